Context: an optimization exercise on an open-source flow, tuned for small area. The choices shown serve that exercise and are no tape-out recipe. Only simulation tests tie the RTL to the original design; equivalence was not proved. Runs are listed by start time; runs that overlapped did not see each other's results, and the first one shown may already differ from the original design. Not every run is shown, and edits may drop behaviour that the tests do not exercise. Power figures rest on the tool's default switching activity, not on a simulated workload.

### flow/design.v
module b58_cliky
	(
		CLOCK_50,						 
    KEY,
    SW,
    HEX0, HEX1, HEX2, HEX3, HEX4, HEX5, HEX6, HEX7,
		PLOT_X,
		PLOT_Y,
		PLOT_COLOUR,
		PLOT_EN
	);
	input			CLOCK_50;				 
	input   [9:0]   SW;
	input   [3:0]   KEY;
    output 	[6:0]   HEX0, HEX1, HEX2, HEX3, HEX4, HEX5, HEX6, HEX7;
	output	[7:0]	PLOT_X;
	output	[7:0]	PLOT_Y;
	output	[2:0]	PLOT_COLOUR;
	output			PLOT_EN;
   wire resetn;
   assign resetn = SW[0];
	wire [2:0] colour;
	wire [7:0] x;
        wire [7:0] y;
	wire writeEn;
	assign PLOT_X = x;
	assign PLOT_Y = y;
	assign PLOT_COLOUR = colour;
	assign PLOT_EN = writeEn;
   wire [2:0] next_square, curr_square;
   wire [6:0] next_colour;
   wire [2:0] curr_colour;
   wire [3:0] next_mode, curr_mode;
   wire [15:0] score, high_score;
   wire [3:0] lives;
   wire times_up, have_pressed, correct_answer;
   wire [9:0] squares_drawn;
   wire [19:0] current_state, next_state;
   wire [4:0] pressed_key;
   top_clicky top(
   		.clk(CLOCK_50),
   		.resetn(resetn),
   		.restart(SW[9]),
   		.key1(~KEY[3]), .key2(~KEY[2]), .key3(~KEY[1]), .key4(~KEY[0]),
   		.next_square(next_square), 
		.curr_square(curr_square),
   		.next_colour(next_colour), 
   		.curr_colour(curr_colour),
   		.next_mode(next_mode), 
   		.curr_mode(curr_mode),
   		.score(score),
  		.high_score(high_score),
  		.lives(lives),
  		.x(x), 
  		.y(y),  
  		.colour(colour),  
  		.times_up(times_up), 
  		.have_pressed(have_pressed), 
  		.correct_answer(correct_answer),
  		.squares_drawn(squares_drawn),
   		.current_state(current_state), 
   		.next_state(next_state),
   		.pressed_key(pressed_key),
   		.plot(writeEn)  
   		);
      hex_display score_1(
        .IN(score[3:0]),
        .OUT(HEX0)
      );
      hex_display score_2(
        .IN(score[7:4]),
        .OUT(HEX1)
      );
	hex_display high_score_1(
        .IN(high_score[3:0]),
        .OUT(HEX6)
      );
	hex_display high_score_2(
        .IN(high_score[7:4]),
        .OUT(HEX7)
      );
      hex_display lives_count(
        .IN(lives),
        .OUT(HEX4)
      );
	assign HEX5 = 7'b1000111;
	assign HEX3 = 7'b0010010;
	assign HEX2 = 7'b1000110;
endmodule
module hex_display(IN, OUT);
   input [3:0] IN;
	 output reg [6:0] OUT;
	 always @(*)
	 begin
		case(IN[3:0])
			4'b0000: OUT = 7'b1000000;
			4'b0001: OUT = 7'b1111001;
			4'b0010: OUT = 7'b0100100;
			4'b0011: OUT = 7'b0110000;
			4'b0100: OUT = 7'b0011001;
			4'b0101: OUT = 7'b0010010;
			4'b0110: OUT = 7'b0000010;
			4'b0111: OUT = 7'b1111000;
			4'b1000: OUT = 7'b0000000;
			4'b1001: OUT = 7'b0011000;
			4'b1010: OUT = 7'b0001000;
			4'b1011: OUT = 7'b0000011;
			4'b1100: OUT = 7'b1000110;
			4'b1101: OUT = 7'b0100001;
			4'b1110: OUT = 7'b0000110;
			4'b1111: OUT = 7'b0001110;
			default: OUT = 7'b0111111;
		endcase
	end
endmodule
 module top_clicky(
   input clk, resetn, restart,
   input key1, key2, key3, key4,
   output wire [2:0] next_square, curr_square,
   output wire [6:0] next_colour, 
   output wire [2:0] curr_colour,
   output wire [3:0] next_mode,
   output wire [3:0] curr_mode,
   output wire [15:0] score,
   output wire [15:0] high_score,
   output wire [3:0] lives,
   output wire [7:0] x, y,
   output wire [2:0] colour,
   output wire times_up, have_pressed, correct_answer,
   output wire [9:0] squares_drawn,
   output wire [19:0] current_state, next_state,
   output wire [4:0] pressed_key,
   output wire plot
   );
    wire [4:0] ld_w_square;
    wire ld_next_square;
    wire update;
    wire reset, set_answer, drawing_bar;
    clicky_datapath d0(
      .clk(clk),
      .resetn(resetn),
      .start(1'd1),
      .reset(reset),
      .ld_w_square(ld_w_square),
      .ld_next_square(ld_next_square),
      .plot(plot),
      .pressed_key(pressed_key),
      .update(update),
      .set_answer(set_answer),
      .drawing_bar(drawing_bar),
      .times_up(times_up),
      .have_pressed(have_pressed), 
      .correct_answer(correct_answer),
      .squares_drawn(squares_drawn),
      .out_x(x),
      .out_y(y),
      .colour(colour),
      .score(score),
      .high_score(high_score),
      .lives(lives),
      .next_square(next_square),
      .next_colour(next_colour),
      .curr_colour(curr_colour),
      .curr_square(curr_square),
      .next_mode(next_mode),
      .curr_mode(curr_mode)
    );
    clicky_control c0(
      .resetn(resetn),
      .start(1'd1),
      .restart(restart),
      .times_up(times_up),
      .clk(clk),
      .key1(key1), 
      .key2(key2), 
      .key3(key3), 
      .key4(key4),
      .have_pressed(have_pressed), 
      .correct_answer(correct_answer),
      .squares_drawn(squares_drawn),
      .lives(lives), 
      .score(score),
      .ld_w_square(ld_w_square),
      .ld_next_square(ld_next_square),
      .plot(plot),
      .pressed_key(pressed_key),
      .update(update),
      .current_state(current_state), 
      .next_state(next_state),
      .reset(reset),
      .set_answer(set_answer),
      .drawing_bar(drawing_bar)
    );
endmodule
module clicky_control(
    input resetn,
    input start, 
    input restart,
    input times_up,
    input clk,
    input key1, key2, key3, key4,
    input have_pressed, correct_answer,
    input [9:0] squares_drawn,
    input [3:0] lives, 
    input [15:0] score,
    output reg [4:0] ld_w_square,
    output reg ld_next_square,
    output reg plot,
    output reg [4:0] pressed_key,
    output reg update,
    output reg [19:0] current_state, next_state,
    output reg reset,
    output reg set_answer,
    output reg drawing_bar
    );
    localparam
    START		           = 20'd1,
    LOAD_W_SQUARE_1		    =	20'd2,
    DRAW_W_SQUARE_1		    =	20'd3,
    DRAW_W_SQUARE_1_WAIT	    =	20'd4,
    LOAD_W_SQUARE_2		    =	20'd5,
    DRAW_W_SQUARE_2		    =	20'd6,
    DRAW_W_SQUARE_2_WAIT	    =	20'd7,
    LOAD_W_SQUARE_3		    =	20'd8,
    DRAW_W_SQUARE_3		    =	20'd9,
    DRAW_W_SQUARE_3_WAIT	    =	20'd10,
    LOAD_W_SQUARE_4		    =  20'd11,
    DRAW_W_SQUARE_4		    =  20'd12,
    DRAW_W_SQUARE_4_WAIT	    =	20'd13,
    LOAD_NEXT_SQUARE		    =  20'd14,
    DRAW_NEXT_SQUARE		    =	20'd15,
    DRAW_NEXT_SQUARE_WAIT	    =	20'd16,
    LOAD_LEFT_BAR           =    20'd30,
    DRAW_LEFT_BAR           =    20'd31,
    DRAW_LEFT_BAR_WAIT      =    20'd32,
    LOAD_RIGHT_BAR          =    20'd33,
    DRAW_RIGHT_BAR          =    20'd34,
    DRAW_RIGHT_BAR_WAIT     =    20'd35,
    WAIT_ANSWER		    =	20'd17,
    PRESSED_KEY_1_WAIT	    =	20'd19,
    PRESSED_KEY_2_WAIT	    =	20'd21,
    PRESSED_KEY_3_WAIT	    =	20'd23,
    PRESSED_KEY_4_WAIT	    =	20'd25,
    TIMES_UP			    =	20'd26,
    UPDATE_SCORE		    =	20'd27,
    RESTART			   	    =	20'd28,
    RESTART_WAIT	        =   20'd29,
	UPDATE_SCORE_WAIT		=   20'd36;
    always@(*)
    begin: state_table 
            case (current_state)
              START: next_state = start ? LOAD_W_SQUARE_1 : START;
              LOAD_W_SQUARE_1: next_state = DRAW_W_SQUARE_1;
              DRAW_W_SQUARE_1: next_state = (squares_drawn < 10'd256) ? DRAW_W_SQUARE_1 : DRAW_W_SQUARE_1_WAIT;
              DRAW_W_SQUARE_1_WAIT: next_state = LOAD_W_SQUARE_2;
              LOAD_W_SQUARE_2: next_state = DRAW_W_SQUARE_2;
              DRAW_W_SQUARE_2: next_state = (squares_drawn < 10'd256) ? DRAW_W_SQUARE_2 : DRAW_W_SQUARE_2_WAIT;
              DRAW_W_SQUARE_2_WAIT: next_state = LOAD_W_SQUARE_3;
              LOAD_W_SQUARE_3: next_state = DRAW_W_SQUARE_3;
              DRAW_W_SQUARE_3: next_state = (squares_drawn < 10'd256) ? DRAW_W_SQUARE_3 : DRAW_W_SQUARE_3_WAIT;
              DRAW_W_SQUARE_3_WAIT: next_state = LOAD_W_SQUARE_4;
              LOAD_W_SQUARE_4: next_state = DRAW_W_SQUARE_4;
              DRAW_W_SQUARE_4: next_state = (squares_drawn < 10'd256) ? DRAW_W_SQUARE_4 : DRAW_W_SQUARE_4_WAIT;
              DRAW_W_SQUARE_4_WAIT: next_state = LOAD_NEXT_SQUARE;
              LOAD_NEXT_SQUARE: next_state = DRAW_NEXT_SQUARE;
              DRAW_NEXT_SQUARE: next_state = (squares_drawn < 10'd256) ? DRAW_NEXT_SQUARE : DRAW_NEXT_SQUARE_WAIT;
              DRAW_NEXT_SQUARE_WAIT: next_state = LOAD_LEFT_BAR;
              LOAD_LEFT_BAR: next_state = DRAW_LEFT_BAR;
              DRAW_LEFT_BAR: next_state = (squares_drawn < 10'd480) ? DRAW_LEFT_BAR : DRAW_LEFT_BAR_WAIT;
              DRAW_LEFT_BAR_WAIT: next_state = LOAD_RIGHT_BAR;
              LOAD_RIGHT_BAR: next_state = DRAW_RIGHT_BAR;
              DRAW_RIGHT_BAR: next_state = (squares_drawn < 10'd480) ? DRAW_RIGHT_BAR : DRAW_RIGHT_BAR_WAIT;
              DRAW_RIGHT_BAR_WAIT: next_state = WAIT_ANSWER;
              WAIT_ANSWER:
                    begin
		              if (times_up == 1'b1)
                            next_state = TIMES_UP;
                      else if ((key1 == 1'b1) && (have_pressed == 1'b0))
                        	next_state = PRESSED_KEY_1_WAIT;
                      else if ((key2 == 1'b1) && (have_pressed == 1'b0))
                        	next_state = PRESSED_KEY_2_WAIT;
                      else if ((key3 == 1'b1) && (have_pressed == 1'b0))
                        	next_state = PRESSED_KEY_3_WAIT;
                      else if ((key4 == 1'b1) && (have_pressed == 1'b0))
                        	next_state = PRESSED_KEY_4_WAIT;
                      else
                        	next_state = WAIT_ANSWER;	
                    end
		    PRESSED_KEY_1_WAIT:
			begin
				if ((times_up == 1'b0) && (key1 == 1'b0))
					next_state = WAIT_ANSWER;
				else if (times_up == 1'b1)
					next_state = TIMES_UP;
				else
					next_state = PRESSED_KEY_1_WAIT;
			end
            PRESSED_KEY_2_WAIT:
			begin
				if ((times_up == 1'b0) && (key2 == 1'b0))
					next_state = WAIT_ANSWER;
				else if (times_up == 1'b1)
					next_state = TIMES_UP;
				else
					next_state = PRESSED_KEY_2_WAIT;
			end
            PRESSED_KEY_3_WAIT:
			begin
				if ((times_up == 1'b0) && (key3 == 1'b0))
					next_state = WAIT_ANSWER;
				else if (times_up == 1'b1)
					next_state = TIMES_UP;
				else
					next_state = PRESSED_KEY_3_WAIT;
			end
            PRESSED_KEY_4_WAIT:
			begin
				if ((times_up == 1'b0) && (key4 == 1'b0))
					next_state = WAIT_ANSWER;
				else if (times_up == 1'b1)
					next_state = TIMES_UP;
				else
					next_state = PRESSED_KEY_4_WAIT;
			end
                TIMES_UP: next_state = UPDATE_SCORE;
                UPDATE_SCORE: next_state = UPDATE_SCORE_WAIT;
					 UPDATE_SCORE_WAIT: next_state = (lives != 4'd0) ? LOAD_W_SQUARE_1 : RESTART;
                RESTART: next_state = restart ? RESTART_WAIT : RESTART;
                RESTART_WAIT: next_state = restart ? RESTART_WAIT : START;
            default:     next_state = START;
        endcase
    end
    always @(*)
    begin: enable_signals
	    set_answer = 1'b0;
      	reset = 1'b0;
      	ld_w_square = 5'd0;
		ld_next_square = 1'b0;
      	plot = 1'b0;
		pressed_key = 5'd0;
		update = 1'b0;
		drawing_bar = 1'b0;
        case (current_state)
           START:
             	begin
                reset = 1'b1;
                end
           LOAD_W_SQUARE_1: 
                begin
                set_answer = 1'b1;
                ld_w_square = 5'd1;
                end
           LOAD_W_SQUARE_2: 
                begin
                ld_w_square = 5'd2;
                end
           LOAD_W_SQUARE_3: 
                begin
                ld_w_square = 5'd3;
                end
           LOAD_W_SQUARE_4: 
                begin
                ld_w_square = 5'd4;
                end
           LOAD_NEXT_SQUARE: 
                begin
                ld_next_square = 1'b1;
                end
           LOAD_LEFT_BAR:
                begin
                ld_w_square = 5'd5;
                end
           LOAD_RIGHT_BAR:
                begin
                ld_w_square = 5'd6;
                end
           DRAW_W_SQUARE_1:
             	begin
                plot = 1'b1;
                end
           DRAW_W_SQUARE_2:
             	begin
                plot = 1'b1;
                end
           DRAW_W_SQUARE_3:
             	begin
                plot = 1'b1;
                end
           DRAW_W_SQUARE_4:
             	begin
                plot = 1'b1;
                end
           DRAW_NEXT_SQUARE:
             	begin
                plot = 1'b1;
                end
           DRAW_LEFT_BAR:
             	begin
                plot = 1'b1;
                drawing_bar = 1'b1;
                end
           DRAW_RIGHT_BAR:
             	begin
                plot = 1'b1;
                drawing_bar = 1'b1;
                end
           PRESSED_KEY_1_WAIT:
                begin
                pressed_key = 5'd1;
                end
           PRESSED_KEY_2_WAIT:
                begin
                pressed_key = 5'd2;
                end
           PRESSED_KEY_3_WAIT:
                begin
                pressed_key = 5'd3;
                end
           PRESSED_KEY_4_WAIT:
           	    begin
                pressed_key = 5'd4;
                end
           UPDATE_SCORE:
             	begin
                update = 1'b1;
                end
        endcase
    end 
    always@(posedge clk)
    begin: state_FFs
      if(!resetn || !start)
            current_state <= START;
        else
            current_state <= next_state;
    end 
endmodule
module clicky_datapath(
   input clk,
   input resetn,
   input start,
   input reset,
   input [4:0] ld_w_square,
   input ld_next_square,
   input plot,
   input [4:0] pressed_key,
   input update,
   input set_answer,
   input drawing_bar,
   output times_up,
   output reg have_pressed, correct_answer,
   output reg [9:0] squares_drawn,  
   output reg [7:0] out_x, out_y,
   output reg [2:0] colour, 
   output reg [15:0] score,
   output reg [15:0] high_score,
   output reg [3:0] lives,  
   output reg [2:0] next_square,
   output reg [6:0] next_colour,
   output reg [2:0] curr_colour,
   output reg [2:0] curr_square,
   output reg [3:0] next_mode,
   output reg [3:0] curr_mode
    );
    localparam
    w_square_1_x		=	8'd30,
    w_square_1_y		=	8'd52,
    w_square_2_x		=	8'd60,
    w_square_2_y		=	8'd52,
    w_square_3_x		=	8'd90,
    w_square_3_y		=	8'd52,
    w_square_4_x		=	8'd120,
    w_square_4_y		=	8'd52,
    left_bar_x          =   8'd0,
    right_bar_x         =   8'd156,
    bar_y               =   8'd0,
    black			=      3'b000,
    blue			=      3'b001,
    green			=      3'b010,
    cyan			=      3'b011,
    red			    =	   3'b100,
    pink			=      3'b101,
    yellow			=	   3'b110,
    white		    =	   3'b111;
    reg [17:0] max_count;
    reg inc_life, dec_life, inc_speed, dec_speed, inc_score, dec_score;
   rate_divider rate_div(
   			.clk(clk), 
   			.resetn(resetn),
   			.reset(reset), 
   			.max_count(max_count),
   		    .enable(times_up)
   		    );
   reg [7:0] x,y;
   reg [2:0] c;  
   reg [9:0] ct;
   wire [3:0] x_add = ct[3:0];
   wire [3:0] y_add = ct[7:4];
   wire [1:0] x_add_bar = ct[1:0];
   wire [7:0] y_add_bar = ct[9:2];
   always @(posedge clk)
   begin
		if (next_square >= 3'd4)
		    next_square <= 3'd0;
		else
		    next_square <= next_square + 3'd1;
		if (next_colour >= 7'd100)
		    next_colour <= 7'd0;
		else
		    next_colour <= next_colour + 7'd1;
		if (next_mode >= 4'd10)
		    next_mode <= 4'd0;
		else
		    next_mode <= next_mode + 7'd1;
       if (set_answer == 1'b1)
           correct_answer <= 1'b0;
        if (reset == 1'b1)
        begin
        x <= 8'd0;
        y <= 8'd0;
        c <= 3'd0;
        inc_speed <= 0;
        dec_speed <= 0;
        inc_life <= 0;
		  dec_life <= 0;
		  inc_score <= 0;
		  dec_score <= 0;
        have_pressed <= 1'd0;
        lives <= 4'd3;
        score <= 16'd0;
		  max_count <= 18'd18_000;
		  curr_mode <= 0;
        end
        if (update == 1'b1)
        begin
					 if (inc_speed)
    	            max_count <= max_count - (18'd1_000);
                if (dec_speed)
                    max_count <= max_count + (18'd1_000);
                if (inc_score)
					     begin
                    score <= score + 1;
						  if (high_score <= score+1)
								high_score <= score +1;
						  end
                if (dec_score)
                    score <= score - 1;
                if (inc_life)
                    lives <= lives + 1;
                if ((dec_life) & (lives != 0)) 
                    lives <= lives - 1;
					 if ((have_pressed == 1'b0) && ((curr_colour == 3'd0) || (curr_colour == 3'd1)) && (lives != 3'd0))
					     lives <= lives -1;
		    if (curr_mode == 4'd0)      
		    begin
		        if (next_mode == 4'd1)   
		            curr_mode <= 4'd1;
		    end
		    else if (curr_mode == 4'd3)  
		        curr_mode <= 4'd0;
		    else                         
		        curr_mode <= curr_mode + 4'd1;
        end
        if (pressed_key == 5'd1)
            begin
            inc_speed <= 0;
            dec_speed <= 0;
            inc_life <= 0;
            dec_life <= 0;
            inc_score <= 0;
            dec_score <= 0;
            if (curr_mode == 4'd0)
            begin
                if (curr_colour == 3'd4 && curr_square == 3'd1)
                begin
                	inc_speed <= 1'b1;
                end
                else if (curr_colour == 3'd3 && curr_square == 3'd1)
                begin
                        dec_speed <= 1'b1;
                end
                else if (curr_colour == 3'd2 && curr_square == 3'd1)
                begin
                        inc_life <= 1'b1;
                end
                else if (curr_colour == 3'd1)
                begin
                    if (curr_square == 3'd1)
                        inc_score <= 1'b1;
                    else
                        dec_life <= 1'b1;
                end
                else if (curr_colour == 3'd0)
                begin
                    if (curr_square != 3'd1)
                        inc_score <= 1'b1;
                    else
                        dec_life <= 1'b1;
                end
            end
         	else
         	begin
                if (curr_colour == 3'd4 && curr_square == 3'd1)
                begin
                    dec_speed <= 1'b1;
                end
                else if (curr_colour == 3'd3 && curr_square == 3'd1)
                begin
                    inc_speed <= 1'b1;
                end
                else if (curr_colour == 3'd2 && curr_square == 3'd1)
                begin
                     dec_life <= 1'b1;
                end
                else if (curr_colour == 3'd0)
                begin
                    if (curr_square == 3'd1)
                        inc_score <= 1'b1;
                    else
                        dec_life <= 1'b1;
                end
                else if (curr_colour == 3'd1)
                begin
                    if (curr_square != 3'd1)
                        inc_score <= 1'b1;
                    else
                        dec_life <= 1'b1;
                end
         	end    
            have_pressed <= 1'b1;
            end
        if (pressed_key == 5'd2)
            begin
            inc_speed <= 0;
            dec_speed <= 0;
            inc_life <= 0;
            dec_life <= 0;
            inc_score <= 0;
            dec_score <= 0;
            if (curr_mode == 4'd0)
            begin
                if (curr_colour == 3'd4 && curr_square == 3'd2)
                begin
                	inc_speed <= 1'b1;
                end
                else if (curr_colour == 3'd3 && curr_square == 3'd2)
                begin
                        dec_speed <= 1'b1;
                end
                else if (curr_colour == 3'd2 && curr_square == 3'd2)
                begin
                        inc_life <= 1'b1;
                end
                else if (curr_colour == 3'd1)
                begin
                    if (curr_square == 3'd2)
                        inc_score <= 1'b1;
                    else
                        dec_life <= 1'b1;
                end
                else if (curr_colour == 3'd0)
                begin
                    if (curr_square != 3'd2)
                        inc_score <= 1'b1;
                    else
                        dec_life <= 1'b1;
                end
            end
         	else
         	begin
                if (curr_colour == 3'd4 && curr_square == 3'd2)
                begin
                    dec_speed <= 1'b1;
                end
                else if (curr_colour == 3'd3 && curr_square == 3'd2)
                begin
                    inc_speed <= 1'b1;
                end
                else if (curr_colour == 3'd2 && curr_square == 3'd2)
                begin
                     dec_life <= 1'b1;
                end
                else if (curr_colour == 3'd0)
                begin
                    if (curr_square == 3'd2)
                        inc_score <= 1'b1;
                    else
                        dec_life <= 1'b1;
                end
                else if (curr_colour == 3'd1)
                begin
                    if (curr_square != 3'd2)
                        inc_score <= 1'b1;
                    else
                        dec_life <= 1'b1;
                end
         	end    
            have_pressed <= 1'b1;
            end
        if (pressed_key == 5'd3)
            begin
            inc_speed <= 0;
            dec_speed <= 0;
            inc_life <= 0;
            dec_life <= 0;
            inc_score <= 0;
            dec_score <= 0;
            if (curr_mode == 4'd0)
            begin
                if (curr_colour == 3'd4 && curr_square == 3'd3)
                begin
                	inc_speed <= 1'b1;
                end
                else if (curr_colour == 3'd3 && curr_square == 3'd3)
                begin
                        dec_speed <= 1'b1;
                end
                else if (curr_colour == 3'd2 && curr_square == 3'd3)
                begin
                        inc_life <= 1'b1;
                end
                else if (curr_colour == 3'd1)
                begin
                    if (curr_square == 3'd3)
                        inc_score <= 1'b1;
                    else
                        dec_life <= 1'b1;
                end
                else if (curr_colour == 3'd0)
                begin
                    if (curr_square != 3'd3)
                        inc_score <= 1'b1;
                    else
                        dec_life <= 1'b1;
                end
            end
         	else
         	begin
                if (curr_colour == 3'd4 && curr_square == 3'd3)
                begin
                    dec_speed <= 1'b1;
                end
                else if (curr_colour == 3'd3 && curr_square == 3'd3)
                begin
                    inc_speed <= 1'b1;
                end
                else if (curr_colour == 3'd2 && curr_square == 3'd3)
                begin
                     dec_life <= 1'b1;
                end
                else if (curr_colour == 3'd0)
                begin
                    if (curr_square == 3'd3)
                        inc_score <= 1'b1;
                    else
                        dec_life <= 1'b1;
                end
                else if (curr_colour == 3'd1)
                begin
                    if (curr_square != 3'd3)
                        inc_score <= 1'b1;
                    else
                        dec_life <= 1'b1;
                end
         	end    
            have_pressed <= 1'b1;
            end
        if (pressed_key == 5'd4)
            begin
            inc_speed <= 0;
            dec_speed <= 0;
            inc_life <= 0;
            dec_life <= 0;
            inc_score <= 0;
            dec_score <= 0;
            if (curr_mode == 4'd0)
            begin
                if (curr_colour == 3'd4 && curr_square == 3'd4)
                begin
                	inc_speed <= 1'b1;
                end
                else if (curr_colour == 3'd3 && curr_square == 3'd4)
                begin
                        dec_speed <= 1'b1;
                end
                else if (curr_colour == 3'd2 && curr_square == 3'd4)
                begin
                        inc_life <= 1'b1;
                end
                else if (curr_colour == 3'd1)
                begin
                    if (curr_square == 3'd4)
                        inc_score <= 1'b1;
                    else
                        dec_life <= 1'b1;
                end
                else if (curr_colour == 3'd0)
                begin
                    if (curr_square != 3'd4)
                        inc_score <= 1'b1;
                    else
                        dec_life <= 1'b1;
                end
            end
         	else
         	begin
                if (curr_colour == 3'd4 && curr_square == 3'd4)
                begin
                    dec_speed <= 1'b1;
                end
                else if (curr_colour == 3'd3 && curr_square == 3'd4)
                begin
                    inc_speed <= 1'b1;
                end
                else if (curr_colour == 3'd2 && curr_square == 3'd4)
                begin
                     dec_life <= 1'b1;
                end
                else if (curr_colour == 3'd0)
                begin
                    if (curr_square == 3'd4)
                        inc_score <= 1'b1;
                    else
                        dec_life <= 1'b1;
                end
                else if (curr_colour == 3'd1)
                begin
                    if (curr_square != 3'd4)
                        inc_score <= 1'b1;
                    else
                        dec_life <= 1'b1;
                end
         	end    
            have_pressed <= 1'b1;
            end
        if (ld_w_square == 5'd1)
        begin
		      have_pressed <= 1'd0;
            x <= w_square_1_x;
            y <= w_square_1_y;
            c <= white;
				inc_speed <= 0;
            dec_speed <= 0;
            inc_life <= 0;
            dec_life <= 0;
            inc_score <= 0;
            dec_score <= 0;
        end
        else if (ld_w_square == 5'd2)
        begin
            x <= w_square_2_x;
            y <= w_square_2_y;
            c <= white;
        end
        else if (ld_w_square == 5'd3)
        begin
            x <= w_square_3_x;
            y <= w_square_3_y;
            c <= white;
        end
        else if (ld_w_square == 5'd4)
        begin
            x <= w_square_4_x;
            y <= w_square_4_y;
            c <= white;
        end
        else if (ld_w_square == 5'd5)
        begin
            x <= left_bar_x;
            y <= bar_y;
            if (curr_mode == 4'd0)
                c <= black;
            else
                c <= red;
        end
        else if (ld_w_square == 5'd6)
        begin
            x <= right_bar_x;
            y <= bar_y;
            if (curr_mode == 4'd0)
                c <= black;
            else
                c <= red;
        end
       if (ld_next_square == 1'b1)
       begin
	    if (score%5 == 4)
	    begin
	        max_count <= max_count - (18'd1_000);
	    end
	    if (next_colour >= 7'd0 && next_colour <= 7'd44)
	    begin
	            c <= red;
                curr_colour <= 3'd1;
        end
	    else if (next_colour >= 7'd45 && next_colour <= 7'd89)
	    begin
	            c <= yellow;
                curr_colour <= 3'd0;
        end
	    else if (next_colour >= 7'd90 && next_colour <= 7'd94)
	    begin
	            c <= green;
                curr_colour <= 3'd2;
        end
	    else if (next_colour >= 7'd95 && next_colour <= 7'd97)
	    begin
                c <= pink;
                curr_colour <= 3'd4;
        end
	    else if (next_colour >= 7'd98 && next_colour <= 7'd100)
	    begin
		        c <= cyan;
                curr_colour <= 3'd3;
        end
            if (next_square == 3'd1)
            begin
            	x <= w_square_1_x;
            	y <= w_square_1_y;
              	curr_square <= 3'd1;
            end
            else if (next_square == 3'd2)
            begin
            	x <= w_square_2_x;
            	y <= w_square_2_y;
                curr_square <= 3'd2;
            end
            else if (next_square == 3'd3)
            begin
            	x <= w_square_3_x;
            	y <= w_square_3_y;
                curr_square <= 3'd3;
            end
            else if (next_square == 3'd4)
            begin
            	x <= w_square_4_x;
            	y <= w_square_4_y;
                curr_square <= 3'd4;
            end
        end
        if (plot == 1'b0)
            ct <= 0;
        else if (ct == 10'd1023)
            begin
            ct <= 0;
            end
        else if (plot == 1'b1)
            ct <= ct + 1'b1;
        else
            ct <= ct;
        if (plot == 1'b0) 
        begin
            out_x <= 8'b0000_0000;
            out_y <= 8'b0000_0000;
            colour <= 3'b000;
            squares_drawn <= 10'd0;
        end
        else
        begin
            if (drawing_bar == 1'b1)
            begin
                out_x <= x + x_add_bar;
                out_y <= y + y_add_bar;
                colour <= c;
            end
            else
            begin
                out_x <= x + x_add;
                out_y <= y + y_add;
                colour <= c;
            end
            squares_drawn <= squares_drawn + 10'd1;
        end
        if (!resetn)
        begin
            lives <= 4'd3;
            score <= 16'd0;
            have_pressed <= 1'b0;
            correct_answer <= 1'b0;
            next_square <= 3'd1;
            next_colour <= 7'd0;
            squares_drawn <= 10'd0;
            max_count <= 18'd18_000;
            high_score <= 16'd0;
            inc_life <= 0;
            dec_life <= 0;
            inc_speed <= 0;
            dec_speed <= 0;
            inc_score <= 0;
            dec_score <= 0;
            curr_mode <= 0;
            next_mode <= 0;
            curr_colour <= 3'd0;
            curr_square <= 3'd0;
            x <= 8'd0;
            y <= 8'd0;
            c <= 3'd0;
            ct <= 10'd0;
            out_x <= 8'd0;
            out_y <= 8'd0;
            colour <= 3'd0;
        end
    end
endmodule
module rate_divider(
  	input clk,
  	input resetn,
	input reset,
  	input [17:0] max_count, 
  	output reg enable
    );
  	reg [17:0] ct;
    always @(posedge clk)
    begin
		  if (!resetn)
		  begin
		      ct <= 18'd0;
				enable <= 1'b0;
		  end
		  else if (reset)
		  begin
		      ct <= max_count - 1;
				enable <= 1'b0;
		  end
        else if (ct > 0)
        begin
            ct <= ct - 18'd1;
      		enable <= 1'b0;
        end
        else
        begin
            ct <= max_count;
          	enable <= 1'b1;
        end
    end
endmodule
### flow/config.mk
export PLATFORM = sky130hd
export DESIGN_NAME = b58_cliky
export DESIGN_NICKNAME = b58_cliky
export VERILOG_FILES = /design/flow/design.v
export SDC_FILE = /design/flow/constraint.sdc
export NUM_CORES = 4
export LEC_CHECK = 0
export CAP_MARGIN = 20
export CORE_MARGIN = 2
export CORE_UTILIZATION = 40
export PLACE_DENSITY = 0.6
export SLEW_MARGIN = 20
### flow/run.sh
#!/bin/bash
# synth_recipe.tcl (not shown) runs the flow's synth.tcl, then flattens the netlist and writes it again
# the make line also repeats each setting of config.mk as NAME=value (left out here)
make -C /OpenROAD-flow-scripts/flow DESIGN_CONFIG=/design/flow/config.mk WORK_HOME=/design/flow/orfs CLKGATE_MAP_FILE= SYNTH_SCRIPT=/design/flow/synth_recipe.tcl finish
### flow/constraint.sdc
create_clock -name core_clock -period 16.0 [get_ports {CLOCK_50}]
set_input_delay 3.2000 -clock core_clock [delete_from_list [all_inputs] [get_ports {CLOCK_50}]]
set_output_delay 3.2000 -clock core_clock [all_outputs]
set_load 0.01 [all_outputs]
==> results.yml, run 1 <==
yosys:
  area_share_of_the_largest_cell_type_after_synthesis: 0.231
  ffs_latches_synth: 213
  synth_compound_gate_area_share: 0.259
  synth_enable_flop_cells: 0
  synthSimpleGateAreaFrac: 0.285
  synth_sequential_area_ratio: 0.231
  synth.cell_area_sq_mm: 0.0184
  syn-instance-count: 2546
  dominant_synthesized_flop_cell: "sky130_fd_sc_hd__dfxtp_1"
  yosys.area_share.adder: 0.0616
  async_flop_share: 0
  synth_top_family_by_area: "simple AND/OR/NAND/NOR gates"
  yosysMostFrequentCell: "sky130_fd_sc_hd__nor2_1"
  ys_types: 126
  synth_common_cells: "sky130_fd_sc_hd__nor2_1 (315), sky130_fd_sc_hd__nand2_1 (271), sky130_fd_sc_hd__dfxtp_1 (213), sky130_fd_sc_hd__a21oi_1 (160), sky130_fd_sc_hd__o21ai_0 (151)"
  yosys.area_share.xor_xnor: 0.0603
  syn-mean-instance-area_sq_um: 7.24
  yosysWarningCount: 4
  synthTopCellsByArea: "sky130_fd_sc_hd__dfxtp_1 (23%), sky130_fd_sc_hd__nor2_1 (6.4%), sky130_fd_sc_hd__ha_1 (5.8%)"
  synth_largest_area_cell: "sky130_fd_sc_hd__dfxtp_1"
  yosys-mux-area-fraction: 0.0348
timing:
  finalClockSkew_ps: 9.63
  setup_viol: 0
  fin_worst_hold_slack_ps: 435
  final-max-slew-violation-count: 0
  max_freq_ghz: 0.0673
  worst-slew-pin-transition_ps: 1180
  layout_worst_path_cycle_share: 0.929
  report.final.hold_viol_count: 0
  rsz_0062_raised_after_global_routing: "false"
  layout_min_cycle_time_ps: 14860
  setup_tns_ps: 0
  max-slew-margin-rel: 0.212
worst_hold_path:
  hold-path-cell-count: 2
  min_path_type: "reg2reg"
  worst_hold_startpoint: "top.d0.x[0]$_SDFF_PN0_"
  worst_hold_path.endpoint: "top.d0.x[0]$_SDFF_PN0_"
global_routing:
  globalRouteTotalUtil: 0.214
  grt_first_pass_wirelength_um: 86000
  globalRoute.totalOverflow: 0
  grt_antenna_before_repair: 0
  grt_start_max_net_pins: 55
  via_count_of_the_first_global_routing_pass: 17260
critical_path:
  max_stage_delay_ps: 760
  regToRegStartpoint: "top.d0.score[13]$_SDFF_PN0_"
  cp-end-kind: "flop"
  crit_path_start_kind: "flop"
  regToRegEndpoint: "top.d0.max_count[11]$_SDFF_PN0_"
  r2r.worst_path.cells: 46
  crit_required_ps: 16510
  crit_slowest_cell: "sky130_fd_sc_hd__dfxtp_1"
  worst-setup-path-type: "reg2reg"
  rrSetupSlack_ps: 1140
  worstPathMaxFanout: 18
  crit_arrival_ps: 15370
detailed_routing:
  drt_wl_total_um: 52300
  detail_route.drc_violations: 0
  met2_wirelength_um: 24900
  antenna_violating_nets_post_route: 0
  wirelength_met1_um: 23200
  met3WireLength_um: 3070
  wl_per_cell_um: 16.7
  drt_iter0_drc: 1549
  drt_first_pass_iters: 5
  detailroute.via_count: 18406
  route.detailed.vias_per_inst: 5.89
  top_sig_layer: "met4"
cts:
  clk_pin_slew_ps: 60
  cts_setup_buffers: 0
  cts_max_path_buffers: 3
  numClockSinks: 213
  cts_inserted_buffers: 27
  htree_levels: 1
  clock_tree_from_tritoncts: "yes"
  cts_root_buf: "sky130_fd_sc_hd__clkbuf_16"
  clkLatencyLatePin_ps: 580
pwr:
  switching_power_uw: 481
  ir_drop_v: 0.000104
  p_seq_frac: 0.387
  leakage_nw: 7.86
  share_clk_of_total_power: 0.438
  combinationalPowerShare: 0.175
  swShare: 0.307
  p_per_area_mw_per_mm2: 77.5
  internal-power_mw: 1.08
layout:
  post_route_cells_drive_above_1_share: 0.0665
  fin_nets: 2607
  n_antenna_cell: 0
  postLayoutCellArea_sq_mm: 0.0202
  areaGrowthSynthToFinish_pct: 9.59
floorplan:
  floorplan.die.height_um: 219
  design.core.area_sq_mm: 0.0454
  die_width_um: 219
  start_util: 0.406
  num_rows: 78
  floorplan.die_area_sq_mm: 0.0478
  ioPinCount: 91
flow_run:
  maxCapViolations: 0
placed_design:
  post_dp_cell_area_sq_mm: 0.0192
  place.detailed.hpwl_um: 38200
  gpl.final_weighted_congestion: 0.911
  port-buffer-count: 61
status:
  outcome: "no timing/DRC/antenna violations"
-- worst max-delay path by stage --
stage | from | endpoint | slack, ps
2_1_floorplan | top.d0.score[13]$_SDFF_PN0_ | top.d0.max_count[11]$_SDFF_PN0_ | 3950
3_5_place_dp | top.d0.score[15]$_SDFF_PN0_ | top.d0.max_count[11]$_SDFF_PN0_ | 1300
4_1_cts | top.d0.score[13]$_SDFF_PN0_ | top.d0.max_count[11]$_SDFF_PN0_ | 1220
6_report | top.d0.score[13]$_SDFF_PN0_ | top.d0.max_count[11]$_SDFF_PN0_ | 1140
5_1_grt | top.d0.score[13]$_SDFF_PN0_ | top.d0.max_count[11]$_SDFF_PN0_ | 60
3_3_place_gp | top.d0.score[13]$_SDFF_PN0_ | top.d0.max_count[11]$_SDFF_PN0_ | 1500
-- placed cells by master, fill, tap and decap left out, types with 29 or more instances in the layout --
| master | instances |
|---|---|
| sky130_fd_sc_hd__a21oi_1 | 160 |
| sky130_fd_sc_hd__a31oi_1 | 46 |
| sky130_fd_sc_hd__and2_1 | 38 |
| sky130_fd_sc_hd__and3_1 | 34 |
| sky130_fd_sc_hd__clkdlybuf4s50_1 | 60 |
| sky130_fd_sc_hd__dfxtp_1 | 213 |
| sky130_fd_sc_hd__ha_1 | 86 |
| sky130_fd_sc_hd__inv_1 | 111 |
| sky130_fd_sc_hd__mux2i_1 | 40 |
| sky130_fd_sc_hd__nand2_1 | 271 |
| sky130_fd_sc_hd__nand2b_1 | 31 |
| sky130_fd_sc_hd__nand3_1 | 101 |
| sky130_fd_sc_hd__nand4_1 | 29 |
| sky130_fd_sc_hd__nor2_1 | 314 |
| sky130_fd_sc_hd__nor3_1 | 60 |
| sky130_fd_sc_hd__nor4_1 | 29 |
| sky130_fd_sc_hd__o21ai_0 | 151 |
| sky130_fd_sc_hd__xnor2_1 | 84 |
| sky130_fd_sc_hd__xor2_1 | 41 |
-- worst max-delay path, delay by kind of cell (launching register included) --
| kind | cells | cell delay, ps |
|---|---|---|
| fa+ha+maj | 3 | 890 |
| simple gates | 15 | 5130 |
| xor+xnor | 3 | 980 |
| mux | 4 | 1390 |
| flops | 1 | 760 |
| buf+inv | 3 | 530 |
| compound gates | 18 | 5110 |
-- per-layer routing --
layer / up-vias / track usage
li1: 9076 / -
met1: 8712 / 0.280
met2: 533 / 0.368
met3: 85 / 0.0234
met4: 0 / 0.0612
met5: - / 0
-- power by group through the flow --
stage / sequential [mW] / combinational, mW / clock [mW]
after global placement: 0.615 / 0.271 / 0
after global routing: 0.611 / 0.311 / 0.724
after detailed placement: 0.616 / 0.274 / 0
final: 0.606 / 0.274 / 0.685
after CTS: 0.605 / 0.275 / 0.705
after floorplan: 0.592 / 0.224 / 0
-- kinds of logic after synthesis --
kind of cell | Yosys count
and+or+nand+nor | 1068
AOI/OAI and AO/OA | 703
buffers and inverters | 284
DFF | 213
xor gates and xnor gates | 126
adders and majority gates | 90
muxes | 60
other | 2
-- area by class of cell --
class                   count  area (sq um)
fillers                  4555         25200
multi-input cells        2068         13000
flip-flops and latches    213          4260
well taps                 600           751
clock buffers              33           738
repair buffers             76           718
inverters                 118           443
clock inverters            17           263
-- through the flow --
step / setup slack [ps] / instances / power, mW / util
after floorplan: 3950 / 2565 / 0.816 / -
after global placement: 1500 / 3075 / 0.886 / 0.423
after detailed placement: 1300 / 3075 / 0.890 / 0.423
after CTS: 1220 / 3125 / 1.59 / 0.445
after global routing: 62.6 / 3125 / 1.65 / 0.445
final: 1140 / 3125 / 1.57 / 0.445
-- registers in the layout, indices dropped and copies added, names as in the netlist, 8 cells and up --
signal	count
top.d0.max_count	18
top.d0.rate_div.ct	18
top.d0.high_score	16
top.d0.score	16
top.d0.ct	10
top.d0.squares_drawn	10
top.d0.out_x	8
top.d0.out_y	8
top.d0.x	8
top.d0.y	8
-- what timing repair did --
action | 4_1_cts | 5_1_grt
hold buffers | 0 | 0
resized for setup | 0 | 1
setup endpoints to repair | 0 | 15
==> run 2, diff against run 1 <==
==> flow/design.v (replaced) <==
module b58_cliky
	(
		CLOCK_50,
		KEY,
		SW,
		HEX0, HEX1, HEX2, HEX3, HEX4, HEX5, HEX6, HEX7,
		PLOT_X,
		PLOT_Y,
		PLOT_COLOUR,
		PLOT_EN
	);
	input			CLOCK_50;
	input   [9:0]   SW;
	input   [3:0]   KEY;
	output 	[6:0]   HEX0, HEX1, HEX2, HEX3, HEX4, HEX5, HEX6, HEX7;
	output	[7:0]	PLOT_X;
	output	[7:0]	PLOT_Y;
	output	[2:0]	PLOT_COLOUR;
	output			PLOT_EN;
	wire clk     = CLOCK_50;
	wire resetn  = SW[0];
	wire restart = SW[9];
	wire key1 = ~KEY[3], key2 = ~KEY[2], key3 = ~KEY[1], key4 = ~KEY[0];
	localparam [1:0] PH_MISC = 2'b00, PH_LOAD = 2'b01, PH_DRAW = 2'b11, PH_WAIT = 2'b10;
	localparam [2:0] M_START = 3'd0, M_ANSWER = 3'd1, M_PRESSED = 3'd2, M_TIMESUP = 3'd3,
	                 M_UPDATE = 3'd4, M_UPWAIT = 3'd5, M_RESTART = 3'd6, M_RSWAIT = 3'd7;
	reg [1:0] ph;
	reg [2:0] id;
	reg [8:0]  q;           
	reg        pv;          
	reg [2:0]  c5;          
	reg [6:0]  ncol;        
	reg [3:0]  nmode;       
	reg [2:0]  cc;          
	reg        sqv;         
	reg [1:0]  sqi;         
	reg        p0;          
	reg [1:0]  mode;        
	reg        hp;          
	reg [1:0]  kreg;        
	reg [3:0]  lives;
	reg [15:0] score;
	reg [2:0]  r5;          
	reg [15:0] high_score;
	reg [14:0] m;           
	reg [17:0] tct;         
	reg        skip;
	reg        times_up;
	wire misc = (ph == PH_MISC);
	wire st_start   = misc & (id == M_START);
	wire st_answer  = misc & (id == M_ANSWER);
	wire st_pressed = misc & (id == M_PRESSED);
	wire st_update  = misc & (id == M_UPDATE);
	wire plot       = (ph == PH_DRAW);
	wire ld_next    = (ph == PH_LOAD) & (id == 3'd4);
	wire is_bar  = id[2] & (id[1] | id[0]);
	wire draw_done = q[7] & q[6] & (&q[4:0]) & (is_bar ? q[8] : q[5]);
	wire anykey = key1 | key2 | key3 | key4;
	wire [1:0] kprio = key1 ? 2'd0 : key2 ? 2'd1 : key3 ? 2'd2 : 2'd3;
	reg  ksel;
	always @(*)
		case (kreg)
			2'd0: ksel = key1;
			2'd1: ksel = key2;
			2'd2: ksel = key3;
			default: ksel = key4;
		endcase
	reg [1:0] nph;
	reg [2:0] nid;
	always @(*) begin
		nph = ph;
		nid = id;
		case (ph)
			PH_LOAD: nph = PH_DRAW;
			PH_DRAW: if (draw_done) nph = PH_WAIT;
			PH_WAIT: begin
				if (id == 3'd6) begin
					nph = PH_MISC;
					nid = M_ANSWER;
				end else begin
					nph = PH_LOAD;
					nid = id + 3'd1;
				end
			end
			default: begin
				case (id)
					M_START: begin nph = PH_LOAD; nid = 3'd0; end
					M_ANSWER: begin
						if (times_up) nid = M_TIMESUP;
						else if (anykey & ~hp) nid = M_PRESSED;
					end
					M_PRESSED: begin
						if (times_up) nid = M_TIMESUP;
						else if (~ksel) nid = M_ANSWER;
					end
					M_TIMESUP: nid = M_UPDATE;
					M_UPDATE:  nid = M_UPWAIT;
					M_UPWAIT: begin
						if (lives != 4'd0) begin nph = PH_LOAD; nid = 3'd0; end
						else nid = M_RESTART;
					end
					M_RESTART: if (restart) nid = M_RSWAIT;
					default:   if (~restart) nid = M_START;
				endcase
			end
		endcase
	end
	always @(posedge clk) begin
		if (!resetn) begin
			ph <= PH_MISC;
			id <= M_START;
		end else begin
			ph <= nph;
			id <= nid;
		end
	end
	wire red    = (cc == 3'b100);
	wire yellow = (cc == 3'b110);
	wire green  = (cc == 3'b010);
	wire pink   = (cc == 3'b101);
	wire cyan   = (cc == 3'b011);
	wire ry     = red | yellow;
	wire mode_on = (mode != 2'd0);
	wire match  = sqv & (sqi == kreg);
	wire inc_score = hp & ry & (match ^ yellow ^ mode_on);
	wire dec_life  = (~hp & ry) | (hp & ry & ~(match ^ yellow ^ mode_on)) | (hp & match & green & mode_on);
	wire inc_life  = hp & match & green & ~mode_on;
	wire inc_speed = hp & match & (mode_on ? cyan : pink);
	wire dec_speed = hp & match & (mode_on ? pink : cyan);
	wire [15:0] score_inc = score + 16'd1;
	wire hs_eq = (high_score == score);
	wire dec_speed_sel = st_update & dec_speed;
	wire [14:0] m_step = m + (dec_speed_sel ? 15'd125 : 15'h7F83);
	wire m_upd = (st_update & (inc_speed | dec_speed)) | (ld_next & (r5 == 3'd4));
	wire rst_any = ~resetn | st_start;
	always @(posedge clk) begin
		c5    <= (!resetn || c5 == 3'd4) ? 3'd0 : c5 + 3'd1;
		ncol  <= (!resetn || ncol == 7'd100) ? 7'd0 : ncol + 7'd1;
		nmode <= (!resetn || nmode == 4'd10) ? 4'd0 : nmode + 4'd1;
		if (st_start) begin
			tct <= {m, 3'b000};
			skip <= 1'b1;
			times_up <= 1'b0;
		end else if (tct == {17'd0, skip}) begin
			tct <= {m, 3'b000};
			skip <= 1'b0;
			times_up <= 1'b1;
		end else begin
			tct <= tct - 18'd1;
			times_up <= 1'b0;
		end
		if (rst_any)
			m <= 15'd2250;
		else if (m_upd)
			m <= m_step;
		if (st_answer & ~hp)
			kreg <= kprio;
		if (st_start | (ph == PH_LOAD && id == 3'd0))
			hp <= 1'b0;
		else if (st_pressed)
			hp <= 1'b1;
		if (!resetn)
			sqv <= 1'b0;
		else if (ld_next && !c5[2])
			sqv <= 1'b1;
		if (ld_next) begin
			if (!c5[2])
				sqi <= c5[1:0];
			p0 <= c5[2];
			if (ncol <= 7'd44)      cc <= 3'b100;
			else if (ncol <= 7'd89) cc <= 3'b110;
			else if (ncol <= 7'd94) cc <= 3'b010;
			else if (ncol <= 7'd97) cc <= 3'b101;
			else                    cc <= 3'b011;
		end
		if (rst_any) begin
			score <= 16'd0;
			r5 <= 3'd0;
			lives <= 4'd3;
		end else if (st_update) begin
			if (inc_score) begin
				score <= score_inc;
				r5 <= (r5 == 3'd4) ? 3'd0 : r5 + 3'd1;
			end
			if (inc_life)
				lives <= lives + 4'd1;
			else if (dec_life && lives != 4'd0)
				lives <= lives - 4'd1;
		end
		if (!resetn)
			high_score <= 16'd0;
		else if (st_update && inc_score && hs_eq)
			high_score <= score_inc;
		if (st_start)
			mode <= 2'd0;
		else if (st_update) begin
			if (mode == 2'd0) begin
				if (nmode == 4'd1)
					mode <= 2'd1;
			end else
				mode <= mode + 2'd1;
		end
		pv <= plot & resetn;
		q  <= pv ? q + 9'd1 : 9'd0;
	end
	wire [1:0] pos = id[2] ? (p0 ? 2'd3 : sqi) : id[1:0];
	reg  [7:0] sq_x;
	always @(*)
		case (pos)
			2'd0: sq_x = 8'd30;
			2'd1: sq_x = 8'd60;
			2'd2: sq_x = 8'd90;
			default: sq_x = 8'd120;
		endcase
	wire [7:0] px = is_bar ? (id[1] ? {6'b100111, q[1:0]} : {6'b000000, q[1:0]})
	                       : sq_x + {4'd0, q[3:0]};
	wire [7:0] py = is_bar ? {1'b0, q[8:2]} : 8'd52 + {4'd0, q[7:4]};
	wire [2:0] pc = ~id[2] ? 3'b111 : (~is_bar ? cc : (mode_on ? 3'b100 : 3'b000));
	assign PLOT_EN     = plot;
	assign PLOT_X      = pv ? px : 8'd0;
	assign PLOT_Y      = pv ? py : 8'd0;
	assign PLOT_COLOUR = pv ? pc : 3'd0;
	hex_display score_1(.IN(score[3:0]), .OUT(HEX0));
	hex_display score_2(.IN(score[7:4]), .OUT(HEX1));
	hex_display high_score_1(.IN(high_score[3:0]), .OUT(HEX6));
	hex_display high_score_2(.IN(high_score[7:4]), .OUT(HEX7));
	hex_display lives_count(.IN(lives), .OUT(HEX4));
	assign HEX5 = 7'b1000111;
	assign HEX3 = 7'b0010010;
	assign HEX2 = 7'b1000110;
endmodule
module hex_display(IN, OUT);
	input [3:0] IN;
	output reg [6:0] OUT;
	always @(*)
		case (IN)
			4'h0: OUT = 7'b1000000;
			4'h1: OUT = 7'b1111001;
			4'h2: OUT = 7'b0100100;
			4'h3: OUT = 7'b0110000;
			4'h4: OUT = 7'b0011001;
			4'h5: OUT = 7'b0010010;
			4'h6: OUT = 7'b0000010;
			4'h7: OUT = 7'b1111000;
			4'h8: OUT = 7'b0000000;
			4'h9: OUT = 7'b0011000;
			4'hA: OUT = 7'b0001000;
			4'hB: OUT = 7'b0000011;
			4'hC: OUT = 7'b1000110;
			4'hD: OUT = 7'b0100001;
			4'hE: OUT = 7'b0000110;
			default: OUT = 7'b0001110;
		endcase
endmodule
==> run 2 against run 1 <==
Compared with the run above: still clean; largest power group unchanged; register-to-register slack improved by 10000 ps; count of clock-buffer cells in the layout fell by 14; non-clock buffer count fell by 11; clock skew rose by 0.81 ps; largest cell class unchanged; critical path depth fell by 37; sequential power fell by 33%; utilization rose by 2.2 points.
==> results.yml, run 2 <==
timing:
  finalClockSkew_ps: 10.4
  report.final.hold_viol_count: 0
  final-max-slew-violation-count: 0
  setup_slack_ps: 9420
  max-slew-margin-rel: 0.310
  max_freq_ghz: 0.152
  setup_viol: 0
  setup_tns_ps: 0
  worst-slew-pin-transition_ps: 1030
  rsz_0062_raised_after_global_routing: "false"
  layout_worst_path_cycle_share: 0.411
  layout_min_cycle_time_ps: 6580
cts:
  clock_tree_from_tritoncts: "yes"
  cts_setup_buffers: 0
  cts_max_path_buffers: 2
  clk_pin_slew_ps: 60
  clkLatencyLatePin_ps: 430
  cts_hold_buffers: 0
  cts_inserted_buffers: 17
  numClockSinks: 150
  cts_root_buf: "sky130_fd_sc_hd__clkbuf_16"
  htree_levels: 4
  cts_resized: 0
pwr:
  ir_drop_v: 0.0000706
  internal-power_uw: 665
  combinationalPowerShare: 0.062
  p_seq_frac: 0.459
  share_clk_of_total_power: 0.478
  leakage_nw: 4.11
  switching_power_uw: 213
  swShare: 0.243
  p_per_area_mw_per_mm2: 86.0
yosys:
  synth_sequential_area_ratio: 0.347
  dominant_synthesized_flop_cell: "sky130_fd_sc_hd__dfxtp_1"
  ys_types: 77
  async_flop_share: 0
  synth_common_cells: "sky130_fd_sc_hd__dfxtp_1 (142), sky130_fd_sc_hd__nor2_1 (140), sky130_fd_sc_hd__nand2_1 (88), sky130_fd_sc_hd__a21oi_1 (74)"
  synthTopCellsByArea: "sky130_fd_sc_hd__dfxtp_1 (32%), sky130_fd_sc_hd__ha_1 (8.3%), sky130_fd_sc_hd__nor2_1 (5.9%)"
  yosysWarningCount: 2
  synth_compound_gate_area_share: 0.154
  area_share_of_the_largest_cell_type_after_synthesis: 0.320
  syn-mean-instance-area_sq_um: 8.41
  synthSimpleGateAreaFrac: 0.203
  synth.cell_area_sq_mm: 0.00888
  syn-instance-count: 1056
  ffs_latches_synth: 150
  synth_enable_flop_cells: 8
  yosys-mux-area-fraction: 0.0475
  synth_largest_area_cell: "sky130_fd_sc_hd__dfxtp_1"
  yosys.area_share.adder: 0.0898
  yosys.area_share.xor_xnor: 0.0918
  synth_top_family_by_area: "simple AND/OR/NAND/NOR gates"
  yosysMostFrequentCell: "sky130_fd_sc_hd__dfxtp_1"
critical_path:
  worstPathMaxFanout: 20
  crit_path_start_kind: "flop"
  crit_slowest_cell: "sky130_fd_sc_hd__dfxtp_1"
  crit_arrival_ps: 3380
  worst-setup-path-type: "reg2out"
  timing.critical_path.cells: "nand2b_1, o22ai_1, ha_1, inv_1, fa_1, ha_1, xnor2_1, nor2_1, clkdlybuf4s50_1"
  critical_path_buf_inv_count: 2
  cp-end-kind: "output pin"
  cp_most_frequent_cell: "sky130_fd_sc_hd__ha_1"
  max_stage_delay_ps: 760
  critPathTopFamily: "adder cells"
  crit_required_ps: 12800
layout:
  fin_nets: 1171
  registers.top_by_ff_count: "tct"
  areaGrowthSynthToFinish_pct: 14.8
  post_route_cells_drive_above_1_share: 0.0596
  finalCoreUtilization: 0.467
  layout_commonest_cell: "sky130_fd_sc_hd__dfxtp_1"
  postLayoutCellArea_sq_mm: 0.0102
  largest_register_ffs: 18
  final_cell_mix: "sky130_fd_sc_hd__dfxtp_1 (142), sky130_fd_sc_hd__nor2_1 (140), sky130_fd_sc_hd__nand2_1 (88)"
  n_antenna_cell: 0
  fill_cells: 2135
  instances_no_fill: 1387
  largest_registers: "tct: 18 flops, high_score: 16 flops, score: 16 flops"
detailed_routing:
  route.detailed.vias_per_inst: 5.15
  drt_wl_total_um: 18500
  drt_first_pass_iters: 4
  detail_route.drc_violations: 0
  detailroute.via_count: 7138
  drt_iter0_drc: 411
  wl_per_cell_um: 13.3
  antenna_violating_nets_post_route: 0
placed_design:
  gpl.final_weighted_congestion: 0.833
  port-buffer-count: 60
  dp_slack_ps: 9250
  placed_cells: 1355
  post_dp_cell_area_sq_mm: 0.00958
  place.detailed.hpwl_um: 13100
floorplan:
  start_util: 0.407
  ioPinCount: 91
  design.core.area_sq_mm: 0.0218
  floorplan.die_area_sq_mm: 0.0234
  num_rows: 54
  die_width_um: 153
  floorplan.die.height_um: 153
flow_run:
  maxCapViolations: 0
global_routing:
  globalRoute.totalOverflow: 0
  via_count_of_the_first_global_routing_pass: 6836
  globalRouteTotalUtil: 0.162
  grt_start_max_net_pins: 32
  grt_first_pass_wirelength_um: 32100
  grt_antenna_before_repair: 0
worst_hold_path:
  min_path_type: "reg2reg"
status:
  outcome: "no timing/DRC/antenna violations"
-- run 2: cell count changes in the layout (fill, tap and decap cells not counted), moves of 52 or more --
cell,before,now
sky130_fd_sc_hd__nand2_1,271,88
sky130_fd_sc_hd__o21ai_0,151,30
sky130_fd_sc_hd__nor2_1,314,140
sky130_fd_sc_hd__a21oi_1,160,74
sky130_fd_sc_hd__dfxtp_1,213,142
sky130_fd_sc_hd__nand3_1,101,20
sky130_fd_sc_hd__inv_1,111,59
-- run 2: cell families after synthesis --
logic type	Yosys count
mux	39
other cells	2
buf+inv	127
compound gates	209
fa+ha+maj	62
xor+xnor	90
simple gates	377
flops	150
-- run 2: layer usage --
layer,vias to the layer above,GRT usage,part of all wire
li1,3665,-,-
met1,3339,0.210,0.48
met2,111,0.270,0.47
met3,23,0.0369,0.037
met4,0,0.0476,0.013
met5,-,0,0
-- run 2: layout make-up --
| cell class | instances | area [sq um] | area share |
|---|---|---|---|
| Clock inverter | 13 | 171 | 0.0168 |
| Inverter | 61 | 229 | 0.0224 |
| Sequential cell | 150 | 3080 | 0.302 |
| Tap cell | 280 | 350 | 0.0343 |
| Clock buffer | 19 | 443 | 0.0434 |
| Multi-Input combinational cell | 799 | 5290 | 0.518 |
| Timing Repair Buffer | 65 | 638 | 0.0625 |
-- run 2: final timing paths --
path | endpoint | cells past startpoint | slack [ps] | start
setup / recovery | PLOT_X[5] | 9 | 9420 | id[2]$_SDFFE_PN0P_
hold / removal | skip$_SDFFE_PP1P_ | 2 | 460 | skip$_SDFFE_PP1P_
setup reg to reg | m[13]$_SDFFE_PP0P_ | 15 | 11530 | sqi[1]$_DFFE_PP_
hold reg to reg | skip$_SDFFE_PP1P_ | 2 | 460 | skip$_SDFFE_PP1P_
-- run 2: per-stage QoR --
stage,hold WS (ps),total power [mW]
after floorplan,431,0.455
after detailed placement,453,0.466
after global routing,498,0.911
after CTS,463,0.886
after global placement,443,0.465
final,464,0.878
-- run 2: worst register-to-register path: cells and delay by family, from the launching register on --
kind | cells | cell delay (ps)
and+or+nand+nor | 5 | 1340
AOI/OAI and AO/OA | 5 | 1220
xor gates and xnor gates | 2 | 470
DFF | 1 | 410
adders and majority gates | 1 | 390
buffers and inverters | 1 | 380
muxes | 1 | 140
-- run 2: power by group through the flow --
stage | sequential (mW) | combinational, mW | clock (mW)
2_1_floorplan | 0.407 | 0.0482 | 0
3_3_place_gp | 0.411 | 0.0543 | 0
3_5_place_dp | 0.411 | 0.0545 | 0
4_1_cts | 0.403 | 0.0553 | 0.428
5_1_grt | 0.405 | 0.0626 | 0.443
6_report | 0.403 | 0.0547 | 0.420
==> run 3, diff against run 2 <==
--- a/flow/design.v
+++ b/flow/design.v
@@ -231,24 +231,10 @@
 endmodule
 module hex_display(IN, OUT);
 	input [3:0] IN;
-	output reg [6:0] OUT;
-	always @(*)
-		case (IN)
-			4'h0: OUT = 7'b1000000;
-			4'h1: OUT = 7'b1111001;
-			4'h2: OUT = 7'b0100100;
-			4'h3: OUT = 7'b0110000;
-			4'h4: OUT = 7'b0011001;
-			4'h5: OUT = 7'b0010010;
-			4'h6: OUT = 7'b0000010;
-			4'h7: OUT = 7'b1111000;
-			4'h8: OUT = 7'b0000000;
-			4'h9: OUT = 7'b0011000;
-			4'hA: OUT = 7'b0001000;
-			4'hB: OUT = 7'b0000011;
-			4'hC: OUT = 7'b1000110;
-			4'hD: OUT = 7'b0100001;
-			4'hE: OUT = 7'b0000110;
-			default: OUT = 7'b0001110;
-		endcase
+	output [6:0] OUT;
+	wire [111:0] tbl = {7'b0001110, 7'b0000110, 7'b0100001, 7'b1000110,
+	                    7'b0000011, 7'b0001000, 7'b0011000, 7'b0000000,
+	                    7'b1111000, 7'b0000010, 7'b0010010, 7'b0011001,
+	                    7'b0110000, 7'b0100100, 7'b1111001, 7'b1000000};
+	assign OUT = tbl[IN * 7 +: 7];
 endmodule
==> run 3 against run 2 <==
Compared with the run above: synthesized cell count fell by 6.0%; setup slack worse by 40 ps; global-route usage grew 0.10 points; critical endpoint unchanged; largest cell class unchanged; critical path type unchanged; area after synthesis down 11%; via count shrank 8.6%; sequential cell count fell by 35.
==> results.yml, run 3 <==
detailed_routing:
  detail_route.drc_violations: 0
  route.detailed.vias_per_inst: 5.04
  antenna_violating_nets_post_route: 0
  detailroute.via_count: 6526
  drt_wl_total_um: 16900
  drt_first_pass_iters: 5
  drt_iter0_drc: 330
  wl_per_cell_um: 13.0
global_routing:
  grt_start_max_net_pins: 34
  globalRouteTotalUtil: 0.163
  grt_first_pass_wirelength_um: 28800
  grt_antenna_before_repair: 0
  via_count_of_the_first_global_routing_pass: 6011
  globalRoute.totalOverflow: 0
timing:
  max_freq_ghz: 0.151
  finalClockSkew_ps: 9.44
  layout_worst_path_cycle_share: 0.414
  setup_tns_ps: 0
  final-max-slew-violation-count: 0
  max-slew-margin-rel: 0.367
  setup_viol: 0
  setup_slack_ps: 9380
  worst-slew-pin-transition_ps: 950
  layout_min_cycle_time_ps: 6620
  rsz_0062_raised_after_global_routing: "false"
  report.final.hold_viol_count: 0
yosys:
  ys_types: 66
  yosysWarningCount: 1
  synth_enable_flop_cells: 8
  syn-instance-count: 993
  synthTopCellsByArea: "sky130_fd_sc_hd__dfxtp_1 (27%), sky130_fd_sc_hd__ha_1 (9.1%), sky130_fd_sc_hd__xnor2_1 (7.2%)"
  area_share_of_the_largest_cell_type_after_synthesis: 0.270
  syn-mean-instance-area_sq_um: 8.00
  async_flop_share: 0
  yosysMostFrequentCell: "sky130_fd_sc_hd__nor2_1"
  synth_largest_area_cell: "sky130_fd_sc_hd__dfxtp_1"
  ffs_latches_synth: 115
  dominant_synthesized_flop_cell: "sky130_fd_sc_hd__dfxtp_1"
  synth_sequential_area_ratio: 0.300
  synth_common_cells: "sky130_fd_sc_hd__nor2_1 (116), sky130_fd_sc_hd__dfxtp_1 (107), sky130_fd_sc_hd__nand2_1 (100), sky130_fd_sc_hd__xnor2_1 (65), sky130_fd_sc_hd__ha_1 (58)"
  synth.cell_area_sq_mm: 0.00795
cts:
  numClockSinks: 115
  cts_setup_buffers: 0
  cts_max_path_buffers: 2
  clk_pin_slew_ps: 50
  cts_hold_buffers: 0
  clock_tree_from_tritoncts: "yes"
  cts_resized: 0
  htree_levels: 4
  cts_inserted_buffers: 17
  cts_root_buf: "sky130_fd_sc_hd__clkbuf_16"
  clkLatencyLatePin_ps: 420
pwr:
  share_clk_of_total_power: 0.508
  p_per_area_mw_per_mm2: 84.3
  swShare: 0.233
  combinationalPowerShare: 0.081
  leakage_nw: 3.47
  p_seq_frac: 0.411
  internal-power_uw: 593
  switching_power_uw: 180
  ir_drop_v: 0.0000778
floorplan:
  die_width_um: 145
  floorplan.die.height_um: 145
  design.core.area_sq_mm: 0.0195
  floorplan.die_area_sq_mm: 0.0210
  ioPinCount: 91
  num_rows: 51
  start_util: 0.408
layout:
  n_antenna_cell: 0
  registers.top_by_ff_count: "tct"
  post_route_cells_drive_above_1_share: 0.0543
  sequential_cell_area_sq_mm: 0.00238
  postLayoutCellArea_sq_mm: 0.00916
  areaGrowthSynthToFinish_pct: 15.3
  final_cell_mix: "sky130_fd_sc_hd__nor2_1 (116), sky130_fd_sc_hd__dfxtp_1 (107), sky130_fd_sc_hd__nand2_1 (100)"
  fill_cells: 1921
  layout_commonest_cell: "sky130_fd_sc_hd__nor2_1"
  multi_input_comb_area_sq_mm: 0.00503
  instances_no_fill: 1296
  largest_registers: "tct: 18 flops, high_score: 16 flops, score: 16 flops"
  largest_register_ffs: 18
  fin_nets: 1095
critical_path:
  cp-end-kind: "output pin"
  timing.critical_path.cells: "nand2b_1, o21ai_0, ha_1, inv_1, fa_1, ha_1, xnor2_1, nor2_1, clkdlybuf4s50_1"
  crit_arrival_ps: 3420
  max_stage_delay_ps: 680
  worst-setup-path-type: "reg2out"
  cp_most_frequent_cell: "sky130_fd_sc_hd__ha_1"
  worstPathMaxFanout: 18
  crit_slowest_cell: "sky130_fd_sc_hd__dfxtp_1"
  crit_required_ps: 12800
  crit_path_start_kind: "flop"
worst_hold_path:
  min_path_type: "reg2reg"
placed_design:
  place.detailed.hpwl_um: 11800
  dp_slack_ps: 9780
  post_dp_cell_area_sq_mm: 0.00855
  gpl.final_weighted_congestion: 0.798
  port-buffer-count: 60
  placed_cells: 1265
flow_run:
  maxCapViolations: 0
status:
  outcome: "no timing/DRC/antenna violations"
run 3: final cells by class:
class	instances	area share
repair buffers	65	0.0697
well taps	265	0.0362
inverters	46	0.0188
clock buffers	21	0.0492
clock inverters	10	0.0173
multi-input cells	774	0.549
flip-flops and latches	115	0.260
run 3: per-layer routing:
layer,wire length (um),up-vias,GRT usage
met5,0,-,0
met4,227,0,0.0525
met3,632,17,0.0327
met2,7810,121,0.271
met1,8210,2968,0.212
li1,-,3420,-
run 3: final timing paths:
kind,startpoint,end,slack [ps],depth (start not counted)
hold reg to reg,skip$_SDFFE_PP1P_,skip$_SDFFE_PP1P_,460,2
setup / recovery,id[2]$_SDFFE_PN0P_,PLOT_X[5],9380,9
hold / removal,skip$_SDFFE_PP1P_,skip$_SDFFE_PP1P_,460,2
setup reg to reg,id[2]$_SDFFE_PN0P_,m[14]$_SDFFE_PP0P_,12020,13
run 3: stage by stage:
step	hold WS [ps]	utilization	total power, mW
floorplan	424	-	0.374
global placement	448	0.439	0.385
detailed placement	456	0.439	0.386
CTS	463	0.471	0.782
global route	477	0.471	0.805
finish	455	0.471	0.773
run 3: kinds of logic after synthesis:
logic type,after synthesis,synth area share
AOI/OAI and AO/OA,201,0.165
xor gates and xnor gates,92,0.103
adders and majority gates,61,0.0989
buffers and inverters,124,0.0768
DFF,115,0.300
muxes,21,0.0283
other,2,0.000945
and+or+nand+nor,377,0.227
run 3: power by group through the flow:
stage               Combinational, mW  Sequential, mW  Clock, mW
finish                         0.0623           0.318      0.393
global route                   0.0713           0.320      0.414
CTS                            0.0630           0.318      0.402
detailed placement             0.0623           0.323          0
global placement               0.0618           0.323          0
floorplan                      0.0558           0.318          0
run 3: worst max-delay path, delay by kind of cell (launching register included):
kind / cells / cell delay [ps]
compound gates: 1 / 470
xor+xnor: 1 / 120
fa+ha+maj: 3 / 900
buf+inv: 2 / 610
flops: 1 / 680
simple gates: 2 / 230
==> run 4, diff against run 3 <==
--- a/flow/config.mk
+++ b/flow/config.mk
@@ -8,5 +8,6 @@
 export CAP_MARGIN = 20
 export CORE_MARGIN = 2
 export CORE_UTILIZATION = 40
+export CTS_BUF_LIST = sky130_fd_sc_hd__clkbuf_4
 export PLACE_DENSITY = 0.6
 export SLEW_MARGIN = 20
==> run 4 against run 3 <==
Compared with the run above: still clean on timing, DRC and antenna; hold slack better by 7.3 ps; area after synthesis did not move; critical path depth unchanged; register-to-register slack got worse by 30 ps; sequential share of layout area rose by 0.86 points; first-iteration DRC count is 3.9% lower; routed wire length fell by 0.69%; sequential power about the same; die area did not move; critical path type unchanged; highest routed layer unchanged.
==> results.yml, run 4 <==
status:
  outcome: "no timing/DRC/antenna violations"
placed_design:
  placed_cells: 1265
  post_dp_cell_area_sq_mm: 0.00855
  dp_slack_ps: 9780
  port-buffer-count: 60
  place.detailed.hpwl_um: 11800
  gpl.final_weighted_congestion: 0.798
detailed_routing:
  drt_first_pass_iters: 5
  drt_iter0_drc: 317
  route.detailed.vias_per_inst: 5.03
  drt_wl_total_um: 16800
  detailroute.via_count: 6520
  antenna_violating_nets_post_route: 0
  wl_per_cell_um: 12.9
  detail_route.drc_violations: 0
cts:
  htree_levels: 4
  cts_hold_buffers: 0
  numClockSinks: 115
  clock_tree_from_tritoncts: "yes"
  cts_resized: 0
  cts_max_path_buffers: 2
  cts_root_buf: "sky130_fd_sc_hd__clkbuf_4"
  clk_pin_slew_ps: 110
  cts_inserted_buffers: 17
  cts_setup_buffers: 0
  clkLatencyLatePin_ps: 530
yosys:
  yosysWarningCount: 1
  synth_common_cells: "sky130_fd_sc_hd__nor2_1 (116), sky130_fd_sc_hd__dfxtp_1 (107), sky130_fd_sc_hd__nand2_1 (100), sky130_fd_sc_hd__xnor2_1 (65), sky130_fd_sc_hd__ha_1 (58)"
  synthTopCellsByArea: "sky130_fd_sc_hd__dfxtp_1 (27%), sky130_fd_sc_hd__ha_1 (9.1%), sky130_fd_sc_hd__xnor2_1 (7.2%)"
  synth_sequential_area_ratio: 0.300
  area_share_of_the_largest_cell_type_after_synthesis: 0.270
  async_flop_share: 0
  synth_enable_flop_cells: 8
  ffs_latches_synth: 115
  syn-mean-instance-area_sq_um: 8.00
  ys_types: 66
  syn-instance-count: 993
  dominant_synthesized_flop_cell: "sky130_fd_sc_hd__dfxtp_1"
  synth.cell_area_sq_mm: 0.00795
  synth_largest_area_cell: "sky130_fd_sc_hd__dfxtp_1"
  yosysMostFrequentCell: "sky130_fd_sc_hd__nor2_1"
floorplan:
  die_width_um: 145
  num_rows: 51
  start_util: 0.408
  floorplan.die.height_um: 145
  floorplan.die_area_sq_mm: 0.0210
  ioPinCount: 91
  design.core.area_sq_mm: 0.0195
pwr:
  ir_drop_v: 0.0000394
  total_power_uw: 616
  leakage_nw: 3.34
  p_per_area_mw_per_mm2: 69.5
critical_path:
  crit_required_ps: 12800
  crit_path_start_kind: "flop"
  crit_arrival_ps: 3550
  worst-setup-path-type: "reg2out"
  worstPathMaxFanout: 18
  cp-end-kind: "output pin"
layout:
  largest_register_ffs: 18
  largest_registers: "tct: 18 flops, high_score: 16 flops, score: 16 flops"
  final_cell_mix: "sky130_fd_sc_hd__nor2_1 (116), sky130_fd_sc_hd__dfxtp_1 (107), sky130_fd_sc_hd__nand2_1 (100)"
  post_route_cells_drive_above_1_share: 0.0563
  instances_no_fill: 1297
  areaGrowthSynthToFinish_pct: 11.6
  finalCoreUtilization: 0.456
  registers.top_by_ff_count: "tct"
  layout_commonest_cell: "sky130_fd_sc_hd__nor2_1"
  postLayoutCellArea_sq_mm: 0.00887
  fin_nets: 1095
global_routing:
  grt_first_pass_wirelength_um: 28500
  grt_start_max_net_pins: 34
  globalRouteTotalUtil: 0.162
  via_count_of_the_first_global_routing_pass: 5975
  globalRoute.totalOverflow: 0
  grt_antenna_before_repair: 1
worst_hold_path:
  min_path_type: "reg2reg"
timing:
  layout_worst_path_cycle_share: 0.422
  fin_worst_hold_slack_ps: 462
  rsz_0062_raised_after_global_routing: "false"
  setup_slack_ps: 9250
  layout_min_cycle_time_ps: 6750
  setup_tns_ps: 0
  setup_viol: 0
  report.final.hold_viol_count: 0
  max-slew-margin-rel: 0.373
  max_freq_ghz: 0.148
  worst-slew-pin-transition_ps: 941
  final-max-slew-violation-count: 0
  finalClockSkew_ps: 19.2
flow_run:
  maxCapViolations: 0
-- run 4: cell count changes in the layout (fill, tap and decap cells not counted) --
cell                        delta
sky130_fd_sc_hd__clkbuf_4     +20
sky130_fd_sc_hd__clkbuf_16    -17
sky130_fd_sc_hd__clkbuf_1      -3
sky130_fd_sc_hd__clkbuf_8      -1
sky130_fd_sc_hd__clkinv_1      +1
sky130_fd_sc_hd__diode_2       +1
-- run 4: critical path, cell delays in order (launching register included) --
cell,delay (ps)
sky130_fd_sc_hd__dfxtp_1,690
sky130_fd_sc_hd__nand2b_1,130
sky130_fd_sc_hd__o21ai_0,470
sky130_fd_sc_hd__ha_1,290
sky130_fd_sc_hd__inv_1,70
sky130_fd_sc_hd__fa_1,400
sky130_fd_sc_hd__ha_1,210
sky130_fd_sc_hd__xnor2_1,120
sky130_fd_sc_hd__nor2_1,100
sky130_fd_sc_hd__clkdlybuf4s50_1,540
-- run 4: kinds of logic after synthesis --
family,count (synthesis),share of synthesized area
mux,21,0.0283
buf+inv,124,0.0768
other cells,2,0.000945
xor+xnor,92,0.103
flops,115,0.300
compound gates,201,0.165
simple gates,377,0.227
fa+ha+maj,61,0.0989
-- run 4: cell type report --
type | instances | area (sq um)
timing repair buffer | 65 | 638
antenna | 1 | 2.50
clock buffer | 20 | 150
inverter | 46 | 173
fill | 1970 | 10600
sequential | 115 | 2380
multi-input combinational | 774 | 5030
clock inverter | 11 | 163
tap | 265 | 332
-- run 4: report_power, final --
| group | internal (mW) | switching [mW] |
|---|---|---|
| Sequential | 0.302 | 0.0145 |
| Combinational | 0.0270 | 0.0352 |
| Clock | 0.127 | 0.110 |
| Total | 0.456 | 0.160 |
-- run 4: final timing paths --
| kind | startpoint | end | slack (ps) | cells past startpoint |
|---|---|---|---|---|
| worst min register to register | skip$_SDFFE_PP1P_ | skip$_SDFFE_PP1P_ | 460 | 2 |
| worst min-delay path | skip$_SDFFE_PP1P_ | skip$_SDFFE_PP1P_ | 460 | 2 |
| worst max register to register | id[2]$_SDFFE_PN0P_ | m[14]$_SDFFE_PP0P_ | 11990 | 13 |
| worst max-delay path | id[2]$_SDFFE_PN0P_ | PLOT_X[5] | 9250 | 9 |
-- run 4: metal layers --
layer  global-route usage  vias to the layer above  part of all wire  wire (um)
met5                    0                        -                 0          0
li1                     -                     3422                 -          -
met2                0.268                      108              0.46       7720
met1                0.210                     2981              0.49       8290
met4               0.0406                        0            0.0064        108
met3               0.0421                        9             0.038        638
==> run 5, diff against run 4 <==
--- a/flow/design.v
+++ b/flow/design.v
@@ -46,6 +46,45 @@
 	reg [17:0] tct;         
 	reg        skip;
 	reg        times_up;
+	function [17:0] inc18;
+		input [17:0] x;
+		integer i;
+		reg c;
+		begin
+			c = 1'b1;
+			for (i = 0; i < 18; i = i + 1) begin
+				inc18[i] = x[i] ^ c;
+				c = c & x[i];
+			end
+		end
+	endfunction
+	function [17:0] dec18;
+		input [17:0] x;
+		integer i;
+		reg b;
+		begin
+			b = 1'b1;
+			for (i = 0; i < 18; i = i + 1) begin
+				dec18[i] = x[i] ^ b;
+				b = b & ~x[i];
+			end
+		end
+	endfunction
+	function [14:0] step125;
+		input [14:0] x;
+		input up;
+		integer i;
+		reg [14:0] a;
+		reg c;
+		begin
+			a = up ? 15'd125 : 15'h7F83;
+			c = 1'b0;
+			for (i = 0; i < 15; i = i + 1) begin
+				step125[i] = x[i] ^ a[i] ^ c;
+				c = (x[i] & a[i]) | (x[i] & c) | (a[i] & c);
+			end
+		end
+	endfunction
 	wire misc = (ph == PH_MISC);
 	wire st_start   = misc & (id == M_START);
 	wire st_answer  = misc & (id == M_ANSWER);
@@ -127,16 +166,24 @@
 	wire inc_life  = hp & match & green & ~mode_on;
 	wire inc_speed = hp & match & (mode_on ? cyan : pink);
 	wire dec_speed = hp & match & (mode_on ? pink : cyan);
-	wire [15:0] score_inc = score + 16'd1;
+	wire [17:0] score_inc18 = inc18({2'b00, score});
+	wire [15:0] score_inc = score_inc18[15:0];
 	wire hs_eq = (high_score == score);
 	wire dec_speed_sel = st_update & dec_speed;
-	wire [14:0] m_step = m + (dec_speed_sel ? 15'd125 : 15'h7F83);
+	wire [14:0] m_step = step125(m, dec_speed_sel);
 	wire m_upd = (st_update & (inc_speed | dec_speed)) | (ld_next & (r5 == 3'd4));
 	wire rst_any = ~resetn | st_start;
+	wire [17:0] c5_inc    = inc18({15'd0, c5});
+	wire [17:0] ncol_inc  = inc18({11'd0, ncol});
+	wire [17:0] nmode_inc = inc18({14'd0, nmode});
+	wire [17:0] r5_inc    = inc18({15'd0, r5});
+	wire [17:0] lives_inc = inc18({14'd0, lives});
+	wire [17:0] lives_dec = dec18({14'd0, lives});
+	wire [17:0] q_inc     = inc18({9'd0, q});
 	always @(posedge clk) begin
-		c5    <= (!resetn || c5 == 3'd4) ? 3'd0 : c5 + 3'd1;
-		ncol  <= (!resetn || ncol == 7'd100) ? 7'd0 : ncol + 7'd1;
-		nmode <= (!resetn || nmode == 4'd10) ? 4'd0 : nmode + 4'd1;
+		c5    <= (!resetn || c5 == 3'd4) ? 3'd0 : c5_inc[2:0];
+		ncol  <= (!resetn || ncol == 7'd100) ? 7'd0 : ncol_inc[6:0];
+		nmode <= (!resetn || nmode == 4'd10) ? 4'd0 : nmode_inc[3:0];
 		if (st_start) begin
 			tct <= {m, 3'b000};
 			skip <= 1'b1;
@@ -146,7 +193,7 @@
 			skip <= 1'b0;
 			times_up <= 1'b1;
 		end else begin
-			tct <= tct - 18'd1;
+			tct <= dec18(tct);
 			times_up <= 1'b0;
 		end
 		if (rst_any)
@@ -180,12 +227,12 @@
 		end else if (st_update) begin
 			if (inc_score) begin
 				score <= score_inc;
-				r5 <= (r5 == 3'd4) ? 3'd0 : r5 + 3'd1;
+				r5 <= (r5 == 3'd4) ? 3'd0 : r5_inc[2:0];
 			end
 			if (inc_life)
-				lives <= lives + 4'd1;
+				lives <= lives_inc[3:0];
 			else if (dec_life && lives != 4'd0)
-				lives <= lives - 4'd1;
+				lives <= lives_dec[3:0];
 		end
 		if (!resetn)
 			high_score <= 16'd0;
@@ -201,7 +248,7 @@
 				mode <= mode + 2'd1;
 		end
 		pv <= plot & resetn;
-		q  <= pv ? q + 9'd1 : 9'd0;
+		q  <= pv ? q_inc[8:0] : 9'd0;
 	end
 	wire [1:0] pos = id[2] ? (p0 ? 2'd3 : sqi) : id[1:0];
 	reg  [7:0] sq_x;
==> flow/flow/run.sh (new file) <==
#!/bin/bash
# Own layout flow: the standard ORFS flow (standard.sh) with
#  - synthesis through flow/my_synth.tcl: the standard synthesis script with
#    an area-oriented ABC mapping (flow/abc_small.script) and no full/half
#    adder extraction; registers are inferred and mapped as in the standard
#    synthesis;
#  - port buffers of the smallest buffer cell (buf_1) instead of the default;
#  - clock tree of clkbuf_4 cells, without dummy loads.
# Each tool's output goes to the ORFS logs under orfs/logs; make's own output
# goes to flow_make.log in this folder.
set -euo pipefail
W=$PWD
bash standard.sh \
  SYNTH_SCRIPT=$W/flow/my_synth.tcl \
  "BUFFER_PORTS_ARGS=-buffer_cell sky130_fd_sc_hd__buf_1" \
  "CTS_ARGS=-sink_clustering_enable -repair_clock_nets -buf_list sky130_fd_sc_hd__clkbuf_4 -dont_use_dummy_load" \
  finish > flow_make.log 2>&1
==> flow/flow/abc_small.script (new file) <==
strash
&get -n
&deepsyn -T 60
&put
dch -f
amap
topo
==> flow/flow/my_synth.tcl (new file) <==
# The standard synthesis (synth_recipe.tcl) with two changes to the
# combinational mapping only: no full/half-adder extraction, and an
# area-oriented ABC script. Registers are inferred and mapped exactly as in
# the standard synthesis.
proc synth {args} { yosys synth -nofsm -noshare {*}$args }
proc extract_fa {args} { }
set ::my_abc_script [file join [file dirname [file normalize [info script]]] abc_small.script]
proc abc {args} {
  set out {}
  set skip 0
  foreach a $args {
    if {$skip} { lappend out $::my_abc_script; set skip 0; continue }
    if {$a eq "-script"} { set skip 1 }
    lappend out $a
  }
  yosys abc {*}$out
}
source $::env(SCRIPTS_DIR)/synth.tcl
# left out here: clear keep_hierarchy, flatten, clean up, hide names made inside functions, write 1_2_yosys.v
==> flow/standard.sh (new file) <==
#!/bin/bash
# synth_recipe.tcl (not shown) runs the flow's synth.tcl, then flattens the netlist and writes it again
# the make line also repeats each setting of config.mk as NAME=value (left out here)
make -C /OpenROAD-flow-scripts/flow DESIGN_CONFIG=/design/flow/config.mk WORK_HOME=/design/flow/orfs CLKGATE_MAP_FILE= SYNTH_SCRIPT=/design/flow/synth_recipe.tcl "${@:-finish}"
--- a/flow/config.mk
+++ b/flow/config.mk
@@ -8,6 +8,5 @@
 export CAP_MARGIN = 20
 export CORE_MARGIN = 2
 export CORE_UTILIZATION = 40
-export CTS_BUF_LIST = sky130_fd_sc_hd__clkbuf_4
 export PLACE_DENSITY = 0.6
 export SLEW_MARGIN = 20
removed: flow/run.sh
==> run 5 against run 4 <==
Compared with the run above: clock power down 42%; power down 7.4%; first-iteration DRC count up 0.32%; utilization down 1.6 points; setup slack better by 250 ps; area after synthesis down 27%; critical path type unchanged; largest power group unchanged.
==> results.yml, run 5 <==
status:
  outcome: "no timing/DRC/antenna violations"
critical_path:
  critical_path_buf_inv_count: 3
  worstPathMaxFanout: 10
  cp-end-kind: "output pin"
  crit_arrival_ps: 3300
  max_stage_delay_ps: 690
  rrSetupSlack_ps: 11220
  crit_slowest_cell: "sky130_fd_sc_hd__o32ai_1"
  regToRegStartpoint: "kreg[1]$_SDFFCE_PN0P_"
  crit_path_start_kind: "flop"
  timing.critical_path.cells: "clkinv_1, o32ai_1, clkinv_1, o22ai_1, o22ai_1, a21oi_1, nor2_1, nor3_1, buf_1"
  crit_required_ps: 12800
  r2r.worst_path.cells: 24
  regToRegEndpoint: "high_score[15]$_SDFFE_PN0P_"
  critPathTopFamily: "compound AO/OA/AOI/OAI gates"
  worst-setup-path-type: "reg2out"
yosys:
  synth_enable_flop_cells: 8
  yosysMostFrequentCell: "sky130_fd_sc_hd__nor2_1"
  ffs_latches_synth: 115
  area_share_of_the_largest_cell_type_after_synthesis: 0.368
  synth_sequential_area_ratio: 0.410
  yosysWarningCount: 1
  synth.cell_area_sq_mm: 0.00581
  async_flop_share: 0
  synth_largest_area_cell: "sky130_fd_sc_hd__dfxtp_1"
  syn-instance-count: 813
  dominant_synthesized_flop_cell: "sky130_fd_sc_hd__dfxtp_1"
  synth_common_cells: "sky130_fd_sc_hd__nor2_1 (201), sky130_fd_sc_hd__clkinv_1 (116), sky130_fd_sc_hd__dfxtp_1 (107), sky130_fd_sc_hd__a21oi_1 (55)"
  ys_types: 43
  syn-mean-instance-area_sq_um: 7.15
  synthTopCellsByArea: "sky130_fd_sc_hd__dfxtp_1 (37%), sky130_fd_sc_hd__nor2_1 (13%), sky130_fd_sc_hd__clkinv_1 (7.5%)"
cts:
  cts_resized: 0
  cts_inserted_buffers: 17
  cts_setup_buffers: 0
  cts_root_buf: "sky130_fd_sc_hd__clkbuf_4"
  numClockSinks: 115
  clk_pin_slew_ps: 90
  clock_tree_from_tritoncts: "yes"
  clkLatencyLatePin_ps: 510
  htree_levels: 4
  cts_max_path_buffers: 2
  cts_hold_buffers: 0
layout:
  fill_cells: 1515
  fin_nets: 907
  postLayoutCellArea_sq_mm: 0.00632
  layout_commonest_cell: "sky130_fd_sc_hd__nor2_1"
  largest_register_ffs: 18
  registers.top_by_ff_count: "tct"
  largest_registers: "tct: 18 flops, high_score: 16 flops, score: 16 flops"
  post_route_cells_drive_above_1_share: 0.0213
  areaGrowthSynthToFinish_pct: 8.78
  final_cell_mix: "sky130_fd_sc_hd__nor2_1 (201), sky130_fd_sc_hd__clkinv_1 (116), sky130_fd_sc_hd__dfxtp_1 (107)"
floorplan:
  ioPinCount: 91
  die_width_um: 125
  floorplan.die.height_um: 125
  num_rows: 44
  floorplan.die_area_sq_mm: 0.0155
  design.core.area_sq_mm: 0.0144
  start_util: 0.405
detailed_routing:
  detailroute.via_count: 5547
  wl_per_cell_um: 12.1
  antenna_violating_nets_post_route: 0
  route.detailed.vias_per_inst: 5.16
  drt_wl_total_um: 13000
  detail_route.drc_violations: 0
  drt_first_pass_iters: 4
  drt_iter0_drc: 318
timing:
  setup_slack_ps: 9500
  max_freq_ghz: 0.154
  max-slew-margin-rel: 0.335
  layout_min_cycle_time_ps: 6500
  setup_viol: 0
  worst-slew-pin-transition_ps: 985
  report.final.hold_viol_count: 0
  setup_tns_ps: 0
  layout_worst_path_cycle_share: 0.406
  final-max-slew-violation-count: 0
  finalClockSkew_ps: 19.3
  rsz_0062_raised_after_global_routing: "false"
flow_run:
  maxCapViolations: 0
placed_design:
  dp_slack_ps: 10110
  place.detailed.hpwl_um: 9710
  port-buffer-count: 60
  gpl.final_weighted_congestion: 0.811
  post_dp_cell_area_sq_mm: 0.00619
global_routing:
  via_count_of_the_first_global_routing_pass: 4983
  grt_first_pass_wirelength_um: 22300
  globalRoute.totalOverflow: 0
  grt_start_max_net_pins: 30
  globalRouteTotalUtil: 0.172
  grt_antenna_before_repair: 1
worst_hold_path:
  worst_hold_startpoint: "q[0]$_SDFF_PN0_"
  hold-path-cell-count: 1
  worst_hold_path.endpoint: "q[0]$_SDFF_PN0_"
  min_path_type: "reg2reg"
pwr:
  p_per_area_mw_per_mm2: 90.2
  leakage_nw: 2.11
  ir_drop_v: 0.0000401
  total_power_uw: 571
run 5: cell types whose count changed in the layout (fill, tap and decap cells not counted), moves of 30 or more:
| cell | previous run | this run |
|---|---|---|
| sky130_fd_sc_hd__clkdlybuf4s50_1 | 60 | 0 |
| sky130_fd_sc_hd__xnor2_1 | 65 | 0 |
| sky130_fd_sc_hd__nor2_1 | 116 | 201 |
| sky130_fd_sc_hd__nand3_1 | 37 | 7 |
| sky130_fd_sc_hd__inv_1 | 45 | 0 |
| sky130_fd_sc_hd__clkinv_1 | 1 | 116 |
| sky130_fd_sc_hd__ha_1 | 58 | 0 |
| sky130_fd_sc_hd__nand2_1 | 100 | 53 |
| sky130_fd_sc_hd__buf_1 | 0 | 60 |
run 5: worst max path at each step:
stage / startpoint / endpoint / depth (start not counted)
2_1_floorplan: id[2]$_SDFFE_PN0P_ / PLOT_X[6] / 8
3_3_place_gp: id[2]$_SDFFE_PN0P_ / PLOT_X[6] / 9
3_5_place_dp: id[2]$_SDFFE_PN0P_ / PLOT_X[6] / 9
4_1_cts: id[2]$_SDFFE_PN0P_ / PLOT_X[6] / 9
5_1_grt: id[2]$_SDFFE_PN0P_ / PLOT_X[6] / 9
6_report: id[2]$_SDFFE_PN0P_ / PLOT_X[6] / 9
run 5: final cells by class:
cell class              instances  area (sq um)  share of cell area
diodes                          1          2.50            0.000396
multi-input cells             580          2910               0.459
inverters                     116           435              0.0689
well taps                     184           230              0.0364
clock buffers                  17           128              0.0202
repair buffers                 62           240              0.0380
flip-flops and latches        115          2380               0.377
run 5: cells by family (layout without fill, tap and decap cells):
| kind of cell | count (synthesis) | after routing | synth area share |
|---|---|---|---|
| AO/OA/AOI/OAI | 223 | 223 | 0.244 |
| AND/OR/NAND/NOR | 335 | 335 | 0.242 |
| buffers and inverters | 138 | 195 | 0.103 |
| flip-flops | 115 | 115 | 0.410 |
| other | 2 | 23 | 0.00129 |
run 5: metrics by stage:
stage	hold slack, ps	util	instances
4_1_cts	416	0.440	1074
5_1_grt	465	0.440	1075
3_5_place_dp	404	0.431	1057
2_1_floorplan	389	-	833
6_report	415	0.440	1075
3_3_place_gp	399	0.431	1057
run 5: metal layers:
layer  vias up  track usage  share of wire
met5         -            0              0
met4         0       0.0701          0.020
met3        24       0.0399          0.038
met2       102        0.272           0.44
met1      2448        0.227           0.50
li1       2973            -              -
run 5: power by group:
part / total [mW] / internal [mW] / switching [mW]
logic: 0.0963 / 0.0332 / 0.0631
clock network: 0.137 / 0.0484 / 0.0889
registers: 0.337 / 0.317 / 0.0203
==> run 6, diff against run 5 <==
--- a/flow/flow/run.sh
+++ b/flow/flow/run.sh
@@ -13,5 +13,5 @@
 bash standard.sh \
   SYNTH_SCRIPT=$W/flow/my_synth.tcl \
   "BUFFER_PORTS_ARGS=-buffer_cell sky130_fd_sc_hd__buf_1" \
-  "CTS_ARGS=-sink_clustering_enable -repair_clock_nets -buf_list sky130_fd_sc_hd__clkbuf_4 -dont_use_dummy_load" \
+  "CTS_ARGS=-sink_clustering_enable -repair_clock_nets -buf_list sky130_fd_sc_hd__clkbuf_8 -dont_use_dummy_load" \
   finish > flow_make.log 2>&1
==> run 6 against run 5 <==
Compared with the run above: non-clock buffer count stayed put; first-iteration DRC count is 21% higher; count of clock-buffer cells in the layout stayed put; maximum frequency is 1.1% higher; via count is 0.22% lower; sequential share of layout area is 0.61 points lower; critical endpoint unchanged.
==> results.yml, run 6 <==
cts:
  cts_inserted_buffers: 17
  cts_hold_buffers: 0
  clk_pin_slew_ps: 60
  htree_levels: 4
  cts_setup_buffers: 0
  cts_max_path_buffers: 2
  cts_root_buf: "sky130_fd_sc_hd__clkbuf_8"
  clock_tree_from_tritoncts: "yes"
  clkLatencyLatePin_ps: 430
  numClockSinks: 115
  cts_resized: 0
pwr:
  share_clk_of_total_power: 0.303
  p_per_area_mw_per_mm2: 96.8
  combinationalPowerShare: 0.154
  ir_drop_v: 0.0000443
  internal-power_uw: 444
  p_seq_frac: 0.542
  switching_power_uw: 179
  leakage_nw: 2.16
  swShare: 0.287
placed_design:
  port-buffer-count: 60
  placed_cells: 1057
  post_dp_cell_area_sq_mm: 0.00619
  place.detailed.hpwl_um: 9710
  gpl.final_weighted_congestion: 0.811
yosys:
  yosysMostFrequentCell: "sky130_fd_sc_hd__nor2_1"
  yosysWarningCount: 1
  synth_common_cells: "sky130_fd_sc_hd__nor2_1 (201), sky130_fd_sc_hd__clkinv_1 (116), sky130_fd_sc_hd__dfxtp_1 (107), sky130_fd_sc_hd__a21oi_1 (55)"
  area_share_of_the_largest_cell_type_after_synthesis: 0.368
  synth.cell_area_sq_mm: 0.00581
  ys_types: 43
  synth_largest_area_cell: "sky130_fd_sc_hd__dfxtp_1"
  ffs_latches_synth: 115
  dominant_synthesized_flop_cell: "sky130_fd_sc_hd__dfxtp_1"
  async_flop_share: 0
  syn-instance-count: 813
  synthTopCellsByArea: "sky130_fd_sc_hd__dfxtp_1 (37%), sky130_fd_sc_hd__nor2_1 (13%), sky130_fd_sc_hd__clkinv_1 (7.5%)"
  synth_enable_flop_cells: 8
  synth_sequential_area_ratio: 0.410
  syn-mean-instance-area_sq_um: 7.15
timing:
  report.final.hold_viol_count: 0
  final-max-slew-violation-count: 0
  worst-slew-pin-transition_ps: 984
  layout_worst_path_cycle_share: 0.402
  setup_viol: 0
  max_freq_ghz: 0.156
  finalClockSkew_ps: 12.9
  layout_min_cycle_time_ps: 6420
  setup_tns_ps: 0
  rsz_0062_raised_after_global_routing: "false"
  max-slew-margin-rel: 0.335
detailed_routing:
  drt_iter0_drc: 384
  antenna_violating_nets_post_route: 0
  drt_wl_total_um: 13000
  detail_route.drc_violations: 0
  drt_first_pass_iters: 4
  route.detailed.vias_per_inst: 5.15
  detailroute.via_count: 5535
  wl_per_cell_um: 12.1
critical_path:
  crit_path_start_kind: "flop"
  crit_required_ps: 12800
  regToRegStartpoint: "kreg[1]$_SDFFCE_PN0P_"
  crit_arrival_ps: 3220
  cp-end-kind: "output pin"
  worst-setup-path-type: "reg2out"
  worstPathMaxFanout: 10
  timing.critical_path.from: "id[2]$_SDFFE_PN0P_"
global_routing:
  grt_first_pass_wirelength_um: 22300
  globalRoute.totalOverflow: 0
  globalRouteTotalUtil: 0.172
  grt_start_max_net_pins: 30
  grt_antenna_before_repair: 0
  via_count_of_the_first_global_routing_pass: 4981
layout:
  layout_commonest_cell: "sky130_fd_sc_hd__nor2_1"
  postLayoutCellArea_sq_mm: 0.00643
  registers.top_by_ff_count: "tct"
  post_route_cells_drive_above_1_share: 0.0213
  instances_no_fill: 1074
  largest_register_ffs: 18
  areaGrowthSynthToFinish_pct: 10.6
  largest_registers: "tct: 18 flops, high_score: 16 flops, score: 16 flops"
  final_cell_mix: "sky130_fd_sc_hd__nor2_1 (201), sky130_fd_sc_hd__clkinv_1 (116), sky130_fd_sc_hd__dfxtp_1 (107)"
  n_antenna_cell: 0
  fin_nets: 907
flow_run:
  maxCapViolations: 0
floorplan:
  num_rows: 44
  floorplan.die_area_sq_mm: 0.0155
  start_util: 0.405
  ioPinCount: 91
  design.core.area_sq_mm: 0.0144
  floorplan.die.height_um: 125
  die_width_um: 125
worst_hold_path:
  min_path_type: "reg2reg"
  worst_hold_startpoint: "q[0]$_SDFF_PN0_"
status:
  outcome: "no timing/DRC/antenna violations"
## run 6: cell counts after synthesis
No cell type changed its count.
## run 6: routing by layer
metal / track usage / part of all wire
met1: 0.227 / 0.50
met2: 0.273 / 0.44
met3: 0.0451 / 0.040
met4: 0.0621 / 0.020
met5: 0 / 0
## run 6: power by group through the flow
stage                     Combinational (mW)  Sequential (mW)  Clock [mW]
after floorplan                       0.0796            0.338           0
after global placement                0.0963            0.343           0
after detailed placement              0.0966            0.343           0
after CTS                             0.0970            0.337       0.195
after global routing                   0.112            0.341       0.208
final                                 0.0961            0.338       0.189
## run 6: cell type report
| type | count | area, sq um |
|---|---|---|
| inverters | 116 | 435 |
| fillers | 1511 | 7940 |
| well taps | 184 | 230 |
| multi-input cells | 580 | 2910 |
| repair buffers | 62 | 240 |
| clock buffers | 17 | 234 |
| flip-flops and latches | 115 | 2380 |
## run 6: final timing paths
| check | to | slack (ps) | cells after the start |
|---|---|---|---|
| worst max-delay path | PLOT_X[6] | 9580 | 9 |
| worst min-delay path | q[0]$_SDFF_PN0_ | 410 | 1 |
| worst max register to register | high_score[15]$_SDFFE_PN0P_ | 11230 | 24 |
| worst min register to register | q[0]$_SDFF_PN0_ | 410 | 1 |
## run 6: worst max-delay path, stage by stage, from the launching register on
cell	delay [ps]
sky130_fd_sc_hd__dfxtp_1	570
sky130_fd_sc_hd__clkinv_1	290
sky130_fd_sc_hd__o32ai_1	690
sky130_fd_sc_hd__clkinv_1	190
sky130_fd_sc_hd__o22ai_1	240
sky130_fd_sc_hd__o22ai_1	160
sky130_fd_sc_hd__a21oi_1	220
sky130_fd_sc_hd__nor2_1	60
sky130_fd_sc_hd__nor3_1	210
sky130_fd_sc_hd__buf_1	180
## run 6: stage by stage
| step | hold slack, ps | util | worst slack (ps) | power (mW) |
|---|---|---|---|---|
| floorplan | 389 | - | 10680 | 0.418 |
| global placement | 399 | 0.431 | 10060 | 0.439 |
| detailed placement | 404 | 0.431 | 10110 | 0.440 |
| CTS | 412 | 0.447 | 9610 | 0.629 |
| global route | 460 | 0.447 | 9250 | 0.661 |
| finish | 411 | 0.447 | 9580 | 0.622 |
## run 6: kinds of logic (layout without fill, tap and decap cells)
group / after synthesis / count (layout) / share of synthesized area
other: 2 / 22 / 0.00129
and+or+nand+nor: 335 / 335 / 0.242
AOI/OAI and AO/OA: 223 / 223 / 0.244
DFF: 115 / 115 / 0.410
buffers and inverters: 138 / 195 / 0.103
==> run 7, diff against run 6 <==
--- a/flow/flow/run.sh
+++ b/flow/flow/run.sh
@@ -13,5 +13,5 @@
 bash standard.sh \
   SYNTH_SCRIPT=$W/flow/my_synth.tcl \
   "BUFFER_PORTS_ARGS=-buffer_cell sky130_fd_sc_hd__buf_1" \
-  "CTS_ARGS=-sink_clustering_enable -repair_clock_nets -buf_list sky130_fd_sc_hd__clkbuf_8 -dont_use_dummy_load" \
+  "CTS_ARGS=-sink_clustering_enable -repair_clock_nets -buf_list sky130_fd_sc_hd__clkbuf_4 -sink_clustering_size 30 -sink_clustering_max_diameter 100 -dont_use_dummy_load" \
   finish > flow_make.log 2>&1
==> run 7 against run 6 <==
Compared with the run above: cell area down 1.6%; first-iteration DRC count decreased by 17%; via count grew 0.22%; die area unchanged; register-to-register slack about the same; non-clock buffer count did not move; critical path type unchanged; clock power fell by 28%; count of clock-buffer cells in the layout unchanged.
==> results.yml, run 7 <==
yosys:
  yosysWarningCount: 1
  area_share_of_the_largest_cell_type_after_synthesis: 0.368
  async_flop_share: 0
  yosysMostFrequentCell: "sky130_fd_sc_hd__nor2_1"
  synth_sequential_area_ratio: 0.410
  synth_enable_flop_cells: 8
  dominant_synthesized_flop_cell: "sky130_fd_sc_hd__dfxtp_1"
  ys_types: 43
  syn-instance-count: 813
  synth_common_cells: "sky130_fd_sc_hd__nor2_1 (201), sky130_fd_sc_hd__clkinv_1 (116), sky130_fd_sc_hd__dfxtp_1 (107), sky130_fd_sc_hd__a21oi_1 (55)"
  synth_largest_area_cell: "sky130_fd_sc_hd__dfxtp_1"
  synth.cell_area_sq_mm: 0.00581
  syn-mean-instance-area_sq_um: 7.15
  ffs_latches_synth: 115
  synthTopCellsByArea: "sky130_fd_sc_hd__dfxtp_1 (37%), sky130_fd_sc_hd__nor2_1 (13%), sky130_fd_sc_hd__clkinv_1 (7.5%)"
cts:
  cts_max_path_buffers: 2
  cts_resized: 0
  cts_inserted_buffers: 17
  cts_setup_buffers: 0
  numClockSinks: 115
  cts_hold_buffers: 0
  clkLatencyLatePin_ps: 510
  clock_tree_from_tritoncts: "yes"
  htree_levels: 4
  cts_root_buf: "sky130_fd_sc_hd__clkbuf_4"
  clk_pin_slew_ps: 90
detailed_routing:
  wl_per_cell_um: 12.1
  drt_iter0_drc: 318
  antenna_violating_nets_post_route: 0
  route.detailed.vias_per_inst: 5.16
  detail_route.drc_violations: 0
  detailroute.via_count: 5547
  drt_first_pass_iters: 4
  drt_wl_total_um: 13000
layout:
  areaGrowthSynthToFinish_pct: 8.78
  sequential_cell_area_sq_mm: 0.00238
  layout_commonest_cell: "sky130_fd_sc_hd__nor2_1"
  fin_nets: 907
  final_cell_mix: "sky130_fd_sc_hd__nor2_1 (201), sky130_fd_sc_hd__clkinv_1 (116), sky130_fd_sc_hd__dfxtp_1 (107)"
  multi_input_comb_area_sq_mm: 0.00291
  largest_registers: "tct: 18 flops, high_score: 16 flops, score: 16 flops"
  largest_register_ffs: 18
  post_route_cells_drive_above_1_share: 0.0213
  fill_cells: 1515
  registers.top_by_ff_count: "tct"
global_routing:
  globalRouteTotalUtil: 0.172
  grt_start_max_net_pins: 30
  via_count_of_the_first_global_routing_pass: 4983
  groute.layer.met3.usage: 0.0399
  use_met1: 0.227
  grt_most_used_layer: "met2"
  globalRoute.totalOverflow: 0
  grt_antenna_before_repair: 1
  grt_first_pass_wirelength_um: 22300
  grt_use_met2: 0.272
critical_path:
  r2r.worst_path.cells: 24
  worstPathMaxFanout: 10
  regToRegEndpoint: "high_score[15]$_SDFFE_PN0P_"
  crit_path_start_kind: "flop"
  regToRegStartpoint: "kreg[1]$_SDFFCE_PN0P_"
  worst-setup-path-type: "reg2out"
  rrSetupSlack_ps: 11220
  crit_arrival_ps: 3300
  crit_required_ps: 12800
  cp-end-kind: "output pin"
placed_design:
  place.detailed.hpwl_um: 9710
  port-buffer-count: 60
  gpl.final_weighted_congestion: 0.811
  dp_slack_ps: 10110
timing:
  worst-slew-pin-transition_ps: 985
  setup_slack_ps: 9500
  final-max-slew-violation-count: 0
  max-slew-margin-rel: 0.335
  max_freq_ghz: 0.154
  setup_tns_ps: 0
  layout_min_cycle_time_ps: 6500
  report.final.hold_viol_count: 0
  layout_worst_path_cycle_share: 0.406
  rsz_0062_raised_after_global_routing: "false"
  setup_viol: 0
  finalClockSkew_ps: 19.3
floorplan:
  ioPinCount: 91
  design.core.area_sq_mm: 0.0144
  num_rows: 44
  die_width_um: 125
  floorplan.die_area_sq_mm: 0.0155
  floorplan.die.height_um: 125
  start_util: 0.405
flow_run:
  maxCapViolations: 0
pwr:
  leakage_nw: 2.11
  ir_drop_v: 0.0000401
  p_per_area_mw_per_mm2: 90.2
status:
  outcome: "no timing/DRC/antenna violations"
worst_hold_path:
  hold-path-cell-count: 1
  min_path_type: "reg2reg"
  worst_hold_startpoint: "q[0]$_SDFF_PN0_"
  worst_hold_path.endpoint: "q[0]$_SDFF_PN0_"
-- run 7: changes by cell type in the layout (fill, tap and decap cells not counted), sizes merged --
| cell | change |
|---|---|
| diode | +1 |
-- run 7: layout make-up --
class | count | area share
inverters | 116 | 0.0689
diodes | 1 | 0.000396
well taps | 184 | 0.0364
repair buffers | 62 | 0.0380
clock buffers | 17 | 0.0202
multi-input cells | 580 | 0.459
flip-flops and latches | 115 | 0.377
-- run 7: cell families (layout without fill, tap and decap cells) --
logic type | after synthesis | count (layout) | share of synthesized area
simple gates | 335 | 335 | 0.242
compound gates | 223 | 223 | 0.244
flops | 115 | 115 | 0.410
other cells | 2 | 23 | 0.00129
buf+inv | 138 | 195 | 0.103
-- run 7: worst max-delay path, cell delays in order, from the launching register on --
cell and delay [ps]:
sky130_fd_sc_hd__dfxtp_1 570, sky130_fd_sc_hd__clkinv_1 280, sky130_fd_sc_hd__o32ai_1 690, sky130_fd_sc_hd__clkinv_1 190
sky130_fd_sc_hd__o22ai_1 240, sky130_fd_sc_hd__o22ai_1 150, sky130_fd_sc_hd__a21oi_1 220, sky130_fd_sc_hd__nor2_1 60
sky130_fd_sc_hd__nor3_1 210, sky130_fd_sc_hd__buf_1 180
-- run 7: report_power, final --
part	total (mW)	leakage, nW	switching [mW]	internal (mW)
clock	0.137	0.0782	0.0889	0.0484
combinational	0.0963	1.09	0.0631	0.0332
sequential	0.337	0.942	0.0203	0.317
-- run 7: worst max-delay path by stage --
stage	to	startpoint	depth (start not counted)
after floorplan	PLOT_X[6]	id[2]$_SDFFE_PN0P_	8
after global placement	PLOT_X[6]	id[2]$_SDFFE_PN0P_	9
after detailed placement	PLOT_X[6]	id[2]$_SDFFE_PN0P_	9
after CTS	PLOT_X[6]	id[2]$_SDFFE_PN0P_	9
after global routing	PLOT_X[6]	id[2]$_SDFFE_PN0P_	9
final	PLOT_X[6]	id[2]$_SDFFE_PN0P_	9
-- run 7: stage by stage --
stage,std cells,util,hold WS (ps),total power [mW],area (sq um)
6_report,1075,0.440,415,0.571,6320
5_1_grt,1075,0.440,465,0.608,6320
4_1_cts,1074,0.440,416,0.577,6320
3_5_place_dp,1057,0.431,404,0.440,6190
3_3_place_gp,1057,0.431,399,0.439,6190
2_1_floorplan,833,-,389,0.418,5890
-- run 7: metal layers --
metal	routed length, um	vias up
met5	0	-
met4	263	0
met3	489	24
met2	5790	102
met1	6500	2448
li1	-	2973
==> run 8, diff against run 7 <==
--- a/flow/design.v
+++ b/flow/design.v
@@ -70,17 +70,28 @@
 			end
 		end
 	endfunction
-	function [14:0] step125;
+	function [17:0] incc18;
+		input [17:0] x;
+		input cin;
+		integer i;
+		reg c;
+		begin
+			c = cin;
+			for (i = 0; i < 18; i = i + 1) begin
+				incc18[i] = x[i] ^ c;
+				c = c & x[i];
+			end
+		end
+	endfunction
+	function [14:0] add15;
 		input [14:0] x;
-		input up;
-		integer i;
-		reg [14:0] a;
+		input [14:0] a;
+		integer i;
 		reg c;
 		begin
-			a = up ? 15'd125 : 15'h7F83;
 			c = 1'b0;
 			for (i = 0; i < 15; i = i + 1) begin
-				step125[i] = x[i] ^ a[i] ^ c;
+				add15[i] = x[i] ^ a[i] ^ c;
 				c = (x[i] & a[i]) | (x[i] & c) | (a[i] & c);
 			end
 		end
@@ -166,19 +177,22 @@
 	wire inc_life  = hp & match & green & ~mode_on;
 	wire inc_speed = hp & match & (mode_on ? cyan : pink);
 	wire dec_speed = hp & match & (mode_on ? pink : cyan);
-	wire [17:0] score_inc18 = inc18({2'b00, score});
-	wire [15:0] score_inc = score_inc18[15:0];
 	wire hs_eq = (high_score == score);
-	wire dec_speed_sel = st_update & dec_speed;
-	wire [14:0] m_step = step125(m, dec_speed_sel);
-	wire m_upd = (st_update & (inc_speed | dec_speed)) | (ld_next & (r5 == 3'd4));
+	wire m_up = st_update & dec_speed;
+	wire m_dn = (st_update & inc_speed) | (ld_next & (r5 == 3'd4));
+	wire [14:0] m_add = {{8{m_dn}}, {5{m_up}}, m_dn, m_up | m_dn};
+	wire [14:0] m_next = add15(m, m_add);
 	wire rst_any = ~resetn | st_start;
 	wire [17:0] c5_inc    = inc18({15'd0, c5});
 	wire [17:0] ncol_inc  = inc18({11'd0, ncol});
 	wire [17:0] nmode_inc = inc18({14'd0, nmode});
 	wire [17:0] r5_inc    = inc18({15'd0, r5});
-	wire [17:0] lives_inc = inc18({14'd0, lives});
-	wire [17:0] lives_dec = dec18({14'd0, lives});
+	wire score_en = st_update & inc_score;
+	wire [17:0] score_nx  = incc18({2'b00, score}, score_en);
+	wire [15:0] score_d   = rst_any ? 16'd0 : score_nx[15:0];
+	wire life_dn = st_update & dec_life & ~inc_life & (lives != 4'd0);
+	wire life_up = st_update & inc_life;
+	wire [14:0] lives_nx  = add15({11'd0, lives}, {11'd0, life_dn, life_dn, life_dn, life_dn | life_up});
 	wire [17:0] q_inc     = inc18({9'd0, q});
 	always @(posedge clk) begin
 		c5    <= (!resetn || c5 == 3'd4) ? 3'd0 : c5_inc[2:0];
@@ -196,10 +210,7 @@
 			tct <= dec18(tct);
 			times_up <= 1'b0;
 		end
-		if (rst_any)
-			m <= 15'd2250;
-		else if (m_upd)
-			m <= m_step;
+		m <= rst_any ? 15'd2250 : m_next;
 		if (st_answer & ~hp)
 			kreg <= kprio;
 		if (st_start | (ph == PH_LOAD && id == 3'd0))
@@ -220,24 +231,14 @@
 			else if (ncol <= 7'd97) cc <= 3'b101;
 			else                    cc <= 3'b011;
 		end
-		if (rst_any) begin
-			score <= 16'd0;
+		score <= score_d;
+		lives <= rst_any ? 4'd3 : lives_nx[3:0];
+		if (rst_any)
 			r5 <= 3'd0;
-			lives <= 4'd3;
-		end else if (st_update) begin
-			if (inc_score) begin
-				score <= score_inc;
-				r5 <= (r5 == 3'd4) ? 3'd0 : r5_inc[2:0];
-			end
-			if (inc_life)
-				lives <= lives_inc[3:0];
-			else if (dec_life && lives != 4'd0)
-				lives <= lives_dec[3:0];
-		end
-		if (!resetn)
-			high_score <= 16'd0;
-		else if (st_update && inc_score && hs_eq)
-			high_score <= score_inc;
+		else if (score_en)
+			r5 <= (r5 == 3'd4) ? 3'd0 : r5_inc[2:0];
+		if (!resetn || (score_en && hs_eq))
+			high_score <= score_d;
 		if (st_start)
 			mode <= 2'd0;
 		else if (st_update) begin
--- a/flow/flow/run.sh
+++ b/flow/flow/run.sh
@@ -13,5 +13,5 @@
 bash standard.sh \
   SYNTH_SCRIPT=$W/flow/my_synth.tcl \
   "BUFFER_PORTS_ARGS=-buffer_cell sky130_fd_sc_hd__buf_1" \
-  "CTS_ARGS=-sink_clustering_enable -repair_clock_nets -buf_list sky130_fd_sc_hd__clkbuf_4 -sink_clustering_size 30 -sink_clustering_max_diameter 100 -dont_use_dummy_load" \
+  "CTS_ARGS=-sink_clustering_enable -repair_clock_nets -buf_list sky130_fd_sc_hd__clkbuf_4 -dont_use_dummy_load" \
   finish > flow_make.log 2>&1
==> flow/flow/abc_small.script (replaced) <==
strash
&get -n
&deepsyn -T 120
&put
dch -f
amap
topo
==> run 8 against run 7 <==
Compared with the run above: largest cell class unchanged; power increased by 21%; combinational power rose by 98%; global-route usage is 0.090 points higher; critical endpoint unchanged.
==> results.yml, run 8 <==
layout:
  final_cell_mix: "sky130_fd_sc_hd__nor2_1 (156), sky130_fd_sc_hd__clkinv_1 (112), sky130_fd_sc_hd__dfxtp_1 (91)"
  fin_nets: 861
  largest_register_ffs: 18
  layout_commonest_cell: "sky130_fd_sc_hd__nor2_1"
  finalCoreUtilization: 0.450
  instances_no_fill: 1024
  largest_registers: "tct: 18 flops, high_score: 16 flops, score: 16 flops"
  post_route_cells_drive_above_1_share: 0.0249
  registers.top_by_ff_count: "tct"
  areaGrowthSynthToFinish_pct: 8.96
  postLayoutCellArea_sq_mm: 0.00630
  n_antenna_cell: 0
yosys:
  syn-instance-count: 766
  yosys-mux-area-fraction: 0
  synth_top_family_by_area: "compound AO/OA/AOI/OAI gates"
  dominant_synthesized_flop_cell: "sky130_fd_sc_hd__dfxtp_1"
  synthTopCellsByArea: "sky130_fd_sc_hd__dfxtp_1 (32%), sky130_fd_sc_hd__edfxtp_1 (12%), sky130_fd_sc_hd__nor2_1 (10%)"
  syn-mean-instance-area_sq_um: 7.55
  yosys.area_share.adder: 0
  synth.cell_area_sq_mm: 0.00578
  yosysMostFrequentCell: "sky130_fd_sc_hd__nor2_1"
  async_flop_share: 0
  synth_compound_gate_area_share: 0.258
  synth_common_cells: "sky130_fd_sc_hd__nor2_1 (156), sky130_fd_sc_hd__clkinv_1 (112), sky130_fd_sc_hd__dfxtp_1 (91), sky130_fd_sc_hd__a21oi_1 (67), sky130_fd_sc_hd__nand2_1 (64)"
  ffs_latches_synth: 115
  yosys.area_share.xor_xnor: 0.00151
  area_share_of_the_largest_cell_type_after_synthesis: 0.315
  yosysWarningCount: 1
  ys_types: 43
  synth_enable_flop_cells: 24
  synth_sequential_area_ratio: 0.440
  synthSimpleGateAreaFrac: 0.199
  synth_largest_area_cell: "sky130_fd_sc_hd__dfxtp_1"
status:
  outcome: "no timing/DRC/antenna violations"
pwr:
  total_power_uw: 688
  ir_drop_v: 0.0000567
  leakage_nw: 2.08
  p_per_area_mw_per_mm2: 109
critical_path:
  cp-end-kind: "output pin"
  crit_path_start_kind: "flop"
  crit_slowest_cell: "sky130_fd_sc_hd__dfxtp_1"
  rrSetupSlack_ps: 11100
  critPathTopFamily: "compound AO/OA/AOI/OAI gates"
  worstPathMaxFanout: 11
  crit_arrival_ps: 2940
  timing.critical_path.cells: "nor2_1, a21oi_1, clkinv_1, o22ai_1, o22ai_1, nand2_1, nand2_1, a221oi_1, buf_1"
  max_stage_delay_ps: 570
  crit_required_ps: 12800
  critical_path_buf_inv_count: 2
  worst-setup-path-type: "reg2out"
timing:
  layout_min_cycle_time_ps: 6140
  max_freq_ghz: 0.163
  layout_worst_path_cycle_share: 0.384
  worst-slew-pin-transition_ps: 816
  finalClockSkew_ps: 24.7
  max-slew-margin-rel: 0.450
  final-max-slew-violation-count: 0
  setup_tns_ps: 0
  report.final.hold_viol_count: 0
  setup_viol: 0
  rsz_0062_raised_after_global_routing: "false"
floorplan:
  die_width_um: 124
  ioPinCount: 91
  start_util: 0.413
  num_rows: 43
  floorplan.die.height_um: 124
  design.core.area_sq_mm: 0.0140
  floorplan.die_area_sq_mm: 0.0154
placed_design:
  gpl.final_weighted_congestion: 0.917
  placed_cells: 1007
  place.detailed.hpwl_um: 9900
  port-buffer-count: 60
  post_dp_cell_area_sq_mm: 0.00617
cts:
  numClockSinks: 115
  cts_resized: 0
  cts_setup_buffers: 0
  clk_pin_slew_ps: 90
  clkLatencyLatePin_ps: 530
  clock_tree_from_tritoncts: "yes"
  htree_levels: 4
  cts_inserted_buffers: 17
  cts_max_path_buffers: 2
  cts_hold_buffers: 0
  cts_root_buf: "sky130_fd_sc_hd__clkbuf_4"
detailed_routing:
  detail_route.drc_violations: 0
  drt_iter0_drc: 211
  drt_first_pass_iters: 5
  antenna_violating_nets_post_route: 0
  route.detailed.vias_per_inst: 5.39
  detailroute.via_count: 5518
  drt_wl_total_um: 13100
  wl_per_cell_um: 12.8
global_routing:
  globalRouteTotalUtil: 0.173
  grt_first_pass_wirelength_um: 22400
  grt_start_max_net_pins: 25
  via_count_of_the_first_global_routing_pass: 5003
  globalRoute.totalOverflow: 0
  grt_antenna_before_repair: 0
flow_run:
  maxCapViolations: 0
worst_hold_path:
  min_path_type: "reg2reg"
-- run 8: cell count changes after synthesis, moves of 4 or more --
cell | before | now
sky130_fd_sc_hd__or2_0 | 5 | 1
sky130_fd_sc_hd__dfxtp_1 | 107 | 91
sky130_fd_sc_hd__nand2_1 | 53 | 64
sky130_fd_sc_hd__a211oi_1 | 31 | 24
sky130_fd_sc_hd__o21a_1 | 2 | 8
sky130_fd_sc_hd__clkinv_1 | 116 | 112
sky130_fd_sc_hd__a221oi_1 | 17 | 13
sky130_fd_sc_hd__a22oi_1 | 4 | 11
sky130_fd_sc_hd__a21oi_1 | 55 | 67
sky130_fd_sc_hd__nor3_1 | 45 | 22
sky130_fd_sc_hd__edfxtp_1 | 8 | 24
sky130_fd_sc_hd__o211ai_1 | 5 | 1
sky130_fd_sc_hd__nor2_1 | 201 | 156
sky130_fd_sc_hd__o21ai_0 | 53 | 59
-- run 8: kinds of logic (layout without fill, tap and decap cells) --
| family | count (synthesis) | after routing |
|---|---|---|
| compound gates | 238 | 238 |
| xor+xnor | 1 | 1 |
| buf+inv | 134 | 192 |
| flops | 115 | 115 |
| other cells | 2 | 22 |
| simple gates | 276 | 276 |
-- run 8: per-layer routing --
metal  track usage  share of wire
met1         0.217           0.46
met2         0.281           0.46
met3        0.0452          0.058
met4        0.0773          0.024
met5             0              0
-- run 8: path summary, 6_finish.rpt --
path                        startpoint                  endpoint  cells after the start
setup / recovery    id[2]$_SDFFE_PN0P_                 PLOT_X[6]                      9
hold / removal         q[0]$_SDFF_PN0_           q[0]$_SDFF_PN0_                      1
setup reg to reg  mode[1]$_SDFFE_PP0P_  high_score[15]$_DFFE_PP_                     26
hold reg to reg        q[0]$_SDFF_PN0_           q[0]$_SDFF_PN0_                      1
-- run 8: layout make-up --
type / count / area, sq um
tap: 180 / 225
inverter: 112 / 420
sequential: 115 / 2540
timing repair buffer: 63 / 248
clock buffer: 17 / 128
multi-input combinational: 537 / 2740
fill: 1407 / 7690
-- run 8: stage by stage --
step | setup WS [ps] | hold slack (ps)
floorplan | 10920 | 389
global placement | 10440 | 401
detailed placement | 10440 | 409
CTS | 9860 | 423
global route | 9560 | 452
finish | 9860 | 424
-- run 8: where the power goes --
part	internal, mW	switching, mW
registers	0.330	0.0324
clock network	0.0483	0.0874
logic	0.0623	0.128
-- run 8: worst register-to-register path: stages (launching register included) --
cell                       delay, ps
sky130_fd_sc_hd__dfxtp_1         330
sky130_fd_sc_hd__nor2_1          310
sky130_fd_sc_hd__clkinv_1        190
sky130_fd_sc_hd__o22ai_1         270
sky130_fd_sc_hd__clkinv_1        150
sky130_fd_sc_hd__a21oi_1         150
sky130_fd_sc_hd__o22ai_1         110
sky130_fd_sc_hd__nor4_1          190
sky130_fd_sc_hd__buf_4           190
sky130_fd_sc_hd__clkinv_1         70
sky130_fd_sc_hd__nor2_1          190
sky130_fd_sc_hd__nand2_1         100
sky130_fd_sc_hd__nor2_1          210
sky130_fd_sc_hd__nand2_1         140
sky130_fd_sc_hd__nor2_1          220
sky130_fd_sc_hd__nand2_1         110
sky130_fd_sc_hd__nor2_1          220
sky130_fd_sc_hd__nand2_1         110
sky130_fd_sc_hd__nor2_1          210
sky130_fd_sc_hd__nand2_1         110
sky130_fd_sc_hd__nor2_1          220
sky130_fd_sc_hd__nand2_1         110
sky130_fd_sc_hd__nor2_1          220
sky130_fd_sc_hd__nand2_1         110
sky130_fd_sc_hd__nor2_1          170
sky130_fd_sc_hd__nor2_1           60
sky130_fd_sc_hd__a211oi_1        250
==> run 9, diff against run 8 <==
--- a/flow/flow/run.sh
+++ b/flow/flow/run.sh
@@ -14,4 +14,5 @@
   SYNTH_SCRIPT=$W/flow/my_synth.tcl \
   "BUFFER_PORTS_ARGS=-buffer_cell sky130_fd_sc_hd__buf_1" \
   "CTS_ARGS=-sink_clustering_enable -repair_clock_nets -buf_list sky130_fd_sc_hd__clkbuf_4 -dont_use_dummy_load" \
+  SKIP_REPAIR_TIE_FANOUT=1 \
   finish > flow_make.log 2>&1
==> run 9 against run 8 <==
Compared with the run above: sequential power hardly changed; largest cell class unchanged; die area unchanged; power grew 0.24%; critical endpoint unchanged.
==> results.yml, run 9 <==
status:
  outcome: "no timing/DRC/antenna violations"
layout:
  layout_commonest_cell: "sky130_fd_sc_hd__nor2_1"
  areaGrowthSynthToFinish_pct: 7.66
  sequential_cell_area_sq_mm: 0.00254
  final_cell_mix: "sky130_fd_sc_hd__nor2_1 (156), sky130_fd_sc_hd__clkinv_1 (112), sky130_fd_sc_hd__dfxtp_1 (91)"
  n_antenna_cell: 0
  registers.top_by_ff_count: "tct"
  finalCoreUtilization: 0.445
  post_route_cells_drive_above_1_share: 0.0255
  multi_input_comb_area_sq_mm: 0.00266
  fill_cells: 1441
  largest_registers: "tct: 18 flops, high_score: 16 flops, score: 16 flops"
  largest_register_ffs: 18
  fin_nets: 841
detailed_routing:
  detailroute.via_count: 5438
  detail_route.drc_violations: 0
  antenna_violating_nets_post_route: 0
  wl_per_cell_um: 13.1
  drt_wl_total_um: 13200
  drt_first_pass_iters: 5
  drt_iter0_drc: 245
  route.detailed.vias_per_inst: 5.42
floorplan:
  floorplan.die.height_um: 124
  ioPinCount: 91
  floorplan.die_area_sq_mm: 0.0154
  design.core.area_sq_mm: 0.0140
  num_rows: 43
  die_width_um: 124
  start_util: 0.413
yosys:
  synth_enable_flop_cells: 24
  synth.cell_area_sq_mm: 0.00578
  dominant_synthesized_flop_cell: "sky130_fd_sc_hd__dfxtp_1"
  ffs_latches_synth: 115
  yosysWarningCount: 1
  synth_largest_area_cell: "sky130_fd_sc_hd__dfxtp_1"
  synthTopCellsByArea: "sky130_fd_sc_hd__dfxtp_1 (32%), sky130_fd_sc_hd__edfxtp_1 (12%), sky130_fd_sc_hd__nor2_1 (10%)"
  yosysMostFrequentCell: "sky130_fd_sc_hd__nor2_1"
  area_share_of_the_largest_cell_type_after_synthesis: 0.315
  ys_types: 43
  syn-instance-count: 766
  synth_common_cells: "sky130_fd_sc_hd__nor2_1 (156), sky130_fd_sc_hd__clkinv_1 (112), sky130_fd_sc_hd__dfxtp_1 (91), sky130_fd_sc_hd__a21oi_1 (67), sky130_fd_sc_hd__nand2_1 (64)"
  syn-mean-instance-area_sq_um: 7.55
  async_flop_share: 0
  synth_sequential_area_ratio: 0.440
global_routing:
  via_count_of_the_first_global_routing_pass: 4974
  globalRouteTotalUtil: 0.173
  grt_start_max_net_pins: 25
  grt_first_pass_wirelength_um: 22300
  grt_antenna_before_repair: 0
  globalRoute.totalOverflow: 0
cts:
  cts_hold_buffers: 0
  cts_root_buf: "sky130_fd_sc_hd__clkbuf_4"
  cts_setup_buffers: 0
  cts_resized: 0
  numClockSinks: 115
  clock_tree_from_tritoncts: "yes"
  clk_pin_slew_ps: 90
  cts_inserted_buffers: 17
  clkLatencyLatePin_ps: 510
  htree_levels: 4
  cts_max_path_buffers: 2
timing:
  finalClockSkew_ps: 45.6
  rsz_0062_raised_after_global_routing: "false"
  fin_worst_hold_slack_ps: 425
  report.final.hold_viol_count: 0
  max-slew-margin-rel: 0.440
  setup_slack_ps: 9910
  layout_min_cycle_time_ps: 6090
  max_freq_ghz: 0.164
  setup_viol: 0
  setup_tns_ps: 0
  final-max-slew-violation-count: 0
  worst-slew-pin-transition_ps: 831
  layout_worst_path_cycle_share: 0.381
placed_design:
  dp_slack_ps: 10400
  gpl.final_weighted_congestion: 0.878
  place.detailed.hpwl_um: 9880
  port-buffer-count: 60
critical_path:
  r2r.worst_path.cells: 26
  cp-end-kind: "output pin"
  worst-setup-path-type: "reg2out"
  crit_path_start_kind: "flop"
  regToRegEndpoint: "high_score[15]$_DFFE_PP_"
  worstPathMaxFanout: 11
  crit_arrival_ps: 2890
  crit_required_ps: 12800
  regToRegStartpoint: "mode[0]$_SDFFE_PP0P_"
  rrSetupSlack_ps: 11250
pwr:
  p_seq_frac: 0.525
  swShare: 0.362
  p_per_area_mw_per_mm2: 111
  internal-power_uw: 440
  combinationalPowerShare: 0.276
  share_clk_of_total_power: 0.200
  ir_drop_v: 0.0000514
  leakage_nw: 2.02
  total_power_uw: 690
  switching_power_uw: 250
worst_hold_path:
  worst_hold_path.endpoint: "q[0]$_SDFF_PN0_"
  worst_hold_startpoint: "q[0]$_SDFF_PN0_"
  hold-path-cell-count: 1
  min_path_type: "reg2reg"
flow_run:
  maxCapViolations: 0
run 9: cell counts after synthesis:
Identical to the previous run, type by type.
run 9: layer usage:
metal,GRT usage,wire length [um],vias up
met5,0,0,-
met4,0.0628,193,0
met3,0.0478,646,15
met2,0.283,6110,143
met1,0.218,6250,2476
li1,-,-,2804
run 9: worst max-delay path: stages, from the launching register on:
cell and delay, ps:
sky130_fd_sc_hd__dfxtp_1 570, sky130_fd_sc_hd__nor2_1 140, sky130_fd_sc_hd__a21oi_1 390, sky130_fd_sc_hd__clkinv_1 200, sky130_fd_sc_hd__o22ai_1 270, sky130_fd_sc_hd__o22ai_1 140, sky130_fd_sc_hd__nand2_1 130, sky130_fd_sc_hd__nand2_1 80
sky130_fd_sc_hd__a221oi_1 310, sky130_fd_sc_hd__buf_1 180
run 9: cells by family after synthesis:
kind of cell | share of synthesized area
simple gates | 0.199
compound gates | 0.258
buf+inv | 0.101
flops | 0.440
other cells | 0.00130
xor+xnor | 0.00152
run 9: layout make-up:
cell class                 count  area share
tap                          180      0.0362
timing repair buffer          63      0.0398
clock buffer                  17      0.0205
multi-input combinational    517       0.428
sequential                   115       0.408
inverter                     112      0.0675
run 9: per-stage QoR:
step / cell area, sq um / instances
after CTS: 6220 / 1004
after global routing: 6220 / 1004
after detailed placement: 6100 / 987
after floorplan: 5780 / 766
final: 6220 / 1004
after global placement: 6100 / 987
run 9: how the worst max path moves through the flow:
stage / start / to / slack [ps]
after floorplan: id[2]$_SDFFE_PN0P_ / PLOT_X[6] / 10920
after global placement: SW[0] / high_score[14]$_DFFE_PP_ / 10450
after CTS: id[2]$_SDFFE_PN0P_ / PLOT_X[6] / 9940
after global routing: id[2]$_SDFFE_PN0P_ / PLOT_X[6] / 9580
after detailed placement: SW[0] / high_score[4]$_DFFE_PP_ / 10400
final: id[2]$_SDFFE_PN0P_ / PLOT_X[6] / 9910
run 9: power groups by stage:
stage	Sequential [mW]	Combinational, mW	Clock [mW]
4_1_cts	0.361	0.190	0.145
2_1_floorplan	0.359	0.148	0
6_report	0.362	0.190	0.138
3_5_place_dp	0.368	0.189	0
5_1_grt	0.367	0.219	0.155
3_3_place_gp	0.367	0.183	0
==> run 10, diff against run 9 <==
--- a/flow/design.v
+++ b/flow/design.v
@@ -27,7 +27,6 @@
 	reg [1:0] ph;
 	reg [2:0] id;
 	reg [8:0]  q;           
-	reg        pv;          
 	reg [2:0]  c5;          
 	reg [6:0]  ncol;        
 	reg [3:0]  nmode;       
@@ -104,7 +103,8 @@
 	wire plot       = (ph == PH_DRAW);
 	wire ld_next    = (ph == PH_LOAD) & (id == 3'd4);
 	wire is_bar  = id[2] & (id[1] | id[0]);
-	wire draw_done = q[7] & q[6] & (&q[4:0]) & (is_bar ? q[8] : q[5]);
+	wire draw_done = q[7] & q[6] & (&q[4:0]) & (is_bar ? (q[8] & ~q[5]) : (q[5] & ~q[8]));
+	wire pv = ~&q;         
 	wire anykey = key1 | key2 | key3 | key4;
 	wire [1:0] kprio = key1 ? 2'd0 : key2 ? 2'd1 : key3 ? 2'd2 : 2'd3;
 	reg  ksel;
@@ -248,8 +248,7 @@
 			end else
 				mode <= mode + 2'd1;
 		end
-		pv <= plot & resetn;
-		q  <= pv ? q_inc[8:0] : 9'd0;
+		q  <= (plot & resetn) ? q_inc[8:0] : 9'h1FF;
 	end
 	wire [1:0] pos = id[2] ? (p0 ? 2'd3 : sqi) : id[1:0];
 	reg  [7:0] sq_x;
==> run 10 against run 9 <==
Compared with the run above: cell area is 0.32% higher; critical path depth is 4 higher; clock power hardly changed; combinational power fell by 44%; critical path type unchanged; register-to-register slack about the same; still clean on timing, DRC and antenna; clock skew shrank 15 ps; maximum frequency down 6.1%.
==> results.yml, run 10 <==
global_routing:
  grt_first_pass_wirelength_um: 21500
  via_count_of_the_first_global_routing_pass: 4670
  grt_start_max_net_pins: 31
  grt_antenna_before_repair: 0
  globalRouteTotalUtil: 0.168
  globalRoute.totalOverflow: 0
timing:
  finalClockSkew_ps: 31.0
  max-slew-margin-rel: 0.372
  max_freq_ghz: 0.154
  setup_tns_ps: 0
  setup_slack_ps: 9510
  layout_min_cycle_time_ps: 6490
  final-max-slew-violation-count: 0
  worst-slew-pin-transition_ps: 936
  fin_worst_hold_slack_ps: 405
  report.final.hold_viol_count: 0
  setup_viol: 0
  rsz_0062_raised_after_global_routing: "false"
  layout_worst_path_cycle_share: 0.406
cts:
  cts_inserted_buffers: 17
  cts_resized: 0
  clkLatencyLatePin_ps: 520
  clock_tree_from_tritoncts: "yes"
  clk_pin_slew_ps: 80
  cts_root_buf: "sky130_fd_sc_hd__clkbuf_4"
  htree_levels: 4
  cts_max_path_buffers: 2
  cts_hold_buffers: 0
  numClockSinks: 114
  cts_setup_buffers: 0
floorplan:
  num_rows: 44
  die_width_um: 124
  start_util: 0.404
  design.core.area_sq_mm: 0.0144
  ioPinCount: 91
  floorplan.die.height_um: 124
  floorplan.die_area_sq_mm: 0.0155
layout:
  largest_registers: "tct: 18 flops, high_score: 16 flops, score: 16 flops"
  final_cell_mix: "sky130_fd_sc_hd__nor2_1 (191), sky130_fd_sc_hd__clkinv_1 (114), sky130_fd_sc_hd__dfxtp_1 (90)"
  layout_commonest_cell: "sky130_fd_sc_hd__nor2_1"
  areaGrowthSynthToFinish_pct: 7.54
  largest_register_ffs: 18
  post_route_cells_drive_above_1_share: 0.0237
  postLayoutCellArea_sq_mm: 0.00624
  fin_nets: 860
  n_antenna_cell: 0
  registers.top_by_ff_count: "tct"
critical_path:
  crit_arrival_ps: 3290
  crit_path_start_kind: "flop"
  worst-setup-path-type: "reg2out"
  crit_required_ps: 12800
  worstPathMaxFanout: 12
  cp-end-kind: "output pin"
placed_design:
  dp_slack_ps: 9420
  place.detailed.hpwl_um: 9610
  port-buffer-count: 60
  gpl.final_weighted_congestion: 0.839
  post_dp_cell_area_sq_mm: 0.00612
yosys:
  synth.cell_area_sq_mm: 0.00581
  yosysWarningCount: 1
  synth_common_cells: "sky130_fd_sc_hd__nor2_1 (191), sky130_fd_sc_hd__clkinv_1 (114), sky130_fd_sc_hd__dfxtp_1 (90), sky130_fd_sc_hd__nand2_1 (55), sky130_fd_sc_hd__o21ai_0 (55)"
  syn-mean-instance-area_sq_um: 7.39
  yosysMostFrequentCell: "sky130_fd_sc_hd__nor2_1"
  area_share_of_the_largest_cell_type_after_synthesis: 0.310
  ffs_latches_synth: 114
  dominant_synthesized_flop_cell: "sky130_fd_sc_hd__dfxtp_1"
  synthTopCellsByArea: "sky130_fd_sc_hd__dfxtp_1 (31%), sky130_fd_sc_hd__edfxtp_1 (12%), sky130_fd_sc_hd__nor2_1 (12%)"
  synth_sequential_area_ratio: 0.434
  synth_largest_area_cell: "sky130_fd_sc_hd__dfxtp_1"
  syn-instance-count: 786
  async_flop_share: 0
  ys_types: 38
  synth_enable_flop_cells: 24
detailed_routing:
  drt_iter0_drc: 283
  drt_first_pass_iters: 5
  antenna_violating_nets_post_route: 0
  wl_per_cell_um: 12.6
  detail_route.drc_violations: 0
  drt_wl_total_um: 12900
  route.detailed.vias_per_inst: 5.17
  detailroute.via_count: 5312
flow_run:
  maxCapViolations: 0
pwr:
  leakage_nw: 2.09
  total_power_uw: 577
  ir_drop_v: 0.0000620
  p_per_area_mw_per_mm2: 92.4
status:
  outcome: "no timing/DRC/antenna violations"
worst_hold_path:
  min_path_type: "reg2reg"
==> run 10: changes by cell type after synthesis, sizes merged, moves of 3 or more <==
cell / change
nor2: +35
a21oi: -16
nor3: +13
nand2: -9
a221oi: -7
a22oi: -6
and3: +4
o21ai: -4
a21boi: +3
nor4: +3
o22a: +3
o22ai: +3
==> run 10: critical path, stage by stage, from the launching register on <==
cell and delay, ps:
sky130_fd_sc_hd__dfxtp_1 450, sky130_fd_sc_hd__clkinv_1 350, sky130_fd_sc_hd__o31ai_1 650, sky130_fd_sc_hd__nor2_1 80
sky130_fd_sc_hd__a21oi_1 180, sky130_fd_sc_hd__nand2_1 90, sky130_fd_sc_hd__o21ai_0 160, sky130_fd_sc_hd__nand2_1 160
sky130_fd_sc_hd__o21a_1 130, sky130_fd_sc_hd__nor2_1 80, sky130_fd_sc_hd__nor2_1 40, sky130_fd_sc_hd__nor2_1 130
sky130_fd_sc_hd__o21a_1 140, sky130_fd_sc_hd__buf_1 140
==> run 10: power breakdown <==
part	switching (mW)	internal [mW]
clock network	0.0882	0.0484
registers	0.0183	0.316
logic	0.0705	0.0355
total	0.177	0.400
==> run 10: worst paths after layout <==
path,startpoint,endpoint,slack (ps),cells after the start
setup / recovery,id[2]$_SDFFE_PN0P_,PLOT_X[4],9510,13
setup reg to reg,id[0]$_SDFFE_PN0P_,high_score[15]$_DFFE_PP_,11260,15
hold / removal,q[0]$_SDFF_PN1_,q[0]$_SDFF_PN1_,400,1
hold reg to reg,q[0]$_SDFF_PN1_,q[0]$_SDFF_PN1_,400,1
==> run 10: per-stage QoR <==
stage / util / std cells
after floorplan: - / 786
after global placement: 0.426 / 1010
after detailed placement: 0.426 / 1010
after CTS: 0.435 / 1027
after global routing: 0.435 / 1027
final: 0.435 / 1027
==> run 10: final cells by class <==
cell class	instances	area [sq um]
Fill cell	1498	8120
Multi-Input combinational cell	536	2700
Sequential cell	114	2520
Inverter	114	428
Timing Repair Buffer	62	240
Tap cell	184	230
Clock buffer	17	128
==> run 10: metal layers <==
layer	GRT usage	share of wire	wire (um)
met2	0.256	0.43	5580
met3	0.0412	0.037	474
met4	0.0601	0.015	192
met5	0	0	0
met1	0.231	0.52	6680
==> run 10: logic make-up (layout without fill, tap and decap cells) <==
kind of cell	count (synthesis)	after routing	share of synthesized area
flops	114	114	0.434
other cells	2	2	0.00129
simple gates	318	318	0.229
buf+inv	136	193	0.102
compound gates	216	216	0.233
==> run 11, diff against run 10 <==
--- a/flow/flow/run.sh
+++ b/flow/flow/run.sh
@@ -13,6 +13,6 @@
 bash standard.sh \
   SYNTH_SCRIPT=$W/flow/my_synth.tcl \
   "BUFFER_PORTS_ARGS=-buffer_cell sky130_fd_sc_hd__buf_1" \
-  "CTS_ARGS=-sink_clustering_enable -repair_clock_nets -buf_list sky130_fd_sc_hd__clkbuf_4 -dont_use_dummy_load" \
+  "CTS_ARGS=-sink_clustering_enable -repair_clock_nets -buf_list sky130_fd_sc_hd__clkbuf_16 -dont_use_dummy_load" \
   SKIP_REPAIR_TIE_FANOUT=1 \
   finish > flow_make.log 2>&1
==> flow/flow/abc_small.script (replaced) <==
strash
dch -f
amap
topo
==> run 11 against run 10 <==
Compared with the run above: first-iteration DRC count is 4.6% lower; count of clock-buffer cells in the layout unchanged; synthesized cell count grew 4.3%; sequential share of layout area is 3.7 points lower; combinational power fell by 13%; cell area rose by 10%; clock skew shrank 15 ps; largest cell class unchanged.
==> results.yml, run 11 <==
global_routing:
  via_count_of_the_first_global_routing_pass: 5200
  globalRouteTotalUtil: 0.178
  globalRoute.totalOverflow: 0
  grt_antenna_before_repair: 0
  grt_first_pass_wirelength_um: 23900
  grt_start_max_net_pins: 25
worst_hold_path:
  hold-path-cell-count: 1
  worst_hold_startpoint: "q[0]$_SDFF_PN1_"
  worst_hold_path.endpoint: "q[0]$_SDFF_PN1_"
  min_path_type: "reg2reg"
yosys:
  synth.cell_area_sq_mm: 0.00608
  yosysWarningCount: 1
  async_flop_share: 0
  area_share_of_the_largest_cell_type_after_synthesis: 0.296
  synth_largest_area_cell: "sky130_fd_sc_hd__dfxtp_1"
  synthTopCellsByArea: "sky130_fd_sc_hd__dfxtp_1 (30%), sky130_fd_sc_hd__edfxtp_1 (12%), sky130_fd_sc_hd__nor2_1 (11%)"
  dominant_synthesized_flop_cell: "sky130_fd_sc_hd__dfxtp_1"
  synth_common_cells: "sky130_fd_sc_hd__nor2_1 (183), sky130_fd_sc_hd__clkinv_1 (105), sky130_fd_sc_hd__dfxtp_1 (90), sky130_fd_sc_hd__nand2_1 (72), sky130_fd_sc_hd__a21oi_1 (62)"
  synth_sequential_area_ratio: 0.415
  ffs_latches_synth: 114
  synth_enable_flop_cells: 24
  syn-instance-count: 820
  ys_types: 44
  yosysMostFrequentCell: "sky130_fd_sc_hd__nor2_1"
  syn-mean-instance-area_sq_um: 7.42
timing:
  fin_worst_hold_slack_ps: 423
  layout_min_cycle_time_ps: 6390
  setup_viol: 0
  report.final.hold_viol_count: 0
  finalClockSkew_ps: 16.2
  max-slew-margin-rel: 0.442
  setup_slack_ps: 9610
  setup_tns_ps: 0
  layout_worst_path_cycle_share: 0.400
  max_freq_ghz: 0.156
  final-max-slew-violation-count: 0
  rsz_0062_raised_after_global_routing: "false"
  worst-slew-pin-transition_ps: 828
critical_path:
  timing.critical_path.cells: "clkinv_1, nor2_1, clkinv_1, nor2_1, nor2_1, clkinv_1, a21oi_1, a31o_1, buf_1"
  crit_arrival_ps: 3190
  worst-setup-path-type: "reg2out"
  crit_path_start_kind: "flop"
  crit_slowest_cell: "sky130_fd_sc_hd__nor2_1"
  cp-end-kind: "output pin"
  regToRegStartpoint: "id[1]$_SDFFE_PN0P_"
  rrSetupSlack_ps: 10510
  regToRegEndpoint: "m[14]$_SDFF_PN0_"
  crit_required_ps: 12800
  critical_path_buf_inv_count: 4
  critPathTopFamily: "simple AND/OR/NAND/NOR gates"
  worstPathMaxFanout: 12
  max_stage_delay_ps: 670
  r2r.worst_path.cells: 32
layout:
  fill_cells: 1528
  multi_input_comb_area_sq_mm: 0.00302
  areaGrowthSynthToFinish_pct: 13.1
  n_antenna_cell: 0
  fin_nets: 900
  largest_register_ffs: 18
  finalCoreUtilization: 0.458
  final_cell_mix: "sky130_fd_sc_hd__nor2_1 (183), sky130_fd_sc_hd__clkinv_1 (105), sky130_fd_sc_hd__dfxtp_1 (90)"
  registers.top_by_ff_count: "tct"
  largest_registers: "tct: 18 flops, high_score: 16 flops, score: 16 flops"
  sequential_cell_area_sq_mm: 0.00252
  layout_commonest_cell: "sky130_fd_sc_hd__nor2_1"
  post_route_cells_drive_above_1_share: 0.0306
cts:
  cts_max_path_buffers: 2
  cts_setup_buffers: 0
  cts_resized: 0
  numClockSinks: 114
  cts_root_buf: "sky130_fd_sc_hd__clkbuf_16"
  cts_inserted_buffers: 17
  clk_pin_slew_ps: 50
  clock_tree_from_tritoncts: "yes"
  htree_levels: 4
  clkLatencyLatePin_ps: 410
  cts_hold_buffers: 0
placed_design:
  gpl.final_weighted_congestion: 0.874
  dp_slack_ps: 10080
  port-buffer-count: 60
  place.detailed.hpwl_um: 10300
detailed_routing:
  drt_wl_total_um: 13900
  detail_route.drc_violations: 0
  antenna_violating_nets_post_route: 0
  route.detailed.vias_per_inst: 5.38
  wl_per_cell_um: 13.0
  detailroute.via_count: 5761
  drt_first_pass_iters: 5
  drt_iter0_drc: 270
floorplan:
  ioPinCount: 91
  die_width_um: 127
  design.core.area_sq_mm: 0.0150
  floorplan.die.height_um: 127
  floorplan.die_area_sq_mm: 0.0162
  start_util: 0.405
  num_rows: 45
pwr:
  ir_drop_v: 0.0000621
  total_power_uw: 714
  leakage_nw: 2.32
  p_per_area_mw_per_mm2: 104
status:
  outcome: "no timing/DRC/antenna violations"
flow_run:
  maxCapViolations: 0
run 11: cell types whose count changed after synthesis, moves of 7 or more:
cell                       before  now
sky130_fd_sc_hd__a21oi_1       51   62
sky130_fd_sc_hd__a32oi_1        2   11
sky130_fd_sc_hd__clkinv_1     114  105
sky130_fd_sc_hd__nand2_1       55   72
sky130_fd_sc_hd__nor2_1       191  183
sky130_fd_sc_hd__nor3_1        35   23
sky130_fd_sc_hd__nor4_1         8   15
sky130_fd_sc_hd__o32ai_1        1   14
sky130_fd_sc_hd__or2_0          3   13
run 11: metal layers:
| metal | part of all wire | GRT usage |
|---|---|---|
| met1 | 0.50 | 0.240 |
| met2 | 0.45 | 0.285 |
| met3 | 0.040 | 0.0431 |
| met4 | 0.012 | 0.0478 |
| met5 | 0 | 0 |
run 11: final cells by class:
cell class | count | area share
clock buffer | 17 | 0.0619
inverter | 105 | 0.0573
multi-input combinational | 579 | 0.438
sequential | 114 | 0.367
tap | 188 | 0.0342
timing repair buffer | 68 | 0.0415
run 11: power breakdown:
| group | total [mW] | leakage (nW) | internal [mW] | switching, mW |
|---|---|---|---|---|
| clock network | 0.291 | 0.209 | 0.182 | 0.109 |
| logic | 0.0924 | 1.13 | 0.0317 | 0.0607 |
| registers | 0.331 | 0.972 | 0.315 | 0.0159 |
run 11: stage by stage:
| stage | std cells | cell area (sq um) |
|---|---|---|
| after global placement | 1054 | 6440 |
| final | 1071 | 6880 |
| after CTS | 1071 | 6870 |
| after floorplan | 820 | 6080 |
| after global routing | 1071 | 6880 |
| after detailed placement | 1054 | 6440 |
run 11: worst max-delay path by stage:
stage / start / endpoint / slack, ps / cells past startpoint
detailed placement: id[2]$_SDFFE_PN0P_ / PLOT_X[3] / 10080 / 9
CTS: id[2]$_SDFFE_PN0P_ / PLOT_X[3] / 9630 / 9
finish: id[2]$_SDFFE_PN0P_ / PLOT_X[3] / 9610 / 9
global placement: id[2]$_SDFFE_PN0P_ / PLOT_X[3] / 10050 / 9
global route: id[2]$_SDFFE_PN0P_ / PLOT_X[3] / 9330 / 9
floorplan: q[1]$_SDFF_PN1_ / PLOT_X[3] / 10320 / 11
run 11: logic make-up after synthesis:
logic type	synth area share
and+or+nand+nor	0.234
AOI/OAI and AO/OA	0.257
buffers and inverters	0.0920
DFF	0.415
xor gates and xnor gates	0.00144
other	0.00123
==> run 12, diff against run 11 <==
--- a/flow/flow/run.sh
+++ b/flow/flow/run.sh
@@ -13,6 +13,6 @@
 bash standard.sh \
   SYNTH_SCRIPT=$W/flow/my_synth.tcl \
   "BUFFER_PORTS_ARGS=-buffer_cell sky130_fd_sc_hd__buf_1" \
-  "CTS_ARGS=-sink_clustering_enable -repair_clock_nets -buf_list sky130_fd_sc_hd__clkbuf_16 -dont_use_dummy_load" \
+  "CTS_ARGS=-sink_clustering_enable -repair_clock_nets -buf_list sky130_fd_sc_hd__clkbuf_4 -sink_clustering_levels 1 -dont_use_dummy_load" \
   SKIP_REPAIR_TIE_FANOUT=1 \
   finish > flow_make.log 2>&1
==> run 12 against run 11 <==
Compared with the run above: still clean; first-iteration DRC count is 1.9% lower; routed wire length is 0.60% lower; cell area is 4.3% lower; sequential share of layout area is 1.6 points higher; utilization is 2.0 points lower; maximum frequency is 1.5% lower; hold slack better by 8.9 ps; combinational power hardly changed; via count is 0.42% lower; critical endpoint unchanged; clock power is 52% lower; sequential cell count stayed put; non-clock buffer count stayed put.
==> results.yml, run 12 <==
status:
  outcome: "no timing/DRC/antenna violations"
critical_path:
  crit_arrival_ps: 3290
  crit_path_start_kind: "flop"
  regToRegEndpoint: "m[14]$_SDFF_PN0_"
  worstPathMaxFanout: 12
  crit_required_ps: 12800
  worst-setup-path-type: "reg2out"
  regToRegStartpoint: "id[1]$_SDFFE_PN0P_"
  cp-end-kind: "output pin"
  r2r.worst_path.cells: 32
  rrSetupSlack_ps: 10490
timing:
  final-max-slew-violation-count: 0
  worst-slew-pin-transition_ps: 826
  finalClockSkew_ps: 37.4
  layout_worst_path_cycle_share: 0.406
  layout_min_cycle_time_ps: 6490
  report.final.hold_viol_count: 0
  fin_worst_hold_slack_ps: 432
  setup_tns_ps: 0
  rsz_0062_raised_after_global_routing: "false"
  max-slew-margin-rel: 0.443
  max_freq_ghz: 0.154
  setup_viol: 0
cts:
  cts_root_buf: "sky130_fd_sc_hd__clkbuf_4"
  numClockSinks: 114
  cts_setup_buffers: 0
  htree_levels: 4
  cts_hold_buffers: 0
  cts_resized: 0
  cts_inserted_buffers: 17
  clk_pin_slew_ps: 80
  clkLatencyLatePin_ps: 530
  cts_max_path_buffers: 2
  clock_tree_from_tritoncts: "yes"
layout:
  instances_no_fill: 1072
  largest_register_ffs: 18
  layout_commonest_cell: "sky130_fd_sc_hd__nor2_1"
  areaGrowthSynthToFinish_pct: 8.23
  fin_nets: 900
  postLayoutCellArea_sq_mm: 0.00658
  final_cell_mix: "sky130_fd_sc_hd__nor2_1 (183), sky130_fd_sc_hd__clkinv_1 (105), sky130_fd_sc_hd__dfxtp_1 (90)"
  registers.top_by_ff_count: "tct"
  fill_cells: 1566
  largest_registers: "tct: 18 flops, high_score: 16 flops, score: 16 flops"
  post_route_cells_drive_above_1_share: 0.0306
yosys:
  area_share_of_the_largest_cell_type_after_synthesis: 0.296
  synth_common_cells: "sky130_fd_sc_hd__nor2_1 (183), sky130_fd_sc_hd__clkinv_1 (105), sky130_fd_sc_hd__dfxtp_1 (90), sky130_fd_sc_hd__nand2_1 (72), sky130_fd_sc_hd__a21oi_1 (62)"
  ffs_latches_synth: 114
  yosysWarningCount: 1
  synthTopCellsByArea: "sky130_fd_sc_hd__dfxtp_1 (30%), sky130_fd_sc_hd__edfxtp_1 (12%), sky130_fd_sc_hd__nor2_1 (11%)"
  dominant_synthesized_flop_cell: "sky130_fd_sc_hd__dfxtp_1"
  async_flop_share: 0
  syn-mean-instance-area_sq_um: 7.42
  synth_enable_flop_cells: 24
  yosysMostFrequentCell: "sky130_fd_sc_hd__nor2_1"
  synth.cell_area_sq_mm: 0.00608
  syn-instance-count: 820
  synth_sequential_area_ratio: 0.415
  ys_types: 44
  synth_largest_area_cell: "sky130_fd_sc_hd__dfxtp_1"
worst_hold_path:
  hold-path-cell-count: 1
  worst_hold_startpoint: "q[0]$_SDFF_PN1_"
  min_path_type: "reg2reg"
  worst_hold_path.endpoint: "q[0]$_SDFF_PN1_"
pwr:
  total_power_uw: 560
  leakage_nw: 2.19
  p_per_area_mw_per_mm2: 85.1
  ir_drop_v: 0.0000408
detailed_routing:
  wirelength_met1_um: 6850
  antenna_violating_nets_post_route: 0
  route.detailed.vias_per_inst: 5.35
  detail_route.drc_violations: 0
  top_sig_layer: "met4"
  met2_wirelength_um: 6230
  detailroute.via_count: 5737
  wl_per_cell_um: 12.9
  drt_first_pass_iters: 4
  met3WireLength_um: 502
  drt_wl_total_um: 13800
  drt_iter0_drc: 265
floorplan:
  start_util: 0.405
  ioPinCount: 91
  design.core.area_sq_mm: 0.0150
  die_width_um: 127
  num_rows: 45
  floorplan.die_area_sq_mm: 0.0162
  floorplan.die.height_um: 127
global_routing:
  via_count_of_the_first_global_routing_pass: 5173
  globalRoute.totalOverflow: 0
  globalRouteTotalUtil: 0.178
  grt_start_max_net_pins: 25
  grt_first_pass_wirelength_um: 23800
  grt_antenna_before_repair: 1
placed_design:
  place.detailed.hpwl_um: 10300
  placed_cells: 1054
  gpl.final_weighted_congestion: 0.874
  post_dp_cell_area_sq_mm: 0.00644
  port-buffer-count: 60
flow_run:
  maxCapViolations: 0
[run 12: worst max path at each step]
| stage | from | to | slack, ps | cells after the start |
|---|---|---|---|---|
| after floorplan | q[1]$_SDFF_PN1_ | PLOT_X[3] | 10320 | 11 |
| after global placement | id[2]$_SDFFE_PN0P_ | PLOT_X[3] | 10050 | 9 |
| after detailed placement | id[2]$_SDFFE_PN0P_ | PLOT_X[3] | 10080 | 9 |
| after CTS | id[2]$_SDFFE_PN0P_ | PLOT_X[3] | 9500 | 9 |
| after global routing | id[2]$_SDFFE_PN0P_ | PLOT_X[3] | 9180 | 9 |
| final | id[2]$_SDFFE_PN0P_ | PLOT_X[3] | 9510 | 9 |
[run 12: worst max-delay path: stages (launching register included)]
cell and delay (ps):
sky130_fd_sc_hd__dfxtp_1 580, sky130_fd_sc_hd__clkinv_1 230, sky130_fd_sc_hd__nor2_1 660, sky130_fd_sc_hd__clkinv_1 550, sky130_fd_sc_hd__nor2_1 250, sky130_fd_sc_hd__nor2_1 90, sky130_fd_sc_hd__clkinv_1 70, sky130_fd_sc_hd__a21oi_1 50
sky130_fd_sc_hd__a31o_1 190, sky130_fd_sc_hd__buf_1 120
[run 12: cells by family (layout without fill, tap and decap cells)]
logic type	Yosys count	count (layout)	synth area share
buf+inv	127	190	0.0920
xor+xnor	1	1	0.00144
compound gates	241	241	0.257
simple gates	335	335	0.234
other cells	2	3	0.00123
flops	114	114	0.415
[run 12: cell type report]
class / count / area, sq um / area share
Sequential cell: 114 / 2520 / 0.383
Multi-Input combinational cell: 579 / 3020 / 0.458
Clock buffer: 17 / 128 / 0.0194
Antenna cell: 1 / 2.50 / 0.000380
Timing Repair Buffer: 68 / 285 / 0.0433
Inverter: 105 / 394 / 0.0599
Tap cell: 188 / 235 / 0.0357
[run 12: layer usage]
metal / vias up / track usage
met1: 2557 / 0.240
met2: 105 / 0.284
met3: 20 / 0.0318
met5: - / 0
met4: 0 / 0.0672
li1: 3055 / -
[run 12: through the flow]
| step | setup WS [ps] | utilization |
|---|---|---|
| 2_1_floorplan | 10320 | - |
| 6_report | 9510 | 0.438 |
| 3_5_place_dp | 10080 | 0.429 |
| 5_1_grt | 9180 | 0.438 |
| 3_3_place_gp | 10050 | 0.429 |
| 4_1_cts | 9500 | 0.437 |
[run 12: power by group]
group          switching [mW]  total [mW]  internal (mW)
clock                  0.0902       0.139         0.0484
combinational          0.0605      0.0923         0.0317
sequential             0.0160       0.329          0.313
total                   0.167       0.560          0.393
==> run 13, diff against run 12 <==
--- a/flow/design.v
+++ b/flow/design.v
@@ -233,7 +233,7 @@
 		end
 		score <= score_d;
 		lives <= rst_any ? 4'd3 : lives_nx[3:0];
-		if (rst_any)
+		if (rst_any || score_nx[16])
 			r5 <= 3'd0;
 		else if (score_en)
 			r5 <= (r5 == 3'd4) ? 3'd0 : r5_inc[2:0];
==> flow/flow/run.sh (replaced) <==
#!/bin/bash
# Own layout flow: the standard ORFS flow (standard.sh) with
#  - synthesis through flow/my_synth.tcl: the standard synthesis script with
#    an area-oriented ABC mapping (flow/abc_small.script) and no full/half
#    adder extraction; registers are inferred and mapped as in the standard
#    synthesis;
#  - port buffers of the smallest buffer cell (buf_1) instead of the default;
#  - clock tree of clkbuf_4 cells, without dummy loads;
#  - constant outputs driven by one shared tie cell per value instead of
#    one tie cell per output (SKIP_REPAIR_TIE_FANOUT).
# Each tool's output goes to the ORFS logs under orfs/logs; make's own output
# goes to flow_make.log in this folder.
set -euo pipefail
W=$PWD
bash standard.sh \
  SYNTH_SCRIPT=$W/flow/my_synth.tcl \
  "BUFFER_PORTS_ARGS=-buffer_cell sky130_fd_sc_hd__buf_1" \
  "CTS_ARGS=-sink_clustering_enable -repair_clock_nets -buf_list sky130_fd_sc_hd__clkbuf_4 -dont_use_dummy_load" \
  SKIP_REPAIR_TIE_FANOUT=1 \
  finish > flow_make.log 2>&1
==> flow/flow/abc_small.script (replaced) <==
strash
&get -n
&deepsyn -T 120
&put
dch -f
amap
topo
==> run 13 against run 12 <==
Compared with the run above: still clean on timing, DRC and antenna; highest routed layer unchanged; clock power barely moved; cell area fell by 6.1%; register-to-register slack improved by 1200 ps; non-clock buffer count fell by 6; combinational power rose by 43%; largest cell class unchanged; maximum frequency rose by 6.7%; utilization rose by 0.55 points; first-iteration DRC count rose by 7.9%; area after synthesis fell by 5.7%; sequential cell count did not move.
==> results.yml, run 13 <==
status:
  outcome: "no timing/DRC/antenna violations"
critical_path:
  cp-end-kind: "output pin"
  worst-setup-path-type: "reg2out"
  crit_arrival_ps: 2880
  rrSetupSlack_ps: 11720
  regToRegEndpoint: "high_score[14]$_DFFE_PP_"
  timing.critical_path.from: "q[1]$_SDFF_PN1_"
  r2r.worst_path.cells: 17
  crit_required_ps: 12800
  crit_path_start_kind: "flop"
  worstPathMaxFanout: 9
  regToRegStartpoint: "sqi[1]$_DFFE_PP_"
yosys:
  yosysMostFrequentCell: "sky130_fd_sc_hd__nor2_1"
  yosysWarningCount: 1
  syn-instance-count: 762
  synthSimpleGateAreaFrac: 0.220
  ys_types: 45
  synth_compound_gate_area_share: 0.241
  synth_sequential_area_ratio: 0.440
  async_flop_share: 0
  synth_top_family_by_area: "compound AO/OA/AOI/OAI gates"
  yosys.area_share.xor_xnor: 0
  yosys.area_share.adder: 0
  synthTopCellsByArea: "sky130_fd_sc_hd__dfxtp_1 (31%), sky130_fd_sc_hd__edfxtp_1 (13%), sky130_fd_sc_hd__nor2_1 (11%)"
  yosys-mux-area-fraction: 0
  syn-mean-instance-area_sq_um: 7.53
  synth_enable_flop_cells: 24
  dominant_synthesized_flop_cell: "sky130_fd_sc_hd__dfxtp_1"
  ffs_latches_synth: 114
  synth_common_cells: "sky130_fd_sc_hd__nor2_1 (168), sky130_fd_sc_hd__clkinv_1 (107), sky130_fd_sc_hd__dfxtp_1 (90), sky130_fd_sc_hd__o21ai_0 (60), sky130_fd_sc_hd__nand2_1 (57)"
  synth_largest_area_cell: "sky130_fd_sc_hd__dfxtp_1"
  synth.cell_area_sq_mm: 0.00574
  area_share_of_the_largest_cell_type_after_synthesis: 0.314
cts:
  cts_hold_buffers: 0
  htree_levels: 4
  cts_max_path_buffers: 2
  clkLatencyLatePin_ps: 530
  clock_tree_from_tritoncts: "yes"
  clk_pin_slew_ps: 70
  cts_root_buf: "sky130_fd_sc_hd__clkbuf_4"
  cts_resized: 0
  cts_setup_buffers: 0
  cts_inserted_buffers: 17
  numClockSinks: 114
layout:
  post_route_cells_drive_above_1_share: 0.0244
  registers.top_by_ff_count: "tct"
  sequential_cell_area_sq_mm: 0.00252
  layout_commonest_cell: "sky130_fd_sc_hd__nor2_1"
  final_cell_mix: "sky130_fd_sc_hd__nor2_1 (168), sky130_fd_sc_hd__clkinv_1 (107), sky130_fd_sc_hd__dfxtp_1 (90)"
  fill_cells: 1390
  fin_nets: 836
  areaGrowthSynthToFinish_pct: 7.68
  multi_input_comb_area_sq_mm: 0.00266
  largest_registers: "tct: 18 flops, high_score: 16 flops, score: 16 flops"
  largest_register_ffs: 18
global_routing:
  via_count_of_the_first_global_routing_pass: 4758
  grt_first_pass_wirelength_um: 21200
  grt_antenna_before_repair: 1
  globalRoute.totalOverflow: 0
  globalRouteTotalUtil: 0.175
  grt_start_max_net_pins: 29
floorplan:
  num_rows: 43
  die_width_um: 124
  ioPinCount: 91
  start_util: 0.412
  floorplan.die_area_sq_mm: 0.0153
  design.core.area_sq_mm: 0.0139
  floorplan.die.height_um: 124
detailed_routing:
  detail_route.drc_violations: 0
  wl_per_cell_um: 12.8
  drt_iter0_drc: 286
  detailroute.via_count: 5350
  drt_first_pass_iters: 5
  antenna_violating_nets_post_route: 0
  drt_wl_total_um: 12800
  route.detailed.vias_per_inst: 5.34
timing:
  finalClockSkew_ps: 41.0
  rsz_0062_raised_after_global_routing: "false"
  report.final.hold_viol_count: 0
  max_freq_ghz: 0.164
  fin_worst_hold_slack_ps: 403
  setup_viol: 0
  setup_tns_ps: 0
  layout_worst_path_cycle_share: 0.380
  layout_min_cycle_time_ps: 6080
  worst-slew-pin-transition_ps: 968
  final-max-slew-violation-count: 0
  max-slew-margin-rel: 0.346
pwr:
  leakage_nw: 2.07
  p_per_area_mw_per_mm2: 99.1
  ir_drop_v: 0.0000386
placed_design:
  place.detailed.hpwl_um: 9700
  port-buffer-count: 60
  gpl.final_weighted_congestion: 0.808
worst_hold_path:
  hold-path-cell-count: 1
  worst_hold_startpoint: "q[0]$_SDFF_PN1_"
  worst_hold_path.endpoint: "q[0]$_SDFF_PN1_"
  min_path_type: "reg2reg"
flow_run:
  maxCapViolations: 0
## run 13: final cells by class
class                   instances  area share
clock buffers                  17      0.0207
multi-input cells             519       0.430
flip-flops and latches        114       0.408
diodes                          2    0.000810
repair buffers                 62      0.0389
inverters                     107      0.0650
well taps                     180      0.0365
## run 13: critical path, cell delays in order (launching register included)
cell and delay, ps:
sky130_fd_sc_hd__dfxtp_1 370, sky130_fd_sc_hd__clkinv_1 100, sky130_fd_sc_hd__nor2_1 170, sky130_fd_sc_hd__nand2_1 100, sky130_fd_sc_hd__nor2_1 170, sky130_fd_sc_hd__nand2_1 110, sky130_fd_sc_hd__nor2_1 190, sky130_fd_sc_hd__nand2_1 100
sky130_fd_sc_hd__clkinv_1 70, sky130_fd_sc_hd__and3_1 350, sky130_fd_sc_hd__o21bai_1 200, sky130_fd_sc_hd__o21ai_0 150, sky130_fd_sc_hd__a21boi_0 140, sky130_fd_sc_hd__buf_1 140
## run 13: worst max-delay path by stage
stage | endpoint | slack [ps]
detailed placement | r5[2]$_SDFFE_PP0P_ | 9450
floorplan | PLOT_X[4] | 10760
CTS | PLOT_X[4] | 9890
finish | PLOT_X[4] | 9920
global placement | high_score[15]$_DFFE_PP_ | 9530
global route | PLOT_X[4] | 9460
## run 13: metal layers
metal / up-vias / part of all wire / GRT usage
li1: 2789 / - / -
met1: 2421 / 0.47 / 0.223
met2: 124 / 0.46 / 0.287
met3: 16 / 0.052 / 0.0430
met4: 0 / 0.014 / 0.0661
met5: - / 0 / 0
## run 13: report_power, final
| part | switching (mW) | leakage (nW) | internal [mW] | total [mW] |
|---|---|---|---|---|
| logic | 0.0859 | 1.02 | 0.0457 | 0.132 |
| clock network | 0.0878 | 0.0782 | 0.0483 | 0.136 |
| registers | 0.0236 | 0.975 | 0.321 | 0.345 |
## run 13: per-stage QoR
| step | area (sq um) | util | std cells | setup slack, ps | power [mW] |
|---|---|---|---|---|---|
| finish | 6180 | 0.443 | 1001 | 9920 | 0.612 |
| floorplan | 5740 | - | 762 | 10760 | 0.448 |
| global placement | 6050 | 0.434 | 982 | 9530 | 0.478 |
| CTS | 6170 | 0.443 | 999 | 9890 | 0.619 |
| detailed placement | 6050 | 0.434 | 982 | 9450 | 0.483 |
| global route | 6180 | 0.443 | 1001 | 9460 | 0.654 |
## run 13: kinds of logic after synthesis
kind of cell           Yosys count
AND/OR/NAND/NOR                297
AO/OA/AOI/OAI                  220
buffers and inverters          129
flip-flops                     114
other                            2
==> run 14, diff against run 13 <==
--- a/flow/design.v
+++ b/flow/design.v
@@ -21,7 +21,7 @@
 	wire resetn  = SW[0];
 	wire restart = SW[9];
 	wire key1 = ~KEY[3], key2 = ~KEY[2], key3 = ~KEY[1], key4 = ~KEY[0];
-	localparam [1:0] PH_MISC = 2'b00, PH_LOAD = 2'b01, PH_DRAW = 2'b11, PH_WAIT = 2'b10;
+	localparam [1:0] PH_MISC = 2'b00, PH_LOAD = 2'b11, PH_DRAW = 2'b10, PH_WAIT = 2'b01;
 	localparam [2:0] M_START = 3'd0, M_ANSWER = 3'd1, M_PRESSED = 3'd2, M_TIMESUP = 3'd3,
 	                 M_UPDATE = 3'd4, M_UPWAIT = 3'd5, M_RESTART = 3'd6, M_RSWAIT = 3'd7;
 	reg [1:0] ph;
==> run 14 against run 13 <==
Compared with the run above: synthesized cell count grew 3.3%; sequential power grew 5%; sequential cell count is the same; cell area grew 1.2%; via count shrank 1.1%; cell count grew 2.7%; routed wire length shrank 1.6%; global-route usage shrank 0.87 points; critical path type unchanged; clock power is essentially flat.
==> results.yml, run 14 <==
cts:
  cts_resized: 0
  cts_root_buf: "sky130_fd_sc_hd__clkbuf_4"
  htree_levels: 4
  clk_pin_slew_ps: 70
  cts_setup_buffers: 0
  cts_hold_buffers: 0
  clock_tree_from_tritoncts: "yes"
  cts_inserted_buffers: 17
  cts_max_path_buffers: 2
  numClockSinks: 114
  clkLatencyLatePin_ps: 520
global_routing:
  grt_antenna_before_repair: 1
  globalRouteTotalUtil: 0.166
  via_count_of_the_first_global_routing_pass: 4682
  globalRoute.totalOverflow: 0
  grt_first_pass_wirelength_um: 21400
  grt_start_max_net_pins: 29
layout:
  final_cell_mix: "sky130_fd_sc_hd__nor2_1 (183), sky130_fd_sc_hd__clkinv_1 (119), sky130_fd_sc_hd__dfxtp_1 (90)"
  instances_no_fill: 1028
  multi_input_comb_area_sq_mm: 0.00269
  areaGrowthSynthToFinish_pct: 7.49
  fill_cells: 1517
  registers.top_by_ff_count: "tct"
  largest_registers: "tct: 18 flops, high_score: 16 flops, score: 16 flops"
  post_route_cells_drive_above_1_share: 0.0225
  fin_nets: 860
  postLayoutCellArea_sq_mm: 0.00625
  sequential_cell_area_sq_mm: 0.00252
  largest_register_ffs: 18
  layout_commonest_cell: "sky130_fd_sc_hd__nor2_1"
detailed_routing:
  route.detailed.vias_per_inst: 5.15
  wl_per_cell_um: 12.2
  detailroute.via_count: 5291
  drt_iter0_drc: 225
  antenna_violating_nets_post_route: 0
  drt_first_pass_iters: 5
  detail_route.drc_violations: 0
  drt_wl_total_um: 12600
placed_design:
  placed_cells: 1010
  gpl.final_weighted_congestion: 0.838
  dp_slack_ps: 9150
  post_dp_cell_area_sq_mm: 0.00612
  place.detailed.hpwl_um: 9560
  port-buffer-count: 60
floorplan:
  start_util: 0.405
  ioPinCount: 91
  num_rows: 44
  floorplan.die.height_um: 125
  die_width_um: 125
  design.core.area_sq_mm: 0.0144
  floorplan.die_area_sq_mm: 0.0155
timing:
  worst-slew-pin-transition_ps: 977
  setup_viol: 0
  max-slew-margin-rel: 0.341
  layout_min_cycle_time_ps: 6530
  max_freq_ghz: 0.153
  report.final.hold_viol_count: 0
  setup_tns_ps: 0
  layout_worst_path_cycle_share: 0.408
  setup_slack_ps: 9470
  finalClockSkew_ps: 30.8
  final-max-slew-violation-count: 0
  rsz_0062_raised_after_global_routing: "false"
yosys:
  synthTopCellsByArea: "sky130_fd_sc_hd__dfxtp_1 (31%), sky130_fd_sc_hd__edfxtp_1 (12%), sky130_fd_sc_hd__nor2_1 (12%)"
  synth.cell_area_sq_mm: 0.00581
  syn-instance-count: 787
  ys_types: 45
  yosysMostFrequentCell: "sky130_fd_sc_hd__nor2_1"
  synth_enable_flop_cells: 24
  async_flop_share: 0
  area_share_of_the_largest_cell_type_after_synthesis: 0.310
  ffs_latches_synth: 114
  dominant_synthesized_flop_cell: "sky130_fd_sc_hd__dfxtp_1"
  synth_largest_area_cell: "sky130_fd_sc_hd__dfxtp_1"
  yosysWarningCount: 1
  synth_common_cells: "sky130_fd_sc_hd__nor2_1 (183), sky130_fd_sc_hd__clkinv_1 (119), sky130_fd_sc_hd__dfxtp_1 (90), sky130_fd_sc_hd__o21ai_0 (66), sky130_fd_sc_hd__a21oi_1 (57)"
  syn-mean-instance-area_sq_um: 7.39
  synth_sequential_area_ratio: 0.434
critical_path:
  crit_required_ps: 12800
  worstPathMaxFanout: 7
  crit_arrival_ps: 3330
  crit_path_start_kind: "flop"
  worst-setup-path-type: "reg2out"
  cp-end-kind: "output pin"
pwr:
  total_power_uw: 812
  p_per_area_mw_per_mm2: 130
  ir_drop_v: 0.0000527
  leakage_nw: 2.07
flow_run:
  maxCapViolations: 0
worst_hold_path:
  min_path_type: "reg2reg"
status:
  outcome: "no timing/DRC/antenna violations"
run 14: cell count changes after synthesis, moves of 3 or more:
cell	change
sky130_fd_sc_hd__nor2_1	+15
sky130_fd_sc_hd__clkinv_1	+12
sky130_fd_sc_hd__o21ai_0	+6
sky130_fd_sc_hd__a311oi_1	+5
sky130_fd_sc_hd__nand3_1	+5
sky130_fd_sc_hd__nor2b_1	-5
sky130_fd_sc_hd__nor3_1	-5
sky130_fd_sc_hd__nor4_1	-4
sky130_fd_sc_hd__a211oi_1	+3
sky130_fd_sc_hd__a21oi_1	+3
run 14: worst paths after layout:
check                                            from               end  slack [ps]  cells past startpoint
worst max-delay path                  q[1]$_SDFF_PN1_         PLOT_Y[1]        9470                     12
worst min-delay path                  q[0]$_SDFF_PN1_   q[0]$_SDFF_PN1_         400                      1
worst max register to register  kreg[1]$_SDFFCE_PN0P_  m[14]$_SDFF_PN0_       11450                     21
worst min register to register        q[0]$_SDFF_PN1_   q[0]$_SDFF_PN1_         400                      1
run 14: cells by family (layout without fill, tap and decap cells):
| logic type | count (synthesis) | count (layout) | share of synthesized area |
|---|---|---|---|
| DFF | 114 | 114 | 0.434 |
| buffers and inverters | 141 | 197 | 0.105 |
| and+or+nand+nor | 302 | 302 | 0.217 |
| other | 2 | 3 | 0.00129 |
| AOI/OAI and AO/OA | 228 | 228 | 0.243 |
run 14: cell type report:
class                   instances  area share
clock buffers                  17      0.0204
repair buffers                 61      0.0372
flip-flops and latches        114       0.404
multi-input cells             532       0.430
diodes                          1    0.000400
inverters                     119      0.0715
well taps                     184      0.0368
run 14: critical path, stage by stage, from the launching register on:
cell	delay (ps)
sky130_fd_sc_hd__dfxtp_1	370
sky130_fd_sc_hd__clkinv_1	90
sky130_fd_sc_hd__nor2_1	170
sky130_fd_sc_hd__nand2_1	100
sky130_fd_sc_hd__nor2_1	150
sky130_fd_sc_hd__nand2_1	120
sky130_fd_sc_hd__nor2_1	170
sky130_fd_sc_hd__nand2_1	110
sky130_fd_sc_hd__nor3_1	700
sky130_fd_sc_hd__nor2_1	210
sky130_fd_sc_hd__nand2_1	330
sky130_fd_sc_hd__o22ai_1	150
sky130_fd_sc_hd__buf_1	150
run 14: layer usage:
metal | part of all wire | vias to the layer above | GRT usage
li1 | - | 2851 | -
met1 | 0.50 | 2310 | 0.222
met2 | 0.44 | 117 | 0.261
met3 | 0.046 | 13 | 0.0481
met4 | 0.012 | 0 | 0.0529
met5 | 0 | - | 0
run 14: through the flow:
step	util	hold slack, ps
global placement	0.426	390
finish	0.435	401
global route	0.435	416
detailed placement	0.426	387
floorplan	-	375
CTS	0.435	402
run 14: power by group:
group | switching (mW) | internal [mW] | total (mW)
Combinational | 0.214 | 0.0990 | 0.313
Sequential | 0.0324 | 0.330 | 0.362
Clock | 0.0881 | 0.0483 | 0.136
Total | 0.335 | 0.477 | 0.812

==> port drivers added, routing unchanged <==
The flow's constraints put no driver on any port. The routed layouts listed below were extracted and timed again, unchanged, in two steps. Step 1 assumes that a clkbuf_16 drives the clock port and a buf_2 every other input. Step 2 also shifts input and output timing later by t, the mid clock arrival at the registers, as if the neighbouring blocks saw the same clock. a / b / c = no drivers / after step 1 / after step 2; a / b = the first two.
| run | shift t [ns] | setup slack, ns | worst setup path after step 2 | worst slew at a driven data input, ns | pins driven straight from the clock port |
|---|---|---|---|---|---|
| run 1 | 0.634 | 1.144 / 1.144 / 1.144 | register to register | 0.03 | 1 |
| run 2 | 0.472 | 9.420 / 9.373 / 9.345 | input to register | 0.03 | 1 |
| run 3 | 0.455 | 9.380 / 9.339 / 9.794 | register to output | 0.04 | 1 |
| run 4 | 0.559 | 9.253 / 9.217 / 9.777 | register to output | 0.04 | 1 |
| run 5 | 0.536 | 9.503 / 9.469 / 10.005 | register to output | 0.03 | 1 |
| run 6 | 0.456 | 9.575 / 9.540 / 9.996 | register to output | 0.03 | 1 |
| run 7 | 0.536 | 9.503 / 9.469 / 10.005 | register to output | 0.03 | 1 |
| run 8 | 0.553 | 9.860 / 9.829 / 10.382 | register to output | 0.03 | 1 |
| run 9 | 0.523 | 9.910 / 9.879 / 10.388 | input to register | 0.03 | 1 |
| run 10 | 0.540 | 9.512 / 9.479 / 9.462 | input to register | 0.03 | 1 |
| run 11 | 0.438 | 9.607 / 9.570 / 10.007 | register to output | 0.03 | 1 |
| run 12 | 0.544 | 9.511 / 9.476 / 10.020 | register to output | 0.03 | 1 |
| run 13 | 0.549 | 9.918 / 9.883 / 9.500 | input to register | 0.03 | 1 |
| run 14 | 0.542 | 9.466 / 9.432 / 9.260 | input to register | 0.03 | 1 |
After both steps every run listed still meets setup and hold. For run 13, which loses most, drivers alone change the setup slack by -0.035 ns; drivers and shift together by -0.418 ns.
